What follows belongs to an exercise in optimizing a design on an open flow for small area; a production flow would make more cautious choices.
Function was checked by simulation only, so behaviour that the tests miss may differ from the original.
Runs are listed by start time; runs that overlapped did not see each other's results, and the first one shown may already differ from the original design.
Some runs may be left out. An edit can pass the tests and still lose a function that they never use.

**flow/run.sh**
```bash
#!/bin/bash
# synth_recipe.tcl (not shown) runs the flow's synth.tcl, then flattens the netlist and writes it again
# the make line also repeats each setting of config.mk as NAME=value (left out here)
make -C /OpenROAD-flow-scripts/flow DESIGN_CONFIG=/design/flow/config.mk WORK_HOME=/design/flow/orfs CLKGATE_MAP_FILE= SYNTH_SCRIPT=/design/flow/synth_recipe.tcl finish
```
**flow/config.mk**
```make
export PLATFORM = sky130hd
export DESIGN_NAME = flappy_core
export DESIGN_NICKNAME = flappy_core
export VERILOG_FILES = /design/flow/design.v
export SDC_FILE = /design/flow/constraint.sdc
export NUM_CORES = 4
export LEC_CHECK = 0
export CAP_MARGIN = 20
export CORE_MARGIN = 2
export CORE_UTILIZATION = 40
export SLEW_MARGIN = 20
```
**flow/constraint.sdc**
```tcl
create_clock -name core_clock -period 10.0 [get_ports {clock}]
set_input_delay 2.0000 -clock core_clock [delete_from_list [all_inputs] [get_ports {clock}]]
set_output_delay 2.0000 -clock core_clock [all_outputs]
set_load 0.01 [all_outputs]
```
**flow/design.v**
```verilog
module flappy_core(
    input clock,
    input resetn,
    input go,
    input fly,
    output [8:0] x_vga,
    output [6:0] y_vga,
    output [2:0] colour_vga,
    output [7:0] count_food,
    output [6:0] hex0,
    output [6:0] hex1
    );
    wire birdEn, treeEn, foodEn, eraseEn, overEn;
    wire hit, shift, finish_erase, reset_data;
    datapath d0(
        .clock(clock), .resetn(resetn), .reset_data(reset_data), .shift(shift), .fly(fly),
        .birdEn(birdEn), .treeEn(treeEn), .foodEn(foodEn), .eraseEn(eraseEn), .overEn(overEn),
        .finish_erase(finish_erase), .hit(hit),
        .x_vga(x_vga), .y_vga(y_vga), .colour_vga(colour_vga), .count_food(count_food));
    control #(.RATE(16'd1999), .FRAMES(7'd3)) c0(
        .clock(clock), .resetn(resetn), .hit(hit), .go(go), .finish_erase(finish_erase),
        .birdEn(birdEn), .treeEn(treeEn), .foodEn(foodEn), .eraseEn(eraseEn), .overEn(overEn),
        .shift(shift), .reset_data(reset_data));
    hex H0(.hex_digit(count_food[3:0]), .segments(hex0));
    hex H1(.hex_digit(count_food[7:4]), .segments(hex1));
endmodule
module draw_bird(
    input clock, resetn, birdEn,
    input [8:0] loc_xb,
	 input [6:0] loc_yb,
    output [8:0] x_out,
    output [6:0] y_out,
    output [2:0] colour_out
	 );
    reg [8:0] x;
    reg [6:0] y;
    reg [1:0] count_x;
    reg [1:0] count_y;
    wire j, birdEny;
    always @(posedge clock) 
	     begin
            if(resetn == 1'b0)
                begin
                    x <= 9'd20;
                    y <= 7'd40;
                end
            else 
                begin
                    x <= loc_xb;
                    y <= loc_yb;
                end
        end
    always @(posedge clock)
        begin
            if (resetn == 1'b0 | birdEn == 1'b0)
                count_x <= 2'b00;
            else if (birdEn == 1'b1) begin
               if (count_x == 2'b11)
                   count_x <= 2'b00;
               else
                   count_x <= count_x + 1;
            end
        end
    assign j = (count_x == 2'b11) ? 1 : 0;
    assign birdEny = birdEn & j;
    always @(posedge clock)
        begin
            if (resetn == 1'b0 | birdEn == 1'b0)
                count_y <= 2'b00;
            else if (birdEny == 1'b1) begin
                if (count_y == 2'b11)
                    count_y <= 2'b00;
                else
                    count_y <= count_y + 1;
            end
        end
    assign colour_out = 3'b100;
    assign x_out = x - count_x;
    assign y_out = y + count_y;
endmodule
module draw_food(
    input clock, resetn, foodEn,
    input [8:0] loc_xf1, loc_xf2, loc_xf3,
	 input [6:0] loc_yf1, loc_yf2, loc_yf3,
	 input f1, f2, f3,
    output [8:0] x_out,
	 output [6:0] y_out,
    output [2:0] colour_out
	 );
    reg [8:0] x;
    reg [6:0] y;
	 reg [1:0] round;
    reg [2:0] colour;
    reg [1:0] count_x;
	 reg [1:0] count_y;
	 wire j, writeEny;
    always @(posedge clock)
        begin
            if (resetn == 1'b0)
                begin
                    x <= 9'b000000000;
				        y <= 7'b0000000;
				        colour <= 3'b110;
		          end
            else begin
			       if (round == 2'b00) begin
						  if (f1 == 1'b0)
						      colour <= 3'b110;
					     else
						      colour <= 3'b011;
				        x <= loc_xf1;
				        y <= loc_yf1;
			       end
			       else if (round == 2'b01) begin
					     if (f2 == 1'b0)
						      colour <= 3'b110;
					     else
						    colour <= 3'b011;
				        x <= loc_xf2;
				        y <= loc_yf2;
			       end
			       else if (round == 2'b10) begin
					     if (f3 == 1'b0)
						      colour <= 3'b110;
					     else
						      colour <= 3'b011;
				        x <= loc_xf3;
				        y <= loc_yf3;
			       end
            end    
        end
    always @(posedge clock)
        begin
            if (resetn == 1'b0 | foodEn == 1'b0)
                count_x <= 2'b00;
            else if (foodEn == 1'b1)
                begin
                    if (count_x == 2'b11)
			               count_x <= 2'b00;
			           else
                        count_x <= count_x + 1;
                end
        end
    assign j = (count_x == 2'b11) ? 1 : 0;
    assign writeEny = foodEn & j;
    always @(posedge clock)
        begin
            if (resetn == 1'b0 | foodEn == 1'b0) begin
                count_y <= 2'b00;
					 round <= 2'b00;
				end
            else if (writeEny == 1'b1) begin
                if (count_y == 2'b11 & !(round == 2'b10)) 
					     begin
				            round <= round + 1'b1;
								count_y <= 2'b00;
						  end
					 else if (count_y == 2'b11 & round == 2'b10)
					     begin
						      round <= 2'b00;
                        count_y <= 2'b00;
			           end
                else
                    count_y <= count_y + 1;
        end
    end
    assign colour_out = colour;
    assign x_out = x - count_x;
    assign y_out = y + count_y;
endmodule
module draw_tree(
    input clock, resetn, treeEn,
    input [8:0] loc_xt1, loc_xt2, loc_xt3,
	 input [6:0] loc_yt1, loc_yt2, loc_yt3,
	 output [8:0] x_out,
	 output [6:0] y_out,
    output [2:0] colour_out
	 );
    reg [8:0] x;
    reg [6:0] y;
	 reg [1:0] round;
    reg [2:0] colour;
    reg [2:0] count_x;
	 reg [6:0] count_y;
	 wire j, writeEny;
    always @(posedge clock)
        begin
            if (resetn == 1'b0)
                begin
                    x <= 9'b000000000;
				        y <= 7'b0000000;
				        colour <= 3'b010;
		          end
            else begin
		          colour <= 3'b010;
			       if (round == 2'b00)
			           begin
				            x <= loc_xt1;
				            y <= loc_yt1;
			           end
			       else if (round == 2'b01)
			           begin
				            x <= loc_xt2;
				            y <= loc_yt2;
			           end
			       else if (round == 2'b10)
			           begin
				            x <= loc_xt3;
				            y <= loc_yt3;
			           end
             end    
        end
    always @(posedge clock)
        begin
            if (resetn == 1'b0 | treeEn == 1'b0)
                count_x <= 3'b000;
            else if (treeEn == 1'b1)
                begin
                    if (count_x == 3'b111)
			               count_x <= 3'b000;
			           else
                        count_x <= count_x + 1;
                end
        end
    assign j = (count_x == 3'b111) ? 1 : 0;
    assign writeEny = treeEn & j;
    always @(posedge clock)
        begin
            if (resetn == 1'b0 | treeEn == 0) begin
                count_y <= 7'b0000000;
			   	 round <= 2'b00;
				end
            else if (writeEny == 1'b1) begin
                if ((count_y == (7'b1110111 - y)) & !(round == 2'b10))
			           begin
                        count_y <= 7'b0000000;
				            round <= round + 1;
				 	     end
				    else if ((count_y == (7'b1110111 - y)) & round == 2'b10)
				        begin
                        count_y <= 7'b0000000;					      
					         round <= 2'b00;
				        end
                else
                    count_y <= count_y + 1;
            end
        end
    assign colour_out = colour;
    assign x_out = x - count_x;
    assign y_out = y + count_y;
endmodule
module erase(clock, resetn, eraseEn, x_out, y_out, colour_out, finish_erase);
    input clock, resetn, eraseEn;
	 output finish_erase;
    output [8:0] x_out;
    output [6:0] y_out;
    output [2:0] colour_out;
    reg [8:0] count_x;
	 reg [6:0] count_y;
    wire j, writeEny;
    always @(posedge clock)
        begin
            if (resetn == 1'b0)
                count_x <= 9'b000000000;
            else if (eraseEn == 1'b1) begin
                if (count_x == 9'b010011111)
		 	           count_x <= 9'b000000000;
		 	       else
                    count_x <= count_x + 1;
            end
        end
    assign j = (count_x == 9'b010011111) ? 1 : 0;
    assign writeEny = eraseEn & j;
    always @(posedge clock)
        begin
            if (resetn == 1'b0 | eraseEn == 1'b0)
                count_y <= 7'b0000000;
            else if (writeEny == 1'b1)
                begin
                    if (count_y == 7'b1110111)
                        count_y <= 7'b0000000;
                    else
                        count_y <= count_y + 1;
                end
        end
    assign colour_out = 3'b011;
    assign x_out = count_x;
    assign y_out = count_y;
	 assign finish_erase = ((count_x == 9'b010011111) & (count_y == 7'b1110111)) ? 1 : 0;
endmodule
module draw_over(
    input clock, resetn, overEn,
	 output [8:0] x_out,
	 output [6:0] y_out,
    output [2:0] colour_out
	 );
    reg [8:0] x;
	 reg [8:0] x_wide;
    reg [6:0] y;
	 reg [6:0] y_wide;
	 reg [1:0] round;
    reg [2:0] colour;
    reg [8:0] count_x;
	 reg [6:0] count_y;
	 wire j, writeEny;
    always @(posedge clock)
        begin
            if (resetn == 1'b0 | overEn == 1'b0)
                begin
                    x <= 0;
				        y <= 0;
						  x_wide <= 0;
				        y_wide <= 0;
				        colour <= 3'b000;
		          end
            else begin
		          if (round == 2'b00)
			           begin
								colour <= 3'b000;
				            x <= 0;
				            y <= 0;
								x_wide <= 160;
								y_wide <=120;
			           end
					 else if (round == 2'b01)
			           begin
								colour <= 3'b000;
				            x <= 0;
				            y <= 0;
								x_wide <= 160;
								y_wide <=120;
			           end
			       else if (round == 2'b10)
			           begin
							colour <= 3'b111;
				            x <= 20;
				            y <= 40;
								x_wide <= 120;
								y_wide <= 40;
			           end
					 else if (round == 2'b11)
			           begin
								colour <= 3'b111;		
				            x <= 60;
				            y <= 10;
								x_wide <= 40;
								y_wide <= 100;
			           end
             end    
        end
    always @(posedge clock)
        begin
            if (resetn == 1'b0 | overEn == 1'b0)
                count_x <= 0;
            else if (overEn == 1'b1)
                begin
                    if (count_x == x_wide)
			               count_x <= 0;
			           else
                        count_x <= count_x + 1;
                end
        end
    assign j = (count_x == x_wide) ? 1 : 0;
    assign writeEny = overEn & j;
    always @(posedge clock)
        begin
            if (resetn == 1'b0 | overEn == 1'b0) begin
                count_y <= 7'b0000000;
			   	 round <= 2'b00;
				end
            else if (writeEny == 1'b1) begin
                if ((count_y == y_wide) & !(round == 2'b11))
			           begin
                        count_y <= 7'b0000000;
				            round <= round + 1;
				 	     end
				    else if ((count_y == y_wide) & round == 2'b11)
				        begin
                        count_y <= 7'b0000000;					      
					         round <= 2'b10;
				        end
                else
                    count_y <= count_y + 1;
            end
        end
    assign colour_out = colour;
    assign x_out = x + count_x;
    assign y_out = y + count_y;
endmodule
module datapath(
    input clock, resetn, shift, fly, reset_data,
	 input birdEn, treeEn, foodEn, eraseEn, overEn,
	 output finish_erase,
	 output reg hit,
    output reg [2:0] colour_vga,
    output reg [8:0] x_vga,
	 output reg [6:0] y_vga,
	 output [7:0] count_food
	 );
	 wire [8:0] bird_x, tree_x, food_x, erase_x, over_x;
	 wire [6:0] bird_y, tree_y, food_y, erase_y, over_y;
	 wire [2:0] bird_colour, tree_colour, food_colour, erase_colour, over_colour;
	 wire [8:0] xb, xt1, xt2, xt3, xf1, xf2, xf3;
	 wire [6:0] yb, yt1, yt2, yt3, yf1, yf2, yf3, random_out;
	 wire reset, f1, f2, f3;
	 reg [8:0] loc_xb, loc_xf1, loc_xf2, loc_xf3;
	 reg [6:0] loc_yb, loc_yf1, loc_yf2, loc_yf3;
	 reg [6:0] count_food1, count_food2, count_food3;
	 reg food1, food2, food3;  
	 assign reset = (reset_data  == 1'b1) ? 0 : resetn;
	 reg shift_d, f1_d, f2_d, f3_d;
	 wire shift_edge = shift & !shift_d;
	 always @(posedge clock) begin
	     if (!reset) begin
	         shift_d <= 1'b0; f1_d <= 1'b0; f2_d <= 1'b0; f3_d <= 1'b0;
	     end
	     else begin
	         shift_d <= shift; f1_d <= food1; f2_d <= food2; f3_d <= food3;
	     end
	 end
	 always @(posedge clock) 
	     begin
		      if (!reset) begin
			       loc_xb <= 9'd20;
					 loc_yb <= 7'd40;
	         end
				else if (!shift_edge) ;
				else if (fly)
					 loc_yb <= loc_yb - 3'd4;
				else
			       loc_yb <= loc_yb + 3'd2;
		  end
	 always @(posedge clock) 
	     begin
		      if (!reset) begin
			       loc_xf1 <= 9'd112;
			       loc_xf2 <= 9'd165;
			       loc_xf3 <= 9'd218;
					 loc_yf1 <= 7'd105;
					 loc_yf2 <= 7'd65;
					 loc_yf3 <= 7'd90;
				end
	         else if (shift_edge) begin
					 if (loc_xf1 == 9'd0) begin
					     loc_xf1 <= loc_xf3 + 9'd53;
						  loc_yf1 <= 4'd10 + random_out;
					 end
					 else if (loc_xf2 == 9'd0) begin
					     loc_xf2 <= loc_xf1 + 9'd53;
						  loc_yf2 <= 4'd10 + random_out;
					 end
					 else if (loc_xf3 == 9'd0) begin
					     loc_xf3 <= loc_xf2 + 9'd53;
						  loc_yf3 <= 4'd10 + random_out;
					 end
					 else begin
			           loc_xf1 <= loc_xf1 - 1'b1;
			           loc_xf2 <= loc_xf2 - 1'b1;
			           loc_xf3 <= loc_xf3 - 1'b1;
                end
				end
		  end
	 random r1(reset, clock, random_out);
	 assign xb = loc_xb;
	 assign yb = loc_yb;
	 assign xf1 = loc_xf1;
	 assign xf2 = loc_xf2;
	 assign xf3 = loc_xf3;
	 assign yf1 = loc_yf1;
	 assign yf2 = loc_yf2;
	 assign yf3 = loc_yf3;
	 assign xt1 = loc_xf1 + 2'b10;
	 assign xt2 = loc_xf2 + 2'b10;
	 assign xt3 = loc_xf3 + 2'b10;
	 assign yt1 = loc_yf1 + 3'b110;
	 assign yt2 = loc_yf2 + 3'b110;
	 assign yt3 = loc_yf3 + 3'b110;
	 assign f1 = food1;
	 assign f2 = food2;
	 assign f3 = food3;
    draw_bird db(
        .clock(clock),
        .resetn(reset),
        .birdEn(birdEn),
		  .loc_xb(xb),
		  .loc_yb(yb),
		  .x_out(bird_x),
		  .y_out(bird_y),
		  .colour_out(bird_colour)
        );
    draw_tree dt(
        .clock(clock),
        .resetn(reset),
        .treeEn(treeEn),
		  .loc_xt1(xt1),
		  .loc_xt2(xt2),
		  .loc_xt3(xt3),
		  .loc_yt1(yt1),
		  .loc_yt2(yt2),
		  .loc_yt3(yt3),
		  .x_out(tree_x),
		  .y_out(tree_y),
		  .colour_out(tree_colour)
        );
    draw_food df(
        .clock(clock),
        .resetn(reset),
        .foodEn(foodEn),
		  .loc_xf1(xf1),
		  .loc_xf2(xf2),
		  .loc_xf3(xf3),
		  .loc_yf1(yf1),
		  .loc_yf2(yf2),
		  .loc_yf3(yf3),
		  .f1(f1),
		  .f2(f2),
		  .f3(f3),
		  .x_out(food_x),
		  .y_out(food_y),
		  .colour_out(food_colour)
        );
	 erase e0(
	     .clock(clock),
        .resetn(reset),
        .eraseEn(eraseEn),
		  .x_out(erase_x),
		  .y_out(erase_y),
		  .colour_out(erase_colour),
		  .finish_erase(finish_erase)
	     );
	 draw_over o0(
        .clock(clock), 
	     .resetn(reset),
	     .overEn(overEn),
	     .x_out(over_x),
	     .y_out(over_y),
        .colour_out(over_colour)
	 );
	 always @(posedge clock)
	 begin
		  if (reset == 0) begin
		      x_vga <= 9'd0;
				y_vga <= 7'd0;
				colour_vga <= 3'd0;
		  end
		  else begin
		      if (birdEn == 1'b1) begin
				    x_vga <= bird_x;
					 y_vga <= bird_y;
					 colour_vga <= bird_colour;
				end
		      else if (treeEn == 1'b1) begin
				    x_vga <= tree_x;
					 y_vga <= tree_y;
					 colour_vga <= tree_colour;
				end
		      else if (foodEn == 1'b1) begin
				    x_vga <= food_x;
					 y_vga <= food_y;
					 colour_vga <= food_colour;
				end
		      else if (eraseEn == 1'b1) begin
				    x_vga <= erase_x;
					 y_vga <= erase_y;
					 colour_vga <= erase_colour;
				end
				else if (overEn == 1'b1) begin
				    x_vga <= over_x;
					 y_vga <= over_y;
					 colour_vga <= over_colour;
			   end
		  end
	 end
	 always @(*) begin
	    if (reset == 1'b0) begin
		     hit = 1'b0;
		 end
		 else if (yb <= 7'b0000000) begin
		     hit = 1'b1;
		 end
	    else if (yb == 7'b1110100) begin
		     hit = 1'b1;
		 end
		 else if ((xb > (xt1 - 4'd9)) & (xb < (xt1 + 4'd5)) & (yb > (yt1 - 4'd4))) begin
		     hit = 1'b1;
		 end
		 else if ((xb > (xt2 - 4'd9)) & (xb < (xt2 + 4'd5)) & (yb > (yt2 - 4'd4))) begin
		     hit = 1'b1;
		 end
		 else if ((xb > (xt3 - 4'd9)) & (xb < (xt3 + 4'd5)) & (yb > (yt3 - 4'd4))) begin
		     hit = 1'b1;
		 end
		 else if ((xb == (xt1 - 4'd7)) & (yb > (yt1 - 4'd5))) begin
		     hit = 1'b1;
		 end
		 else if ((xb == (xt2 - 4'd7)) & (yb > (yt2 - 4'd5))) begin
		     hit = 1'b1;
		 end
	    else if ((xb == (xt3 - 4'd7)) & (yb > (yt3 - 4'd5))) begin
		     hit = 1'b1;
		 end
		 else begin
		     hit = 1'b0;
		 end
    end
	 always @(posedge clock) begin
	    if ((reset == 1'b0) | (loc_xf1 == 9'd158) | (loc_xf2 == 9'd158) | (loc_xf3 == 9'd158)) begin
		     food1 <= 1'b0;
			  food2 <= 1'b0;
			  food3 <= 1'b0;
		 end
		 else if ((loc_yb > (loc_yf1 - 4'd4)) & (loc_yb < (loc_yf1 + 4'd4)) & (loc_xb > (loc_xf1 - 4'd4)) & (loc_xb < (loc_xf1 + 4'd4))) begin
		     food1 <= 1'b1;
		 end
		 else if ((loc_yb > (loc_yf2 - 4'd4)) & (loc_yb < (loc_yf2 + 4'd4)) & (loc_xb > (loc_xf2 - 4'd4)) & (loc_xb < (loc_xf2 + 4'd4))) begin
		     food2 <= 1'b1;
		 end
		 else if ((loc_yb > (loc_yf3 - 4'd4)) & (loc_yb < (loc_yf3 + 4'd4)) & (loc_xb > (loc_xf3 - 4'd4)) & (loc_xb < (loc_xf3 + 4'd4))) begin
		     food3 <= 1'b1;
		 end
	 end
	always @(posedge clock)
	begin
	    if (reset == 1'b0)
		     count_food1 <= 0;
	    else 
		     if (f1 & !f1_d) count_food1 <= count_food1 + 1;
	end
	always @(posedge clock)
	begin
	    if (reset == 1'b0)
			  count_food2 <= 0;
		 else 
			  if (f2 & !f2_d) count_food2 <= count_food2 + 1;
	end
	always @(posedge clock)
	begin
	    if (reset == 1'b0)
			  count_food3 <= 0;
		 else 
			  if (f3 & !f3_d) count_food3 <= count_food3 + 1;
	end
	assign count_food = count_food1 + count_food2 + count_food3;
endmodule
module control #(parameter RATE = 16'd42000, parameter FRAMES = 7'd100) (
    input clock, resetn, hit, go, finish_erase,
    output reg birdEn, treeEn, foodEn, eraseEn, overEn, shift, reset_data
    );
    reg [2:0] current_state, next_state;
	 wire [15:0] c0;
	 wire [6:0] c1;
	 wire update1, update2;
    localparam  S_WAIT        = 4'd0,
					 S_RESET       = 4'd1,
					 S_ERASE       = 4'd2,
					 S_DRAW_BIRD   = 4'd3,
					 S_DRAW_FOOD   = 4'd4,
					 S_DRAW_TREE   = 4'd5;
    always @(*)
    begin: state_table 
            case (current_state)
                S_WAIT: next_state = (go == 1'b1) ? S_WAIT : S_RESET;  
                S_RESET: next_state = (go == 1'b0) ? S_RESET : S_ERASE;
					 S_ERASE: next_state = (finish_erase == 1'b1) ? S_DRAW_FOOD : S_ERASE;  
                S_DRAW_FOOD: next_state = (update1 == 1'b1) ? S_DRAW_BIRD : S_DRAW_FOOD;  
					 S_DRAW_BIRD: next_state = (update1 == 1'b1) ? S_DRAW_TREE : S_DRAW_BIRD;  
					 S_DRAW_TREE: begin
					     if (hit == 1'b1)
						      next_state = S_WAIT;  
						  else
						      next_state = (update2 == 1'b1) ? S_ERASE : S_DRAW_TREE;  
					 end
					 default: next_state = S_ERASE;
        endcase
    end  
    always @(*)
    begin: enable_signals
		  birdEn = 1'b0;
		  treeEn = 1'b0;
		  foodEn = 1'b0;
        eraseEn = 1'b0;
		  overEn = 1'b0;
		  shift = 1'b0;
		  reset_data = 1'b0;
        case (current_state)
            S_WAIT: begin
                overEn = 1'b1;
				end
				S_RESET: begin
				    reset_data = 1'b1;
				end
				S_ERASE: begin
                eraseEn = 1'b1;
					 shift = 1'b1;
            end
            S_DRAW_BIRD: begin
                birdEn = 1'b1;
            end
				S_DRAW_TREE: begin
                treeEn = 1'b1;
            end
				S_DRAW_FOOD: begin
                foodEn = 1'b1;
            end
        endcase
    end  
    always @(posedge clock)
    begin: state_FFs
        if(!resetn)
            current_state <= S_ERASE;
        else
            current_state <= next_state;
    end  
	 rate_divider #(.RATE(RATE)) r1(
	     .clock(clock),
		  .resetn(resetn),
		  .writeEn(1'b1),
		  .out(c0)
		  );
	 assign update1 = (c0 ==  16'd0) ? 1 : 0;
	 frame_counter #(.FRAMES(FRAMES)) f1(
	     .clock(clock),
	 	  .resetn(resetn),
	 	  .writeEn(update1),
		  .out(c1)
		  );
	 assign update2 = (c1 == 7'd0) ? 1 : 0;
endmodule
module rate_divider #(parameter RATE = 16'd42000) (
	input clock, resetn, writeEn,
	output reg [15:0] out
	);
	always @(posedge clock)
	begin
		if (resetn == 1'b0)
			out <= RATE;
		else if (writeEn == 1'b1)
		begin
			if (out == 16'd0)
				out <= RATE;
			else
				out <= out - 1;
		end
	end
endmodule
module frame_counter #(parameter FRAMES = 7'd100) (
	 input clock, resetn, writeEn,
	 output reg [6:0] out
	 );
	 always @(posedge clock)
	 begin
		  if (resetn == 1'b0)
			   out <= FRAMES;
		  else if (writeEn == 1'b1) begin
			   if (out == 7'd0)
				    out <= FRAMES;
			   else
				    out <= out - 1;
		  end
	 end
endmodule
module hex(hex_digit, segments); 
    input [3:0] hex_digit; 
    output reg [6:0] segments; 
    always @(*) 
        case (hex_digit) 
            4'h0: segments = 7'b1000000; 
            4'h1: segments = 7'b1111001; 
            4'h2: segments = 7'b0100100; 
            4'h3: segments = 7'b0110000; 
            4'h4: segments = 7'b0011001; 
            4'h5: segments = 7'b0010010; 
            4'h6: segments = 7'b0000010; 
            4'h7: segments = 7'b1111000; 
            4'h8: segments = 7'b0000000; 
            4'h9: segments = 7'b0011000; 
            4'hA: segments = 7'b0001000; 
            4'hB: segments = 7'b0000011; 
            4'hC: segments = 7'b1000110; 
            4'hD: segments = 7'b0100001; 
            4'hE: segments = 7'b0000110; 
            4'hF: segments = 7'b0001110;    
            default: segments = 7'h7f; 
        endcase 
endmodule 
module random(resetn, enable, q);
	input resetn, enable;
	output [6:0] q;
	wire [3:0] ran4;
	wire [5:0] ran6;
	assign q = ran4 + ran6 + 5'd20;
	random4 r4(enable, resetn, ran4);
	random6 r6(enable, resetn, ran6);
endmodule
module random4(clk, reset_n, q);
	input clk, reset_n;
	output [3:0] q;
	dff_1 r1(clk, reset_n, q[2] ^ q[3], q[0]);
	dff_2 r2(clk, reset_n, q[0], q[1]);
	dff_2 r3(clk, reset_n, q[1], q[2]);
	dff_2 r4(clk, reset_n, q[2], q[3]);
endmodule
module random6(clk, reset_n, q);
	input clk, reset_n;
	output [5:0] q;
	wire qq1;
	assign qq1 = q[5] ^ q[3];
	dff_1 r5(clk, reset_n, qq1 ^ q[2], q[0]);
	dff_2 r6(clk, reset_n, q[0], q[1]);
	dff_2 r7(clk, reset_n, q[1], q[2]);
	dff_2 r8(clk, reset_n, q[2], q[3]);
	dff_2 r9(clk, reset_n, q[3], q[4]);
	dff_2 r10(clk, reset_n, q[4], q[5]);
endmodule
module dff_1(clk, reset_n, data_in, q);
	input clk, reset_n, data_in;
	output reg q;
	always @(posedge clk)
		begin
			if (reset_n == 0)
				q <= 1'b0;
			else
				q <= data_in;
			end
endmodule
module dff_2(clk, reset_n, data_in, q);
	input clk, reset_n, data_in;
	output reg q;
	always @(posedge clk)
		begin
			if (reset_n == 0)
				q <= 1'b1;
			else
				q <=data_in;
			end
endmodule
```
==> qor.csv, run 1 <==
stage;metric;value;unit
outcome;status;finished clean;
floorplan;die_footprint;0.04875;mm²
placed_design;gpl.final_weighted_congestion;0.8974;
finish;area_of_the_multi_input_gates;0.01303;mm²
timing;final.setup_skew;0.02423;ns
setup_path;reg2reg_depth;16;
timing;worst_slew_pin_slew;0.9426;ns
clock_tree;cts_sinks;242;
setup_path;worstReg2RegEnd;c0.current_state[0];
timing;layout_worst_path_cycle_share;0.6657;
floorplan;core_region_area;0.04646;mm²
placed_design;place.detailed.hpwl;39.80;mm
yosys;ys_top_cells_by_area;sky130_fd_sc_hd__dfxtp_1, sky130_fd_sc_hd__ha_1, sky130_fd_sc_hd__xnor2_1;
detailed_routing;drt-pass1-iter-count;6;
hold_path;worstHoldEndpoint;c0.r1.out[0];
detailed_routing;routed_wire_length_per_instance;17.95;µm
global_route;groute.usage.overall;0.2137;
finish;area_delta_synth_final;10.34;%
global_route;first_pass_grt_wire_length;86.66;mm
clock_tree;clk_path_buf_depth;3;
flow_run;drv.max_cap_violation_count;0;
clock_tree;clkLatencyLatePin;0.58;ns
timing;postLayoutSetupSlackWorst;3.343;ns
setup_path;timing.setup.critical_path_class;reg2out;
yosys;dominantRegCellSynth;sky130_fd_sc_hd__dfxtp_1;
setup_path;worst_setup_path_end_kind;output port;
timing;endpoints_failing_hold;0;
floorplan;die_height;220.8;µm
finish;ratio_of_cells_with_drive_above_1_in_the_final_layout;0.04181;
yosys;async_set_or_reset_register_ratio_after_synthesis;0;
finish;finalNetCount;2622;
hold_path;hold_depth;1;
floorplan;effective_utilization_at_floorplan;0.4047;
detailed_routing;drc;0;
timing;timing.max_slew.rel_slack;0.3707;
hold_path;hp-start;c0.r1.out[0];
timing;max_freq;150.2;MHz
setup_path;critical_path.reg2reg.startpoint;d0.loc_yf3[1];
placed_design;port-buffer-count;44;
finish;utilization;0.4466;
setup_path;crit_path_start_kind;register;
global_route;grt_max_degree;70;
clock_tree;tritoncts.num_buffers;29;
global_route;global_route.overflow_total;0;
clock_tree;post_cts.repair.setup_buffers;0;
yosys;synth_top_cell_by_area;sky130_fd_sc_hd__dfxtp_1;
detailed_routing;detailroute.via_count;16930;
yosys;synthesis.nets;2646;
setup_path;critPathRequiredTime;8.00;ns
clock_tree;hold_buffer_count_at_cts;0;
yosys;synth_enable_flop_cells;0;
timing;setup_tns_final;0;ns
clock_tree;tritoncts_clock_tree;yes;
placed_design;post-place-cells;2947;
setup_path;setup_slack_of_the_most_critical_reg_to_reg_path;5.88;ns
clock_tree;depth_of_the_cts_h_tree;1;
global_route;antenna_found_initial;0;
setup_path;worst_ep_arrival_time;4.66;ns
placed_design;pre_cts_slack;3.939;ns
yosys;synth-warning-count;12;
timing;timing.final.max_slew_violations;0;
yosys;syn_inst;2395;
detailed_routing;drt-total-wl;53.83;mm
floorplan;i_o_pins;45;
yosys;number_of_distinct_library_cells_after_synthesis;85;
detailed_routing;ant_nets;0;
yosys;netlist.area_leader.share;0.2577;
yosys;synth_area_per_cell;7.850;µm²
global_route;first_global_vias;16350;
timing;fin_crit;6.657;ns
yosys;syn_area;0.01880;mm²
timing;setup-violations-final;0;
detailed_routing;drt-initial-drc-count;1210;
yosys;ys_seq_area_frac;0.2577;
timing;rsz0062_at_grt;false;
yosys;synth-seq-cells;242;
floorplan;fp.dieW;220.8;µm
finish;nFillCells;4573;
finish;area_used_by_sequential_logic_in_the_layout;0.004845;mm²
detailed_routing;viasPerCell;5.645;
clock_tree;post_cts_resized;0;
setup_path;critical_path_peak_fanout;12;
finish;number_of_antenna_diodes;0;
clock_tree;clk_pin_slew_worst_paths;0.06;ns
clock_tree;ctsRootBufferMaster;sky130_fd_sc_hd__clkbuf_16;
finish;instances_no_fill;2999;
hold_path;timing.hold.worst.class;reg2reg;
floorplan;rows;79;
-- routing by layer --
layer / up-vias / track usage / share of wire
met3: 95 / 0.02307 / 0.052
met5: - / 0 / 0
li1: 8302 / - / -
met1: 8067 / 0.2939 / 0.47
met4: 0 / 0.06646 / 0.028
met2: 465 / 0.3507 / 0.45
-- placed cells by master (no fill, tap or decap), types with 22 or more instances in the layout --
| cell type | netlist | final |
|---|---|---|
| sky130_fd_sc_hd__mux2i_1 | 27 | 27 |
| sky130_fd_sc_hd__xor2_1 | 93 | 93 |
| sky130_fd_sc_hd__nand3_1 | 78 | 78 |
| sky130_fd_sc_hd__inv_1 | 120 | 120 |
| sky130_fd_sc_hd__o21ai_0 | 96 | 96 |
| sky130_fd_sc_hd__ha_1 | 233 | 233 |
| sky130_fd_sc_hd__nor2b_1 | 31 | 31 |
| sky130_fd_sc_hd__clkbuf_16 | 0 | 29 |
| sky130_fd_sc_hd__xnor2_1 | 147 | 147 |
| sky130_fd_sc_hd__nor2_1 | 308 | 308 |
| sky130_fd_sc_hd__buf_4 | 0 | 22 |
| sky130_fd_sc_hd__a211oi_1 | 62 | 62 |
| sky130_fd_sc_hd__nand2_1 | 232 | 231 |
| sky130_fd_sc_hd__a21oi_1 | 190 | 189 |
| sky130_fd_sc_hd__nand4_1 | 27 | 27 |
| sky130_fd_sc_hd__dfxtp_1 | 242 | 242 |
| sky130_fd_sc_hd__nor3_1 | 47 | 47 |
| sky130_fd_sc_hd__clkdlybuf4s50_1 | 0 | 44 |
-- state kept, by name, summed over array words and instances, names as in the netlist, 9 cells and up --
| signal | count |
|---|---|
| d0.x_vga | 9 |
| d0.e0.count_x | 9 |
| c0.r1.out | 16 |
| d0.dt.x | 9 |
| d0.o0.count_x | 9 |
| d0.loc_xf2 | 9 |
| d0.df.x | 9 |
| d0.loc_xf1 | 9 |
| d0.loc_xf3 | 9 |
-- stage by stage --
stage	instance area, µm²	hold WS (ns)
after floorplan	18800	0.3912
after global placement	19710	0.4117
after detailed placement	19710	0.4168
after CTS	20750	0.4307
after global routing	20750	0.4367
final	20750	0.4250
-- worst max-delay path by stage --
stage | startpoint | endpoint | cells past startpoint
floorplan | d0.count_food3[1] | hex1[3] | 11
global placement | d0.count_food3[1] | hex1[3] | 13
detailed placement | d0.count_food3[1] | hex1[3] | 13
CTS | d0.count_food3[1] | hex1[3] | 13
global route | d0.count_food3[1] | hex1[3] | 11
finish | d0.count_food3[1] | hex1[3] | 13
-- worst max-delay path, stage by stage, from the launching register on --
cell and delay (ns):
sky130_fd_sc_hd__dfxtp_1 0.35, sky130_fd_sc_hd__fa_1 0.49, sky130_fd_sc_hd__ha_1 0.24, sky130_fd_sc_hd__fa_1 0.40, sky130_fd_sc_hd__a21o_1 0.18, sky130_fd_sc_hd__a21oi_1 0.23, sky130_fd_sc_hd__o21bai_1 0.09, sky130_fd_sc_hd__a21oi_1 0.17
sky130_fd_sc_hd__xor2_1 0.66, sky130_fd_sc_hd__inv_1 0.13, sky130_fd_sc_hd__mux2i_1 0.18, sky130_fd_sc_hd__nor2_1 0.05, sky130_fd_sc_hd__a2111oi_0 0.30, sky130_fd_sc_hd__clkdlybuf4s50_1 0.61
-- cells by family after synthesis --
logic type,share of synthesized area
simple gates,0.2144
compound gates,0.1767
fa+ha+maj,0.1700
buf+inv,0.05038
xor+xnor,0.1135
flops,0.2577
mux,0.01737
-- Yosys cell counts, drive strengths merged, types with 13 or more instances --
cell and count:
a211oi 62, o22ai 16, mux2i 27, nor2b 31, clkbuf 86, nand3 78, inv 122, a31oi 13
nor3 48, nand2 234, nand2b 19, o21ai 96, xnor2 148, or3 14, nand4 28, buf 35
dfxtp 242, nor2 311, a21o 18, ha 233, a21oi 190, xor2 94, a221oi 13, fa 14
o211ai 18, and3 18, nor4 18
-- area by class of cell --
| cell class | instances | area share |
|---|---|---|
| clock buffers | 39 | 0.03872 |
| inverters | 125 | 0.02262 |
| repair buffers | 66 | 0.02919 |
| well taps | 607 | 0.03661 |
| clock inverters | 13 | 0.01128 |
| flip-flops and latches | 242 | 0.2335 |
| multi-input cells | 1907 | 0.6281 |
Power of run 1 is not shown: the default activity estimate is doubtful for this run.
==> run 2, diff against run 1 <==
==> flow/design.v (replaced) <==
module flappy_core(
    input clock,
    input resetn,
    input go,
    input fly,
    output reg [8:0] x_vga,
    output reg [6:0] y_vga,
    output reg [2:0] colour_vga,
    output [7:0] count_food,
    output [6:0] hex0,
    output [6:0] hex1
    );
    localparam S_WAIT = 3'd0, S_RESET = 3'd1, S_ERASE = 3'd2,
               S_BIRD = 3'd3, S_FOOD = 3'd4, S_TREE = 3'd5;
    reg [2:0] st, nst;
    reg [10:0] rc;           
    reg [1:0] fc;            
    wire upd1 = (rc == 11'd0);
    wire upd2 = (fc == 2'd0);
    wire finish, hit;
    always @(*) begin
        case (st)
            S_WAIT:  nst = go ? S_WAIT : S_RESET;
            S_RESET: nst = go ? S_ERASE : S_RESET;
            S_ERASE: nst = finish ? S_FOOD : S_ERASE;
            S_FOOD:  nst = upd1 ? S_BIRD : S_FOOD;
            S_BIRD:  nst = upd1 ? S_TREE : S_BIRD;
            S_TREE:  nst = hit ? S_WAIT : (upd2 ? S_ERASE : S_TREE);
            default: nst = S_ERASE;
        endcase
    end
    always @(posedge clock) begin
        if (!resetn) begin
            st <= S_ERASE;
            rc <= 11'd1999;
            fc <= 2'd3;
        end else begin
            st <= nst;
            rc <= upd1 ? 11'd1999 : rc - 11'd1;
            if (upd1) fc <= fc - 2'd1;
        end
    end
    wire rst = !resetn | (st == S_RESET);    
    wire chg = (nst != st);
    reg [7:0] cx;
    reg [6:0] cy;
    reg [1:0] round, rd;
    reg [5:0] yh;                  
    reg [6:0] p;                   
    reg [1:0] lead;                
    reg [6:0] yf0, yf1, yf2;       
    reg e, e_d;                    
    reg [6:0] c0, c1, c2;          
    reg [3:0] r4;
    reg [5:0] r6;
    wire [6:0] yb = {yh, 1'b0};
    reg [7:0] ow; reg [6:0] oh; reg [5:0] ox; reg [5:0] oy; reg ocol;
    always @(*) begin
        if (round == 2'd0) begin
            ow = 8'd0; oh = 7'd0; ox = 6'd0; oy = 6'd0; ocol = 1'b0;
        end else case (rd)
            2'd2: begin ow = 8'd120; oh = 7'd40; ox = 6'd20; oy = 6'd40; ocol = 1'b1; end
            2'd3: begin ow = 8'd40; oh = 7'd100; ox = 6'd60; oy = 6'd10; ocol = 1'b1; end
            default: begin ow = 8'd160; oh = 7'd120; ox = 6'd0; oy = 6'd0; ocol = 1'b0; end
        endcase
    end
    wire [1:0] slot = (rd == lead) ? 2'd0 :
                      (rd == ((lead == 2'd2) ? 2'd0 : lead + 2'd1)) ? 2'd1 : 2'd2;
    wire [8:0] xf_rd = {2'b00, p} + ((slot == 2'd1) ? 9'd53 : (slot == 2'd2) ? 9'd106 : 9'd0);
    wire [6:0] yf_rd = (rd == 2'd0) ? yf0 : (rd == 2'd1) ? yf1 : yf2;
    wire [6:0] yfl = (lead == 2'd0) ? yf0 : (lead == 2'd1) ? yf1 : yf2;
    wire [1:0] own = p[5] ? ((lead == 2'd0) ? 2'd2 : lead - 2'd1) : lead;
    wire f_rd = e & (own == rd);
    reg [8:0] xo; reg [6:0] yo; reg [2:0] co;
    always @(*) begin
        case (st)
            S_BIRD:  begin xo = 9'd20 - cx[1:0]; yo = yb + cy[1:0]; co = 3'b100; end
            S_TREE:  begin xo = xf_rd + 9'd2 - cx[2:0]; yo = yf_rd + 7'd6 + cy; co = 3'b010; end
            S_FOOD:  begin xo = xf_rd - cx[1:0]; yo = yf_rd + cy[1:0]; co = f_rd ? 3'b011 : 3'b110; end
            S_ERASE: begin xo = cx; yo = cy; co = 3'b011; end
            default: begin xo = ox + cx; yo = oy + cy; co = {3{ocol}}; end
        endcase
    end
    reg [7:0] xend; reg yend;
    always @(*) begin
        case (st)
            S_ERASE: begin xend = 8'd159; yend = (cy == 7'd119); end
            S_BIRD:  begin xend = 8'd3; yend = (cy == 7'd3); end
            S_FOOD:  begin xend = 8'd3; yend = (cy == 7'd3); end
            S_TREE:  begin xend = 8'd7; yend = (yo == 7'd119); end
            default: begin xend = ow; yend = (cy == oh); end
        endcase
    end
    wire xw = (cx == xend);
    assign finish = xw & yend;    
    always @(posedge clock) begin
        if (!resetn | chg | (st == S_RESET)) begin
            cx <= 8'd0; cy <= 7'd0; round <= 2'd0;
        end else begin
            cx <= xw ? 8'd0 : cx + 8'd1;
            if (xw) begin
                if (yend) begin
                    cy <= 7'd0;
                    if (st == S_WAIT) round <= (round == 2'd3) ? 2'd2 : round + 2'd1;
                    else if (st == S_FOOD || st == S_TREE) round <= (round == 2'd2) ? 2'd0 : round + 2'd1;
                end else
                    cy <= cy + 7'd1;
            end
        end
        rd <= round;
    end
    always @(posedge clock) begin
        if (rst) begin
            x_vga <= 9'd0; y_vga <= 7'd0; colour_vga <= 3'd0;
        end else begin
            x_vga <= xo; y_vga <= yo; colour_vga <= co;
        end
    end
    wire shift_edge = (st == S_ERASE) & (cx == 8'd0) & (cy == 7'd0);
    wire [6:0] ynew = r4 + r6 + 7'd30;
    always @(posedge clock) begin
        if (rst) begin
            yh <= 6'd20; p <= 7'd112; lead <= 2'd0;
            yf0 <= 7'd105; yf1 <= 7'd65; yf2 <= 7'd90;
        end else if (shift_edge) begin
            yh <= fly ? yh - 6'd2 : yh + 6'd1;
            if (p == 7'd0) begin
                p <= 7'd53;
                lead <= (lead == 2'd2) ? 2'd0 : lead + 2'd1;
                if (lead == 2'd0) yf0 <= ynew;
                if (lead == 2'd1) yf1 <= ynew;
                if (lead == 2'd2) yf2 <= ynew;
            end else
                p <= p - 7'd1;
        end
    end
    always @(posedge clock) begin
        if (rst) begin
            r4 <= 4'b1110; r6 <= 6'b111110;
        end else begin
            r4 <= {r4[2:0], r4[2] ^ r4[3]};
            r6 <= {r6[4:0], r6[5] ^ r6[3] ^ r6[2]};
        end
    end
    wire eat = (p >= 7'd17) & (p <= 7'd23) & (yb > yfl - 7'd4) & (yb < yfl + 7'd4);
    always @(posedge clock) begin
        if (rst | (p[5] & !p[0])) e <= 1'b0;
        else if (eat) e <= 1'b1;
        e_d <= rst ? 1'b0 : e;
    end
    wire inc = e & !e_d;
    always @(posedge clock) begin
        if (rst) begin
            c0 <= 7'd0; c1 <= 7'd0; c2 <= 7'd0;
        end else if (inc) begin
            if (lead == 2'd0) c0 <= c0 + 7'd1;
            if (lead == 2'd1) c1 <= c1 + 7'd1;
            if (lead == 2'd2) c2 <= c2 + 7'd1;
        end
    end
    assign count_food = c0 + c1 + c2;
    assign hit = (yb == 7'd0) | (yb == 7'd116) |
                 ((p >= 7'd14) & (p <= 7'd26) & (yb > yfl + 7'd2)) |
                 ((p == 7'd25) & (yb > yfl + 7'd1));
    hex H0(.hex_digit(count_food[3:0]), .segments(hex0));
    hex H1(.hex_digit(count_food[7:4]), .segments(hex1));
endmodule
module hex(hex_digit, segments);
    input [3:0] hex_digit;
    output reg [6:0] segments;
    always @(*)
        case (hex_digit)
            4'h0: segments = 7'b1000000;
            4'h1: segments = 7'b1111001;
            4'h2: segments = 7'b0100100;
            4'h3: segments = 7'b0110000;
            4'h4: segments = 7'b0011001;
            4'h5: segments = 7'b0010010;
            4'h6: segments = 7'b0000010;
            4'h7: segments = 7'b1111000;
            4'h8: segments = 7'b0000000;
            4'h9: segments = 7'b0011000;
            4'hA: segments = 7'b0001000;
            4'hB: segments = 7'b0000011;
            4'hC: segments = 7'b1000110;
            4'hD: segments = 7'b0100001;
            4'hE: segments = 7'b0000110;
            default: segments = 7'b0001110;
        endcase
endmodule
==> qor.csv, run 2 <==
stage;metric;value;unit;change
outcome;status;finished clean;;unchanged
placed_design;place.detailed.hpwl;17.95;mm;was 39.80 mm
clock_tree;ctsRootBufferMaster;sky130_fd_sc_hd__clkbuf_16;;unchanged
setup_path;crit_path_start_kind;register;;unchanged
placed_design;pre_cts_slack;4.150;ns;was 3.939 ns
finish;biggestRegsByFlops;rc (11), x_vga (9), cx (8);;
yosys;synth-seq-cells;123;;was 242
clock_tree;tritoncts.num_buffers;17;;was 29
timing;timing.max_slew.rel_slack;0.3274;;was 0.3707
floorplan;fp.dieW;159.9;µm;was 220.8 µm
timing;max_freq;158.6;MHz;was 150.2 MHz
finish;number_of_antenna_diodes;0;;unchanged
clock_tree;hold_buffer_count_at_cts;0;;unchanged
finish;layout.cells.most_common;sky130_fd_sc_hd__nand2_1;;was sky130_fd_sc_hd__nor2_1
global_route;global_route.overflow_total;0;;unchanged
clock_tree;depth_of_the_cts_h_tree;4;;was 1
yosys;synth_area_per_cell;8.095;µm²;was 7.850 µm²
clock_tree;tritoncts_clock_tree;yes;;unchanged
clock_tree;post_cts_resized;0;;unchanged
yosys;synth_enable_flop_cells;0;;unchanged
timing;finalHoldWorstSlack;0.4095;ns;was 0.4250 ns
setup_path;path_cells;fa_1, ha_1, fa_1, a21o_1, a21oi_1, o21bai_1, a21oi_1, xor2_1, inv_1, nand2_1, o21ai_0, a221o_1, clkdlybuf4s50_1;;was fa_1, ha_1, fa_1, a21o_1, a21oi_1, o21bai_1, a21oi_1, xor2_1, inv_1, mux2i_1, nor2_1, a2111oi_0, clkdlybuf4s50_1
floorplan;rows;57;;was 79
finish;ratio_of_cells_with_drive_above_1_in_the_final_layout;0.04886;;was 0.04181
yosys;ys_top_cells_by_area;sky130_fd_sc_hd__dfxtp_1, sky130_fd_sc_hd__ha_1, sky130_fd_sc_hd__xnor2_1;;unchanged
timing;final.setup_skew;0.01103;ns;was 0.02423 ns
finish;finalNetCount;1358;;was 2622
floorplan;core_region_area;0.02411;mm²;was 0.04646 mm²
setup_path;crit_path_largest_cell_delay;0.55;ns;was 0.66 ns
clock_tree;clk_path_buf_depth;2;;was 3
timing;worst_slew_pin_slew;1.009;ns;was 0.9426 ns
timing;postLayoutSetupSlackWorst;3.695;ns;was 3.343 ns
floorplan;effective_utilization_at_floorplan;0.4033;;was 0.4047
timing;layout_worst_path_cycle_share;0.6305;;was 0.6657
floorplan;die_footprint;0.02557;mm²;was 0.04875 mm²
timing;setup-violations-final;0;;unchanged
detailed_routing;drt-pass1-iter-count;5;;was 6
detailed_routing;ant_nets;0;;unchanged
timing;timing.final.max_slew_violations;0;;unchanged
global_route;groute.usage.overall;0.1949;;was 0.2137
yosys;netlist.area_leader.share;0.2533;;was 0.2577
global_route;first_global_vias;7816;;was 16350
yosys;dominantRegCellSynth;sky130_fd_sc_hd__dfxtp_1;;unchanged
yosys;async_set_or_reset_register_ratio_after_synthesis;0;;unchanged
finish;area_delta_synth_final;12.90;%;was 10.34%
floorplan;i_o_pins;45;;unchanged
global_route;grt_max_degree;59;;was 70
setup_path;worst_setup_path_end_kind;output port;;unchanged
yosys;syn_area;0.009722;mm²;was 0.01880 mm²
setup_path;critPathRequiredTime;8.00;ns;about the same
setup_path;critical-path-slowest-cell;sky130_fd_sc_hd__xor2_1;;unchanged
setup_path;worst_ep_arrival_time;4.31;ns;was 4.66 ns
detailed_routing;drc;0;;unchanged
detailed_routing;drt-initial-drc-count;576;;was 1210
finish;top_library_cells_by_usage_in_the_layout_fill_and_taps_aside;sky130_fd_sc_hd__nand2_1, sky130_fd_sc_hd__dfxtp_1, sky130_fd_sc_hd__ha_1;;was sky130_fd_sc_hd__nor2_1, sky130_fd_sc_hd__dfxtp_1, sky130_fd_sc_hd__ha_1
global_route;antenna_found_initial;0;;unchanged
hold_path;timing.hold.worst.class;reg2reg;;unchanged
yosys;ys_top_cells_by_count;sky130_fd_sc_hd__nand2_1, sky130_fd_sc_hd__dfxtp_1, sky130_fd_sc_hd__ha_1;;was sky130_fd_sc_hd__nor2_1, sky130_fd_sc_hd__dfxtp_1, sky130_fd_sc_hd__ha_1
finish;nFillCells;2409;;was 4573
detailed_routing;detailroute.via_count;8299;;was 16930
clock_tree;clk_pin_slew_worst_paths;0.06;ns;about the same
timing;endpoints_failing_hold;0;;unchanged
floorplan;die_height;159.9;µm;was 220.8 µm
clock_tree;cts_sinks;123;;was 242
finish;largest_reg_flops;11;;was 16
setup_path;critical_path_peak_fanout;10;;was 12
timing;fin_crit;6.305;ns;was 6.657 ns
timing;rsz0062_at_grt;false;;unchanged
timing;setup_tns_final;0;ns;unchanged
yosys;yosysMostFrequentCell;sky130_fd_sc_hd__nand2_1;;was sky130_fd_sc_hd__nor2_1
yosys;synthesis.nets;1343;;was 2646
finish;regMostFlops;rc;;was c0.r1.out
clock_tree;clkLatencyLatePin;0.42;ns;was 0.58 ns
yosys;synth_top_cell_by_area;sky130_fd_sc_hd__dfxtp_1;;unchanged
yosys;ys_seq_area_frac;0.2533;;was 0.2577
flow_run;drv.max_cap_violation_count;0;;unchanged
yosys;syn_inst;1201;;was 2395
placed_design;port-buffer-count;44;;unchanged
detailed_routing;viasPerCell;5.347;;was 5.645
setup_path;timing.setup.critical_path_class;reg2out;;unchanged
detailed_routing;routed_wire_length_per_instance;15.79;µm;was 17.95 µm
yosys;synth-warning-count;2;;was 12
detailed_routing;drt-total-wl;24.51;mm;was 53.83 mm
clock_tree;post_cts.repair.setup_buffers;0;;unchanged
placed_design;gpl.final_weighted_congestion;0.8438;;was 0.8974
global_route;first_pass_grt_wire_length;40.50;mm;was 86.66 mm
yosys;number_of_distinct_library_cells_after_synthesis;77;;was 85
==> run 2: cell types whose count changed in the layout (fill, tap and decap cells not counted), moves of 25 or more <==
cell	change
sky130_fd_sc_hd__xnor2_1	-78
sky130_fd_sc_hd__nor3_1	-28
sky130_fd_sc_hd__xor2_1	-48
sky130_fd_sc_hd__a21oi_1	-105
sky130_fd_sc_hd__nor2_1	-211
sky130_fd_sc_hd__nand2_1	-107
sky130_fd_sc_hd__dfxtp_1	-119
sky130_fd_sc_hd__nor2b_1	-25
sky130_fd_sc_hd__ha_1	-111
sky130_fd_sc_hd__o21ai_0	-52
sky130_fd_sc_hd__inv_1	-31
sky130_fd_sc_hd__a211oi_1	-46
==> run 2: path summary, 6_finish.rpt <==
path / from / endpoint / slack (ns) / depth (start not counted)
setup / recovery: c1[1] / hex1[3] / 3.69 / 13
hold / removal: rc[0] / rc[0] / 0.41 / 1
setup reg to reg: lead[1] / cy[6] / 4.73 / 17
hold reg to reg: rc[0] / rc[0] / 0.41 / 1
==> run 2: kinds of logic after synthesis <==
group,synth area share
AO/OA/AOI/OAI,0.1736
XOR/XNOR,0.1027
adder cells (fa/ha/maj),0.1910
buffers and inverters,0.05766
flip-flops,0.2533
multiplexers,0.02278
AND/OR/NAND/NOR,0.1990
==> run 2: layer usage <==
metal | up-vias | wire length [µm] | track usage
met5 | - | 0 | 0
met4 | 0 | 365 | 0.05446
met3 | 28 | 1023 | 0.03143
met2 | 171 | 11010 | 0.3119
met1 | 3891 | 12120 | 0.2720
li1 | 4209 | - | -
==> run 2: cell type report <==
type                       count  area [µm²]  share of cell area
timing repair buffer          54       515.5             0.04697
sequential                   123        2462              0.2244
multi-input combinational    931        6716              0.6119
tap                          324       405.4             0.03694
clock buffer                  17       425.4             0.03876
inverter                      89       334.1             0.03044
clock inverter                14       116.4             0.01060
==> run 2: worst max-delay path, delay by kind of cell, from the launching register on <==
family          cells  cell delay (ns)
flops               1             0.41
fa+ha+maj           3             1.09
compound gates      6             1.00
simple gates        1             0.16
buf+inv             2             0.68
xor+xnor            1             0.55
==> run 2: stage by stage <==
stage	instance area, µm²	utilization	instances
after detailed placement	10430	0.4328	1521
after floorplan	9722	-	1201
after global routing	10980	0.4553	1552
final	10980	0.4553	1552
after CTS	10980	0.4553	1552
after global placement	10430	0.4328	1521
Power of run 2 is not shown: the default activity estimate is doubtful for this run.
==> run 3, diff against run 2 <==
==> flow/design.v (replaced) <==
module flappy_core(
    input clock,
    input resetn,
    input go,
    input fly,
    output reg [8:0] x_vga,
    output reg [6:0] y_vga,
    output reg [2:0] colour_vga,
    output [7:0] count_food,
    output [6:0] hex0,
    output [6:0] hex1
    );
    localparam S_WAIT = 3'd0, S_RESET = 3'd1, S_ERASE = 3'd2,
               S_BIRD = 3'd3, S_FOOD = 3'd4, S_TREE = 3'd5;
    reg [2:0] st, nst;
    reg [10:0] rc;           
    reg [1:0] fc;            
    wire upd1 = (rc == 11'h22c);
    wire upd2 = (fc == 2'd0);
    wire finish, hit;
    always @(*) begin
        case (st)
            S_WAIT:  nst = go ? S_WAIT : S_RESET;
            S_RESET: nst = go ? S_ERASE : S_RESET;
            S_ERASE: nst = finish ? S_FOOD : S_ERASE;
            S_FOOD:  nst = upd1 ? S_BIRD : S_FOOD;
            S_BIRD:  nst = upd1 ? S_TREE : S_BIRD;
            S_TREE:  nst = hit ? S_WAIT : (upd2 ? S_ERASE : S_TREE);
            default: nst = S_ERASE;
        endcase
    end
    always @(posedge clock) begin
        if (!resetn) begin
            st <= S_ERASE;
            fc <= 2'd3;
        end else begin
            st <= nst;
            if (upd1) fc <= fc - 2'd1;
        end
        if (!resetn | upd1) rc <= 11'h7ff;
        else rc <= {rc[9:0], rc[10] ^ rc[8]};
    end
    wire rst = !resetn | (st == S_RESET);    
    wire clr = rst | (nst != st);            
    wire m_erase = (st == S_ERASE);
    wire m_bird  = (st == S_BIRD);
    wire m_food  = (st == S_FOOD);
    wire m_tree  = (st == S_TREE);
    wire m_over  = (st == S_WAIT);
    reg fst;                       
    reg [2:0] cx;                  
    reg [1:0] cy;                  
    reg [1:0] round;
    reg [5:0] yh;                  
    reg [6:0] p;                   
    reg [1:0] lead;                
    reg [6:0] ys0, ys1, ys2;       
    reg e, e_d;                    
    reg [6:0] c0, c1, c2;          
    reg [3:0] r4;
    reg [5:0] r6;
    wire [8:0] X = x_vga;
    wire [6:0] Y = y_vga;
    wire [6:0] yb = {yh, 1'b0};
    wire q  = (cx == 3'd0) & (cy == 2'd0);    
    wire s2 = (cx == 3'd1) & (cy == 2'd0);    
    wire rs = (cx == 3'd0) & (cy != 2'd0);    
    wire [1:0] rdec = (round == 2'd0) ? 2'd2 : round - 2'd1;
    wire [1:0] rinc = (round == 2'd2) ? 2'd0 : round + 2'd1;
    wire [1:0] idx = q ? (fst ? 2'd0 : rdec) : round;
    wire [1:0] lead1 = (lead == 2'd2) ? 2'd0 : lead + 2'd1;
    wire [1:0] slot = (idx == lead) ? 2'd0 : (idx == lead1) ? 2'd1 : 2'd2;
    wire [6:0] ysl = (slot == 2'd0) ? ys0 : (slot == 2'd1) ? ys1 : ys2;
    wire f_idx = e & (p[5] ? (slot == 2'd2) : (slot == 2'd0));
    wire X159 = (X == 9'd159);
    reg [8:0] oxk; reg [6:0] oyk; reg [2:0] ock;
    reg [8:0] oend; reg [6:0] oyend;
    always @(*) begin
        if (q) begin
            if (round == 2'd3 || (round == 2'd2 && !X[7])) begin
                oxk = (round == 2'd3) ? 9'd20 : 9'd60;
                oyk = (round == 2'd3) ? 7'd40 : 7'd10;
                ock = 3'b111;
            end else begin
                oxk = 9'd0; oyk = 7'd0; ock = 3'b000;
            end
        end else begin
            oxk = ((round == 2'd2) ? 9'd20 : (round == 2'd3) ? 9'd60 : 9'd0) + {8'd0, s2};
            oyk = (round == 2'd2) ? 7'd40 : (round == 2'd3) ? 7'd10 : 7'd0;
            ock = {3{round[1]}};
        end
        oend  = (round == 2'd2) ? 9'd139 : (round == 2'd3) ? 9'd99 : 9'd159;
        oyend = (round == 2'd2) ? 7'd80 : (round == 2'd3) ? 7'd110 : 7'd120;
    end
    wire olast = (X == oend);
    reg xload, yload, yinc;
    reg [8:0] K;
    reg [6:0] ybase;
    reg [2:0] co;
    always @(*) begin
        xload = 1'b0; yload = 1'b0; yinc = 1'b0;
        K = 9'd0; ybase = 7'd0; co = 3'b011;
        if (m_erase) begin
            xload = fst | X159;
            yload = fst;
            yinc = X159;
        end else if (m_bird) begin
            xload = (cx[1:0] == 2'd0);
            K = 9'd20;
            yload = q;
            yinc = rs;
            ybase = yb;
            co = 3'b100;
        end else if (m_food | m_tree) begin
            xload = q | s2 | rs;
            case ({m_tree, s2, slot})
                4'b0000: K = 9'd0;    4'b0001: K = 9'd53;  4'b0010: K = 9'd106;
                4'b0100: K = 9'd511;  4'b0101: K = 9'd52;  4'b0110: K = 9'd105;
                4'b1000: K = 9'd2;    4'b1001: K = 9'd55;  4'b1010: K = 9'd108;
                4'b1100: K = 9'd1;    4'b1101: K = 9'd54;  4'b1110: K = 9'd107;
                default: K = 9'bx;
            endcase
            yload = q | s2;
            yinc = rs;
            ybase = ysl + (m_tree ? 7'd6 : 7'd0);
            co = m_tree ? 3'b010 : f_idx ? 3'b011 : 3'b110;
        end else begin
            xload = q | s2 | rs;
            K = rs ? ((round == 2'd2) ? 9'd20 : (round == 2'd3) ? 9'd60 : 9'd0) : oxk;
            yload = q | s2;
            yinc = rs;
            ybase = oyk;
            co = rs ? {3{round[1]}} : ock;
        end
    end
    wire xdec = m_bird | m_food | m_tree;
    wire [8:0] xbase = ((m_food | m_tree) ? {2'b00, p} : 9'd0) + K;
    wire [8:0] xstep = xdec ? X - 9'd1 : X + 9'd1;
    wire [8:0] xo = xload ? xbase : xstep;
    wire [6:0] yo = yload ? ybase : yinc ? Y + 7'd1 : Y;
    assign finish = !fst & (X == 9'd158) & (Y == 7'd119);
    always @(posedge clock) begin
        if (rst) begin
            x_vga <= 9'd0; y_vga <= 7'd0; colour_vga <= 3'd0;
        end else begin
            x_vga <= xo; y_vga <= yo; colour_vga <= co;
        end
        fst <= clr;
    end
    always @(posedge clock) begin
        if (clr) begin
            cx <= 3'd0; cy <= 2'd0; round <= 2'd0;
        end else if (m_bird | m_food) begin
            cx <= {1'b0, cx[1:0] + 2'd1};
            if (cx[1:0] == 2'd3) begin
                cy <= cy + 2'd1;
                if (cy == 2'd3 && m_food) round <= rinc;
            end
        end else if (m_tree) begin
            cx <= cx + 3'd1;
            if (cx == 3'd7) begin
                if (Y == 7'd119) begin
                    cy <= 2'd0; round <= rinc;
                end else
                    cy <= 2'd1;
            end
        end else if (m_over) begin
            if (round == 2'd0)
                round <= 2'd1;
            else if (olast) begin
                cx <= 3'd0;
                if (Y == oyend) begin
                    cy <= 2'd0;
                    round <= (round == 2'd3) ? 2'd2 : round + 2'd1;
                end else
                    cy <= 2'd1;
            end else
                cx <= (cx == 3'd0) ? 3'd1 : 3'd2;
        end
    end
    wire shift_edge = m_erase & fst;
    wire [6:0] ynew = r4 + r6 + 7'd30;
    always @(posedge clock) begin
        if (rst) begin
            yh <= 6'd20; p <= 7'd112; lead <= 2'd0;
            ys0 <= 7'd105; ys1 <= 7'd65; ys2 <= 7'd90;
        end else if (shift_edge) begin
            yh <= fly ? yh - 6'd2 : yh + 6'd1;
            if (p == 7'd0) begin
                p <= 7'd53;
                lead <= lead1;
                ys0 <= ys1; ys1 <= ys2; ys2 <= ynew;
            end else
                p <= p - 7'd1;
        end
    end
    always @(posedge clock) begin
        if (rst) begin
            r4 <= 4'b1110; r6 <= 6'b111110;
        end else begin
            r4 <= {r4[2:0], r4[2] ^ r4[3]};
            r6 <= {r6[4:0], r6[5] ^ r6[3] ^ r6[2]};
        end
    end
    wire [7:0] d = {1'b0, yb} - {1'b0, ys0};
    wire d_ge3 = !d[7] & (d[6:0] >= 7'd3);
    wire d_ge2 = !d[7] & (d[6:0] >= 7'd2);
    wire d_near = d[7] ? (d[6:0] >= 7'd125) : (d[6:0] <= 7'd3);
    wire eat = (p >= 7'd17) & (p <= 7'd23) & d_near;
    always @(posedge clock) begin
        if (rst | (p[5] & !p[0])) e <= 1'b0;
        else if (eat) e <= 1'b1;
        e_d <= e;
    end
    wire inc = e & !e_d;
    always @(posedge clock) begin
        if (rst) begin
            c0 <= 7'd0; c1 <= 7'd0; c2 <= 7'd0;
        end else if (inc) begin
            if (lead == 2'd0) c0 <= c0 + 7'd1;
            if (lead == 2'd1) c1 <= c1 + 7'd1;
            if (lead == 2'd2) c2 <= c2 + 7'd1;
        end
    end
    assign count_food = c0 + c1 + c2;
    assign hit = (yb == 7'd0) | (yb == 7'd116) |
                 ((p >= 7'd14) & (p <= 7'd26) & d_ge3) |
                 ((p == 7'd25) & d_ge2);
    hex H0(.hex_digit(count_food[3:0]), .segments(hex0));
    hex H1(.hex_digit(count_food[7:4]), .segments(hex1));
endmodule
module hex(hex_digit, segments);
    input [3:0] hex_digit;
    output reg [6:0] segments;
    always @(*)
        case (hex_digit)
            4'h0: segments = 7'b1000000;
            4'h1: segments = 7'b1111001;
            4'h2: segments = 7'b0100100;
            4'h3: segments = 7'b0110000;
            4'h4: segments = 7'b0011001;
            4'h5: segments = 7'b0010010;
            4'h6: segments = 7'b0000010;
            4'h7: segments = 7'b1111000;
            4'h8: segments = 7'b0000000;
            4'h9: segments = 7'b0011000;
            4'hA: segments = 7'b0001000;
            4'hB: segments = 7'b0000011;
            4'hC: segments = 7'b1000110;
            4'hD: segments = 7'b0100001;
            4'hE: segments = 7'b0000110;
            default: segments = 7'b0001110;
        endcase
endmodule
==> qor.csv, run 3 <==
stage;metric;value;unit;change
flow_run;drv.max_cap_violation_count;0;;unchanged
timing;endpoints_failing_hold;0;;unchanged
clock_tree;post_cts.repair.setup_buffers;0;;unchanged
global_route;antenna_found_initial;0;;unchanged
placed_design;gpl.final_weighted_congestion;0.8458;;was 0.8438
placed_design;place.detailed.hpwl;14.62;mm;was 17.95 mm
placed_design;pre_cts_slack;4.407;ns;was 4.150 ns
setup_path;worst_ep_arrival_time;3.99;ns;was 4.31 ns
finish;number_of_antenna_diodes;0;;unchanged
clock_tree;clk_path_buf_depth;2;;unchanged
clock_tree;cts_sinks;112;;was 123
setup_path;critPathRequiredTime;8.00;ns;about the same
global_route;first_global_vias;6520;;was 7816
finish;layout.cells.most_common;sky130_fd_sc_hd__dfxtp_1;;was sky130_fd_sc_hd__nand2_1
timing;timing.final.max_slew_violations;0;;unchanged
yosys;number_of_distinct_library_cells_after_synthesis;80;;was 77
yosys;syn_area;0.008117;mm²;was 0.009722 mm²
finish;finalNetCount;1131;;was 1358
detailed_routing;viasPerCell;5.340;;was 5.347
yosys;synth_top_cell_by_area;sky130_fd_sc_hd__dfxtp_1;;unchanged
floorplan;rows;52;;was 57
finish;top_library_cells_by_usage_in_the_layout_fill_and_taps_aside;sky130_fd_sc_hd__dfxtp_1, sky130_fd_sc_hd__nor2_1, sky130_fd_sc_hd__nand2_1;;was sky130_fd_sc_hd__nand2_1, sky130_fd_sc_hd__dfxtp_1, sky130_fd_sc_hd__ha_1
setup_path;worst_setup_path_end_kind;output port;;unchanged
timing;setup_tns_final;0;ns;unchanged
detailed_routing;ant_nets;0;;unchanged
placed_design;port-buffer-count;44;;unchanged
finish;final_design_area_no_fill;0.009075;mm²;was 0.01098 mm²
timing;final.setup_skew;0.01147;ns;was 0.01103 ns
timing;worst_slew_pin_slew;0.9994;ns;was 1.009 ns
timing;layout_worst_path_cycle_share;0.5990;;was 0.6305
finish;largest_reg_flops;11;;unchanged
clock_tree;tritoncts_clock_tree;yes;;unchanged
yosys;synth-seq-cells;112;;was 123
yosys;synth-warning-count;2;;unchanged
timing;finalHoldWorstSlack;0.4390;ns;was 0.4095 ns
timing;fin_crit;5.990;ns;was 6.305 ns
yosys;synth_enable_flop_cells;0;;unchanged
finish;ratio_of_cells_with_drive_above_1_in_the_final_layout;0.05283;;was 0.04886
outcome;status;finished clean;;unchanged
detailed_routing;routed_wire_length_per_instance;14.84;µm;was 15.79 µm
clock_tree;ctsRootBufferMaster;sky130_fd_sc_hd__clkbuf_16;;unchanged
detailed_routing;drt-pass1-iter-count;5;;unchanged
clock_tree;hold_buffer_count_at_cts;0;;unchanged
yosys;syn_inst;1016;;was 1201
floorplan;fp.dieW;146.4;µm;was 159.9 µm
yosys;synth_area_per_cell;7.989;µm²;was 8.095 µm²
floorplan;i_o_pins;45;;unchanged
finish;regMostFlops;rc;;unchanged
floorplan;die_height;146.4;µm;was 159.9 µm
global_route;groute.usage.overall;0.1874;;was 0.1949
yosys;ys_top_cells_by_count;sky130_fd_sc_hd__dfxtp_1, sky130_fd_sc_hd__nor2_1, sky130_fd_sc_hd__nand2_1;;was sky130_fd_sc_hd__nand2_1, sky130_fd_sc_hd__dfxtp_1, sky130_fd_sc_hd__ha_1
global_route;grt_max_degree;49;;was 59
timing;postLayoutSetupSlackWorst;4.010;ns;was 3.695 ns
yosys;ys_seq_area_frac;0.2762;;was 0.2533
yosys;dominantRegCellSynth;sky130_fd_sc_hd__dfxtp_1;;unchanged
yosys;ys_top_cells_by_area;sky130_fd_sc_hd__dfxtp_1, sky130_fd_sc_hd__ha_1, sky130_fd_sc_hd__nor2_1;;was sky130_fd_sc_hd__dfxtp_1, sky130_fd_sc_hd__ha_1, sky130_fd_sc_hd__xnor2_1
detailed_routing;drt-initial-drc-count;485;;was 576
timing;timing.max_slew.rel_slack;0.3244;;was 0.3274
hold_path;timing.hold.worst.class;reg2reg;;unchanged
setup_path;critical_path_peak_fanout;12;;was 10
timing;rsz0062_at_grt;false;;unchanged
yosys;synthesis.nets;1111;;was 1343
clock_tree;post_cts_resized;0;;unchanged
detailed_routing;drc;0;;unchanged
placed_design;postPlaceCellArea;0.008768;mm²;was 0.01043 mm²
setup_path;crit_path_start_kind;register;;unchanged
setup_path;timing.setup.critical_path_class;reg2out;;unchanged
floorplan;core_region_area;0.02010;mm²;was 0.02411 mm²
clock_tree;tritoncts.num_buffers;9;;was 17
finish;area_delta_synth_final;11.81;%;was 12.90%
timing;setup-violations-final;0;;unchanged
timing;max_freq;166.9;MHz;was 158.6 MHz
floorplan;effective_utilization_at_floorplan;0.4037;;was 0.4033
yosys;netlist.area_leader.share;0.2762;;was 0.2533
yosys;yosysMostFrequentCell;sky130_fd_sc_hd__dfxtp_1;;was sky130_fd_sc_hd__nand2_1
floorplan;die_footprint;0.02145;mm²;was 0.02557 mm²
global_route;first_pass_grt_wire_length;33.00;mm;was 40.50 mm
yosys;async_set_or_reset_register_ratio_after_synthesis;0;;unchanged
finish;biggestRegsByFlops;rc (11), x_vga (9);;was rc (11), x_vga (9), cx (8)
detailed_routing;drt-total-wl;19.46;mm;was 24.51 mm
clock_tree;clk_pin_slew_worst_paths;0.07;ns;was 0.06 ns
clock_tree;depth_of_the_cts_h_tree;3;;was 4
clock_tree;clkLatencyLatePin;0.37;ns;was 0.42 ns
global_route;global_route.overflow_total;0;;unchanged
detailed_routing;detailroute.via_count;7001;;was 8299
run 3: cell count changes after synthesis, moves of 10 or more:
cell / delta
sky130_fd_sc_hd__a21oi_1: -10
sky130_fd_sc_hd__clkbuf_1: -25
sky130_fd_sc_hd__dfxtp_1: -11
sky130_fd_sc_hd__ha_1: -44
sky130_fd_sc_hd__inv_1: -16
sky130_fd_sc_hd__nand2_1: -22
sky130_fd_sc_hd__nand3_1: -34
sky130_fd_sc_hd__o21ai_0: +11
sky130_fd_sc_hd__xnor2_1: -38
sky130_fd_sc_hd__xor2_1: -18
run 3: worst paths after layout:
check,start,to,slack (ns),depth (start not counted)
worst min-delay path,r6[1],r6[2],0.44,2
worst max-delay path,c2[1],hex1[0],4.01,12
worst min register to register,r6[1],r6[2],0.44,2
worst max register to register,round[1],x_vga[8],5.46,21
run 3: final cells by class:
| class | instances | area [µm²] |
|---|---|---|
| clock buffers | 11 | 242.7 |
| clock inverters | 5 | 63.81 |
| fillers | 2036 | 11030 |
| inverters | 74 | 277.8 |
| multi-input cells | 790 | 5433 |
| flip-flops and latches | 112 | 2242 |
| well taps | 270 | 337.8 |
| repair buffers | 49 | 478.0 |
run 3: critical path, cell delays in order, from the launching register on:
cell and delay [ns]:
sky130_fd_sc_hd__dfxtp_1 0.44, sky130_fd_sc_hd__fa_1 0.45, sky130_fd_sc_hd__ha_1 0.24, sky130_fd_sc_hd__fa_1 0.40
sky130_fd_sc_hd__a21o_1 0.17, sky130_fd_sc_hd__a21oi_1 0.21, sky130_fd_sc_hd__o21bai_1 0.09, sky130_fd_sc_hd__a21oi_1 0.18
sky130_fd_sc_hd__xnor2_1 0.40, sky130_fd_sc_hd__and2_1 0.30, sky130_fd_sc_hd__a22oi_1 0.09, sky130_fd_sc_hd__o31ai_1 0.08
sky130_fd_sc_hd__clkdlybuf4s50_1 0.57
run 3: stage by stage:
step	std cells	utilization
after floorplan	1016	-
after global placement	1295	0.4361
after detailed placement	1295	0.4361
after CTS	1311	0.4514
after global routing	1311	0.4514
final	1311	0.4514
run 3: logic make-up after synthesis:
kind of cell | synth area share
mux | 0.02513
buf+inv | 0.05580
simple gates | 0.2315
compound gates | 0.1964
flops | 0.2762
fa+ha+maj | 0.1523
xor+xnor | 0.06259
run 3: routing by layer:
metal | part of all wire | global-route usage
met1 | 0.51 | 0.2673
met2 | 0.44 | 0.2939
met3 | 0.033 | 0.02563
met4 | 0.016 | 0.05874
met5 | 0 | 0
Power of run 3 is not shown: the default activity estimate is doubtful for this run.
==> run 4, diff against run 3 <==
==> flow/flow/run.sh (new file) <==
#!/bin/bash
# Standard ORFS layout with an area-oriented synthesis mapping and small port buffers.
#  - synthesis: the standard flow's own synthesis script (synth_recipe.tcl), with the abc call
#    given flow/area.script and no adder cells (plain gates for abc)
#  - port buffers: sky130_fd_sc_hd__buf_1
# Each tool's log is in orfs/logs/; this script's own output is in run.log.
set -euo pipefail
HERE=$(pwd)
exec > "$HERE/run.log" 2>&1
cat > "$HERE/my_synth.tcl" <<EOT
proc abc {args} {
  set i [lsearch -exact \$args -script]
  if {\$i >= 0} { lset args [expr {\$i + 1}] $HERE/flow/area.script }
  yosys abc {*}\$args
}
source $HERE/synth_recipe.tcl
EOT
bash standard.sh SYNTH_SCRIPT="$HERE/my_synth.tcl" ADDER_MAP_FILE= \
  "BUFFER_PORTS_ARGS=-buffer_cell sky130_fd_sc_hd__buf_1" finish
==> flow/flow/area.script (new file) <==
strash
&get -n
&deepsyn -T 30
&put
&get -n
&dch -f
&nf -R 1000
&put
==> flow/standard.sh (new file) <==
#!/bin/bash
# synth_recipe.tcl (not shown) runs the flow's synth.tcl, then flattens the netlist and writes it again
# the make line also repeats each setting of config.mk as NAME=value (left out here)
make -C /OpenROAD-flow-scripts/flow DESIGN_CONFIG=/design/flow/config.mk WORK_HOME=/design/flow/orfs CLKGATE_MAP_FILE= SYNTH_SCRIPT=/design/flow/synth_recipe.tcl "${@:-finish}"
removed: flow/run.sh
==> qor.csv, run 4 <==
stage;metric;value;unit;change
clock_tree;clk_path_buf_depth;2;;unchanged
floorplan;fp.dieW;127.1;µm;was 146.4 µm
clock_tree;clk_pin_slew_worst_paths;0.07;ns;about the same
timing;setup-violations-final;0;;unchanged
finish;number_of_antenna_diodes;0;;unchanged
yosys;synth_area_per_cell;7.792;µm²;was 7.989 µm²
placed_design;postPlaceCellArea;0.006495;mm²;was 0.008768 mm²
global_route;grt_max_degree;38;;was 49
clock_tree;cts_sinks;112;;unchanged
finish;final_design_area_no_fill;0.006773;mm²;was 0.009075 mm²
timing;worst_slew_pin_slew;1.043;ns;was 0.9994 ns
timing;max_freq;149.4;MHz;was 166.9 MHz
timing;timing.max_slew.rel_slack;0.3047;;was 0.3244
detailed_routing;drt-pass1-iter-count;5;;unchanged
global_route;antenna_found_initial;0;;unchanged
yosys;synth_enable_flop_cells;0;;unchanged
yosys;synth-seq-cells;112;;unchanged
detailed_routing;drt-initial-drc-count;435;;was 485
global_route;global_route.overflow_total;0;;unchanged
placed_design;port-buffer-count;44;;unchanged
setup_path;critPathRequiredTime;8.00;ns;about the same
timing;rsz0062_at_grt;false;;unchanged
finish;regMostFlops;rc;;unchanged
yosys;ys_top_cells_by_count;sky130_fd_sc_hd__dfxtp_1, sky130_fd_sc_hd__nor2_1, sky130_fd_sc_hd__nand2_1;;unchanged
clock_tree;post_cts_resized;0;;unchanged
global_route;first_pass_grt_wire_length;25.52;mm;was 33.00 mm
timing;fin_crit;6.694;ns;was 5.990 ns
floorplan;effective_utilization_at_floorplan;0.4140;;was 0.4037
yosys;netlist.area_leader.share;0.3699;;was 0.2762
finish;biggestRegsByFlops;rc (11), x_vga (9);;unchanged
yosys;dominantRegCellSynth;sky130_fd_sc_hd__dfxtp_1;;unchanged
yosys;number_of_distinct_library_cells_after_synthesis;52;;was 80
timing;setup_tns_final;0;ns;unchanged
finish;finalNetCount;842;;was 1131
floorplan;die_footprint;0.01616;mm²;was 0.02145 mm²
hold_path;timing.hold.worst.class;reg2reg;;unchanged
detailed_routing;ant_nets;0;;unchanged
clock_tree;post_cts.repair.setup_buffers;0;;unchanged
detailed_routing;viasPerCell;5.540;;was 5.340
setup_path;worst_ep_arrival_time;4.69;ns;was 3.99 ns
detailed_routing;routed_wire_length_per_instance;15.05;µm;was 14.84 µm
floorplan;rows;44;;was 52
clock_tree;clkLatencyLatePin;0.36;ns;was 0.37 ns
floorplan;i_o_pins;45;;unchanged
clock_tree;tritoncts.num_buffers;9;;unchanged
outcome;status;finished clean;;unchanged
detailed_routing;drc;0;;unchanged
yosys;async_set_or_reset_register_ratio_after_synthesis;0;;unchanged
global_route;first_global_vias;5106;;was 6520
clock_tree;depth_of_the_cts_h_tree;3;;unchanged
yosys;ys_seq_area_frac;0.3699;;was 0.2762
yosys;synth-warning-count;2;;unchanged
placed_design;gpl.final_weighted_congestion;0.8422;;was 0.8458
setup_path;crit_path_start_kind;register;;unchanged
timing;final.setup_skew;0.009961;ns;was 0.01147 ns
floorplan;core_region_area;0.01464;mm²;was 0.02010 mm²
detailed_routing;drt-total-wl;15.44;mm;was 19.46 mm
flow_run;drv.max_cap_violation_count;0;;unchanged
yosys;syn_inst;778;;was 1016
placed_design;place.detailed.hpwl;11.47;mm;was 14.62 mm
finish;area_delta_synth_final;11.72;%;was 11.81%
finish;top_library_cells_by_usage_in_the_layout_fill_and_taps_aside;sky130_fd_sc_hd__dfxtp_1, sky130_fd_sc_hd__nor2_1, sky130_fd_sc_hd__nand2_1;;unchanged
yosys;yosysMostFrequentCell;sky130_fd_sc_hd__dfxtp_1;;unchanged
floorplan;die_height;127.1;µm;was 146.4 µm
clock_tree;ctsRootBufferMaster;sky130_fd_sc_hd__clkbuf_16;;unchanged
setup_path;worst_setup_path_end_kind;output port;;unchanged
yosys;ys_top_cells_by_area;sky130_fd_sc_hd__dfxtp_1, sky130_fd_sc_hd__nor2_1, sky130_fd_sc_hd__o21ai_0;;was sky130_fd_sc_hd__dfxtp_1, sky130_fd_sc_hd__ha_1, sky130_fd_sc_hd__nor2_1
clock_tree;hold_buffer_count_at_cts;0;;unchanged
timing;timing.final.max_slew_violations;0;;unchanged
global_route;groute.usage.overall;0.1940;;was 0.1874
detailed_routing;detailroute.via_count;5684;;was 7001
finish;ratio_of_cells_with_drive_above_1_in_the_final_layout;0.02375;;was 0.05283
finish;layout.cells.most_common;sky130_fd_sc_hd__dfxtp_1;;unchanged
setup_path;timing.setup.critical_path_class;reg2out;;unchanged
clock_tree;tritoncts_clock_tree;yes;;unchanged
timing;layout_worst_path_cycle_share;0.6694;;was 0.5990
setup_path;critical_path_peak_fanout;7;;was 12
yosys;synth_top_cell_by_area;sky130_fd_sc_hd__dfxtp_1;;unchanged
yosys;synthesis.nets;782;;was 1111
finish;nFillCells;1484;;was 2036
yosys;syn_area;0.006062;mm²;was 0.008117 mm²
finish;largest_reg_flops;11;;unchanged
timing;endpoints_failing_hold;0;;unchanged
## run 4: path summary, 6_finish.rpt
| path | depth (start not counted) | slack (ns) | start | to |
|---|---|---|---|---|
| worst min register to register | 0 | 0.40 | e | e_d |
| worst min-delay path | 0 | 0.40 | e | e_d |
| worst max register to register | 23 | 5.22 | cy[0] | x_vga[7] |
| worst max-delay path | 13 | 3.31 | c0[2] | hex1[5] |
## run 4: area by class of cell
| cell class | count | area, µm² | area share |
|---|---|---|---|
| timing repair buffer | 49 | 202.7 | 0.02993 |
| inverter | 18 | 67.56 | 0.009976 |
| multi-input combinational | 648 | 3752 | 0.5540 |
| tap | 184 | 230.2 | 0.03399 |
| clock inverter | 6 | 52.55 | 0.007759 |
| clock buffer | 9 | 225.2 | 0.03325 |
| sequential | 112 | 2242 | 0.3311 |
## run 4: logic make-up (layout without fill, tap and decap cells)
kind of cell | count (synthesis) | in the layout | synth area share
buffers and inverters | 18 | 82 | 0.01114
muxes | 4 | 4 | 0.007017
xor gates and xnor gates | 59 | 59 | 0.08772
and+or+nand+nor | 350 | 350 | 0.2815
DFF | 112 | 112 | 0.3699
adders and majority gates | 7 | 7 | 0.01156
AOI/OAI and AO/OA | 228 | 228 | 0.2312
## run 4: through the flow
step	hold slack, ns	setup slack, ns	util	cells
final	0.4032	3.306	0.4625	1026
after global routing	0.4166	2.983	0.4625	1026
after CTS	0.4082	3.315	0.4625	1026
after detailed placement	0.3988	3.731	0.4435	1011
after global placement	0.4005	3.838	0.4435	1011
after floorplan	0.3556	3.861	-	778
## run 4: critical path, stage by stage, from the launching register on
cell and delay, ns:
sky130_fd_sc_hd__dfxtp_1 0.36, sky130_fd_sc_hd__maj3_1 0.40, sky130_fd_sc_hd__xor2_1 0.17, sky130_fd_sc_hd__xnor2_1 0.16
sky130_fd_sc_hd__xnor2_1 0.50, sky130_fd_sc_hd__clkinv_1 0.20, sky130_fd_sc_hd__maj3_1 0.42, sky130_fd_sc_hd__maj3_1 0.40
sky130_fd_sc_hd__maj3_1 0.42, sky130_fd_sc_hd__xnor2_1 0.45, sky130_fd_sc_hd__o21ai_0 0.26, sky130_fd_sc_hd__o22a_1 0.28
sky130_fd_sc_hd__a21oi_1 0.15, sky130_fd_sc_hd__buf_1 0.16
## run 4: routing by layer
| layer | global-route usage | vias to the layer above | share of wire |
|---|---|---|---|
| li1 | - | 2955 | - |
| met1 | 0.2676 | 2561 | 0.48 |
| met2 | 0.3144 | 153 | 0.44 |
| met3 | 0.04188 | 15 | 0.060 |
| met4 | 0.04137 | 0 | 0.011 |
| met5 | 0 | - | 0 |
Power of run 4 is not shown: the default activity estimate is doubtful for this run.
==> run 5, diff against run 4 <==
--- a/flow/flow/run.sh
+++ b/flow/flow/run.sh
@@ -3,6 +3,7 @@
 #  - synthesis: the standard flow's own synthesis script (synth_recipe.tcl), with the abc call
 #    given flow/area.script and no adder cells (plain gates for abc)
 #  - port buffers: sky130_fd_sc_hd__buf_1
+#  - clock tree: clkbuf_8 buffers, no dummy loads
 # Each tool's log is in orfs/logs/; this script's own output is in run.log.
 set -euo pipefail
 HERE=$(pwd)
@@ -16,4 +17,6 @@
 source $HERE/synth_recipe.tcl
 EOT
 bash standard.sh SYNTH_SCRIPT="$HERE/my_synth.tcl" ADDER_MAP_FILE= \
-  "BUFFER_PORTS_ARGS=-buffer_cell sky130_fd_sc_hd__buf_1" finish
+  "BUFFER_PORTS_ARGS=-buffer_cell sky130_fd_sc_hd__buf_1" \
+  "CTS_ARGS=-sink_clustering_enable -repair_clock_nets -dont_use_dummy_load -buf_list sky130_fd_sc_hd__clkbuf_8 -root_buf sky130_fd_sc_hd__clkbuf_8 -sink_clustering_size 24 -sink_clustering_max_diameter 60" \
+  finish
==> qor.csv, run 5 <==
stage;metric;value;unit;change
outcome;status;finished clean;;unchanged
floorplan;i_o_pins;45;;unchanged
timing;fin_crit;6.718;ns;was 6.694 ns
yosys;synth_area_per_cell;7.792;µm²;unchanged
yosys;syn_area;0.006062;mm²;unchanged
yosys;number_of_distinct_library_cells_after_synthesis;52;;unchanged
timing;worst_slew_pin_slew;1.030;ns;was 1.043 ns
finish;regMostFlops;rc;;unchanged
detailed_routing;drt-total-wl;15.40;mm;was 15.44 mm
global_route;first_pass_grt_wire_length;25.33;mm;was 25.52 mm
yosys;synth-warning-count;2;;unchanged
global_route;antenna_found_initial;0;;unchanged
timing;final.setup_skew;0.03222;ns;was 0.009961 ns
timing;endpoints_failing_hold;0;;unchanged
detailed_routing;drt-pass1-iter-count;5;;unchanged
clock_tree;tritoncts_clock_tree;yes;;unchanged
global_route;groute.usage.overall;0.1934;;was 0.1940
clock_tree;cts_sinks;112;;unchanged
setup_path;timing.setup.critical_path_class;reg2out;;unchanged
setup_path;critical_path_peak_fanout;7;;unchanged
yosys;async_set_or_reset_register_ratio_after_synthesis;0;;unchanged
detailed_routing;drt-initial-drc-count;417;;was 435
floorplan;die_height;127.1;µm;unchanged
finish;largest_reg_flops;11;;unchanged
placed_design;gpl.final_weighted_congestion;0.8422;;unchanged
yosys;synth_top_cell_by_area;sky130_fd_sc_hd__dfxtp_1;;unchanged
flow_run;drv.max_cap_violation_count;0;;unchanged
timing;timing.max_slew.rel_slack;0.3130;;was 0.3047
finish;area_of_the_multi_input_gates;0.003752;mm²;unchanged
global_route;global_route.overflow_total;0;;unchanged
yosys;synthesis.nets;782;;unchanged
detailed_routing;detailroute.via_count;5684;;unchanged
detailed_routing;ant_nets;0;;unchanged
clock_tree;post_cts.repair.setup_buffers;0;;unchanged
placed_design;port-buffer-count;44;;unchanged
clock_tree;hold_buffer_count_at_cts;0;;unchanged
timing;setup_tns_final;0;ns;unchanged
finish;ratio_of_cells_with_drive_above_1_in_the_final_layout;0.01675;;was 0.02375
clock_tree;tritoncts.num_buffers;9;;unchanged
finish;area_delta_synth_final;9.185;%;was 11.72%
timing;finalHoldWorstSlack;0.4049;ns;was 0.4032 ns
floorplan;die_footprint;0.01616;mm²;unchanged
clock_tree;ctsRootBufferMaster;sky130_fd_sc_hd__clkbuf_8;;was sky130_fd_sc_hd__clkbuf_16
setup_path;critPathRequiredTime;8.00;ns;about the same
finish;nFillCells;1497;;was 1484
finish;number_of_antenna_diodes;0;;unchanged
global_route;first_global_vias;5069;;was 5106
clock_tree;depth_of_the_cts_h_tree;3;;unchanged
timing;layout_worst_path_cycle_share;0.6718;;was 0.6694
hold_path;timing.hold.worst.class;reg2reg;;unchanged
timing;setup-violations-final;0;;unchanged
yosys;yosysMostFrequentCell;sky130_fd_sc_hd__dfxtp_1;;unchanged
finish;top_library_cells_by_usage_in_the_layout_fill_and_taps_aside;sky130_fd_sc_hd__dfxtp_1, sky130_fd_sc_hd__nor2_1, sky130_fd_sc_hd__nand2_1;;unchanged
clock_tree;clk_path_buf_depth;2;;unchanged
clock_tree;clkLatencyLatePin;0.39;ns;was 0.36 ns
floorplan;core_region_area;0.01464;mm²;unchanged
yosys;ys_seq_area_frac;0.3699;;unchanged
clock_tree;clk_pin_slew_worst_paths;0.09;ns;was 0.07 ns
floorplan;fp.dieW;127.1;µm;unchanged
finish;finalNetCount;842;;unchanged
floorplan;rows;44;;unchanged
timing;rsz0062_at_grt;false;;unchanged
setup_path;crit_path_start_kind;register;;unchanged
setup_path;reg2reg_depth;22;;was 23
global_route;grt_max_degree;38;;unchanged
detailed_routing;viasPerCell;5.573;;was 5.540
detailed_routing;drc;0;;unchanged
yosys;ys_top_cells_by_count;sky130_fd_sc_hd__dfxtp_1, sky130_fd_sc_hd__nor2_1, sky130_fd_sc_hd__nand2_1;;unchanged
detailed_routing;routed_wire_length_per_instance;15.10;µm;was 15.05 µm
timing;timing.final.max_slew_violations;0;;unchanged
yosys;netlist.area_leader.share;0.3699;;unchanged
floorplan;effective_utilization_at_floorplan;0.4140;;unchanged
hold_path;hold_depth;0;;unchanged
finish;layout.cells.most_common;sky130_fd_sc_hd__dfxtp_1;;unchanged
yosys;dominantRegCellSynth;sky130_fd_sc_hd__dfxtp_1;;unchanged
clock_tree;post_cts_resized;0;;unchanged
placed_design;place.detailed.hpwl;11.47;mm;unchanged
yosys;ys_top_cells_by_area;sky130_fd_sc_hd__dfxtp_1, sky130_fd_sc_hd__nor2_1, sky130_fd_sc_hd__o21ai_0;;unchanged
setup_path;worst_setup_path_end_kind;output port;;unchanged
yosys;synth-seq-cells;112;;unchanged
finish;area_used_by_sequential_logic_in_the_layout;0.002242;mm²;unchanged
timing;max_freq;148.9;MHz;was 149.4 MHz
finish;biggestRegsByFlops;rc (11), x_vga (9);;unchanged
yosys;syn_inst;778;;unchanged
yosys;synth_enable_flop_cells;0;;unchanged
setup_path;worst_ep_arrival_time;4.72;ns;was 4.69 ns
-- run 5: cell counts after synthesis --
No cell type changed its count.
-- run 5: stage by stage --
stage	utilization	cell area, µm²	setup slack (ns)	cells
6_report	0.4520	6619	3.282	1020
5_1_grt	0.4520	6619	2.946	1020
4_1_cts	0.4520	6619	3.276	1020
3_5_place_dp	0.4435	6495	3.731	1011
3_3_place_gp	0.4435	6495	3.838	1011
2_1_floorplan	-	6062	3.861	778
-- run 5: area by class of cell --
type / instances / area share
well taps: 184 / 0.03478
inverters: 18 / 0.01021
repair buffers: 49 / 0.03062
clock buffers: 9 / 0.01871
multi-input cells: 648 / 0.5669
flip-flops and latches: 112 / 0.3388
-- run 5: kinds of logic after synthesis --
kind of cell / share of synthesized area
DFF: 0.3699
and+or+nand+nor: 0.2815
AOI/OAI and AO/OA: 0.2312
adders and majority gates: 0.01156
muxes: 0.007017
buffers and inverters: 0.01114
xor gates and xnor gates: 0.08772
-- run 5: routing by layer --
layer,vias up,share of wire,track usage
met4,0,0.015,0.05171
li1,2941,-,-
met2,169,0.44,0.3102
met3,18,0.066,0.04062
met5,-,0,0
met1,2556,0.48,0.2660
-- run 5: worst paths after layout --
kind	start	to	slack (ns)
worst max-delay path	c0[2]	hex1[5]	3.28
worst min-delay path	e	e_d	0.40
worst max register to register	cy[0]	x_vga[7]	5.19
worst min register to register	e	e_d	0.40
-- run 5: worst max-delay path: stages (launching register included) --
cell	delay (ns)
sky130_fd_sc_hd__dfxtp_1	0.37
sky130_fd_sc_hd__maj3_1	0.40
sky130_fd_sc_hd__xor2_1	0.17
sky130_fd_sc_hd__xnor2_1	0.16
sky130_fd_sc_hd__xnor2_1	0.50
sky130_fd_sc_hd__clkinv_1	0.20
sky130_fd_sc_hd__maj3_1	0.42
sky130_fd_sc_hd__maj3_1	0.40
sky130_fd_sc_hd__maj3_1	0.42
sky130_fd_sc_hd__xnor2_1	0.45
sky130_fd_sc_hd__o21ai_0	0.26
sky130_fd_sc_hd__o22a_1	0.28
sky130_fd_sc_hd__a21oi_1	0.15
sky130_fd_sc_hd__buf_1	0.16
Power of run 5 is not shown: the default activity estimate is doubtful for this run.
==> run 6, diff against run 5 <==
--- a/flow/design.v
+++ b/flow/design.v
@@ -122,7 +122,7 @@
             endcase
             yload = q | s2;
             yinc = rs;
-            ybase = ysl + (m_tree ? 7'd6 : 7'd0);
+            ybase = ysl;
             co = m_tree ? 3'b010 : f_idx ? 3'b011 : 3'b110;
         end else begin
             xload = q | s2 | rs;
@@ -134,10 +134,12 @@
         end
     end
     wire xdec = m_bird | m_food | m_tree;
-    wire [8:0] xbase = ((m_food | m_tree) ? {2'b00, p} : 9'd0) + K;
-    wire [8:0] xstep = xdec ? X - 9'd1 : X + 9'd1;
-    wire [8:0] xo = xload ? xbase : xstep;
-    wire [6:0] yo = yload ? ybase : yinc ? Y + 7'd1 : Y;
+    wire [8:0] xa = xload ? ((m_food | m_tree) ? {2'b00, p} : 9'd0) : X;
+    wire [8:0] xk = xload ? K : {{8{xdec}}, 1'b1};
+    wire [8:0] xo = xa + xk;
+    wire [6:0] ya = yload ? ybase : Y;
+    wire [6:0] yk = {4'd0, yload & m_tree, yload & m_tree, !yload & yinc};
+    wire [6:0] yo = ya + yk;
     assign finish = !fst & (X == 9'd158) & (Y == 7'd119);
     always @(posedge clock) begin
         if (rst) begin
==> flow/flow/area.script (replaced) <==
strash
&get -n
&deepsyn -T 60
&put
&get -n
&dch -f
&nf -R 1000
&put
&get -n
&dch -f
&nf -R 1000
&put
==> qor.csv, run 6 <==
stage;metric;value;unit;change
yosys;number_of_distinct_library_cells_after_synthesis;50;;was 52
yosys;syn_area;0.005864;mm²;was 0.006062 mm²
yosys;synth-seq-cells;112;;unchanged
yosys;synth_enable_flop_cells;0;;unchanged
setup_path;critical_path_peak_fanout;7;;unchanged
global_route;first_pass_grt_wire_length;25.61;mm;was 25.33 mm
placed_design;gpl.final_weighted_congestion;0.8698;;was 0.8422
timing;finalHoldWorstSlack;0.4086;ns;was 0.4049 ns
timing;timing.max_slew.rel_slack;0.2882;;was 0.3130
setup_path;worst_setup_path_end_kind;output port;;unchanged
global_route;antenna_found_initial;0;;unchanged
timing;worst_slew_pin_slew;1.061;ns;was 1.030 ns
yosys;async_set_or_reset_register_ratio_after_synthesis;0;;unchanged
finish;ratio_of_cells_with_drive_above_1_in_the_final_layout;0.01954;;was 0.01675
clock_tree;hold_buffer_count_at_cts;0;;unchanged
detailed_routing;detailroute.via_count;5771;;was 5684
finish;top_library_cells_by_usage_in_the_layout_fill_and_taps_aside;sky130_fd_sc_hd__dfxtp_1, sky130_fd_sc_hd__nor2_1, sky130_fd_sc_hd__nand2_1;;unchanged
timing;fin_crit;7.178;ns;was 6.718 ns
timing;setup-violations-final;0;;unchanged
timing;endpoints_failing_hold;0;;unchanged
floorplan;die_footprint;0.01565;mm²;was 0.01616 mm²
yosys;ys_top_cells_by_area;sky130_fd_sc_hd__dfxtp_1, sky130_fd_sc_hd__a21oi_1, sky130_fd_sc_hd__nor2_1;;was sky130_fd_sc_hd__dfxtp_1, sky130_fd_sc_hd__nor2_1, sky130_fd_sc_hd__o21ai_0
detailed_routing;drc;0;;unchanged
floorplan;i_o_pins;45;;unchanged
placed_design;port-buffer-count;44;;unchanged
yosys;synthesis.nets;765;;was 782
setup_path;timing.setup.critical_path_class;reg2out;;unchanged
timing;setup_tns_final;0;ns;unchanged
yosys;synth-warning-count;2;;unchanged
detailed_routing;routed_wire_length_per_instance;15.41;µm;was 15.10 µm
floorplan;effective_utilization_at_floorplan;0.4066;;was 0.4140
timing;timing.final.max_slew_violations;0;;unchanged
clock_tree;clkLatencyLatePin;0.40;ns;was 0.39 ns
finish;layout.cells.most_common;sky130_fd_sc_hd__dfxtp_1;;unchanged
timing;rsz0062_at_grt;false;;unchanged
clock_tree;tritoncts.num_buffers;9;;unchanged
yosys;yosysMostFrequentCell;sky130_fd_sc_hd__dfxtp_1;;unchanged
detailed_routing;drt-initial-drc-count;473;;was 417
setup_path;critPathRequiredTime;8.00;ns;about the same
finish;regMostFlops;rc;;unchanged
clock_tree;post_cts.repair.setup_buffers;0;;unchanged
floorplan;fp.dieW;125.1;µm;was 127.1 µm
timing;max_freq;139.3;MHz;was 148.9 MHz
clock_tree;cts_sinks;112;;unchanged
floorplan;core_region_area;0.01442;mm²;was 0.01464 mm²
clock_tree;ctsRootBufferMaster;sky130_fd_sc_hd__clkbuf_8;;unchanged
finish;finalNetCount;825;;was 842
finish;largest_reg_flops;11;;unchanged
yosys;netlist.area_leader.share;0.3823;;was 0.3699
finish;number_of_antenna_diodes;0;;unchanged
yosys;ys_top_cells_by_count;sky130_fd_sc_hd__dfxtp_1, sky130_fd_sc_hd__nor2_1, sky130_fd_sc_hd__nand2_1;;unchanged
global_route;groute.usage.overall;0.1977;;was 0.1934
setup_path;crit_path_start_kind;register;;unchanged
clock_tree;post_cts_resized;0;;unchanged
clock_tree;clk_pin_slew_worst_paths;0.10;ns;was 0.09 ns
timing;layout_worst_path_cycle_share;0.7178;;was 0.6718
hold_path;timing.hold.worst.class;reg2reg;;unchanged
clock_tree;clk_path_buf_depth;2;;unchanged
clock_tree;tritoncts_clock_tree;yes;;unchanged
finish;area_of_the_multi_input_gates;0.003573;mm²;was 0.003752 mm²
global_route;grt_max_degree;23;;was 38
flow_run;drv.max_cap_violation_count;0;;unchanged
finish;biggestRegsByFlops;rc (11), x_vga (9);;unchanged
finish;area_delta_synth_final;9.622;%;was 9.185%
detailed_routing;drt-total-wl;15.46;mm;was 15.40 mm
finish;area_used_by_sequential_logic_in_the_layout;0.002242;mm²;unchanged
yosys;ys_seq_area_frac;0.3823;;was 0.3699
yosys;synth_area_per_cell;7.706;µm²;was 7.792 µm²
finish;nFillCells;1482;;was 1497
floorplan;die_height;125.1;µm;was 127.1 µm
global_route;first_global_vias;5156;;was 5069
setup_path;worst_ep_arrival_time;5.18;ns;was 4.72 ns
global_route;global_route.overflow_total;0;;unchanged
floorplan;rows;44;;unchanged
detailed_routing;drt-pass1-iter-count;5;;unchanged
detailed_routing;ant_nets;0;;unchanged
placed_design;place.detailed.hpwl;11.53;mm;was 11.47 mm
detailed_routing;viasPerCell;5.754;;was 5.573
yosys;dominantRegCellSynth;sky130_fd_sc_hd__dfxtp_1;;unchanged
timing;final.setup_skew;0.02321;ns;was 0.03222 ns
yosys;synth_top_cell_by_area;sky130_fd_sc_hd__dfxtp_1;;unchanged
yosys;syn_inst;761;;was 778
clock_tree;depth_of_the_cts_h_tree;3;;unchanged
outcome;status;finished clean;;unchanged
-- run 6: cell types whose count changed after synthesis, moves of 5 or more --
| cell | delta |
|---|---|
| sky130_fd_sc_hd__xnor2_1 | -15 |
| sky130_fd_sc_hd__nand2_1 | +12 |
| sky130_fd_sc_hd__a21oi_1 | +10 |
| sky130_fd_sc_hd__nor3_1 | -10 |
| sky130_fd_sc_hd__and2_0 | -7 |
| sky130_fd_sc_hd__nand4_1 | -5 |
| sky130_fd_sc_hd__o211ai_1 | +5 |
| sky130_fd_sc_hd__o21a_1 | -5 |
-- run 6: final timing paths --
path | cells after the start | from | slack (ns) | endpoint
setup reg to reg | 22 | cy[0] | 4.36 | x_vga[8]
hold reg to reg | 0 | e | 0.41 | e_d
setup / recovery | 24 | c1[0] | 2.82 | hex1[0]
hold / removal | 0 | e | 0.41 | e_d
-- run 6: cell families after synthesis --
group,count (synthesis),synth area share
DFF,112,0.3823
muxes,4,0.007041
adders and majority gates,6,0.01024
buffers and inverters,15,0.009600
and+or+nand+nor,342,0.2769
xor gates and xnor gates,40,0.05974
AOI/OAI and AO/OA,242,0.2541
-- run 6: worst max-delay path: stages (launching register included) --
cell                       delay (ns)
sky130_fd_sc_hd__dfxtp_1         0.36
sky130_fd_sc_hd__xnor2_1         0.23
sky130_fd_sc_hd__nor2_1          0.08
sky130_fd_sc_hd__nor3b_1         0.29
sky130_fd_sc_hd__or3_1           0.15
sky130_fd_sc_hd__nand2_1         0.05
sky130_fd_sc_hd__nor2_1          0.15
sky130_fd_sc_hd__clkinv_1        0.07
sky130_fd_sc_hd__o21ai_0         0.21
sky130_fd_sc_hd__or2_0           0.20
sky130_fd_sc_hd__nand2_1         0.09
sky130_fd_sc_hd__xnor2_1         0.16
sky130_fd_sc_hd__maj3_1          0.36
sky130_fd_sc_hd__a21oi_1         0.23
sky130_fd_sc_hd__a21oi_1         0.13
sky130_fd_sc_hd__nor2_1          0.10
sky130_fd_sc_hd__nor2_1          0.07
sky130_fd_sc_hd__xor2_1          0.39
sky130_fd_sc_hd__clkinv_1        0.23
sky130_fd_sc_hd__and3_1          0.23
sky130_fd_sc_hd__a21oi_1         0.19
sky130_fd_sc_hd__a21oi_1         0.14
sky130_fd_sc_hd__a21o_1          0.21
sky130_fd_sc_hd__o32ai_1         0.27
sky130_fd_sc_hd__buf_1           0.18
-- run 6: metal layers --
layer,part of all wire,vias up,GRT usage
li1,-,2867,-
met3,0.056,25,0.04536
met5,0,-,0
met4,0.019,0,0.06536
met2,0.46,162,0.3171
met1,0.47,2717,0.2641
-- run 6: final cells by class --
cell class,count,share of cell area
Sequential cell,112,0.3488
Inverter,15,0.008758
Tap cell,184,0.03581
Clock buffer,9,0.01927
Multi-Input combinational cell,634,0.5559
Timing Repair Buffer,49,0.03153
-- run 6: metrics by stage --
stage	std cells	utilization	worst slack [ns]	instance area [µm²]
floorplan	761	-	3.780	5864
global placement	994	0.4371	3.564	6305
detailed placement	994	0.4371	3.292	6305
CTS	1003	0.4457	2.824	6429
global route	1003	0.4457	2.095	6429
finish	1003	0.4457	2.822	6429
Power of run 6 is not shown: the default activity estimate is doubtful for this run.
==> run 7, diff against run 6 <==
==> flow/flow/run.sh (replaced) <==
#!/bin/bash
# Standard ORFS layout with an area-oriented synthesis mapping and small port buffers.
#  - synthesis: the standard flow's own synthesis script (synth_recipe.tcl), with the abc call
#    given flow/area.script and no adder cells (plain gates for abc)
#  - port buffers: sky130_fd_sc_hd__buf_1
#  - clock tree: clkbuf_16 leaf buffers, clkbuf_8 root, no dummy loads
# Each tool's log is in orfs/logs/; this script's own output is in run.log.
set -euo pipefail
HERE=$(pwd)
exec > "$HERE/run.log" 2>&1
cat > "$HERE/my_synth.tcl" <<EOT
proc abc {args} {
  set i [lsearch -exact \$args -script]
  if {\$i >= 0} { lset args [expr {\$i + 1}] $HERE/flow/area.script }
  yosys abc {*}\$args
}
source $HERE/synth_recipe.tcl
EOT
bash standard.sh SYNTH_SCRIPT="$HERE/my_synth.tcl" ADDER_MAP_FILE= \
  "BUFFER_PORTS_ARGS=-buffer_cell sky130_fd_sc_hd__buf_1" \
  "CTS_ARGS=-sink_clustering_enable -repair_clock_nets -dont_use_dummy_load -buf_list sky130_fd_sc_hd__clkbuf_16 -root_buf sky130_fd_sc_hd__clkbuf_8 -sink_clustering_size 40 -sink_clustering_max_diameter 200" \
  finish
==> qor.csv, run 7 <==
stage;metric;value;unit;change
outcome;status;finished clean;;unchanged
flow_run;drv.max_cap_violation_count;0;;unchanged
global_route;groute.usage.overall;0.1977;;unchanged
detailed_routing;viasPerCell;5.754;;unchanged
yosys;synth_top_cell_by_area;sky130_fd_sc_hd__dfxtp_1;;unchanged
yosys;syn_area;0.005864;mm²;unchanged
clock_tree;clkLatencyLatePin;0.40;ns;about the same
placed_design;place.detailed.hpwl;11.53;mm;unchanged
clock_tree;tritoncts_clock_tree;yes;;unchanged
yosys;ys_seq_area_frac;0.3823;;unchanged
global_route;first_pass_grt_wire_length;25.61;mm;unchanged
yosys;ys_top_cells_by_area;sky130_fd_sc_hd__dfxtp_1, sky130_fd_sc_hd__a21oi_1, sky130_fd_sc_hd__nor2_1;;unchanged
floorplan;core_region_area;0.01442;mm²;unchanged
yosys;dominantRegCellSynth;sky130_fd_sc_hd__dfxtp_1;;unchanged
clock_tree;hold_buffer_count_at_cts;0;;unchanged
setup_path;critPathRequiredTime;8.00;ns;about the same
timing;worst_slew_pin_slew;1.061;ns;unchanged
setup_path;worst_ep_arrival_time;5.18;ns;about the same
setup_path;critical_path_peak_fanout;7;;unchanged
timing;postLayoutSetupSlackWorst;2.822;ns;unchanged
detailed_routing;ant_nets;0;;unchanged
timing;layout_worst_path_cycle_share;0.7178;;unchanged
clock_tree;clk_path_buf_depth;2;;unchanged
floorplan;effective_utilization_at_floorplan;0.4066;;unchanged
yosys;synthesis.nets;765;;unchanged
clock_tree;depth_of_the_cts_h_tree;3;;unchanged
timing;timing.max_slew.rel_slack;0.2882;;unchanged
detailed_routing;routed_wire_length_per_instance;15.41;µm;unchanged
yosys;synth_area_per_cell;7.706;µm²;unchanged
yosys;yosysMostFrequentCell;sky130_fd_sc_hd__dfxtp_1;;unchanged
yosys;syn_inst;761;;unchanged
yosys;async_set_or_reset_register_ratio_after_synthesis;0;;unchanged
detailed_routing;detailroute.via_count;5771;;unchanged
floorplan;die_footprint;0.01565;mm²;unchanged
detailed_routing;drt-pass1-iter-count;5;;unchanged
yosys;synth-seq-cells;112;;unchanged
finish;largest_reg_flops;11;;unchanged
timing;setup_tns_final;0;ns;unchanged
timing;rsz0062_at_grt;false;;unchanged
detailed_routing;drc;0;;unchanged
placed_design;port-buffer-count;44;;unchanged
clock_tree;clk_pin_slew_worst_paths;0.10;ns;about the same
global_route;first_global_vias;5156;;unchanged
finish;area_delta_synth_final;9.622;%;unchanged
timing;setup-violations-final;0;;unchanged
yosys;ys_top_cells_by_count;sky130_fd_sc_hd__dfxtp_1, sky130_fd_sc_hd__nor2_1, sky130_fd_sc_hd__nand2_1;;unchanged
setup_path;timing.setup.critical_path_class;reg2out;;unchanged
yosys;number_of_distinct_library_cells_after_synthesis;50;;unchanged
global_route;global_route.overflow_total;0;;unchanged
finish;layout.cells.most_common;sky130_fd_sc_hd__dfxtp_1;;unchanged
yosys;netlist.area_leader.share;0.3823;;unchanged
global_route;antenna_found_initial;0;;unchanged
yosys;synth_enable_flop_cells;0;;unchanged
timing;max_freq;139.3;MHz;unchanged
finish;regMostFlops;rc;;unchanged
timing;finalHoldWorstSlack;0.4086;ns;unchanged
floorplan;fp.dieW;125.1;µm;unchanged
placed_design;pre_cts_slack;3.292;ns;unchanged
hold_path;timing.hold.worst.class;reg2reg;;unchanged
clock_tree;post_cts.repair.setup_buffers;0;;unchanged
finish;instances_no_fill;1003;;unchanged
detailed_routing;drt-total-wl;15.46;mm;unchanged
finish;number_of_antenna_diodes;0;;unchanged
clock_tree;post_cts_resized;0;;unchanged
clock_tree;tritoncts.num_buffers;9;;unchanged
finish;biggestRegsByFlops;rc (11), x_vga (9);;unchanged
floorplan;rows;44;;unchanged
placed_design;post-place-cells;994;;unchanged
setup_path;worst_setup_path_end_kind;output port;;unchanged
finish;finalNetCount;825;;unchanged
timing;endpoints_failing_hold;0;;unchanged
timing;timing.final.max_slew_violations;0;;unchanged
detailed_routing;drt-initial-drc-count;473;;unchanged
clock_tree;cts_sinks;112;;unchanged
timing;fin_crit;7.178;ns;unchanged
timing;final.setup_skew;0.02321;ns;unchanged
floorplan;i_o_pins;45;;unchanged
setup_path;crit_path_start_kind;register;;unchanged
floorplan;die_height;125.1;µm;unchanged
placed_design;gpl.final_weighted_congestion;0.8698;;unchanged
clock_tree;ctsRootBufferMaster;sky130_fd_sc_hd__clkbuf_8;;unchanged
finish;ratio_of_cells_with_drive_above_1_in_the_final_layout;0.01954;;unchanged
finish;top_library_cells_by_usage_in_the_layout_fill_and_taps_aside;sky130_fd_sc_hd__dfxtp_1, sky130_fd_sc_hd__nor2_1, sky130_fd_sc_hd__nand2_1;;unchanged
global_route;grt_max_degree;23;;unchanged
yosys;synth-warning-count;2;;unchanged
-- run 7: layer usage --
layer  vias up  global-route usage  part of all wire
met5         -                   0                 0
li1       2867                   -                 -
met2       162              0.3171              0.46
met3        25             0.04536             0.056
met1      2717              0.2641              0.47
met4         0             0.06536             0.019
-- run 7: critical path, cell delays in order, from the launching register on --
cell and delay [ns]:
sky130_fd_sc_hd__dfxtp_1 0.36, sky130_fd_sc_hd__xnor2_1 0.23, sky130_fd_sc_hd__nor2_1 0.08, sky130_fd_sc_hd__nor3b_1 0.29, sky130_fd_sc_hd__or3_1 0.15, sky130_fd_sc_hd__nand2_1 0.05
sky130_fd_sc_hd__nor2_1 0.15, sky130_fd_sc_hd__clkinv_1 0.07, sky130_fd_sc_hd__o21ai_0 0.21, sky130_fd_sc_hd__or2_0 0.20, sky130_fd_sc_hd__nand2_1 0.09, sky130_fd_sc_hd__xnor2_1 0.16
sky130_fd_sc_hd__maj3_1 0.36, sky130_fd_sc_hd__a21oi_1 0.23, sky130_fd_sc_hd__a21oi_1 0.13, sky130_fd_sc_hd__nor2_1 0.10, sky130_fd_sc_hd__nor2_1 0.07, sky130_fd_sc_hd__xor2_1 0.39
sky130_fd_sc_hd__clkinv_1 0.23, sky130_fd_sc_hd__and3_1 0.23, sky130_fd_sc_hd__a21oi_1 0.19, sky130_fd_sc_hd__a21oi_1 0.14, sky130_fd_sc_hd__a21o_1 0.21, sky130_fd_sc_hd__o32ai_1 0.27
sky130_fd_sc_hd__buf_1 0.18
-- run 7: stage by stage --
stage                       util  instance area [µm²]
after floorplan                -                 5864
after global placement    0.4371                 6305
after detailed placement  0.4371                 6305
after CTS                 0.4457                 6429
after global routing      0.4457                 6429
final                     0.4457                 6429
-- run 7: final timing paths --
| check | start | endpoint | slack, ns | cells after the start |
|---|---|---|---|---|
| max reg2reg | cy[0] | x_vga[8] | 4.36 | 22 |
| min | e | e_d | 0.41 | 0 |
| min reg2reg | e | e_d | 0.41 | 0 |
| max | c1[0] | hex1[0] | 2.82 | 24 |
-- run 7: layout make-up --
type	instances	area, µm²
inverters	15	56.30
repair buffers	49	202.7
well taps	184	230.2
multi-input cells	634	3573
flip-flops and latches	112	2242
fillers	1482	7995
clock buffers	9	123.9
-- run 7: logic make-up (layout without fill, tap and decap cells) --
family / count (synthesis) / after routing / share of synthesized area
simple gates: 342 / 342 / 0.2769
compound gates: 242 / 242 / 0.2541
flops: 112 / 112 / 0.3823
xor+xnor: 40 / 40 / 0.05974
buf+inv: 15 / 73 / 0.009600
fa+ha+maj: 6 / 6 / 0.01024
mux: 4 / 4 / 0.007041
Power of run 7 is not shown: the default activity estimate is doubtful for this run.
==> run 8, diff against run 7 <==
--- a/flow/design.v
+++ b/flow/design.v
@@ -41,7 +41,8 @@
         else rc <= {rc[9:0], rc[10] ^ rc[8]};
     end
     wire rst = !resetn | (st == S_RESET);    
-    wire clr = rst | (nst != st);            
+    wire lv = ((st == S_FOOD) | (st == S_BIRD)) & upd1 | (st == S_TREE) & (hit | upd2);
+    wire clr = rst | lv;
     wire m_erase = (st == S_ERASE);
     wire m_bird  = (st == S_BIRD);
     wire m_food  = (st == S_FOOD);
@@ -103,6 +104,7 @@
         if (m_erase) begin
             xload = fst | X159;
             yload = fst;
+            ybase = {1'b0, r6};          
             yinc = X159;
         end else if (m_bird) begin
             xload = (cx[1:0] == 2'd0);
@@ -138,16 +140,23 @@
     wire [8:0] xk = xload ? K : {{8{xdec}}, 1'b1};
     wire [8:0] xo = xa + xk;
     wire [6:0] ya = yload ? ybase : Y;
-    wire [6:0] yk = {4'd0, yload & m_tree, yload & m_tree, !yload & yinc};
+    reg [6:0] yk;
+    always @(*) begin
+        if (!yload) yk = {6'd0, yinc};
+        else if (m_erase) yk = {3'd0, r4};
+        else if (m_tree) yk = 7'd36;
+        else if (m_food) yk = 7'd30;
+        else yk = 7'd0;
+    end
     wire [6:0] yo = ya + yk;
     assign finish = !fst & (X == 9'd158) & (Y == 7'd119);
     always @(posedge clock) begin
         if (rst) begin
             x_vga <= 9'd0; y_vga <= 7'd0; colour_vga <= 3'd0;
         end else begin
-            x_vga <= xo; y_vga <= yo; colour_vga <= co;
-        end
-        fst <= clr;
+            x_vga <= xo; y_vga <= (m_erase & fst) ? 7'd0 : yo; colour_vga <= co;
+        end
+        fst <= clr | m_erase & finish;
     end
     always @(posedge clock) begin
         if (clr) begin
@@ -181,17 +190,24 @@
         end
     end
     wire shift_edge = m_erase & fst;
-    wire [6:0] ynew = r4 + r6 + 7'd30;
+    wire [5:0] yz = fly ? {~yh[5:1], 1'b1} : yh;
+    wire [5:0] yt;
+    assign yt[0] = !fly;
+    assign yt[1] = fly | yh[0];
+    assign yt[2] = yt[1] & yz[1];
+    assign yt[3] = yt[2] & yz[2];
+    assign yt[4] = yt[3] & yz[3];
+    assign yt[5] = yt[4] & yz[4];
     always @(posedge clock) begin
         if (rst) begin
             yh <= 6'd20; p <= 7'd112; lead <= 2'd0;
-            ys0 <= 7'd105; ys1 <= 7'd65; ys2 <= 7'd90;
+            ys0 <= 7'd75; ys1 <= 7'd35; ys2 <= 7'd60;
         end else if (shift_edge) begin
-            yh <= fly ? yh - 6'd2 : yh + 6'd1;
+            yh <= yh ^ yt;
             if (p == 7'd0) begin
                 p <= 7'd53;
                 lead <= lead1;
-                ys0 <= ys1; ys1 <= ys2; ys2 <= ynew;
+                ys0 <= ys1; ys1 <= ys2; ys2 <= yo;
             end else
                 p <= p - 7'd1;
         end
@@ -204,10 +220,10 @@
             r6 <= {r6[4:0], r6[5] ^ r6[3] ^ r6[2]};
         end
     end
-    wire [7:0] d = {1'b0, yb} - {1'b0, ys0};
-    wire d_ge3 = !d[7] & (d[6:0] >= 7'd3);
-    wire d_ge2 = !d[7] & (d[6:0] >= 7'd2);
-    wire d_near = d[7] ? (d[6:0] >= 7'd125) : (d[6:0] <= 7'd3);
+    wire [7:0] d = {1'b0, yb} - {1'b0, ys0};      
+    wire d_ge3 = !d[7] & (d[6:0] >= 7'd33);
+    wire d_ge2 = !d[7] & (d[6:0] >= 7'd32);
+    wire d_near = !d[7] & (d[6:0] >= 7'd27) & (d[6:0] <= 7'd33);
     wire eat = (p >= 7'd17) & (p <= 7'd23) & d_near;
     always @(posedge clock) begin
         if (rst | (p[5] & !p[0])) e <= 1'b0;
==> flow/flow/run.sh (replaced) <==
#!/bin/bash
# Standard ORFS layout with an area-oriented synthesis mapping and small port buffers.
#  - synthesis: the standard flow's own synthesis script (synth_recipe.tcl), with the abc call
#    given flow/area.script and no adder cells (plain gates for abc)
#  - port buffers: sky130_fd_sc_hd__buf_1
#  - clock tree: clkbuf_8 buffers, no dummy loads
# Each tool's log is in orfs/logs/; this script's own output is in run.log.
set -euo pipefail
HERE=$(pwd)
exec > "$HERE/run.log" 2>&1
cat > "$HERE/my_synth.tcl" <<EOT
proc abc {args} {
  set i [lsearch -exact \$args -script]
  if {\$i >= 0} { lset args [expr {\$i + 1}] $HERE/flow/area.script }
  yosys abc {*}\$args
}
source $HERE/synth_recipe.tcl
EOT
bash standard.sh SYNTH_SCRIPT="$HERE/my_synth.tcl" ADDER_MAP_FILE= \
  "BUFFER_PORTS_ARGS=-buffer_cell sky130_fd_sc_hd__buf_1" \
  "CTS_ARGS=-sink_clustering_enable -repair_clock_nets -dont_use_dummy_load -buf_list sky130_fd_sc_hd__clkbuf_8 -root_buf sky130_fd_sc_hd__clkbuf_8 -sink_clustering_size 24 -sink_clustering_max_diameter 60" \
  finish
==> qor.csv, run 8 <==
stage;metric;value;unit;change
detailed_routing;drt-total-wl;15.74;mm;was 15.46 mm
hold_path;timing.hold.worst.class;reg2reg;;unchanged
clock_tree;post_cts.repair.setup_buffers;0;;unchanged
finish;biggestRegsByFlops;rc (11), x_vga (9);;unchanged
clock_tree;clkLatencyLatePin;0.39;ns;was 0.40 ns
setup_path;worst_setup_path_end_kind;output port;;unchanged
yosys;synthesis.nets;753;;was 765
setup_path;timing.critical_path.max_delay_family;simple AND/OR/NAND/NOR gates;;unchanged
setup_path;critPathRequiredTime;8.00;ns;about the same
timing;timing.max_slew.rel_slack;0.3330;;was 0.2882
setup_path;timing.setup.critical_path_class;reg2out;;unchanged
floorplan;die_footprint;0.01558;mm²;was 0.01565 mm²
floorplan;rows;44;;unchanged
global_route;first_global_vias;5295;;was 5156
setup_path;critical_path_peak_fanout;5;;was 7
detailed_routing;viasPerCell;5.730;;was 5.754
finish;largest_reg_flops;11;;unchanged
floorplan;i_o_pins;45;;unchanged
finish;finalNetCount;810;;was 825
finish;top_library_cells_by_usage_in_the_layout_fill_and_taps_aside;sky130_fd_sc_hd__dfxtp_1, sky130_fd_sc_hd__nor2_1, sky130_fd_sc_hd__nand2_1;;unchanged
detailed_routing;routed_wire_length_per_instance;15.93;µm;was 15.41 µm
timing;endpoints_failing_hold;0;;unchanged
floorplan;effective_utilization_at_floorplan;0.4063;;was 0.4066
yosys;ys_top_cells_by_count;sky130_fd_sc_hd__dfxtp_1, sky130_fd_sc_hd__nor2_1, sky130_fd_sc_hd__nand2_1;;unchanged
yosys;synth-seq-cells;112;;unchanged
detailed_routing;drt-pass1-iter-count;5;;unchanged
clock_tree;clk_pin_slew_worst_paths;0.09;ns;was 0.10 ns
yosys;synth_area_per_cell;7.795;µm²;was 7.706 µm²
flow_run;drv.max_cap_violation_count;0;;unchanged
global_route;global_route.peak_usage_layer;met2;;unchanged
clock_tree;tritoncts_clock_tree;yes;;unchanged
timing;rsz0062_at_grt;false;;unchanged
yosys;synth-warning-count;2;;unchanged
timing;timing.final.max_slew_violations;0;;unchanged
global_route;global_route.overflow_total;0;;unchanged
timing;fin_crit;6.430;ns;was 7.178 ns
yosys;netlist.area_leader.share;0.3841;;was 0.3823
global_route;grtUsageMet1;0.2786;;was 0.2641
clock_tree;cts_sinks;112;;unchanged
setup_path;crit_path_start_kind;register;;unchanged
finish;layout.cells.most_common;sky130_fd_sc_hd__dfxtp_1;;unchanged
yosys;dominantRegCellSynth;sky130_fd_sc_hd__dfxtp_1;;unchanged
global_route;gr-usage-met2;0.3256;;was 0.3171
placed_design;gpl.final_weighted_congestion;0.8592;;was 0.8698
placed_design;place.detailed.hpwl;11.79;mm;was 11.53 mm
floorplan;core_region_area;0.01437;mm²;was 0.01442 mm²
global_route;grt_max_degree;37;;was 23
outcome;status;finished clean;;unchanged
finish;area_delta_synth_final;9.216;%;was 9.622%
detailed_routing;drc;0;;unchanged
global_route;antenna_found_initial;0;;unchanged
clock_tree;depth_of_the_cts_h_tree;3;;unchanged
detailed_routing;drt-initial-drc-count;390;;was 473
yosys;ys_top_cells_by_area;sky130_fd_sc_hd__dfxtp_1, sky130_fd_sc_hd__nor2_1, sky130_fd_sc_hd__a21oi_1;;was sky130_fd_sc_hd__dfxtp_1, sky130_fd_sc_hd__a21oi_1, sky130_fd_sc_hd__nor2_1
placed_design;post-place-cells;979;;was 994
setup_path;setup_slack_of_the_most_critical_reg_to_reg_path;4.34;ns;was 4.36 ns
setup_path;crit_path_largest_cell_delay;0.40;ns;was 0.39 ns
setup_path;path_cells;and2_0, nor3_1, nor2_1, o22ai_1, nand2_1, xnor2_1, o21ai_0, nand2b_1, nand2_1, nand2_1, maj3_1, xnor2_1, nor2b_1, nor2b_1, o21ai_0, o21ai_0, nand2b_1, o32ai_1, buf_1;;was xnor2_1, nor2_1, nor3b_1, or3_1, nand2_1, nor2_1, clkinv_1, o21ai_0, or2_0, nand2_1, xnor2_1, maj3_1, a21oi_1, a21oi_1, nor2_1, nor2_1, xor2_1, clkinv_1, and3_1, a21oi_1, a21oi_1, a21o_1, o32ai_1, buf_1
finish;nFillCells;1498;;was 1482
timing;setup-violations-final;0;;unchanged
clock_tree;post_cts_resized;0;;unchanged
yosys;synth_enable_flop_cells;0;;unchanged
global_route;grt.met3_usage;0.04081;;was 0.04536
finish;number_of_antenna_diodes;0;;unchanged
floorplan;fp.dieW;124.8;µm;was 125.1 µm
detailed_routing;ant_nets;0;;unchanged
finish;area_of_the_multi_input_gates;0.003536;mm²;was 0.003573 mm²
clock_tree;clk_path_buf_depth;2;;unchanged
yosys;synth_top_cell_by_area;sky130_fd_sc_hd__dfxtp_1;;unchanged
yosys;syn_area;0.005838;mm²;was 0.005864 mm²
global_route;first_pass_grt_wire_length;26.11;mm;was 25.61 mm
yosys;yosysMostFrequentCell;sky130_fd_sc_hd__dfxtp_1;;unchanged
finish;instances_no_fill;988;;was 1003
clock_tree;ctsRootBufferMaster;sky130_fd_sc_hd__clkbuf_8;;unchanged
finish;ratio_of_cells_with_drive_above_1_in_the_final_layout;0.01493;;was 0.01954
global_route;groute.usage.overall;0.2025;;was 0.1977
timing;worst_slew_pin_slew;0.9901;ns;was 1.061 ns
clock_tree;tritoncts.num_buffers;9;;unchanged
setup_path;crit_path_buffers_inverters;1;;was 3
timing;max_freq;155.5;MHz;was 139.3 MHz
clock_tree;hold_buffer_count_at_cts;0;;unchanged
timing;layout_worst_path_cycle_share;0.6430;;was 0.7178
finish;final_design_area_no_fill;0.006376;mm²;was 0.006429 mm²
setup_path;critical-path-slowest-cell;sky130_fd_sc_hd__maj3_1;;was sky130_fd_sc_hd__xor2_1
detailed_routing;detailroute.via_count;5661;;was 5771
floorplan;die_height;124.8;µm;was 125.1 µm
yosys;async_set_or_reset_register_ratio_after_synthesis;0;;unchanged
timing;setup_tns_final;0;ns;unchanged
yosys;number_of_distinct_library_cells_after_synthesis;50;;unchanged
yosys;syn_inst;749;;was 761
finish;regMostFlops;rc;;unchanged
finish;area_used_by_sequential_logic_in_the_layout;0.002242;mm²;unchanged
placed_design;postPlaceCellArea;0.006252;mm²;was 0.006305 mm²
yosys;ys_seq_area_frac;0.3841;;was 0.3823
placed_design;port-buffer-count;44;;unchanged
timing;final.setup_skew;0.01634;ns;was 0.02321 ns
setup_path;worst_ep_arrival_time;4.43;ns;was 5.18 ns
## run 8: changes by cell type after synthesis, sizes merged, moves of 5 or more
cell | before | now
a21oi | 77 | 65
or2 | 11 | 23
nand2 | 88 | 77
nor3 | 27 | 38
o21ai | 69 | 60
xor2 | 22 | 14
a211oi | 2 | 7
nor2b | 21 | 26
## run 8: stage by stage
step	util	setup WS (ns)	hold WS, ns
6_report	0.4437	3.570	0.3974
3_5_place_dp	0.4351	3.986	0.3948
5_1_grt	0.4437	3.015	0.4147
3_3_place_gp	0.4351	4.356	0.3962
2_1_floorplan	-	4.353	0.3592
4_1_cts	0.4437	3.551	0.4071
## run 8: layout make-up
cell class	instances	share of cell area
clock buffers	9	0.01943
inverters	17	0.01001
multi-input cells	620	0.5546
flip-flops and latches	112	0.3516
well taps	184	0.03611
repair buffers	46	0.02826
## run 8: metal layers
metal  part of all wire  routed length (µm)  up-vias
met2               0.46                7286      154
met1               0.47                7440     2668
li1                   -                   -     2821
met4              0.015                 231        0
met5                  0                   0        -
met3              0.050                 785       18
## run 8: kinds of logic (layout without fill, tap and decap cells)
family	after synthesis	count (layout)	share of synthesized area
mux	6	6	0.01029
fa+ha+maj	8	8	0.01372
simple gates	355	355	0.2949
flops	112	112	0.3841
buf+inv	17	72	0.01093
compound gates	215	215	0.2321
xor+xnor	36	36	0.05401
## run 8: worst paths after layout
check        depth (start not counted)   from        to
max                                 19  c0[1]   hex1[0]
min                                  0      e       e_d
max reg2reg                         25  cx[0]  x_vga[8]
min reg2reg                          0      e       e_d
Power of run 8 is not shown: the default activity estimate is doubtful for this run.
==> run 9, diff against run 8 <==
--- a/flow/flow/run.sh
+++ b/flow/flow/run.sh
@@ -19,4 +19,4 @@
 bash standard.sh SYNTH_SCRIPT="$HERE/my_synth.tcl" ADDER_MAP_FILE= \
   "BUFFER_PORTS_ARGS=-buffer_cell sky130_fd_sc_hd__buf_1" \
   "CTS_ARGS=-sink_clustering_enable -repair_clock_nets -dont_use_dummy_load -buf_list sky130_fd_sc_hd__clkbuf_8 -root_buf sky130_fd_sc_hd__clkbuf_8 -sink_clustering_size 24 -sink_clustering_max_diameter 60" \
-  finish
+  CAP_MARGIN=0 SLEW_MARGIN=0 finish
==> qor.csv, run 9 <==
stage;metric;value;unit;change
setup_path;worst_ep_arrival_time;4.43;ns;about the same
yosys;post_synth_xor_area_fraction;0.05401;;unchanged
yosys;yosysMostFrequentCell;sky130_fd_sc_hd__dfxtp_1;;unchanged
timing;postLayoutSetupSlackWorst;3.570;ns;unchanged
setup_path;worst_setup_path_end_kind;output port;;unchanged
clock_tree;post_cts.repair.setup_buffers;0;;unchanged
clock_tree;clk_path_buf_depth;2;;unchanged
yosys;number_of_distinct_library_cells_after_synthesis;50;;unchanged
yosys;multiplexer_share_of_the_synthesized_area;0.01029;;unchanged
detailed_routing;ant_nets;0;;unchanged
floorplan;rows;44;;unchanged
floorplan;core_region_area;0.01437;mm²;unchanged
timing;setup-violations-final;0;;unchanged
finish;regMostFlops;rc;;unchanged
finish;top_library_cells_by_usage_in_the_layout_fill_and_taps_aside;sky130_fd_sc_hd__dfxtp_1, sky130_fd_sc_hd__nor2_1, sky130_fd_sc_hd__nand2_1;;unchanged
detailed_routing;drt-total-wl;15.74;mm;unchanged
setup_path;setup_slack_of_the_most_critical_reg_to_reg_path;4.34;ns;about the same
placed_design;gpl.final_weighted_congestion;0.8592;;unchanged
clock_tree;clkLatencyLatePin;0.39;ns;about the same
detailed_routing;detailroute.via_count;5661;;unchanged
timing;finalHoldWorstSlack;0.3974;ns;unchanged
yosys;syn_area;0.005838;mm²;unchanged
yosys;ys_top_cells_by_area;sky130_fd_sc_hd__dfxtp_1, sky130_fd_sc_hd__nor2_1, sky130_fd_sc_hd__a21oi_1;;unchanged
finish;finalNetCount;810;;unchanged
flow_run;drv.max_cap_violation_count;0;;unchanged
clock_tree;post_cts_resized;0;;unchanged
finish;number_of_antenna_diodes;0;;unchanged
yosys;async_set_or_reset_register_ratio_after_synthesis;0;;unchanged
timing;max_freq;155.5;MHz;unchanged
yosys;dominantRegCellSynth;sky130_fd_sc_hd__dfxtp_1;;unchanged
detailed_routing;drc;0;;unchanged
detailed_routing;viasPerCell;5.730;;unchanged
yosys;netlist.area_leader.share;0.3841;;unchanged
placed_design;pre_cts_slack;3.986;ns;unchanged
finish;layout.cells.most_common;sky130_fd_sc_hd__dfxtp_1;;unchanged
yosys;synthesis.nets;753;;unchanged
finish;biggestRegsByFlops;rc (11), x_vga (9);;unchanged
clock_tree;tritoncts.num_buffers;9;;unchanged
floorplan;effective_utilization_at_floorplan;0.4063;;unchanged
finish;nFillCells;1498;;unchanged
yosys;synth-warning-count;2;;unchanged
yosys;synth_enable_flop_cells;0;;unchanged
timing;worst_slew_pin_slew;0.9901;ns;unchanged
timing;rsz0062_at_grt;false;;unchanged
setup_path;critPathRequiredTime;8.00;ns;about the same
finish;area_of_the_multi_input_gates;0.003536;mm²;unchanged
hold_path;timing.hold.worst.class;reg2reg;;unchanged
global_route;global_route.overflow_total;0;;unchanged
setup_path;critical_path_peak_fanout;5;;unchanged
detailed_routing;drt-initial-drc-count;390;;unchanged
yosys;synth-seq-cells;112;;unchanged
yosys;ys_top_cells_by_count;sky130_fd_sc_hd__dfxtp_1, sky130_fd_sc_hd__nor2_1, sky130_fd_sc_hd__nand2_1;;unchanged
finish;area_delta_synth_final;9.216;%;unchanged
timing;layout_worst_path_cycle_share;0.6430;;unchanged
finish;area_used_by_sequential_logic_in_the_layout;0.002242;mm²;unchanged
global_route;groute.usage.overall;0.2025;;unchanged
outcome;status;finished clean;;unchanged
yosys;post_synth_and_or_nand_nor_area_fraction;0.2949;;unchanged
yosys;synth_top_family_by_area;simple AND/OR/NAND/NOR gates;;unchanged
clock_tree;hold_buffer_count_at_cts;0;;unchanged
detailed_routing;drt-pass1-iter-count;5;;unchanged
global_route;first_global_vias;5295;;unchanged
yosys;syn_inst;749;;unchanged
finish;ratio_of_cells_with_drive_above_1_in_the_final_layout;0.01493;;unchanged
global_route;antenna_found_initial;0;;unchanged
clock_tree;ctsRootBufferMaster;sky130_fd_sc_hd__clkbuf_8;;unchanged
timing;endpoints_failing_hold;0;;unchanged
floorplan;die_height;124.8;µm;unchanged
detailed_routing;routed_wire_length_per_instance;15.93;µm;unchanged
yosys;synth_top_cell_by_area;sky130_fd_sc_hd__dfxtp_1;;unchanged
timing;fin_crit;6.430;ns;unchanged
floorplan;die_footprint;0.01558;mm²;unchanged
yosys;ys_seq_area_frac;0.3841;;unchanged
yosys;synth_area_per_cell;7.795;µm²;unchanged
placed_design;port-buffer-count;44;;unchanged
global_route;first_pass_grt_wire_length;26.11;mm;unchanged
timing;final.setup_skew;0.01634;ns;unchanged
clock_tree;cts_sinks;112;;unchanged
global_route;grt_max_degree;37;;unchanged
yosys;synth_adder_area_share;0.01372;;unchanged
finish;utilization;0.4437;;unchanged
placed_design;place.detailed.hpwl;11.79;mm;unchanged
clock_tree;depth_of_the_cts_h_tree;3;;unchanged
yosys;synth-compound-area-share;0.2321;;unchanged
setup_path;timing.setup.critical_path_class;reg2out;;unchanged
floorplan;i_o_pins;45;;unchanged
timing;timing.final.max_slew_violations;0;;unchanged
finish;largest_reg_flops;11;;unchanged
timing;setup_tns_final;0;ns;unchanged
clock_tree;clk_pin_slew_worst_paths;0.09;ns;about the same
clock_tree;tritoncts_clock_tree;yes;;unchanged
floorplan;fp.dieW;124.8;µm;unchanged
setup_path;crit_path_start_kind;register;;unchanged
timing;timing.max_slew.rel_slack;0.3330;;unchanged
-- run 9: logic make-up after synthesis --
group                    Yosys count
AND/OR/NAND/NOR                  355
XOR/XNOR                          36
multiplexers                       6
adder cells (fa/ha/maj)            8
AO/OA/AOI/OAI                    215
buffers and inverters             17
flip-flops                       112
-- run 9: area by class of cell --
| type | count | area share |
|---|---|---|
| multi-input cells | 620 | 0.5546 |
| well taps | 184 | 0.03611 |
| inverters | 17 | 0.01001 |
| clock buffers | 9 | 0.01943 |
| repair buffers | 46 | 0.02826 |
| flip-flops and latches | 112 | 0.3516 |
-- run 9: metrics by stage --
stage | std cells | area, µm²
3_3_place_gp | 979 | 6252
4_1_cts | 988 | 6376
2_1_floorplan | 749 | 5838
5_1_grt | 988 | 6376
3_5_place_dp | 979 | 6252
6_report | 988 | 6376
-- run 9: worst paths after layout --
| path | startpoint | depth (start not counted) | end |
|---|---|---|---|
| worst min register to register | e | 0 | e_d |
| worst max register to register | cx[0] | 25 | x_vga[8] |
| worst min-delay path | e | 0 | e_d |
| worst max-delay path | c0[1] | 19 | hex1[0] |
-- run 9: worst max-delay path, cell delays in order (launching register included) --
cell and delay, ns:
sky130_fd_sc_hd__dfxtp_1 0.34, sky130_fd_sc_hd__and2_0 0.20, sky130_fd_sc_hd__nor3_1 0.21, sky130_fd_sc_hd__nor2_1 0.11
sky130_fd_sc_hd__o22ai_1 0.18, sky130_fd_sc_hd__nand2_1 0.12, sky130_fd_sc_hd__xnor2_1 0.24, sky130_fd_sc_hd__o21ai_0 0.12
sky130_fd_sc_hd__nand2b_1 0.18, sky130_fd_sc_hd__nand2_1 0.07, sky130_fd_sc_hd__nand2_1 0.08, sky130_fd_sc_hd__maj3_1 0.40
sky130_fd_sc_hd__xnor2_1 0.35, sky130_fd_sc_hd__nor2b_1 0.32, sky130_fd_sc_hd__nor2b_1 0.09, sky130_fd_sc_hd__o21ai_0 0.21
sky130_fd_sc_hd__o21ai_0 0.18, sky130_fd_sc_hd__nand2b_1 0.21, sky130_fd_sc_hd__o32ai_1 0.25, sky130_fd_sc_hd__buf_1 0.18
-- run 9: per-layer routing --
metal / part of all wire / global-route usage
met5: 0 / 0
met4: 0.015 / 0.05229
met3: 0.050 / 0.04081
met2: 0.46 / 0.3256
met1: 0.47 / 0.2786
Power of run 9 is not shown: the default activity estimate is doubtful for this run.
==> run 10, diff against run 9 <==
--- a/flow/flow/run.sh
+++ b/flow/flow/run.sh
@@ -19,4 +19,4 @@
 bash standard.sh SYNTH_SCRIPT="$HERE/my_synth.tcl" ADDER_MAP_FILE= \
   "BUFFER_PORTS_ARGS=-buffer_cell sky130_fd_sc_hd__buf_1" \
   "CTS_ARGS=-sink_clustering_enable -repair_clock_nets -dont_use_dummy_load -buf_list sky130_fd_sc_hd__clkbuf_8 -root_buf sky130_fd_sc_hd__clkbuf_8 -sink_clustering_size 24 -sink_clustering_max_diameter 60" \
-  CAP_MARGIN=0 SLEW_MARGIN=0 finish
+  finish
==> flow/flow/area.script (replaced) <==
strash
&get -n
&deepsyn -T 60
&put
&get -n
&dch -f
&nf -R 1000 -p -F 8
&put
&get -n
&dch -f
&nf -R 1000 -p -F 8
&put
==> qor.csv, run 10 <==
stage;metric;value;unit;change
clock_tree;tritoncts_clock_tree;yes;;unchanged
detailed_routing;viasPerCell;5.828;;was 5.730
setup_path;critPathRequiredTime;8.00;ns;about the same
floorplan;rows;44;;unchanged
hold_path;timing.hold.worst.class;reg2reg;;unchanged
yosys;synthesis.nets;760;;was 753
placed_design;port-buffer-count;44;;unchanged
yosys;ys_top_cells_by_area;sky130_fd_sc_hd__dfxtp_1, sky130_fd_sc_hd__a21oi_1, sky130_fd_sc_hd__nor2_1;;was sky130_fd_sc_hd__dfxtp_1, sky130_fd_sc_hd__nor2_1, sky130_fd_sc_hd__a21oi_1
timing;setup_tns_final;0;ns;unchanged
timing;max_freq;152.0;MHz;was 155.5 MHz
yosys;async_set_or_reset_register_ratio_after_synthesis;0;;unchanged
clock_tree;clkLatencyLatePin;0.40;ns;was 0.39 ns
outcome;status;finished clean;;unchanged
flow_run;drv.max_cap_violation_count;0;;unchanged
finish;layout.cells.most_common;sky130_fd_sc_hd__dfxtp_1;;unchanged
floorplan;core_region_area;0.01442;mm²;was 0.01437 mm²
detailed_routing;routed_wire_length_per_instance;16.64;µm;was 15.93 µm
detailed_routing;drc;0;;unchanged
global_route;grt_max_degree;35;;was 37
setup_path;worst_ep_arrival_time;4.58;ns;was 4.43 ns
clock_tree;hold_buffer_count_at_cts;0;;unchanged
global_route;first_pass_grt_wire_length;27.21;mm;was 26.11 mm
finish;finalNetCount;817;;was 810
yosys;netlist.area_leader.share;0.3836;;was 0.3841
yosys;yosysMostFrequentCell;sky130_fd_sc_hd__dfxtp_1;;unchanged
finish;biggestRegsByFlops;rc (11), x_vga (9);;unchanged
clock_tree;cts_sinks;112;;unchanged
placed_design;post-place-cells;986;;was 979
detailed_routing;drt-total-wl;16.56;mm;was 15.74 mm
setup_path;timing.setup.critical_path_class;reg2out;;unchanged
finish;number_of_antenna_diodes;0;;unchanged
detailed_routing;drt-pass1-iter-count;7;;was 5
timing;rsz0062_at_grt;false;;unchanged
detailed_routing;detailroute.via_count;5799;;was 5661
yosys;synth-seq-cells;112;;unchanged
yosys;synth_top_cell_by_area;sky130_fd_sc_hd__dfxtp_1;;unchanged
yosys;ys_seq_area_frac;0.3836;;was 0.3841
detailed_routing;ant_nets;0;;unchanged
global_route;antenna_found_initial;0;;unchanged
clock_tree;clk_pin_slew_worst_paths;0.10;ns;was 0.09 ns
setup_path;critical_path_peak_fanout;7;;was 5
finish;area_delta_synth_final;9.204;%;was 9.216%
floorplan;die_footprint;0.01560;mm²;was 0.01558 mm²
setup_path;worst_setup_path_end_kind;output port;;unchanged
timing;endpoints_failing_hold;0;;unchanged
finish;regMostFlops;rc;;unchanged
timing;worst_slew_pin_slew;1.046;ns;was 0.9901 ns
floorplan;i_o_pins;45;;unchanged
timing;fin_crit;6.580;ns;was 6.430 ns
clock_tree;post_cts.repair.setup_buffers;0;;unchanged
yosys;synth-warning-count;2;;unchanged
floorplan;fp.dieW;124.9;µm;was 124.8 µm
timing;layout_worst_path_cycle_share;0.6580;;was 0.6430
finish;instances_no_fill;995;;was 988
global_route;groute.usage.overall;0.2125;;was 0.2025
clock_tree;depth_of_the_cts_h_tree;3;;unchanged
floorplan;effective_utilization_at_floorplan;0.4053;;was 0.4063
yosys;dominantRegCellSynth;sky130_fd_sc_hd__dfxtp_1;;unchanged
global_route;global_route.overflow_total;0;;unchanged
finish;top_library_cells_by_usage_in_the_layout_fill_and_taps_aside;sky130_fd_sc_hd__dfxtp_1, sky130_fd_sc_hd__nor2_1, sky130_fd_sc_hd__nand2_1;;unchanged
finish;largest_reg_flops;11;;unchanged
yosys;synth_enable_flop_cells;0;;unchanged
clock_tree;clk_path_buf_depth;2;;unchanged
finish;area_used_by_sequential_logic_in_the_layout;0.002242;mm²;unchanged
yosys;synth_area_per_cell;7.732;µm²;was 7.795 µm²
placed_design;place.detailed.hpwl;12.28;mm;was 11.79 mm
timing;setup-violations-final;0;;unchanged
setup_path;crit_path_start_kind;register;;unchanged
clock_tree;ctsRootBufferMaster;sky130_fd_sc_hd__clkbuf_8;;unchanged
detailed_routing;drt-initial-drc-count;465;;was 390
yosys;number_of_distinct_library_cells_after_synthesis;49;;was 50
timing;timing.max_slew.rel_slack;0.2846;;was 0.3330
yosys;syn_area;0.005846;mm²;was 0.005838 mm²
floorplan;die_height;124.9;µm;was 124.8 µm
clock_tree;tritoncts.num_buffers;9;;unchanged
yosys;syn_inst;756;;was 749
timing;timing.final.max_slew_violations;0;;unchanged
yosys;ys_top_cells_by_count;sky130_fd_sc_hd__dfxtp_1, sky130_fd_sc_hd__nor2_1, sky130_fd_sc_hd__nand2_1;;unchanged
finish;nFillCells;1493;;was 1498
finish;area_of_the_multi_input_gates;0.003521;mm²;was 0.003536 mm²
clock_tree;post_cts_resized;0;;unchanged
placed_design;gpl.final_weighted_congestion;0.9174;;was 0.8592
timing;final.setup_skew;0.04139;ns;was 0.01634 ns
finish;ratio_of_cells_with_drive_above_1_in_the_final_layout;0.01480;;was 0.01493
global_route;first_global_vias;5507;;was 5295
run 10: cell types whose count changed after synthesis, moves of 5 or more:
| cell | change |
|---|---|
| sky130_fd_sc_hd__a21oi_1 | +14 |
| sky130_fd_sc_hd__nor2b_1 | -8 |
| sky130_fd_sc_hd__o21ai_0 | -5 |
| sky130_fd_sc_hd__a31oi_1 | +5 |
| sky130_fd_sc_hd__nor2_1 | +8 |
| sky130_fd_sc_hd__xnor2_1 | +7 |
| sky130_fd_sc_hd__clkinv_1 | +6 |
run 10: final timing paths:
| kind | from | to | slack (ns) | cells after the start |
|---|---|---|---|---|
| max | c0[2] | hex1[0] | 3.42 | 16 |
| max reg2reg | st[2] | y_vga[6] | 4.21 | 21 |
| min reg2reg | e | e_d | 0.40 | 0 |
| min | e | e_d | 0.40 | 0 |
run 10: kinds of logic after synthesis:
family                     Yosys count  share of synthesized area
buffers and inverters               23                    0.01477
adders and majority gates            8                    0.01370
DFF                                112                     0.3836
AOI/OAI and AO/OA                  220                     0.2331
xor gates and xnor gates            40                    0.05993
muxes                                7                    0.01263
and+or+nand+nor                    346                     0.2823
run 10: worst max-delay path, cell delays in order (launching register included):
cell	delay [ns]
sky130_fd_sc_hd__dfxtp_1	0.39
sky130_fd_sc_hd__maj3_1	0.42
sky130_fd_sc_hd__a21o_1	0.20
sky130_fd_sc_hd__nand2_1	0.07
sky130_fd_sc_hd__nand2_1	0.08
sky130_fd_sc_hd__xnor2_1	0.23
sky130_fd_sc_hd__o21ai_0	0.17
sky130_fd_sc_hd__maj3_1	0.42
sky130_fd_sc_hd__maj3_1	0.41
sky130_fd_sc_hd__xnor2_1	0.33
sky130_fd_sc_hd__nor2b_1	0.31
sky130_fd_sc_hd__nor2b_1	0.07
sky130_fd_sc_hd__o21ai_0	0.23
sky130_fd_sc_hd__o21ai_0	0.21
sky130_fd_sc_hd__nand2b_1	0.22
sky130_fd_sc_hd__o32ai_1	0.25
sky130_fd_sc_hd__buf_1	0.18
run 10: area by class of cell:
class                   count  area share
inverters                  23     0.01352
multi-input cells         621      0.5515
well taps                 184     0.03606
clock buffers               9     0.01940
repair buffers             46     0.02822
flip-flops and latches    112      0.3512
run 10: stage by stage:
step                  util  worst slack (ns)  hold WS, ns  area, µm²
finish              0.4426             3.420       0.3997       6384
detailed placement  0.4340             3.920       0.3940       6260
floorplan                -             4.192       0.3567       5846
global route        0.4426             2.860       0.4088       6384
CTS                 0.4426             3.454       0.3971       6384
global placement    0.4340             4.175       0.3820       6260
run 10: metal layers:
layer  GRT usage  up-vias  wire length (µm)
met1      0.2801     2724              7569
li1            -     2831                 -
met3     0.04553       34              1150
met2      0.3452      210              7485
met5           0        -                 0
met4     0.07386        0               351
Power of run 10 is not shown: the default activity estimate is doubtful for this run.
==> run 11, diff against run 10 <==
--- a/flow/flow/run.sh
+++ b/flow/flow/run.sh
@@ -1,7 +1,8 @@
 #!/bin/bash
 # Standard ORFS layout with an area-oriented synthesis mapping and small port buffers.
-#  - synthesis: the standard flow's own synthesis script (synth_recipe.tcl), with the abc call
-#    given flow/area.script and no adder cells (plain gates for abc)
+#  - synthesis: the standard flow's own synthesis script (synth_recipe.tcl); its abc call is run
+#    with each of flow/area1..4.script (deepsyn with different seeds, then &nf mapping)
+#    and the smallest mapped netlist is kept; no adder cells (plain gates for abc)
 #  - port buffers: sky130_fd_sc_hd__buf_1
 #  - clock tree: clkbuf_8 buffers, no dummy loads
 # Each tool's log is in orfs/logs/; this script's own output is in run.log.
@@ -11,8 +12,28 @@
 cat > "$HERE/my_synth.tcl" <<EOT
 proc abc {args} {
   set i [lsearch -exact \$args -script]
-  if {\$i >= 0} { lset args [expr {\$i + 1}] $HERE/flow/area.script }
-  yosys abc {*}\$args
+  set l [lsearch -exact \$args -liberty]
+  set lib [lindex \$args [expr {\$l + 1}]]
+  set best 1e18
+  yosys design -save abc_pre
+  foreach s {1 2 3 4} {
+    yosys design -load abc_pre
+    set a2 \$args
+    lset a2 [expr {\$i + 1}] $HERE/flow/area\$s.script
+    yosys abc {*}\$a2
+    yosys tee -q -o $HERE/abc_stat_\$s.txt stat -liberty \$lib
+    set f [open $HERE/abc_stat_\$s.txt r]
+    set txt [read \$f]
+    close \$f
+    regexp {Chip area for module [^:]*: ([0-9.]+)} \$txt -> area
+    puts "abc try \$s: area \$area"
+    if {\$area < \$best} {
+      set best \$area
+      yosys design -save abc_best
+    }
+  }
+  yosys design -load abc_best
+  puts "abc kept area \$best"
 }
 source $HERE/synth_recipe.tcl
 EOT
==> flow/flow/area1.script (new file) <==
strash
&get -n
&deepsyn -T 45 -S 1
&put
&get -n
&dch -f
&nf -R 1000 -p -F 8
&put
&get -n
&dch -f
&nf -R 1000 -p -F 8
&put
==> flow/flow/area2.script (new file) <==
strash
&get -n
&deepsyn -T 45 -S 2
&put
&get -n
&dch -f
&nf -R 1000 -p -F 8
&put
&get -n
&dch -f
&nf -R 1000 -p -F 8
&put
==> flow/flow/area3.script (new file) <==
strash
&get -n
&deepsyn -T 45 -S 3
&put
&get -n
&dch -f
&nf -R 1000 -p -F 8
&put
&get -n
&dch -f
&nf -R 1000 -p -F 8
&put
==> flow/flow/area4.script (new file) <==
strash
&get -n
&deepsyn -T 45 -S 4
&put
&get -n
&dch -f
&nf -R 1000 -p -F 8
&put
&get -n
&dch -f
&nf -R 1000 -p -F 8
&put
removed: flow/flow/area.script
==> qor.csv, run 11 <==
stage;metric;value;unit;change
setup_path;critical_path_peak_fanout;8;;was 7
flow_run;drv.max_cap_violation_count;0;;unchanged
clock_tree;tritoncts.num_buffers;9;;unchanged
finish;finalNetCount;798;;was 817
timing;endpoints_failing_hold;0;;unchanged
placed_design;place.detailed.hpwl;11.66;mm;was 12.28 mm
finish;top_library_cells_by_usage_in_the_layout_fill_and_taps_aside;sky130_fd_sc_hd__dfxtp_1, sky130_fd_sc_hd__nor2_1, sky130_fd_sc_hd__nand2_1;;unchanged
yosys;ys_top_cells_by_area;sky130_fd_sc_hd__dfxtp_1, sky130_fd_sc_hd__nor2_1, sky130_fd_sc_hd__nand2_1;;was sky130_fd_sc_hd__dfxtp_1, sky130_fd_sc_hd__a21oi_1, sky130_fd_sc_hd__nor2_1
yosys;synth-seq-cells;112;;unchanged
setup_path;critPathRequiredTime;8.00;ns;about the same
floorplan;die_height;124.6;µm;was 124.9 µm
timing;setup_tns_final;0;ns;unchanged
yosys;dominantRegCellSynth;sky130_fd_sc_hd__dfxtp_1;;unchanged
global_route;grt_max_degree;24;;was 35
setup_path;path_cells;nor2_1, nor2_1, nand2_1, a21oi_1, nand2b_1, a22oi_1, maj3_1, maj3_1, or2_0, a21boi_0, maj3_1, xor2_1, nor2b_1, a22o_1, o32ai_1, buf_1;;was maj3_1, a21o_1, nand2_1, nand2_1, xnor2_1, o21ai_0, maj3_1, maj3_1, xnor2_1, nor2b_1, nor2b_1, o21ai_0, o21ai_0, nand2b_1, o32ai_1, buf_1
timing;final.setup_skew;0.03467;ns;was 0.04139 ns
finish;largest_reg_flops;11;;unchanged
detailed_routing;drt-initial-drc-count;501;;was 465
yosys;synth_enable_flop_cells;0;;unchanged
global_route;antenna_found_initial;0;;unchanged
clock_tree;post_cts_resized;0;;unchanged
timing;layout_worst_path_cycle_share;0.6517;;was 0.6580
global_route;groute.usage.overall;0.1990;;was 0.2125
yosys;syn_inst;734;;was 756
clock_tree;tritoncts_clock_tree;yes;;unchanged
floorplan;effective_utilization_at_floorplan;0.4046;;was 0.4053
yosys;synth_area_per_cell;7.921;µm²;was 7.732 µm²
yosys;synth-warning-count;2;;unchanged
timing;timing.max_slew.rel_slack;0.3710;;was 0.2846
global_route;first_pass_grt_wire_length;25.52;mm;was 27.21 mm
detailed_routing;ant_nets;0;;unchanged
floorplan;core_region_area;0.01437;mm²;was 0.01442 mm²
yosys;syn_area;0.005814;mm²;was 0.005846 mm²
clock_tree;depth_of_the_cts_h_tree;3;;unchanged
yosys;netlist.area_leader.share;0.3856;;was 0.3836
yosys;synth_top_cell_by_area;sky130_fd_sc_hd__dfxtp_1;;unchanged
detailed_routing;drt-total-wl;15.57;mm;was 16.56 mm
finish;area_delta_synth_final;9.641;%;was 9.204%
yosys;ys_top_cells_by_count;sky130_fd_sc_hd__dfxtp_1, sky130_fd_sc_hd__nor2_1, sky130_fd_sc_hd__nand2_1;;unchanged
floorplan;die_footprint;0.01552;mm²;was 0.01560 mm²
detailed_routing;drt-pass1-iter-count;8;;was 7
clock_tree;ctsRootBufferMaster;sky130_fd_sc_hd__clkbuf_8;;unchanged
clock_tree;cts_sinks;112;;unchanged
timing;fin_crit;6.517;ns;was 6.580 ns
clock_tree;post_cts.repair.setup_buffers;0;;unchanged
floorplan;i_o_pins;45;;unchanged
timing;worst_slew_pin_slew;0.9434;ns;was 1.046 ns
setup_path;timing.setup.critical_path_class;reg2out;;unchanged
clock_tree;clk_path_buf_depth;2;;unchanged
setup_path;worst_ep_arrival_time;4.52;ns;was 4.58 ns
finish;layout.cells.most_common;sky130_fd_sc_hd__dfxtp_1;;unchanged
setup_path;crit_path_largest_cell_delay;0.48;ns;was 0.42 ns
yosys;number_of_distinct_library_cells_after_synthesis;47;;was 49
placed_design;gpl.final_weighted_congestion;0.8855;;was 0.9174
timing;setup-violations-final;0;;unchanged
yosys;synthesis.nets;738;;was 760
outcome;status;finished clean;;unchanged
setup_path;timing.critical_path.max_delay_family;adder cells;;unchanged
timing;max_freq;153.5;MHz;was 152.0 MHz
finish;nFillCells;1446;;was 1493
clock_tree;hold_buffer_count_at_cts;0;;unchanged
detailed_routing;detailroute.via_count;5603;;was 5799
global_route;first_global_vias;5066;;was 5507
finish;regMostFlops;rc;;unchanged
global_route;global_route.overflow_total;0;;unchanged
finish;ratio_of_cells_with_drive_above_1_in_the_final_layout;0.01894;;was 0.01480
setup_path;critical-path-slowest-cell;sky130_fd_sc_hd__xor2_1;;was sky130_fd_sc_hd__maj3_1
finish;number_of_antenna_diodes;0;;unchanged
setup_path;crit_path_buffers_inverters;1;;unchanged
yosys;async_set_or_reset_register_ratio_after_synthesis;0;;unchanged
detailed_routing;viasPerCell;5.741;;was 5.828
floorplan;rows;44;;unchanged
clock_tree;clk_pin_slew_worst_paths;0.09;ns;was 0.10 ns
detailed_routing;drc;0;;unchanged
timing;rsz0062_at_grt;false;;unchanged
detailed_routing;routed_wire_length_per_instance;15.95;µm;was 16.64 µm
timing;timing.final.max_slew_violations;0;;unchanged
hold_path;timing.hold.worst.class;reg2reg;;unchanged
finish;biggestRegsByFlops;rc (11), x_vga (9);;unchanged
floorplan;fp.dieW;124.6;µm;was 124.9 µm
setup_path;crit_path_start_kind;register;;unchanged
yosys;yosysMostFrequentCell;sky130_fd_sc_hd__dfxtp_1;;unchanged
placed_design;port-buffer-count;44;;unchanged
clock_tree;clkLatencyLatePin;0.39;ns;was 0.40 ns
setup_path;worst_path_most_repeated_cell;sky130_fd_sc_hd__maj3_1;;
setup_path;worst_setup_path_end_kind;output port;;unchanged
yosys;ys_seq_area_frac;0.3856;;was 0.3836
run 11: cells by family (layout without fill, tap and decap cells):
| family | after synthesis | in the layout | share of synthesized area |
|---|---|---|---|
| fa+ha+maj | 12 | 12 | 0.02066 |
| mux | 4 | 4 | 0.006886 |
| buf+inv | 16 | 74 | 0.01033 |
| compound gates | 218 | 218 | 0.2365 |
| flops | 112 | 112 | 0.3856 |
| xor+xnor | 51 | 51 | 0.07682 |
| simple gates | 321 | 321 | 0.2632 |
run 11: cell type report:
class	instances	area [µm²]	area share
sequential	112	2242	0.3517
multi-input combinational	606	3516	0.5515
clock buffer	9	123.9	0.01943
timing repair buffer	49	202.7	0.03180
tap	184	230.2	0.03611
inverter	16	60.06	0.009421
run 11: stage by stage:
stage / hold slack, ns / cell area (µm²) / setup WS [ns] / util / cells
after CTS: 0.4348 / 6375 / 3.461 / 0.4437 / 976
after detailed placement: 0.3993 / 6251 / 3.892 / 0.4350 / 967
after floorplan: 0.3590 / 5814 / 4.083 / - / 734
after global placement: 0.3922 / 6251 / 4.077 / 0.4350 / 967
after global routing: 0.4390 / 6375 / 3.119 / 0.4437 / 976
final: 0.4138 / 6375 / 3.483 / 0.4437 / 976
run 11: layer usage:
metal  global-route usage  wire [µm]  part of all wire  vias to the layer above
li1                     -          -                 -                     2789
met1               0.2790       7469              0.48                     2622
met2               0.3076       6812              0.44                      172
met3              0.04725       1065             0.068                       20
met4              0.05221        221             0.014                        0
met5                    0          0                 0                        -
run 11: final timing paths:
kind               from  endpoint  slack [ns]  depth (start not counted)
hold reg to reg       e       e_d        0.41                          0
setup / recovery  c0[1]   hex1[0]        3.48                         16
setup reg to reg  cx[0]  x_vga[8]        3.89                         26
hold / removal        e       e_d        0.41                          0
Power of run 11 is not shown: the default activity estimate is doubtful for this run.

-- port drivers added, routing unchanged --
How much do the figures lean on ideal ports? The routed layouts below were timed once more, with nothing changed but the port constraints.
Step 1 (the two cells are an assumption about what drives the block):
set clk [get_ports {clock}]
set_driving_cell -lib_cell sky130_fd_sc_hd__clkbuf_16 $clk
set_driving_cell -lib_cell sky130_fd_sc_hd__buf_2 [delete_from_list [all_inputs] $clk]
Step 2 times the ports against the registers' clock, not the clock port: input delays grow and output delays shrink by t, the midpoint of the rising clock arrivals with the driver on.
Slacks: no drivers / after step 1 / after step 2; pairs: no drivers / after step 1.
| run | t (ns) | setup WS [ns] | pins driven straight from the clock port |
|---|---|---|---|
| run 1 | 0.627 | 3.343 / 3.289 / 3.916 | 1 |
| run 2 | 0.465 | 3.695 / 3.647 / 4.112 | 1 |
| run 3 | 0.406 | 4.010 / 3.967 / 4.373 | 1 |
| run 4 | 0.400 | 3.306 / 3.265 / 3.664 | 1 |
| run 5 | 0.416 | 3.282 / 3.245 / 3.661 | 1 |
| run 6 | 0.420 | 2.822 / 2.785 / 3.205 | 1 |
| run 7 | 0.420 | 2.822 / 2.785 / 3.205 | 1 |
| run 8 | 0.415 | 3.570 / 3.536 / 3.951 | 1 |
| run 9 | 0.415 | 3.570 / 3.536 / 3.951 | 1 |
| run 10 | 0.419 | 3.420 / 3.380 / 3.799 | 1 |
| run 11 | 0.404 | 3.483 / 3.449 / 3.853 | 1 |
After both steps setup and hold are still met in every run listed.
